Source: an optimization exercise on an open RTL-to-GDS flow (aim: small area). Production flows keep margins and buffers that such runs may drop. Only simulation tests tie the RTL to the original design; equivalence was not proved. Runs are listed by start time; runs that overlapped did not see each other's results, and the first one shown may already differ from the original design. Some runs may be left out. An edit can pass the tests and still lose a function that they never use. Power is estimated from default activity; no workload was simulated. No driver is modelled on the clock port, so clocking that relies on it looks cheaper here than on a real chip.

==> design.v <==
module Axi4LiteSupporter (
    input       S_AXI_ACLK,
    input       S_AXI_ARESETN,
    input       S_AXI_AWVALID,
    input       S_AXI_WVALID,
    input       S_AXI_BREADY,
    input       S_AXI_ARVALID,
    input       S_AXI_RREADY,
    output      wr,
    output      rd,
    output      S_AXI_AWREADY,
    output      S_AXI_WREADY,
    output      S_AXI_BVALID,
    output      S_AXI_ARREADY,
    output      S_AXI_RVALID
    );
    reg rd1;
    assign wr = ~rd1 & S_AXI_AWVALID & S_AXI_WVALID & S_AXI_BREADY;
    assign rd = ~rd1 & S_AXI_ARVALID;
    assign S_AXI_AWREADY = wr;
    assign S_AXI_WREADY  = wr;
    assign S_AXI_BVALID  = wr;
    assign S_AXI_ARREADY = rd;
    assign S_AXI_RVALID  = rd1;
    always @(posedge S_AXI_ACLK) begin
        if (!S_AXI_ARESETN)
            rd1 <= 1'b0;
        else if (rd1)
            rd1 <= ~S_AXI_RREADY;
        else
            rd1 <= S_AXI_ARVALID;
    end
endmodule
module FIR_Filter #(parameter C_S_AXI_ADDR_WIDTH = 6, C_S_AXI_DATA_WIDTH = 32, TAP_WIDTH=16)
    (
    input       S_AXI_ACLK,
    input       S_AXI_ARESETN,
    input       [C_S_AXI_ADDR_WIDTH-1:0] S_AXI_AWADDR,
    input       S_AXI_AWVALID,
    output      S_AXI_AWREADY,
    input       [C_S_AXI_DATA_WIDTH-1:0] S_AXI_WDATA,
    input       [3:0] S_AXI_WSTRB,
    input       S_AXI_WVALID,
    output      S_AXI_WREADY,
    output      [1:0] S_AXI_BRESP,
    output      S_AXI_BVALID,
    input       S_AXI_BREADY,
    input       [C_S_AXI_ADDR_WIDTH-1:0] S_AXI_ARADDR,
    input       S_AXI_ARVALID,
    output      S_AXI_ARREADY,
    output      [C_S_AXI_DATA_WIDTH-1:0] S_AXI_RDATA,
    output      [1:0] S_AXI_RRESP,
    output      S_AXI_RVALID,
    input       S_AXI_RREADY,
    input       signed [15:0] attenInput0,
    input       signed [15:0] attenInput1,
    input       signed [15:0] attenInput2,
    input       signed [15:0] attenInput3,
    input       signed [15:0] attenInput4,
    input       signed [15:0] attenInput5,
    input       signed [15:0] attenInput6,
    input       signed [15:0] attenInput7,
    input       signed [15:0] attenInput8,
    input       signed [15:0] attenInput9,
    input       signed [15:0] attenInput10,
    input       signed [15:0] attenInput11,
    input       signed [15:0] attenInput12
    );
    wire wr, rd;
    Axi4LiteSupporter bus (
        .S_AXI_ACLK(S_AXI_ACLK),
        .S_AXI_ARESETN(S_AXI_ARESETN),
        .S_AXI_AWVALID(S_AXI_AWVALID),
        .S_AXI_WVALID(S_AXI_WVALID),
        .S_AXI_BREADY(S_AXI_BREADY),
        .S_AXI_ARVALID(S_AXI_ARVALID),
        .S_AXI_RREADY(S_AXI_RREADY),
        .wr(wr),
        .rd(rd),
        .S_AXI_AWREADY(S_AXI_AWREADY),
        .S_AXI_WREADY(S_AXI_WREADY),
        .S_AXI_BVALID(S_AXI_BVALID),
        .S_AXI_ARREADY(S_AXI_ARREADY),
        .S_AXI_RVALID(S_AXI_RVALID)
    );
    assign S_AXI_BRESP = 2'b00;
    assign S_AXI_RRESP = 2'b00;
    reg        busy;             
    reg [1:0]  phase;            
    localparam PRE = 2'd0, MAC = 2'd1, GAIN = 2'd2;
    reg [3:0]  cnt;              
    reg [3:0]  band;
    reg        ch;
    reg [3:0]  nm1;              
    reg signed [30:0] acc;       
    reg signed [29:0] r;         
    reg        doneQ;
    wire idle_wr   = wr & ~busy;
    wire addr_hi0  = (S_AXI_AWADDR[5:2] == 4'd0);
    wire wr_ntaps  = idle_wr & addr_hi0 & (S_AXI_AWADDR[1:0] == 2'd0);
    wire wr_tap    = idle_wr & addr_hi0 & (S_AXI_AWADDR[1:0] == 2'd1);
    wire wr_sample = idle_wr & addr_hi0 & S_AXI_AWADDR[1];
    wire done_now  = ~busy & ~wr_sample;
    wire pre_rot = busy & (phase == PRE) & (cnt != 4'd15);
    wire in_mac  = busy & (phase == MAC);
    wire in_gain = busy & (phase == GAIN);
    reg [15:0] tr [0:12][0:15];
    integer f, i;
    always @(posedge S_AXI_ACLK) begin
        for (f = 0; f < 13; f = f + 1) begin
            if (pre_rot | (in_mac & (band == f)) | (wr_tap & (S_AXI_WDATA[31:28] == f))) begin
                for (i = 0; i < 15; i = i + 1)
                    tr[f][i] <= tr[f][i+1];
                tr[f][15] <= wr_tap ? S_AXI_WDATA[15:0] : tr[f][0];
            end
        end
    end
    reg [15:0] hist [0:1][0:15];
    integer c;
    always @(posedge S_AXI_ACLK) begin
        for (c = 0; c < 2; c = c + 1) begin
            if (wr_sample & (S_AXI_AWADDR[0] == c)) begin
                hist[c][0] <= S_AXI_WDATA[15:0];
                for (i = 1; i < 16; i = i + 1)
                    hist[c][i] <= hist[c][i-1];
            end
        end
    end
    reg [15:0] head, gain_sel;
    always @* begin
        head = tr[0][0];
        for (f = 1; f < 13; f = f + 1)
            if (band == f) head = tr[f][0];
        case (band)
            4'd0:  gain_sel = attenInput0;
            4'd1:  gain_sel = attenInput1;
            4'd2:  gain_sel = attenInput2;
            4'd3:  gain_sel = attenInput3;
            4'd4:  gain_sel = attenInput4;
            4'd5:  gain_sel = attenInput5;
            4'd6:  gain_sel = attenInput6;
            4'd7:  gain_sel = attenInput7;
            4'd8:  gain_sel = attenInput8;
            4'd9:  gain_sel = attenInput9;
            4'd10: gain_sel = attenInput10;
            4'd11: gain_sel = attenInput11;
            default: gain_sel = attenInput12;
        endcase
    end
    wire [15:0] xs = hist[ch][cnt];
    wire signed [15:0] opa = in_gain ? acc[30:15] : xs;
    wire signed [15:0] opb = in_gain ? gain_sel : head;
    wire signed [31:0] prod = opa * opb;
    wire [30:0] addend = in_gain ? {1'b0, r} : acc;
    wire [30:0] sum = addend + prod[30:0];
    always @(posedge S_AXI_ACLK) begin
        if (!S_AXI_ARESETN) begin
            busy <= 1'b0;
            r <= 30'd0;
        end else begin
            if (wr_ntaps)
                nm1 <= S_AXI_WDATA[3:0] - 4'd1;
            if (wr_sample) begin
                busy  <= 1'b1;
                phase <= PRE;
                cnt   <= nm1;
                band  <= 4'd0;
                ch    <= S_AXI_AWADDR[0];
                acc   <= 31'h4000;
                r     <= 30'h2000;
            end
            if (busy) begin
                case (phase)
                    PRE: begin
                        if (cnt == 4'd15) begin
                            phase <= MAC;
                            cnt <= 4'd0;
                        end else
                            cnt <= cnt + 4'd1;
                    end
                    MAC: begin
                        acc <= sum;
                        if (cnt == nm1) begin
                            phase <= GAIN;
                            cnt <= 4'd0;
                        end else
                            cnt <= cnt + 4'd1;
                    end
                    default: begin
                        r <= sum[29:0];
                        acc <= 31'h4000;
                        band <= band + 4'd1;
                        if (band == 4'd12)
                            busy <= 1'b0;
                        else
                            phase <= MAC;
                    end
                endcase
            end
        end
    end
    always @(posedge S_AXI_ACLK)
        if (rd) doneQ <= done_now;
    assign S_AXI_RDATA = {doneQ, 15'd0, r[29:14]};
endmodule
==> run.sh <==
#!/bin/bash
# synth_recipe.tcl (not shown) runs the flow's synth.tcl, then flattens the netlist and writes it again
# the make line also repeats each setting of config.mk as NAME=value (left out here)
make -C /OpenROAD-flow-scripts/flow DESIGN_CONFIG=/design/flow/config.mk WORK_HOME=/design/flow/orfs CLKGATE_MAP_FILE= SYNTH_SCRIPT=/design/flow/synth_recipe.tcl finish
==> config.mk <==
export PLATFORM = sky130hd
export DESIGN_NAME = FIR_Filter
export DESIGN_NICKNAME = FIR_Filter
export VERILOG_FILES = /design/flow/design.v
export SDC_FILE = /design/flow/constraint.sdc
export NUM_CORES = 4
export LEC_CHECK = 0
export ABC_AREA = 1
export CAP_MARGIN = 20
export CORE_MARGIN = 2
export CORE_UTILIZATION = 65
export SLEW_MARGIN = 20
==> constraint.sdc <==
create_clock -name core_clock -period 50.0 [get_ports {S_AXI_ACLK}]
set_input_delay 10.0000 -clock core_clock [delete_from_list [all_inputs] [get_ports {S_AXI_ACLK}]]
set_output_delay 10.0000 -clock core_clock [all_outputs]
set_load 0.01 [all_outputs]
==> results of run 1 <==
routing by layer:
metal | global-route usage | vias up
met3 | 0.0470 | 500
met1 | 0.406 | 33500
met5 | 0.00439 | -
li1 | - | 28700
met4 | 0.0923 | 8
met2 | 0.398 | 2536
placed cells by master, fill, tap and decap left out, drive strengths merged, types with 63 or more instances in the layout:
master	n
nand4	78
buf	110
inv	784
ha	104
edfxtp	3887
nand2	690
a221oi	78
nor2	153
clkbuf	455
clkinv	164
a22o	63
nand3	217
o21ai	420
a21oi	196
fa	285
clkdlybuf4s50	261
critical path, cell delays in order:
cell and delay [ps]:
clkdlybuf4s50_1 460, nand2_1 50, nor2_1 510, clkdlybuf4s50_1 670
where the power goes:
group / internal (mW) / leakage (nW) / switching (mW) / total [mW]
sequential: 3.57 / 35.2 / 0.00502 / 3.57
combinational: 1.59 / 12.7 / 2.76 / 4.35
clock: 1.60 / 5.83 / 1.16 / 2.75
total: 6.75 / 53.8 / 3.92 / 10.7
how the worst max path moves through the flow:
stage,cells past startpoint,endpoint,slack [ps]
3_3_place_gp,4,S_AXI_BVALID,28320
6_report,4,S_AXI_WREADY,28310
2_1_floorplan,7,tr[192][0]$_DFFE_PP_,19060
5_1_grt,4,S_AXI_WREADY,28300
3_5_place_dp,4,S_AXI_WREADY,28300
4_1_cts,4,S_AXI_WREADY,28300
final cells by class:
type / count / area [um^2]
multi-input combinational: 2558 / 18500
fill: 12400 / 56300
sequential: 3919 / 117000
clock inverter: 215 / 1950
clock buffer: 455 / 9970
tap: 2838 / 3550
timing repair buffer: 371 / 3610
antenna: 15 / 37.5
inverter: 783 / 2950
through the flow:
| stage | hold WS (ps) | util | area, um^2 | power [mW] |
|---|---|---|---|---|
| final | 376 | 0.737 | 158000 | 10.7 |
| after global routing | 373 | 0.737 | 158000 | 11.4 |
| after CTS | 369 | 0.736 | 158000 | 10.7 |
| after detailed placement | 405 | 0.681 | 146000 | 7.93 |
| after global placement | 400 | 0.681 | 146000 | 7.93 |
| after floorplan | 400 | - | 140000 | 6.82 |
cell families after synthesis:
logic type / synth area share
AO/OA/AOI/OAI: 0.0404
other: 0.0000268
buffers and inverters: 0.0298
flip-flops: 0.840
adder cells (fa/ha/maj): 0.0501
XOR/XNOR: 0.00219
AND/OR/NAND/NOR: 0.0374
state kept, by name (all words and copies together), names as in the netlist, 2 cells and up:
name / flops
acc: 31
nm1: 4
hist: 512
phase: 2
cnt: 4
band: 4
tr: 3328
r: 30
==> notes.md, run 1 <==
- The number of top-level pins is 304.
- The number of H-tree levels is 5.
- The count of hold buffers inserted by post-cts repair is 0.
- The placed wire-length estimate after detailed placement is 179 mm.
- The CTS tree is built.
- edfxtp_1 takes more of the synthesized area than any other cell.
- The first routing iteration left 7666 violations.
- OpenSTA, run right after detailed placement, puts the worst setup slack at 28300 ps.
- For this run, the register share of the synthesized area comes to 0.840.
- The summed instance area of the synthesized netlist is 140000 um^2.
- The per-instance average area after synthesis is 18.7 um^2.
- For the worst setup path, the data required time is 40000 ps.
- The data arrival time of the critical path is 11690 ps.
- The capture instance of the worst register-to-register path is acc[30]$_DFFE_PP_.
- The die is 468 um wide.
- The final critical delay including setup and external delays is 21690 ps.
- Yosys instantiated no cell more often than edfxtp_1.
- The initial cell density of the core is 0.652.
- The worst register-to-register path begins at band[1]$_DFFE_PP_.
- The final layout contains routed wiring with a total length of 293 mm.
- The worst hold path endpoint is tr[152][1]$_DFFE_PP_.
- The number of global-route vias before repair is 64000.
- The flow ran to the end and the layout has no timing, DRC or antenna violations.
- The setup clock skew after layout is 108 ps.
- The wire length on met3 is 19.4 mm.
- For this run, design rule violations remaining after detail routing come to 0.
- The path type of the worst setup path is in2out.
- The vias after detailed routing is 65200.
- The setup slack of the critical path after layout is 28310 ps.
- The post-synthesis instance total is 7470.
- Once layout is complete, the cells apart from fillers number 11200.
- Dividing the detail-routed via count by the number of cells gives 5.85.
- The leftover overflow at the end of global routing is 0.
- CTS saw 3919 sinks.
- The wire length the detailed router placed on met1 is 128 mm.
- The hold violation total from the final report came to 0.
- The timing startpoint of the critical path is S_AXI_BREADY.
- Once the clock tree was built, the resizer swapped 0 gates to a different size.
- The count of flip-flops with a built-in enable after synthesis is 3887.
- The leakage dissipation is 53.8 nW.
- The setup total negative slack is 0 ps.
- After clock tree synthesis, the setup repair step added 0 buffers.
- The async set or reset register ratio after synthesis is 0.
- The slack of the worst reg-to-reg path is 38970 ps.
- In this run, placement finished with an instance count of 10500.
- From bottom edge to top edge, the die measures 468 um.
- Yosys attributes the largest share of cell area to edfxtp_1 84%, fa_1 4.1%, inv_1 2.0%.
- The number of setup violations in the final report is 0.
- Clock latency on the worst-skew pair, taken at its later pin, is 980 ps.
- The average wire per standard cell is 26.3 um.
- Setup repair after global routing left no endpoint under its margin.
- The area growth from synthesis to layout is 13.0%.
- The number of iterations in the first detailed-routing pass is 6.
- The number of flip-flops and latches in the synthesized netlist is 3919.
- The synthesized netlist contains 64 unique library cells.
- The number of cell rows is 170.
- The library cell used as clock root buffer is clkbuf_16.
- The first global-routing pass estimated 420 mm of wire.
- Clock-pin slew was measured on the worst setup and hold paths at 60 ps.
- The most common flop cell mapped by yosys is edfxtp_1.
- The TritonCTS buffer count is 378.
- Static timing analysis puts the maximum clock frequency at 46.1 MHz.
- Entering global routing, the biggest net connects 179 pins.
- The remaining max-slew budget at the tightest pin is 0.151.
- Routability-driven placement finished with a final weighted congestion of 0.899.
- The uppermost signal routing layer after detailed routing is met5.
- The critical-path maximum fanout is 5.
- Dividing the final minimum period by the clock period gives 0.434.
- IR analysis of the VDD net gives a maximum drop of 0.355 mV.
- The met2 routed wirelength is 135 mm.
- The share of layout cells above drive strength 1 is 0.0929.
- The count of final max-slew check failures was 0.
- Power spread over the standard cell area amounts to 67.6 nW/um^2.
- The endpoint kind of the worst setup timing path is an output pin.
- Sorting the synthesized cells by how often they occur yields 3887 x edfxtp_1, 746 x inv_1, 675 x nand2_1.
- The area share of the leading cell type in the synthesized netlist is 0.835.
- The class of the tightest hold or removal check is reg2reg.
- The startpoint type of the worst setup path is a primary input.
- Across every metal layer, demand over resource in global routing totals 0.267.
- The count of nets left with antenna violations after detail routing is 0.
- The final-stage net count is 8663.
- No sink is reached through more buffers than the 4 on the longest clock path.
- The number of cells on the worst hold path is 0.
- The core box area is 214000 um^2.
- At the pin with the least slew margin, the transition time is 1270 ps.
- The number of cells traversed by the worst register-to-register path is 42.
- The max-capacitance violation count is 0.
- The total die area is 219000 um^2.
- The critical hold path startpoint is tr[153][1]$_DFFE_PP_.
- The count of buffers inserted at the top-level ports is 262.
- During synthesis, Yosys emitted a total of 4 warnings.
- The initial antenna violation count is 24.
==> run 2, diff against run 1 <==
==> design.v (replaced) <==
module Axi4LiteSupporter (
    input       S_AXI_ACLK,
    input       S_AXI_ARESETN,
    input       S_AXI_AWVALID,
    input       S_AXI_WVALID,
    input       S_AXI_BREADY,
    input       S_AXI_ARVALID,
    input       S_AXI_RREADY,
    output      wr,
    output      rd,
    output      S_AXI_AWREADY,
    output      S_AXI_WREADY,
    output      S_AXI_BVALID,
    output      S_AXI_ARREADY,
    output      S_AXI_RVALID
    );
    reg rd1;
    assign wr = ~rd1 & S_AXI_AWVALID & S_AXI_WVALID & S_AXI_BREADY;
    assign rd = ~rd1 & S_AXI_ARVALID;
    assign S_AXI_AWREADY = wr;
    assign S_AXI_WREADY  = wr;
    assign S_AXI_BVALID  = wr;
    assign S_AXI_ARREADY = rd;
    assign S_AXI_RVALID  = rd1;
    always @(posedge S_AXI_ACLK) begin
        if (!S_AXI_ARESETN)
            rd1 <= 1'b0;
        else if (rd1)
            rd1 <= ~S_AXI_RREADY;
        else
            rd1 <= S_AXI_ARVALID;
    end
endmodule
module FIR_Filter #(parameter C_S_AXI_ADDR_WIDTH = 6, C_S_AXI_DATA_WIDTH = 32, TAP_WIDTH=16)
    (
    input       S_AXI_ACLK,
    input       S_AXI_ARESETN,
    input       [C_S_AXI_ADDR_WIDTH-1:0] S_AXI_AWADDR,
    input       S_AXI_AWVALID,
    output      S_AXI_AWREADY,
    input       [C_S_AXI_DATA_WIDTH-1:0] S_AXI_WDATA,
    input       [3:0] S_AXI_WSTRB,
    input       S_AXI_WVALID,
    output      S_AXI_WREADY,
    output      [1:0] S_AXI_BRESP,
    output      S_AXI_BVALID,
    input       S_AXI_BREADY,
    input       [C_S_AXI_ADDR_WIDTH-1:0] S_AXI_ARADDR,
    input       S_AXI_ARVALID,
    output      S_AXI_ARREADY,
    output      [C_S_AXI_DATA_WIDTH-1:0] S_AXI_RDATA,
    output      [1:0] S_AXI_RRESP,
    output      S_AXI_RVALID,
    input       S_AXI_RREADY,
    input       signed [15:0] attenInput0,
    input       signed [15:0] attenInput1,
    input       signed [15:0] attenInput2,
    input       signed [15:0] attenInput3,
    input       signed [15:0] attenInput4,
    input       signed [15:0] attenInput5,
    input       signed [15:0] attenInput6,
    input       signed [15:0] attenInput7,
    input       signed [15:0] attenInput8,
    input       signed [15:0] attenInput9,
    input       signed [15:0] attenInput10,
    input       signed [15:0] attenInput11,
    input       signed [15:0] attenInput12
    );
    wire wr, rd;
    Axi4LiteSupporter bus (
        .S_AXI_ACLK(S_AXI_ACLK),
        .S_AXI_ARESETN(S_AXI_ARESETN),
        .S_AXI_AWVALID(S_AXI_AWVALID),
        .S_AXI_WVALID(S_AXI_WVALID),
        .S_AXI_BREADY(S_AXI_BREADY),
        .S_AXI_ARVALID(S_AXI_ARVALID),
        .S_AXI_RREADY(S_AXI_RREADY),
        .wr(wr),
        .rd(rd),
        .S_AXI_AWREADY(S_AXI_AWREADY),
        .S_AXI_WREADY(S_AXI_WREADY),
        .S_AXI_BVALID(S_AXI_BVALID),
        .S_AXI_ARREADY(S_AXI_ARREADY),
        .S_AXI_RVALID(S_AXI_RVALID)
    );
    assign S_AXI_BRESP = 2'b00;
    assign S_AXI_RRESP = 2'b00;
    integer f, i, j, c;
    reg  [3:0]  psi;             
    wire [1:0]  phi = psi[1:0];
    reg  [3:0]  nm1;             
    reg  [3:0]  ptr;             
    reg  [1:0]  cb [0:12];       
    reg         busy;
    reg  [1:0]  st;              
    localparam  SEL = 2'd0, MAC = 2'd1, GAIN = 2'd2;
    reg  [12:0] pend;            
    reg  [3:0]  cur;             
    reg  [3:0]  k;               
    reg  [3:0]  m;               
    reg         ch;
    reg  signed [30:0] acc;
    reg  signed [29:0] r;
    reg         doneQ;
    wire idle_wr   = wr & ~busy;
    wire addr_hi0  = (S_AXI_AWADDR[5:2] == 4'd0);
    wire wr_ntaps  = idle_wr & addr_hi0 & (S_AXI_AWADDR[1:0] == 2'd0);
    wire wr_tap    = idle_wr & addr_hi0 & (S_AXI_AWADDR[1:0] == 2'd1);
    wire wr_sample = idle_wr & addr_hi0 & S_AXI_AWADDR[1];
    wire done_now  = ~busy & ~wr_sample;
    reg  [15:0] fd [0:3];
    reg  [3:0]  fb [0:3];
    reg  [3:0]  fk [0:3];
    reg  [1:0]  frp;
    reg  [2:0]  fcnt;
    wire [1:0]  fwp = frp + fcnt[1:0];
    wire [15:0] hd = fd[frp];
    wire [3:0]  hb = fb[frp];
    wire [3:0]  hk = fk[frp];
    reg  [1:0]  hc;
    always @* begin
        hc = cb[0];
        for (f = 1; f < 13; f = f + 1)
            if (hb == f) hc = cb[f];
    end
    wire retire = (fcnt != 3'd0) & ((hk == 4'd0) | (((hk[1:0] + hc) & 2'd3) == phi));
    always @(posedge S_AXI_ACLK) begin
        if (wr_tap) begin
            fd[fwp] <= S_AXI_WDATA[15:0];
            fb[fwp] <= S_AXI_WDATA[31:28];
            fk[fwp] <= ptr;
        end
        if (retire & (hk == 4'd0))
            for (f = 0; f < 13; f = f + 1)
                if (hb == f) cb[f] <= phi;
    end
    always @(posedge S_AXI_ACLK) begin
        if (!S_AXI_ARESETN) begin
            fcnt <= 3'd0;
        end else begin
            fcnt <= fcnt + {2'b0, wr_tap} - {2'b0, retire};
            if (retire) frp <= frp + 2'd1;
        end
    end
    reg [15:0] tl [0:12][0:3][0:3];
    always @(posedge S_AXI_ACLK) begin
        for (f = 0; f < 13; f = f + 1)
            for (j = 0; j < 4; j = j + 1) begin
                for (i = 0; i < 3; i = i + 1)
                    tl[f][j][i] <= tl[f][j][i+1];
                tl[f][j][3] <= (retire & (hb == f) & (hk[3:2] == j)) ? hd : tl[f][j][0];
            end
    end
    reg [15:0] sr [0:1][0:15];
    reg [3:0]  pc [0:1];
    reg [15:0] hold;
    reg        spend;            
    wire       swr = spend & (psi == pc[ch]);
    always @(posedge S_AXI_ACLK) begin
        for (c = 0; c < 2; c = c + 1) begin
            for (i = 0; i < 15; i = i + 1)
                sr[c][i] <= sr[c][i+1];
            sr[c][15] <= (swr & (ch == c)) ? hold : sr[c][0];
        end
    end
    reg [15:0] tap, gsel;
    always @* begin
        tap = tl[0][k[3:2]][0];
        for (f = 1; f < 13; f = f + 1)
            if (cur == f) tap = tl[f][k[3:2]][0];
        case (cur)
            4'd0:  gsel = attenInput0;
            4'd1:  gsel = attenInput1;
            4'd2:  gsel = attenInput2;
            4'd3:  gsel = attenInput3;
            4'd4:  gsel = attenInput4;
            4'd5:  gsel = attenInput5;
            4'd6:  gsel = attenInput6;
            4'd7:  gsel = attenInput7;
            4'd8:  gsel = attenInput8;
            4'd9:  gsel = attenInput9;
            4'd10: gsel = attenInput10;
            4'd11: gsel = attenInput11;
            default: gsel = attenInput12;
        endcase
    end
    wire [3:0]  sidx = pc[ch] - k - psi;
    wire [15:0] xs = (k == 4'd0) ? hold : sr[ch][sidx];
    wire in_gain = (st == GAIN);
    wire signed [15:0] opa = in_gain ? acc[30:15] : xs;
    wire signed [15:0] opb = in_gain ? gsel : tap;
    wire signed [31:0] prod = opa * opb;
    wire [30:0] addend = in_gain ? {1'b0, r} : acc;
    wire [30:0] sum = addend + prod[30:0];
    wire [1:0] phn = phi + 2'd1;
    wire       anyph = (nm1[1:0] == 2'd3);
    reg        found;
    reg [3:0]  nsel;
    reg [12:0] pmask;
    always @* begin
        pmask = pend;
        if (st == GAIN) pmask[cur] = 1'b0;
        found = 1'b0;
        nsel = 4'd0;
        for (f = 12; f >= 0; f = f - 1)
            if (pmask[f] & (anyph | (cb[f] == phn))) begin
                found = 1'b1;
                nsel = f;
            end
    end
    reg [1:0] ncb;
    always @* begin
        ncb = cb[0];
        for (f = 1; f < 13; f = f + 1)
            if (nsel == f) ncb = cb[f];
    end
    wire can_sel = busy & (((st == SEL) & (fcnt == 3'd0)) | (st == GAIN));
    always @(posedge S_AXI_ACLK) begin
        psi <= psi + 4'd1;
        if (wr_ntaps) begin
            nm1 <= S_AXI_WDATA[3:0] - 4'd1;
            ptr <= 4'd0;
        end
        if (wr_tap)
            ptr <= (ptr == nm1) ? 4'd0 : ptr + 4'd1;
        if (swr)
            spend <= 1'b0;
        if (wr_sample) begin
            hold  <= S_AXI_WDATA[15:0];
            ch    <= S_AXI_AWADDR[0];
            for (c = 0; c < 2; c = c + 1)
                if (S_AXI_AWADDR[0] == c) pc[c] <= pc[c] + 4'd1;
            spend <= 1'b1;
            st    <= SEL;
            pend  <= 13'h1fff;
            acc   <= 31'h4000;
        end
        if (busy) begin
            if (st == MAC) begin
                acc <= sum;
                k   <= (k == nm1) ? 4'd0 : k + 4'd1;
                m   <= m + 4'd1;
                if (m == nm1) st <= GAIN;
            end
            if (st == GAIN) begin
                acc  <= 31'h4000;
                pend <= pmask;
                st   <= SEL;
            end
            if (can_sel & found) begin
                st  <= MAC;
                cur <= nsel;
                k   <= {2'b00, phn - ncb};
                m   <= 4'd0;
            end
        end
        if (!S_AXI_ARESETN) begin
            busy  <= 1'b0;
            spend <= 1'b0;
            r     <= 30'd0;
        end else begin
            if (wr_sample) begin
                busy <= 1'b1;
                r    <= 30'h2000;
            end
            if (busy & (st == GAIN)) begin
                r <= sum[29:0];
                if (pmask == 13'd0) busy <= 1'b0;
            end
        end
    end
    always @(posedge S_AXI_ACLK)
        if (rd) doneQ <= done_now;
    assign S_AXI_RDATA = {doneQ, 15'd0, r[29:14]};
endmodule
==> run 2 against run 1 <==
  * Still clean on timing, DRC and antenna
  * Clock-buffer cell count grew 83
  * Total power shrank 19%
  * Cell count up 31%
  * Wire length increased by 15%
  * Sequential power grew 5%
  * Worst hold slack worse by 96 ps
  * Setup slack better by 480 ps
  * Largest power group is now registers
==> notes.md, run 2 <==
- The run finished with no timing, DRC or antenna violations.
- The wire length of the first global-routing pass is 511 mm (+22%).
- The top cell types in the final layout, fill and taps aside, are 3928 x dfxtp_1, 3112 x nand2_1, 1057 x nand4_1, 549 x inv_1, 389 x clkbuf_16.
- The remaining max-slew budget at the tightest pin came to 0.214 (+0.0632).
- The setup total negative slack is 0 ps (unchanged).
- The number of clock sinks is 4098 (+4.6%).
- The die span in y is 444 um (-5.1%).
- The average wire per standard cell is 23.0 um (-12%).
- The initial cell density of the core is 0.653 (+0.00115).
- The count of flip-flops with a built-in enable after synthesis was 170 (-96%).
- The area share of the leading cell type in the synthesized netlist is 0.625 (-0.210).
- The worst hold margin is 280 ps (-96.4 ps).
- The critical-path maximum fanout is 4 (-1).
- The post-synthesis instance total came to 11700 (+57%).
- The number of cells traversed by the worst register-to-register path is 51 (+21%).
- The number of distinct library cells after synthesis was 71 (+11%).
- Summed over all instances, the cell type with the most area after synthesis is dfxtp_1.
- The TritonCTS buffer count came to 386 (+2.1%).
- The endpoint kind of the worst setup timing path is an output pin.
- The clock transition at the register clock pins on the worst setup and hold paths after CTS is 60 ps (about the same).
- The signal on the critical path passes through clkdlybuf4s50_1, nand4_1, inv_1, clkdlybuf4s50_1.
- The maximum number of pins on one net before global-route repair is 134 (-25%).
- The most common flop cell mapped by yosys is dfxtp_1.
- The detail-routed via count per cell is 5.78 (-1.2%).
- The setup clock skew after layout is 115 ps (+6.13 ps).
- The count of final max-slew check failures came to 0 (unchanged).
- The class of the tightest hold or removal check is reg2reg.
- The number of cell rows is 161 (-5.3%).
- The startpoint identified for the worst register-to-register timing path is ch$_DFFE_PP_.
- The per-instance average area after synthesis came to 10.7 um^2 (-43%).
- The count of hold buffers inserted by post-cts repair is 0 (unchanged).
- The library cell used as clock root buffer is clkbuf_16.
- The number of setup violations in the final report is 0 (unchanged).
- The max-capacitance violation count is 0 (unchanged).
- By count the netlist is led by 3928 x dfxtp_1, 3112 x nand2_1, 1057 x nand4_1.
- The final critical delay including setup and external delays is 21220 ps (-478 ps).
- Among cell families on the critical path, the largest total delay comes from buffers and inverters.
- The initial antenna violation count came to 8 (-67%).
- The number of remaining DRC errors was 0 (unchanged).
- Setup repair after global routing left no endpoint under its margin.
- The most frequent standard cell in the layout excluding fill and tap cells is dfxtp_1.
- The sum of buffers and inverters on the critical path is 3 (+1).
- The summed instance area of the synthesized netlist was 126000 um^2 (-10%).
- The total die area was 197000 um^2 (-9.9%).
- The hold violation total from the final report is 0 (unchanged).
- The capture instance of the worst register-to-register path is acc[30]$_DFF_P_.
- The number of iterations in the first detailed-routing pass is 6 (unchanged).
- The leakage dissipation is 60.6 nW (+13%).
- Ranked by total cell area, the synthesized netlist is headed by dfxtp_1 63%, nand2_1 9.3%, nand4_1 5.3%.
- The number of top-level pins was 304 (unchanged).
- The overall routing resource usage was 0.337 (+0.0698).
- The core box area is 192000 um^2 (-10%).
- The number of global-route vias before repair is 84500 (+32%).
- The highest clock rate is 47.1 MHz (+2.3%).
- The data arrival time of the critical path is 11220 ps (-470 ps).
- The dominant cell type by count on the critical path is clkdlybuf4s50_1.
- The path type of the worst setup path is in2out.
- The ratio of total power to cell area is 60.3 nW/um^2 (-11%).
- The delay of the slowest critical-path stage is 550 ps (-120 ps).
- The count of nets left with antenna violations after detail routing was 0 (unchanged).
- The weighted congestion reported at the end of routability-driven placement is 0.913 (+1.6%).
- The number of violations reported at the end of detailed-routing iteration 0 was 7468 (-2.6%).
- TritonCTS built the clock tree.
- The critical path starts at S_AXI_WVALID.
- The horizontal die dimension is 444 um (-5.1%).
- The share of layout cells above drive strength 1 is 0.0774 (-0.0155).
- The number of H-tree levels came to 5 (unchanged).
- The register area share after synthesis came to 0.666 (-0.174).
- The number of flip-flops and latches in the synthesized netlist was 4098 (+4.6%).
- The maximum clock insertion buffer count is 4 (unchanged).
- The number of flip-flops under the largest register name was 3328 (unchanged).
- The final clock period utilization by the worst path is 0.424 (-0.00956).
- The startpoint type of the worst setup path is a primary input.
- The total of warnings raised by yosys is 6 (+2).
- Relative to the synthesized area, the layout overhead comes to 13.5%.
- The number of cells on the worst hold path was 0 (unchanged).
- The maximum ir drop on the vdd rail is 0.0615 mV (-83%).
- The leftover overflow at the end of global routing is 0 (unchanged).
- The cell with the biggest individual delay on the critical path is clkdlybuf4s50_1.
- The total routed wirelength was 337 mm (+15%).
- The post-CTS repair timing setup buffer count is 0 (unchanged).
- The count of buffers inserted at the top-level ports came to 262 (unchanged).
- The latest clock arrival within the worst-skew pair was 980 ps (about the same).
- Among all cell types in the netlist, the one instantiated most often is dfxtp_1.
- The largest registers in the layout are tl x3328, sr x512, fd x64.
- The placed wire-length estimate after detailed placement came to 198 mm (+11%).
- The endpoint required time on the critical path came to 40000 ps (about the same).
- Ranked by flip-flop count, first place goes to tl.
- The number of gates given a new drive strength after cts came to 0 (unchanged).
- The async set or reset register ratio after synthesis came to 0 (unchanged).
- The final-stage net count is 12500 (+44%).
- The slack of the worst reg-to-reg path is 36880 ps (-2090 ps).
- The actual slew at the worst max-slew pin was 1180 ps (-98.1 ps).
- The vias after detailed routing was 84500 (+30%).
- The critical hold path startpoint is tl[201][5]$_DFF_P_.
- The path with the worst hold slack has its endpoint at tl[200][5]$_DFF_P_.
[run 2: through the flow]
stage                     setup slack (ps)  cells   util  total power, mW  cell area [um^2]
after floorplan                      29650  11700      -             4.99            126000
after global placement               28800  13900  0.674             5.64            130000
after detailed placement             28760  13900  0.674             5.68            130000
after CTS                            28760  14600  0.741             8.60            143000
after global routing                 28700  14600  0.741             8.91            143000
final                                28780  14600  0.741             8.60            143000
[run 2: power by group]
group,internal [mW],switching [mW]
Sequential,3.63,0.111
Combinational,0.421,1.49
Clock,1.74,1.21
[run 2: worst reg2reg max path, delay by kind of cell, from the launching register on]
kind / cells / cell delay [ps]
compound gates: 16 / 4220
fa+ha+maj: 9 / 3670
simple gates: 17 / 2810
buf+inv: 9 / 1950
flops: 1 / 350
[run 2: logic make-up after synthesis]
group | count (synthesis) | share of synthesized area
fa+ha+maj | 404 | 0.0575
mux | 19 | 0.00170
compound gates | 1011 | 0.0527
xor+xnor | 93 | 0.00648
flops | 4098 | 0.666
simple gates | 4769 | 0.169
buf+inv | 1319 | 0.0461
other cells | 1 | 0.0000298
[run 2: cell type report]
type                            instances  area, um^2
Antenna cell                            6        15.0
Tap cell                             2526        3160
Sequential cell                      4098       83700
Multi-Input combinational cell       6315       36700
Inverter                              585        2210
Timing Repair Buffer                  422        3900
Fill cell                           13100       49700
Clock inverter                        144        1770
Clock buffer                          538       11200
[run 2: how the worst max path moves through the flow]
stage / end / slack (ps) / cells past startpoint
2_1_floorplan: S_AXI_BVALID / 29650 / 3
5_1_grt: S_AXI_WREADY / 28700 / 4
6_report: S_AXI_WREADY / 28780 / 4
3_3_place_gp: S_AXI_AWREADY / 28800 / 4
4_1_cts: S_AXI_WREADY / 28760 / 4
3_5_place_dp: S_AXI_WREADY / 28760 / 4
[run 2: metal layers]
metal  vias to the layer above  GRT usage  routed length [um]
met3                       702     0.0476               22300
met1                     41700      0.457              142000
met4                         8      0.140               14300
li1                      38900          -                   -
met2                      3196      0.545              158000
met5                         -          0                  45
==> run 3, diff against run 2 <==
--- a/config.mk
+++ b/config.mk
@@ -9,4 +9,6 @@
 export CAP_MARGIN = 20
 export CORE_MARGIN = 2
 export CORE_UTILIZATION = 65
+export CTS_CLUSTER_DIAMETER = 100
+export CTS_CLUSTER_SIZE = 25
 export SLEW_MARGIN = 20
==> run 3 against run 2 <==
  * Global-route usage shrank 1.0 points
  * Still clean on timing, DRC and antenna
  * Worst hold slack gained 36 ps
  * Synthesized area unchanged
  * Clock skew fell by 59 ps
  * Setup slack is essentially flat
  * Critical path depth is the same
  * Total power decreased by 15%
==> notes.md, run 3 <==
- The actual slew at the worst max-slew pin was 1140 ps (-30.4 ps).
- The TritonCTS buffer count came to 184 (-52%).
- The setup clock skew after layout came to 55.1 ps (-59.5 ps).
- The total die area was 197000 um^2 (unchanged).
- The critical-path maximum fanout came to 4 (unchanged).
- The number of flip-flops and latches in the synthesized netlist came to 4098 (unchanged).
- The average wire per standard cell was 23.0 um (about the same).
- The count of nets left with antenna violations after detail routing is 0 (unchanged).
- The register area share after synthesis was 0.666 (unchanged).
- The cell with the biggest individual delay on the critical path is clkdlybuf4s50_1.
- TritonCTS built the clock tree.
- The cell accounting for the most synthesized area is dfxtp_1.
- The sum of internal, switching and leakage power was 7.29 mW (-15%).
- The weighted congestion reported at the end of routability-driven placement is 0.913 (unchanged).
- Walking the worst path, the cells encountered are clkdlybuf4s50_1, nand4_1, inv_1, clkdlybuf4s50_1.
- The startpoint type of the worst setup path is a primary input.
- The fill cell instance count of the final layout is 14200 (+8.5%).
- The core box area is 192000 um^2 (unchanged).
- The count of flip-flops with a built-in enable after synthesis was 170 (unchanged).
- The number of clock sinks came to 4098 (unchanged).
- The number of global-route vias before repair is 81000 (-4.1%).
- The wire length the detailed router placed on met1 is 141 mm (-0.90%).
- The hold violation total from the final report is 0 (unchanged).
- The critical path's top delay family is buffers and inverters.
- The worst setup slack before clock tree synthesis is 28760 ps (unchanged).
- The endpoint kind of the worst setup timing path is an output pin.
- The number of gates given a new drive strength after cts is 0 (unchanged).
- The die span in y came to 444 um (unchanged).
- The count of final max-slew check failures came to 0 (unchanged).
- The horizontal die dimension is 444 um (unchanged).
- The initial cell density of the core is 0.653 (unchanged).
- The number of flip-flops under the largest register name was 3328 (unchanged).
- The number of remaining DRC errors is 0 (unchanged).
- The highest clock rate came to 47.1 MHz (about the same).
- The area taken by multi-input logic gates is 36700 um^2 (unchanged).
- The delay of the slowest critical-path stage is 550 ps (about the same).
- The number of cell rows was 161 (unchanged).
- The layout overhead on the synthesized area is 7.13%.
- The wire length on met3 came to 20.8 mm (-6.6%).
- The number of violations reported at the end of detailed-routing iteration 0 came to 7558 (+1.2%).
- The clock transition at the register clock pins on the worst setup and hold paths after CTS came to 90 ps (+30 ps).
- The post-synthesis instance total is 11700 (unchanged).
- The class of the tightest hold or removal check is reg2reg.
- The number of distinct library cells after synthesis is 71 (unchanged).
- The total routed wirelength is 326 mm (-3.2%).
- The cell sitting at the root of the clock tree is a clkbuf_16.
- The post-CTS repair timing setup buffer count is 0 (unchanged).
- Setup repair after global routing left no endpoint under its margin.
- The leakage dissipation is 56.7 nW (-6.5%).
- The maximum clock insertion buffer count came to 3 (-1).
- The max-capacitance violation count is 0 (unchanged).
- The area share of the leading cell type in the synthesized netlist is 0.625 (unchanged).
- The most frequent standard cell in the layout excluding fill and tap cells is dfxtp_1.
- The worst setup path is of the in2out kind.
- The library cells used most frequently in the layout, excluding fill and tap cells, are 3928 x dfxtp_1, 3112 x nand2_1, 1057 x nand4_1, 549 x inv_1, 316 x a21oi_1.
- The sum of buffers and inverters on the critical path is 3 (unchanged).
- The overall routing resource usage was 0.326 (-0.0105).
- In the synthesized netlist the dominant register cell turns out to be dfxtp_1.
- The setup total negative slack is 0 ps (unchanged).
- The per-instance average area after synthesis was 10.7 um^2 (unchanged).
- The latest clock arrival within the worst-skew pair is 860 ps (-120 ps).
- The count of hold buffers inserted by post-cts repair is 0 (unchanged).
- The number of H-tree levels was 4 (-1).
- The data arrival time of the critical path is 11220 ps (about the same).
- The summed instance area of the synthesized netlist is 126000 um^2 (unchanged).
- The wire length of the first global-routing pass is 495 mm (-3.2%).
- The uppermost signal routing layer after detailed routing is met5.
- The placed wire-length estimate after detailed placement is 198 mm (unchanged).
- The number of iterations in the first detailed-routing pass is 6 (unchanged).
- The maximum number of pins on one net before global-route repair is 134 (unchanged).
- The met2 routed wirelength was 152 mm (-3.9%).
- The share of layout cells above drive strength 1 came to 0.0451 (-0.0323).
- The final-stage net count is 12300 (-1.6%).
- The maximum ir drop on the vdd rail is 0.0706 mV (+15%).
- The number of top-level pins is 304 (unchanged).
- The remaining max-slew budget at the tightest pin is 0.235 (+0.0203).
- The async set or reset register ratio after synthesis is 0 (unchanged).
- The final clock period utilization by the worst path is 0.424 (about the same).
- In the synthesized netlist, the cells that appear most often are 3928 x dfxtp_1, 3112 x nand2_1, 1057 x nand4_1.
- The number of setup violations in the final report is 0 (unchanged).
- The endpoint required time on the critical path came to 40000 ps (about the same).
- The run finished with no timing, DRC or antenna violations.
- The detail-routed via count per cell is 5.80 (+0.44%).
- The sequential cell area is 83700 um^2 (unchanged).
- The vias after detailed routing is 82200 (-2.7%).
- The final critical delay including setup and external delays is 21220 ps (+0.100 ps).
- The setup slack of the critical path after layout was 28780 ps (-0.100 ps).
- The largest register by flop count is tl.
- The total of warnings raised by yosys is 6 (unchanged).
- Among all cell types in the netlist, the one instantiated most often is dfxtp_1.
- The count of buffers inserted at the top-level ports came to 262 (unchanged).
- The cell that appears most often on the critical path is clkdlybuf4s50_1.
- The ratio of total power to cell area was 54.1 nW/um^2 (-10%).
- The leftover overflow at the end of global routing was 0 (unchanged).
- The largest registers in the layout are tl x3328, sr x512, fd x64.
- Sorting the synthesized cells by area gives the leading types as dfxtp_1 63%, nand2_1 9.3%, nand4_1 5.3%.
- The initial antenna violation count is 6 (-2).
[run 3: kinds of logic after synthesis]
logic type | count (synthesis) | share of synthesized area
flops | 4098 | 0.666
xor+xnor | 93 | 0.00648
other cells | 1 | 0.0000298
fa+ha+maj | 404 | 0.0575
simple gates | 4769 | 0.169
compound gates | 1011 | 0.0527
mux | 19 | 0.00170
buf+inv | 1319 | 0.0461
[run 3: metal layers]
layer  GRT usage  vias up
met5           0        -
met4       0.118        6
met3      0.0433      534
met2       0.526     2943
met1       0.453    40500
li1            -    38200
[run 3: worst paths after layout]
path | endpoint | slack [ps] | from | cells after the start
setup / recovery | S_AXI_WREADY | 28780 | S_AXI_WVALID | 4
hold / removal | tl[56][3]$_DFF_P_ | 320 | tl[57][3]$_DFF_P_ | 0
setup reg to reg | acc[30]$_DFF_P_ | 37010 | ch$_DFFE_PP_ | 49
hold reg to reg | tl[56][3]$_DFF_P_ | 320 | tl[57][3]$_DFF_P_ | 0
[run 3: final cells by class]
type,count,share of cell area
repair buffers,422,0.0289
clock buffers,204,0.0351
diodes,3,0.0000557
clock inverters,17,0.00203
well taps,2526,0.0235
inverters,585,0.0164
flip-flops and latches,4098,0.622
multi-input cells,6315,0.272
[run 3: power by group]
| group | leakage [nW] | internal, mW | total [mW] | switching [mW] |
|---|---|---|---|---|
| Sequential | 33.1 | 3.62 | 3.73 | 0.108 |
| Clock | 2.44 | 0.681 | 1.65 | 0.971 |
| Combinational | 21.1 | 0.421 | 1.90 | 1.48 |
[run 3: stage by stage]
stage,cells,instance area [um^2],util,hold slack (ps)
detailed placement,13900,130000,0.674,312
floorplan,11700,126000,-,310
CTS,14200,135000,0.700,301
global route,14200,135000,0.700,314
global placement,13900,130000,0.674,309
finish,14200,135000,0.700,315
==> run 4, diff against run 3 <==
==> flow/run.sh (new file) <==
#!/bin/bash
# The standard layout (standard.sh: standard synthesis, then ORFS to
# finish) with two placement/CTS choices passed to ORFS:
#  - port buffers are sky130_fd_sc_hd__buf_1 (every port still gets one);
#  - CTS clusters up to 25 sinks within 100 um per leaf buffer and inserts
#    no dummy loads.
# The full output of the run goes to standard.log; ORFS keeps each step's own
# log under orfs/logs/.
export BUFFER_PORTS_ARGS="-buffer_cell sky130_fd_sc_hd__buf_1"
export CTS_ARGS="-sink_clustering_enable -repair_clock_nets -sink_clustering_size 25 -sink_clustering_max_diameter 100 -dont_use_dummy_load"
bash standard.sh finish > standard.log 2>&1
==> standard.sh (new file) <==
#!/bin/bash
# synth_recipe.tcl (not shown) runs the flow's synth.tcl, then flattens the netlist and writes it again
# the make line also repeats each setting of config.mk as NAME=value (left out here)
make -C /OpenROAD-flow-scripts/flow DESIGN_CONFIG=/design/flow/config.mk WORK_HOME=/design/flow/orfs CLKGATE_MAP_FILE= SYNTH_SCRIPT=/design/flow/synth_recipe.tcl "${@:-finish}"
--- a/config.mk
+++ b/config.mk
@@ -9,6 +9,4 @@
 export CAP_MARGIN = 20
 export CORE_MARGIN = 2
 export CORE_UTILIZATION = 65
-export CTS_CLUSTER_DIAMETER = 100
-export CTS_CLUSTER_SIZE = 25
 export SLEW_MARGIN = 20
removed: run.sh
==> run 4 against run 3 <==
  * Via count increased by 0.18%
  * Clock power decreased by 4%
  * Fmax increased by 3.7%
  * Still clean on timing, DRC and antenna
  * Utilization decreased by 1.1 points
  * Synthesized area unchanged
  * Setup slack improved by 760 ps
  * Wire length increased by 0.26%
  * Clock skew increased by 37 ps
  * Sequential power about the same
==> notes.md, run 4 <==
- The share of layout cells above drive strength 1 came to 0.0429 (-0.00216).
- The actual slew at the worst max-slew pin is 1120 ps (-20.4 ps).
- The delay of the slowest critical-path stage is 160 ps (-390 ps).
- The initial antenna violation count is 4 (-2).
- The largest registers in the layout are tl x3328, sr x512, fd x64.
- The data arrival time of the critical path is 10460 ps (-760 ps).
- The setup total negative slack came to 0 ps (unchanged).
- The register area share after synthesis is 0.666 (unchanged).
- The async set or reset register ratio after synthesis is 0 (unchanged).
- The area taken by multi-input logic gates is 36700 um^2 (about the same).
- The number of distinct library cells after synthesis is 71 (unchanged).
- The TritonCTS buffer count came to 182 (-1.1%).
- For this design, the slowest cell found on the critical path is buf_1.
- The maximum ir drop on the vdd rail is 0.0942 mV (+33%).
- The critical-path maximum fanout is 4 (unchanged).
- The number of flip-flops and latches in the synthesized netlist came to 4098 (unchanged).
- The fill cell instance count of the final layout is 14600 (+2.1%).
- The sequential cell area is 83700 um^2 (unchanged).
- The post-CTS repair timing setup buffer count is 0 (unchanged).
- STA classifies the critical path endpoint as an output pin.
- The number of cell rows is 161 (unchanged).
- The final clock period utilization by the worst path was 0.409 (-0.0151).
- The average wire per standard cell came to 23.1 um (+0.56%).
- The instance count after placement with tap cells included is 13900 (-0.036%).
- In the synthesized netlist, the cells that appear most often are 3928 x dfxtp_1, 3112 x nand2_1, 1057 x nand4_1.
- The leftover overflow at the end of global routing is 0 (unchanged).
- The detail-routed via count per cell is 5.83 (+0.47%).
- STA classifies the critical path startpoint as a primary input.
- The placed wire-length estimate after detailed placement is 197 mm (-0.12%).
- The count of buffers inserted at the top-level ports is 262 (unchanged).
- The leakage dissipation is 55.8 nW (-1.6%).
- The cell accounting for the most synthesized area is dfxtp_1.
- The hold violation total from the final report is 0 (unchanged).
- The worst hold margin was 254 ps (-61.4 ps).
- The die span in y is 444 um (unchanged).
- The number of gates given a new drive strength after cts is 0 (unchanged).
- Setup repair after global routing left no endpoint under its margin.
- The most common cell in the netlist is dfxtp_1.
- The count of nets left with antenna violations after detail routing came to 0 (unchanged).
- The clock transition at the register clock pins on the worst setup and hold paths after CTS is 90 ps (about the same).
- The number of clock sinks is 4098 (unchanged).
- The total die area is 197000 um^2 (unchanged).
- The number of setup violations in the final report is 0 (unchanged).
- The number of H-tree levels is 4 (unchanged).
- The count of placed standard cells in the final layout, fillers left out is 14100 (-0.30%).
- The number of iterations in the first detailed-routing pass was 6 (unchanged).
- The count of flip-flops with a built-in enable after synthesis is 170 (unchanged).
- By area the synthesized netlist is led by dfxtp_1 63%, nand2_1 9.3%, nand4_1 5.3%.
- The core box area is 192000 um^2 (unchanged).
- The total routed wirelength came to 327 mm (+0.26%).
- From synthesis to final layout, the design area changed by 5.50%.
- The initial cell density of the core is 0.653 (unchanged).
- The horizontal die dimension is 444 um (unchanged).
- The CTS tree is built.
- The cell area after placement is 128000 um^2 (-1.3%).
- The number of global-route vias before repair came to 81600 (+0.75%).
- The path class of the tightest hold or removal check is reg2reg.
- The most common flop cell mapped by yosys is dfxtp_1.
- The total of warnings raised by yosys is 6 (unchanged).
- The final critical delay including setup and external delays is 20460 ps (-757 ps).
- The number of flip-flops under the largest register name was 3328 (unchanged).
- The maximum number of pins on one net before global-route repair is 173 (+29%).
- The final-stage net count came to 12300 (-0.057%).
- The wire length of the first global-routing pass came to 496 mm (+0.20%).
- The per-instance average area after synthesis is 10.7 um^2 (unchanged).
- The overall routing resource usage was 0.327 (+0.00112).
- The number of violations reported at the end of detailed-routing iteration 0 is 7627 (+0.91%).
- The post-synthesis instance total is 11700 (unchanged).
- The count of final max-slew check failures was 0 (unchanged).
- The latest clock arrival within the worst-skew pair is 890 ps (+30 ps).
- The highest clock rate is 48.9 MHz (+3.7%).
- The final standard cell area without fillers is 133000 um^2 (-1.5%).
- The weighted congestion reported at the end of routability-driven placement was 0.915 (+0.15%).
- The remaining max-slew budget at the tightest pin came to 0.243 (+0.00880).
- The maximum clock insertion buffer count is 3 (unchanged).
- The signal on the critical path passes through buf_1, nand4_1, inv_1, buf_1.
- The setup clock skew after layout is 91.6 ps (+36.5 ps).
- The summed instance area of the synthesized netlist is 126000 um^2 (unchanged).
- The count of hold buffers inserted by post-cts repair is 0 (unchanged).
- The path type of the worst setup path is in2out.
- The most frequent standard cell in the layout excluding fill and tap cells is dfxtp_1.
- The ratio of total power to cell area is 54.3 nW/um^2 (+0.40%).
- The dominant cell type by count on the critical path is buf_1.
- The largest register by flop count is tl.
- The library cell used as clock root buffer is clkbuf_16.
- The number of remaining DRC errors was 0 (unchanged).
- The run finished with no timing, DRC or antenna violations.
- The area share of the leading cell type in the synthesized netlist is 0.625 (unchanged).
- The number of top-level pins is 304 (unchanged).
- In the layout the commonest cells are 3928 x dfxtp_1, 3112 x nand2_1, 1057 x nand4_1, 549 x inv_1, 316 x a21oi_1.
- The max-capacitance violation count is 0 (unchanged).
- The endpoint required time on the critical path is 40000 ps (about the same).
- The vias after detailed routing is 82400 (+0.18%).
[run 4: cell counts after synthesis]
Identical to the previous run, type by type.
[run 4: worst paths after layout]
kind | start | end | slack (ps) | depth (start not counted)
max reg2reg | ch$_DFFE_PP_ | acc[27]$_DFF_P_ | 36830 | 49
min | tl[79][9]$_DFF_P_ | tl[78][9]$_DFF_P_ | 250 | 0
max | S_AXI_AWVALID | S_AXI_AWREADY | 29540 | 4
min reg2reg | tl[79][9]$_DFF_P_ | tl[78][9]$_DFF_P_ | 250 | 0
[run 4: area by class of cell]
| type | count | share of cell area |
|---|---|---|
| tap | 2526 | 0.0238 |
| sequential | 4098 | 0.631 |
| inverter | 585 | 0.0167 |
| clock buffer | 182 | 0.0343 |
| timing repair buffer | 417 | 0.0172 |
| multi-input combinational | 6315 | 0.276 |
| antenna | 5 | 0.0000943 |
[run 4: cells by family after synthesis]
| kind of cell | count (synthesis) | share of synthesized area |
|---|---|---|
| AND/OR/NAND/NOR | 4769 | 0.169 |
| XOR/XNOR | 93 | 0.00648 |
| AO/OA/AOI/OAI | 1011 | 0.0527 |
| multiplexers | 19 | 0.00170 |
| flip-flops | 4098 | 0.666 |
| other | 1 | 0.0000298 |
| adder cells (fa/ha/maj) | 404 | 0.0575 |
| buffers and inverters | 1319 | 0.0461 |
[run 4: where the power goes]
part | switching, mW | internal (mW) | leakage [nW]
sequential | 0.106 | 3.62 | 33.1
combinational | 1.48 | 0.406 | 20.4
clock | 0.942 | 0.651 | 2.24
[run 4: critical path: cells and delay by family]
kind | cells | cell delay, ps
buffers and inverters | 3 | 350
AND/OR/NAND/NOR | 1 | 110
[run 4: layer usage]
layer	global-route usage	routed length (um)	part of all wire
met4	0.135	14200	0.043
met3	0.0406	19900	0.061
met5	0	0	0
met1	0.451	141000	0.43
met2	0.527	152000	0.46
[run 4: through the flow]
step / total power [mW] / utilization / setup WS [ps]
3_3_place_gp: 5.63 / 0.666 / 29570
4_1_cts: 7.21 / 0.689 / 29530
3_5_place_dp: 5.66 / 0.666 / 29540
6_report: 7.20 / 0.689 / 29540
2_1_floorplan: 4.99 / - / 29650
5_1_grt: 7.49 / 0.689 / 29490
==> run 5, diff against run 4 <==
--- a/design.v
+++ b/design.v
@@ -31,6 +31,1549 @@
             rd1 <= S_AXI_ARVALID;
     end
 endmodule
+module mac16 (
+    input  [15:0] a,
+    input  [15:0] b,
+    input  [30:0] c,
+    output [30:0] s
+    );
+    wire t1;
+    assign t1 = a[0] & b[0];
+    wire t2;
+    assign t2 = a[0] & b[1];
+    wire t3;
+    assign t3 = a[0] & b[2];
+    wire t4;
+    assign t4 = a[0] & b[3];
+    wire t5;
+    assign t5 = a[0] & b[4];
+    wire t6;
+    assign t6 = a[0] & b[5];
+    wire t7;
+    assign t7 = a[0] & b[6];
+    wire t8;
+    assign t8 = a[0] & b[7];
+    wire t9;
+    assign t9 = a[0] & b[8];
+    wire t10;
+    assign t10 = a[0] & b[9];
+    wire t11;
+    assign t11 = a[0] & b[10];
+    wire t12;
+    assign t12 = a[0] & b[11];
+    wire t13;
+    assign t13 = a[0] & b[12];
+    wire t14;
+    assign t14 = a[0] & b[13];
+    wire t15;
+    assign t15 = a[0] & b[14];
+    wire t16;
+    assign t16 = ~(a[0] & b[15]);
+    wire t17;
+    assign t17 = a[1] & b[0];
+    wire t18;
+    assign t18 = a[1] & b[1];
+    wire t19;
+    assign t19 = a[1] & b[2];
+    wire t20;
+    assign t20 = a[1] & b[3];
+    wire t21;
+    assign t21 = a[1] & b[4];
+    wire t22;
+    assign t22 = a[1] & b[5];
+    wire t23;
+    assign t23 = a[1] & b[6];
+    wire t24;
+    assign t24 = a[1] & b[7];
+    wire t25;
+    assign t25 = a[1] & b[8];
+    wire t26;
+    assign t26 = a[1] & b[9];
+    wire t27;
+    assign t27 = a[1] & b[10];
+    wire t28;
+    assign t28 = a[1] & b[11];
+    wire t29;
+    assign t29 = a[1] & b[12];
+    wire t30;
+    assign t30 = a[1] & b[13];
+    wire t31;
+    assign t31 = a[1] & b[14];
+    wire t32;
+    assign t32 = ~(a[1] & b[15]);
+    wire t33;
+    assign t33 = a[2] & b[0];
+    wire t34;
+    assign t34 = a[2] & b[1];
+    wire t35;
+    assign t35 = a[2] & b[2];
+    wire t36;
+    assign t36 = a[2] & b[3];
+    wire t37;
+    assign t37 = a[2] & b[4];
+    wire t38;
+    assign t38 = a[2] & b[5];
+    wire t39;
+    assign t39 = a[2] & b[6];
+    wire t40;
+    assign t40 = a[2] & b[7];
+    wire t41;
+    assign t41 = a[2] & b[8];
+    wire t42;
+    assign t42 = a[2] & b[9];
+    wire t43;
+    assign t43 = a[2] & b[10];
+    wire t44;
+    assign t44 = a[2] & b[11];
+    wire t45;
+    assign t45 = a[2] & b[12];
+    wire t46;
+    assign t46 = a[2] & b[13];
+    wire t47;
+    assign t47 = a[2] & b[14];
+    wire t48;
+    assign t48 = ~(a[2] & b[15]);
+    wire t49;
+    assign t49 = a[3] & b[0];
+    wire t50;
+    assign t50 = a[3] & b[1];
+    wire t51;
+    assign t51 = a[3] & b[2];
+    wire t52;
+    assign t52 = a[3] & b[3];
+    wire t53;
+    assign t53 = a[3] & b[4];
+    wire t54;
+    assign t54 = a[3] & b[5];
+    wire t55;
+    assign t55 = a[3] & b[6];
+    wire t56;
+    assign t56 = a[3] & b[7];
+    wire t57;
+    assign t57 = a[3] & b[8];
+    wire t58;
+    assign t58 = a[3] & b[9];
+    wire t59;
+    assign t59 = a[3] & b[10];
+    wire t60;
+    assign t60 = a[3] & b[11];
+    wire t61;
+    assign t61 = a[3] & b[12];
+    wire t62;
+    assign t62 = a[3] & b[13];
+    wire t63;
+    assign t63 = a[3] & b[14];
+    wire t64;
+    assign t64 = ~(a[3] & b[15]);
+    wire t65;
+    assign t65 = a[4] & b[0];
+    wire t66;
+    assign t66 = a[4] & b[1];
+    wire t67;
+    assign t67 = a[4] & b[2];
+    wire t68;
+    assign t68 = a[4] & b[3];
+    wire t69;
+    assign t69 = a[4] & b[4];
+    wire t70;
+    assign t70 = a[4] & b[5];
+    wire t71;
+    assign t71 = a[4] & b[6];
+    wire t72;
+    assign t72 = a[4] & b[7];
+    wire t73;
+    assign t73 = a[4] & b[8];
+    wire t74;
+    assign t74 = a[4] & b[9];
+    wire t75;
+    assign t75 = a[4] & b[10];
+    wire t76;
+    assign t76 = a[4] & b[11];
+    wire t77;
+    assign t77 = a[4] & b[12];
+    wire t78;
+    assign t78 = a[4] & b[13];
+    wire t79;
+    assign t79 = a[4] & b[14];
+    wire t80;
+    assign t80 = ~(a[4] & b[15]);
+    wire t81;
+    assign t81 = a[5] & b[0];
+    wire t82;
+    assign t82 = a[5] & b[1];
+    wire t83;
+    assign t83 = a[5] & b[2];
+    wire t84;
+    assign t84 = a[5] & b[3];
+    wire t85;
+    assign t85 = a[5] & b[4];
+    wire t86;
+    assign t86 = a[5] & b[5];
+    wire t87;
+    assign t87 = a[5] & b[6];
+    wire t88;
+    assign t88 = a[5] & b[7];
+    wire t89;
+    assign t89 = a[5] & b[8];
+    wire t90;
+    assign t90 = a[5] & b[9];
+    wire t91;
+    assign t91 = a[5] & b[10];
+    wire t92;
+    assign t92 = a[5] & b[11];
+    wire t93;
+    assign t93 = a[5] & b[12];
+    wire t94;
+    assign t94 = a[5] & b[13];
+    wire t95;
+    assign t95 = a[5] & b[14];
+    wire t96;
+    assign t96 = ~(a[5] & b[15]);
+    wire t97;
+    assign t97 = a[6] & b[0];
+    wire t98;
+    assign t98 = a[6] & b[1];
+    wire t99;
+    assign t99 = a[6] & b[2];
+    wire t100;
+    assign t100 = a[6] & b[3];
+    wire t101;
+    assign t101 = a[6] & b[4];
+    wire t102;
+    assign t102 = a[6] & b[5];
+    wire t103;
+    assign t103 = a[6] & b[6];
+    wire t104;
+    assign t104 = a[6] & b[7];
+    wire t105;
+    assign t105 = a[6] & b[8];
+    wire t106;
+    assign t106 = a[6] & b[9];
+    wire t107;
+    assign t107 = a[6] & b[10];
+    wire t108;
+    assign t108 = a[6] & b[11];
+    wire t109;
+    assign t109 = a[6] & b[12];
+    wire t110;
+    assign t110 = a[6] & b[13];
+    wire t111;
+    assign t111 = a[6] & b[14];
+    wire t112;
+    assign t112 = ~(a[6] & b[15]);
+    wire t113;
+    assign t113 = a[7] & b[0];
+    wire t114;
+    assign t114 = a[7] & b[1];
+    wire t115;
+    assign t115 = a[7] & b[2];
+    wire t116;
+    assign t116 = a[7] & b[3];
+    wire t117;
+    assign t117 = a[7] & b[4];
+    wire t118;
+    assign t118 = a[7] & b[5];
+    wire t119;
+    assign t119 = a[7] & b[6];
+    wire t120;
+    assign t120 = a[7] & b[7];
+    wire t121;
+    assign t121 = a[7] & b[8];
+    wire t122;
+    assign t122 = a[7] & b[9];
+    wire t123;
+    assign t123 = a[7] & b[10];
+    wire t124;
+    assign t124 = a[7] & b[11];
+    wire t125;
+    assign t125 = a[7] & b[12];
+    wire t126;
+    assign t126 = a[7] & b[13];
+    wire t127;
+    assign t127 = a[7] & b[14];
+    wire t128;
+    assign t128 = ~(a[7] & b[15]);
+    wire t129;
+    assign t129 = a[8] & b[0];
+    wire t130;
+    assign t130 = a[8] & b[1];
+    wire t131;
+    assign t131 = a[8] & b[2];
+    wire t132;
+    assign t132 = a[8] & b[3];
+    wire t133;
+    assign t133 = a[8] & b[4];
+    wire t134;
+    assign t134 = a[8] & b[5];
+    wire t135;
+    assign t135 = a[8] & b[6];
+    wire t136;
+    assign t136 = a[8] & b[7];
+    wire t137;
+    assign t137 = a[8] & b[8];
+    wire t138;
+    assign t138 = a[8] & b[9];
+    wire t139;
+    assign t139 = a[8] & b[10];
+    wire t140;
+    assign t140 = a[8] & b[11];
+    wire t141;
+    assign t141 = a[8] & b[12];
+    wire t142;
+    assign t142 = a[8] & b[13];
+    wire t143;
+    assign t143 = a[8] & b[14];
+    wire t144;
+    assign t144 = ~(a[8] & b[15]);
+    wire t145;
+    assign t145 = a[9] & b[0];
+    wire t146;
+    assign t146 = a[9] & b[1];
+    wire t147;
+    assign t147 = a[9] & b[2];
+    wire t148;
+    assign t148 = a[9] & b[3];
+    wire t149;
+    assign t149 = a[9] & b[4];
+    wire t150;
+    assign t150 = a[9] & b[5];
+    wire t151;
+    assign t151 = a[9] & b[6];
+    wire t152;
+    assign t152 = a[9] & b[7];
+    wire t153;
+    assign t153 = a[9] & b[8];
+    wire t154;
+    assign t154 = a[9] & b[9];
+    wire t155;
+    assign t155 = a[9] & b[10];
+    wire t156;
+    assign t156 = a[9] & b[11];
+    wire t157;
+    assign t157 = a[9] & b[12];
+    wire t158;
+    assign t158 = a[9] & b[13];
+    wire t159;
+    assign t159 = a[9] & b[14];
+    wire t160;
+    assign t160 = ~(a[9] & b[15]);
+    wire t161;
+    assign t161 = a[10] & b[0];
+    wire t162;
+    assign t162 = a[10] & b[1];
+    wire t163;
+    assign t163 = a[10] & b[2];
+    wire t164;
+    assign t164 = a[10] & b[3];
+    wire t165;
+    assign t165 = a[10] & b[4];
+    wire t166;
+    assign t166 = a[10] & b[5];
+    wire t167;
+    assign t167 = a[10] & b[6];
+    wire t168;
+    assign t168 = a[10] & b[7];
+    wire t169;
+    assign t169 = a[10] & b[8];
+    wire t170;
+    assign t170 = a[10] & b[9];
+    wire t171;
+    assign t171 = a[10] & b[10];
+    wire t172;
+    assign t172 = a[10] & b[11];
+    wire t173;
+    assign t173 = a[10] & b[12];
+    wire t174;
+    assign t174 = a[10] & b[13];
+    wire t175;
+    assign t175 = a[10] & b[14];
+    wire t176;
+    assign t176 = ~(a[10] & b[15]);
+    wire t177;
+    assign t177 = a[11] & b[0];
+    wire t178;
+    assign t178 = a[11] & b[1];
+    wire t179;
+    assign t179 = a[11] & b[2];
+    wire t180;
+    assign t180 = a[11] & b[3];
+    wire t181;
+    assign t181 = a[11] & b[4];
+    wire t182;
+    assign t182 = a[11] & b[5];
+    wire t183;
+    assign t183 = a[11] & b[6];
+    wire t184;
+    assign t184 = a[11] & b[7];
+    wire t185;
+    assign t185 = a[11] & b[8];
+    wire t186;
+    assign t186 = a[11] & b[9];
+    wire t187;
+    assign t187 = a[11] & b[10];
+    wire t188;
+    assign t188 = a[11] & b[11];
+    wire t189;
+    assign t189 = a[11] & b[12];
+    wire t190;
+    assign t190 = a[11] & b[13];
+    wire t191;
+    assign t191 = a[11] & b[14];
+    wire t192;
+    assign t192 = ~(a[11] & b[15]);
+    wire t193;
+    assign t193 = a[12] & b[0];
+    wire t194;
+    assign t194 = a[12] & b[1];
+    wire t195;
+    assign t195 = a[12] & b[2];
+    wire t196;
+    assign t196 = a[12] & b[3];
+    wire t197;
+    assign t197 = a[12] & b[4];
+    wire t198;
+    assign t198 = a[12] & b[5];
+    wire t199;
+    assign t199 = a[12] & b[6];
+    wire t200;
+    assign t200 = a[12] & b[7];
+    wire t201;
+    assign t201 = a[12] & b[8];
+    wire t202;
+    assign t202 = a[12] & b[9];
+    wire t203;
+    assign t203 = a[12] & b[10];
+    wire t204;
+    assign t204 = a[12] & b[11];
+    wire t205;
+    assign t205 = a[12] & b[12];
+    wire t206;
+    assign t206 = a[12] & b[13];
+    wire t207;
+    assign t207 = a[12] & b[14];
+    wire t208;
+    assign t208 = ~(a[12] & b[15]);
+    wire t209;
+    assign t209 = a[13] & b[0];
+    wire t210;
+    assign t210 = a[13] & b[1];
+    wire t211;
+    assign t211 = a[13] & b[2];
+    wire t212;
+    assign t212 = a[13] & b[3];
+    wire t213;
+    assign t213 = a[13] & b[4];
+    wire t214;
+    assign t214 = a[13] & b[5];
+    wire t215;
+    assign t215 = a[13] & b[6];
+    wire t216;
+    assign t216 = a[13] & b[7];
+    wire t217;
+    assign t217 = a[13] & b[8];
+    wire t218;
+    assign t218 = a[13] & b[9];
+    wire t219;
+    assign t219 = a[13] & b[10];
+    wire t220;
+    assign t220 = a[13] & b[11];
+    wire t221;
+    assign t221 = a[13] & b[12];
+    wire t222;
+    assign t222 = a[13] & b[13];
+    wire t223;
+    assign t223 = a[13] & b[14];
+    wire t224;
+    assign t224 = ~(a[13] & b[15]);
+    wire t225;
+    assign t225 = a[14] & b[0];
+    wire t226;
+    assign t226 = a[14] & b[1];
+    wire t227;
+    assign t227 = a[14] & b[2];
+    wire t228;
+    assign t228 = a[14] & b[3];
+    wire t229;
+    assign t229 = a[14] & b[4];
+    wire t230;
+    assign t230 = a[14] & b[5];
+    wire t231;
+    assign t231 = a[14] & b[6];
+    wire t232;
+    assign t232 = a[14] & b[7];
+    wire t233;
+    assign t233 = a[14] & b[8];
+    wire t234;
+    assign t234 = a[14] & b[9];
+    wire t235;
+    assign t235 = a[14] & b[10];
+    wire t236;
+    assign t236 = a[14] & b[11];
+    wire t237;
+    assign t237 = a[14] & b[12];
+    wire t238;
+    assign t238 = a[14] & b[13];
+    wire t239;
+    assign t239 = a[14] & b[14];
+    wire t240;
+    assign t240 = ~(a[14] & b[15]);
+    wire t241;
+    assign t241 = ~(a[15] & b[0]);
+    wire t242;
+    assign t242 = ~(a[15] & b[1]);
+    wire t243;
+    assign t243 = ~(a[15] & b[2]);
+    wire t244;
+    assign t244 = ~(a[15] & b[3]);
+    wire t245;
+    assign t245 = ~(a[15] & b[4]);
+    wire t246;
+    assign t246 = ~(a[15] & b[5]);
+    wire t247;
+    assign t247 = ~(a[15] & b[6]);
+    wire t248;
+    assign t248 = ~(a[15] & b[7]);
+    wire t249;
+    assign t249 = ~(a[15] & b[8]);
+    wire t250;
+    assign t250 = ~(a[15] & b[9]);
+    wire t251;
+    assign t251 = ~(a[15] & b[10]);
+    wire t252;
+    assign t252 = ~(a[15] & b[11]);
+    wire t253;
+    assign t253 = ~(a[15] & b[12]);
+    wire t254;
+    assign t254 = ~(a[15] & b[13]);
+    wire t255;
+    assign t255 = ~(a[15] & b[14]);
+    wire t256;
+    assign t256 = a[15] & b[15];
+    wire t257;
+    wire t258;
+    assign t257 = t13 ^ t28;
+    assign t258 = t13 & t28;
+    wire t259;
+    wire t260;
+    assign t259 = t14 ^ t29 ^ t44;
+    assign t260 = (t14 & t29) | (t14 & t44) | (t29 & t44);
+    wire t261;
+    wire t262;
+    assign t261 = t59 ^ t74;
+    assign t262 = t59 & t74;
+    wire t263;
+    wire t264;
+    assign t263 = t15 ^ t30 ^ t45;
+    assign t264 = (t15 & t30) | (t15 & t45) | (t30 & t45);
+    wire t265;
+    wire t266;
+    assign t265 = t60 ^ t75 ^ t90;
+    assign t266 = (t60 & t75) | (t60 & t90) | (t75 & t90);
+    wire t267;
+    wire t268;
+    assign t267 = t105 ^ t120;
+    assign t268 = t105 & t120;
+    wire t269;
+    wire t270;
+    assign t269 = t16 ^ t31 ^ t46;
+    assign t270 = (t16 & t31) | (t16 & t46) | (t31 & t46);
+    wire t271;
+    wire t272;
+    assign t271 = t61 ^ t76 ^ t91;
+    assign t272 = (t61 & t76) | (t61 & t91) | (t76 & t91);
+    wire t273;
+    wire t274;
+    assign t273 = t106 ^ t121 ^ t136;
+    assign t274 = (t106 & t121) | (t106 & t136) | (t121 & t136);
+    wire t275;
+    wire t276;
+    assign t275 = t151 ^ t166;
+    assign t276 = t151 & t166;
+    wire t277;
+    wire t278;
+    assign t277 = t32 ^ t47 ^ t62;
+    assign t278 = (t32 & t47) | (t32 & t62) | (t47 & t62);
+    wire t279;
+    wire t280;
+    assign t279 = t77 ^ t92 ^ t107;
+    assign t280 = (t77 & t92) | (t77 & t107) | (t92 & t107);
+    wire t281;
+    wire t282;
+    assign t281 = t122 ^ t137 ^ t152;
+    assign t282 = (t122 & t137) | (t122 & t152) | (t137 & t152);
+    wire t283;
+    wire t284;
+    assign t283 = t167 ^ t182 ^ t197;
+    assign t284 = (t167 & t182) | (t167 & t197) | (t182 & t197);
+    wire t285;
+    wire t286;
+    assign t285 = t48 ^ t63 ^ t78;
+    assign t286 = (t48 & t63) | (t48 & t78) | (t63 & t78);
+    wire t287;
+    wire t288;
+    assign t287 = t93 ^ t108 ^ t123;
+    assign t288 = (t93 & t108) | (t93 & t123) | (t108 & t123);
+    wire t289;
+    wire t290;
+    assign t289 = t138 ^ t153 ^ t168;
+    assign t290 = (t138 & t153) | (t138 & t168) | (t153 & t168);
+    wire t291;
+    wire t292;
+    assign t291 = t64 ^ t79 ^ t94;
+    assign t292 = (t64 & t79) | (t64 & t94) | (t79 & t94);
+    wire t293;
+    wire t294;
+    assign t293 = t109 ^ t124 ^ t139;
+    assign t294 = (t109 & t124) | (t109 & t139) | (t124 & t139);
+    wire t295;
+    wire t296;
+    assign t295 = t80 ^ t95 ^ t110;
+    assign t296 = (t80 & t95) | (t80 & t110) | (t95 & t110);
+    wire t297;
+    wire t298;
+    assign t297 = t9 ^ t24;
+    assign t298 = t9 & t24;
+    wire t299;
+    wire t300;
+    assign t299 = t10 ^ t25 ^ t40;
+    assign t300 = (t10 & t25) | (t10 & t40) | (t25 & t40);
+    wire t301;
+    wire t302;
+    assign t301 = t55 ^ t70;
+    assign t302 = t55 & t70;
+    wire t303;
+    wire t304;
+    assign t303 = t11 ^ t26 ^ t41;
+    assign t304 = (t11 & t26) | (t11 & t41) | (t26 & t41);
+    wire t305;
+    wire t306;
+    assign t305 = t56 ^ t71 ^ t86;
+    assign t306 = (t56 & t71) | (t56 & t86) | (t71 & t86);
+    wire t307;
+    wire t308;
+    assign t307 = t101 ^ t116;
+    assign t308 = t101 & t116;
+    wire t309;
+    wire t310;
+    assign t309 = t12 ^ t27 ^ t42;
+    assign t310 = (t12 & t27) | (t12 & t42) | (t27 & t42);
+    wire t311;
+    wire t312;
+    assign t311 = t57 ^ t72 ^ t87;
+    assign t312 = (t57 & t72) | (t57 & t87) | (t72 & t87);
+    wire t313;
+    wire t314;
+    assign t313 = t102 ^ t117 ^ t132;
+    assign t314 = (t102 & t117) | (t102 & t132) | (t117 & t132);
+    wire t315;
+    wire t316;
+    assign t315 = t147 ^ t162;
+    assign t316 = t147 & t162;
+    wire t317;
+    wire t318;
+    assign t317 = t43 ^ t58 ^ t73;
+    assign t318 = (t43 & t58) | (t43 & t73) | (t58 & t73);
+    wire t319;
+    wire t320;
+    assign t319 = t88 ^ t103 ^ t118;
+    assign t320 = (t88 & t103) | (t88 & t118) | (t103 & t118);
+    wire t321;
+    wire t322;
+    assign t321 = t133 ^ t148 ^ t163;
+    assign t322 = (t133 & t148) | (t133 & t163) | (t148 & t163);
+    wire t323;
+    wire t324;
+    assign t323 = t178 ^ t193 ^ c[12];
+    assign t324 = (t178 & t193) | (t178 & c[12]) | (t193 & c[12]);
+    wire t325;
+    wire t326;
+    assign t325 = t89 ^ t104 ^ t119;
+    assign t326 = (t89 & t104) | (t89 & t119) | (t104 & t119);
+    wire t327;
+    wire t328;
+    assign t327 = t134 ^ t149 ^ t164;
+    assign t328 = (t134 & t149) | (t134 & t164) | (t149 & t164);
+    wire t329;
+    wire t330;
+    assign t329 = t179 ^ t194 ^ t209;
+    assign t330 = (t179 & t194) | (t179 & t209) | (t194 & t209);
+    wire t331;
+    wire t332;
+    assign t331 = c[13] ^ t258 ^ t259;
+    assign t332 = (c[13] & t258) | (c[13] & t259) | (t258 & t259);
+    wire t333;
+    wire t334;
+    assign t333 = t135 ^ t150 ^ t165;
+    assign t334 = (t135 & t150) | (t135 & t165) | (t150 & t165);
+    wire t335;
+    wire t336;
+    assign t335 = t180 ^ t195 ^ t210;
+    assign t336 = (t180 & t195) | (t180 & t210) | (t195 & t210);
+    wire t337;
+    wire t338;
+    assign t337 = t225 ^ c[14] ^ t260;
+    assign t338 = (t225 & c[14]) | (t225 & t260) | (c[14] & t260);
+    wire t339;
+    wire t340;
+    assign t339 = t262 ^ t263 ^ t265;
+    assign t340 = (t262 & t263) | (t262 & t265) | (t263 & t265);
+    wire t341;
+    wire t342;
+    assign t341 = t181 ^ t196 ^ t211;
+    assign t342 = (t181 & t196) | (t181 & t211) | (t196 & t211);
+    wire t343;
+    wire t344;
+    assign t343 = t226 ^ t241 ^ c[15];
+    assign t344 = (t226 & t241) | (t226 & c[15]) | (t241 & c[15]);
+    wire t345;
+    wire t346;
+    assign t345 = t264 ^ t266 ^ t268;
+    assign t346 = (t264 & t266) | (t264 & t268) | (t266 & t268);
+    wire t347;
+    wire t348;
+    assign t347 = t269 ^ t271 ^ t273;
+    assign t348 = (t269 & t271) | (t269 & t273) | (t271 & t273);
+    wire t349;
+    wire t350;
+    assign t349 = t212 ^ t227 ^ t242;
+    assign t350 = (t212 & t227) | (t212 & t242) | (t227 & t242);
+    wire t351;
+    wire t352;
+    assign t351 = 1'b1 ^ c[16] ^ t270;
+    assign t352 = (1'b1 & c[16]) | (1'b1 & t270) | (c[16] & t270);
+    wire t353;
+    wire t354;
+    assign t353 = t272 ^ t274 ^ t276;
+    assign t354 = (t272 & t274) | (t272 & t276) | (t274 & t276);
+    wire t355;
+    wire t356;
+    assign t355 = t277 ^ t279 ^ t281;
+    assign t356 = (t277 & t279) | (t277 & t281) | (t279 & t281);
+    wire t357;
+    wire t358;
+    assign t357 = t183 ^ t198 ^ t213;
+    assign t358 = (t183 & t198) | (t183 & t213) | (t198 & t213);
+    wire t359;
+    wire t360;
+    assign t359 = t228 ^ t243 ^ c[17];
+    assign t360 = (t228 & t243) | (t228 & c[17]) | (t243 & c[17]);
+    wire t361;
+    wire t362;
+    assign t361 = t278 ^ t280 ^ t282;
+    assign t362 = (t278 & t280) | (t278 & t282) | (t280 & t282);
+    wire t363;
+    wire t364;
+    assign t363 = t284 ^ t285 ^ t287;
+    assign t364 = (t284 & t285) | (t284 & t287) | (t285 & t287);
+    wire t365;
+    wire t366;
+    assign t365 = t154 ^ t169 ^ t184;
+    assign t366 = (t154 & t169) | (t154 & t184) | (t169 & t184);
+    wire t367;
+    wire t368;
+    assign t367 = t199 ^ t214 ^ t229;
+    assign t368 = (t199 & t214) | (t199 & t229) | (t214 & t229);
+    wire t369;
+    wire t370;
+    assign t369 = t244 ^ c[18] ^ t286;
+    assign t370 = (t244 & c[18]) | (t244 & t286) | (c[18] & t286);
+    wire t371;
+    wire t372;
+    assign t371 = t288 ^ t290 ^ t291;
+    assign t372 = (t288 & t290) | (t288 & t291) | (t290 & t291);
+    wire t373;
+    wire t374;
+    assign t373 = t125 ^ t140 ^ t155;
+    assign t374 = (t125 & t140) | (t125 & t155) | (t140 & t155);
+    wire t375;
+    wire t376;
+    assign t375 = t170 ^ t185 ^ t200;
+    assign t376 = (t170 & t185) | (t170 & t200) | (t185 & t200);
+    wire t377;
+    wire t378;
+    assign t377 = t215 ^ t230 ^ t245;
+    assign t378 = (t215 & t230) | (t215 & t245) | (t230 & t245);
+    wire t379;
+    wire t380;
+    assign t379 = c[19] ^ t292 ^ t294;
+    assign t380 = (c[19] & t292) | (c[19] & t294) | (t292 & t294);
+    wire t381;
+    wire t382;
+    assign t381 = t96 ^ t111 ^ t126;
+    assign t382 = (t96 & t111) | (t96 & t126) | (t111 & t126);
+    wire t383;
+    wire t384;
+    assign t383 = t141 ^ t156 ^ t171;
+    assign t384 = (t141 & t156) | (t141 & t171) | (t156 & t171);
+    wire t385;
+    wire t386;
+    assign t385 = t186 ^ t201 ^ t216;
+    assign t386 = (t186 & t201) | (t186 & t216) | (t201 & t216);
+    wire t387;
+    wire t388;
+    assign t387 = t231 ^ t246 ^ c[20];
+    assign t388 = (t231 & t246) | (t231 & c[20]) | (t246 & c[20]);
+    wire t389;
+    wire t390;
+    assign t389 = t112 ^ t127 ^ t142;
+    assign t390 = (t112 & t127) | (t112 & t142) | (t127 & t142);
+    wire t391;
+    wire t392;
+    assign t391 = t157 ^ t172 ^ t187;
+    assign t392 = (t157 & t172) | (t157 & t187) | (t172 & t187);
+    wire t393;
+    wire t394;
+    assign t393 = t202 ^ t217 ^ t232;
+    assign t394 = (t202 & t217) | (t202 & t232) | (t217 & t232);
+    wire t395;
+    wire t396;
+    assign t395 = t128 ^ t143 ^ t158;
+    assign t396 = (t128 & t143) | (t128 & t158) | (t143 & t158);
+    wire t397;
+    wire t398;
+    assign t397 = t173 ^ t188 ^ t203;
+    assign t398 = (t173 & t188) | (t173 & t203) | (t188 & t203);
+    wire t399;
+    wire t400;
+    assign t399 = t144 ^ t159 ^ t174;
+    assign t400 = (t144 & t159) | (t144 & t174) | (t159 & t174);
+    wire t401;
+    wire t402;
+    assign t401 = t6 ^ t21;
+    assign t402 = t6 & t21;
+    wire t403;
+    wire t404;
+    assign t403 = t7 ^ t22 ^ t37;
+    assign t404 = (t7 & t22) | (t7 & t37) | (t22 & t37);
+    wire t405;
+    wire t406;
+    assign t405 = t52 ^ t67;
+    assign t406 = t52 & t67;
+    wire t407;
+    wire t408;
+    assign t407 = t8 ^ t23 ^ t38;
+    assign t408 = (t8 & t23) | (t8 & t38) | (t23 & t38);
+    wire t409;
+    wire t410;
+    assign t409 = t53 ^ t68 ^ t83;
+    assign t410 = (t53 & t68) | (t53 & t83) | (t68 & t83);
+    wire t411;
+    wire t412;
+    assign t411 = t98 ^ t113;
+    assign t412 = t98 & t113;
+    wire t413;
+    wire t414;
+    assign t413 = t39 ^ t54 ^ t69;
+    assign t414 = (t39 & t54) | (t39 & t69) | (t54 & t69);
+    wire t415;
+    wire t416;
+    assign t415 = t84 ^ t99 ^ t114;
+    assign t416 = (t84 & t99) | (t84 & t114) | (t99 & t114);
+    wire t417;
+    wire t418;
+    assign t417 = t129 ^ c[8] ^ t297;
+    assign t418 = (t129 & c[8]) | (t129 & t297) | (c[8] & t297);
+    wire t419;
+    wire t420;
+    assign t419 = t85 ^ t100 ^ t115;
+    assign t420 = (t85 & t100) | (t85 & t115) | (t100 & t115);
+    wire t421;
+    wire t422;
+    assign t421 = t130 ^ t145 ^ c[9];
+    assign t422 = (t130 & t145) | (t130 & c[9]) | (t145 & c[9]);
+    wire t423;
+    wire t424;
+    assign t423 = t298 ^ t299 ^ t301;
+    assign t424 = (t298 & t299) | (t298 & t301) | (t299 & t301);
+    wire t425;
+    wire t426;
+    assign t425 = t131 ^ t146 ^ t161;
+    assign t426 = (t131 & t146) | (t131 & t161) | (t146 & t161);
+    wire t427;
+    wire t428;
+    assign t427 = c[10] ^ t300 ^ t302;
+    assign t428 = (c[10] & t300) | (c[10] & t302) | (t300 & t302);
+    wire t429;
+    wire t430;
+    assign t429 = t303 ^ t305 ^ t307;
+    assign t430 = (t303 & t305) | (t303 & t307) | (t305 & t307);
+    wire t431;
+    wire t432;
+    assign t431 = t177 ^ c[11] ^ t304;
+    assign t432 = (t177 & c[11]) | (t177 & t304) | (c[11] & t304);
+    wire t433;
+    wire t434;
+    assign t433 = t306 ^ t308 ^ t309;
+    assign t434 = (t306 & t308) | (t306 & t309) | (t308 & t309);
+    wire t435;
+    wire t436;
+    assign t435 = t311 ^ t313 ^ t315;
+    assign t436 = (t311 & t313) | (t311 & t315) | (t313 & t315);
+    wire t437;
+    wire t438;
+    assign t437 = t257 ^ t310 ^ t312;
+    assign t438 = (t257 & t310) | (t257 & t312) | (t310 & t312);
+    wire t439;
+    wire t440;
+    assign t439 = t314 ^ t316 ^ t317;
+    assign t440 = (t314 & t316) | (t314 & t317) | (t316 & t317);
+    wire t441;
+    wire t442;
+    assign t441 = t319 ^ t321 ^ t323;
+    assign t442 = (t319 & t321) | (t319 & t323) | (t321 & t323);
+    wire t443;
+    wire t444;
+    assign t443 = t261 ^ t318 ^ t320;
+    assign t444 = (t261 & t318) | (t261 & t320) | (t318 & t320);
+    wire t445;
+    wire t446;
+    assign t445 = t322 ^ t324 ^ t325;
+    assign t446 = (t322 & t324) | (t322 & t325) | (t324 & t325);
+    wire t447;
+    wire t448;
+    assign t447 = t327 ^ t329 ^ t331;
+    assign t448 = (t327 & t329) | (t327 & t331) | (t329 & t331);
+    wire t449;
+    wire t450;
+    assign t449 = t267 ^ t326 ^ t328;
+    assign t450 = (t267 & t326) | (t267 & t328) | (t326 & t328);
+    wire t451;
+    wire t452;
+    assign t451 = t330 ^ t332 ^ t333;
+    assign t452 = (t330 & t332) | (t330 & t333) | (t332 & t333);
+    wire t453;
+    wire t454;
+    assign t453 = t335 ^ t337 ^ t339;
+    assign t454 = (t335 & t337) | (t335 & t339) | (t337 & t339);
+    wire t455;
+    wire t456;
+    assign t455 = t275 ^ t334 ^ t336;
+    assign t456 = (t275 & t334) | (t275 & t336) | (t334 & t336);
+    wire t457;
+    wire t458;
+    assign t457 = t338 ^ t340 ^ t341;
+    assign t458 = (t338 & t340) | (t338 & t341) | (t340 & t341);
+    wire t459;
+    wire t460;
+    assign t459 = t343 ^ t345 ^ t347;
+    assign t460 = (t343 & t345) | (t343 & t347) | (t345 & t347);
+    wire t461;
+    wire t462;
+    assign t461 = t283 ^ t342 ^ t344;
+    assign t462 = (t283 & t342) | (t283 & t344) | (t342 & t344);
+    wire t463;
+    wire t464;
+    assign t463 = t346 ^ t348 ^ t349;
+    assign t464 = (t346 & t348) | (t346 & t349) | (t348 & t349);
+    wire t465;
+    wire t466;
+    assign t465 = t351 ^ t353 ^ t355;
+    assign t466 = (t351 & t353) | (t351 & t355) | (t353 & t355);
+    wire t467;
+    wire t468;
+    assign t467 = t289 ^ t350 ^ t352;
+    assign t468 = (t289 & t350) | (t289 & t352) | (t350 & t352);
+    wire t469;
+    wire t470;
+    assign t469 = t354 ^ t356 ^ t357;
+    assign t470 = (t354 & t356) | (t354 & t357) | (t356 & t357);
+    wire t471;
+    wire t472;
+    assign t471 = t359 ^ t361 ^ t363;
+    assign t472 = (t359 & t361) | (t359 & t363) | (t361 & t363);
+    wire t473;
+    wire t474;
+    assign t473 = t293 ^ t358 ^ t360;
+    assign t474 = (t293 & t358) | (t293 & t360) | (t358 & t360);
+    wire t475;
+    wire t476;
+    assign t475 = t362 ^ t364 ^ t365;
+    assign t476 = (t362 & t364) | (t362 & t365) | (t364 & t365);
+    wire t477;
+    wire t478;
+    assign t477 = t367 ^ t369 ^ t371;
+    assign t478 = (t367 & t369) | (t367 & t371) | (t369 & t371);
+    wire t479;
+    wire t480;
+    assign t479 = t295 ^ t366 ^ t368;
+    assign t480 = (t295 & t366) | (t295 & t368) | (t366 & t368);
+    wire t481;
+    wire t482;
+    assign t481 = t370 ^ t372 ^ t373;
+    assign t482 = (t370 & t372) | (t370 & t373) | (t372 & t373);
+    wire t483;
+    wire t484;
+    assign t483 = t375 ^ t377 ^ t379;
+    assign t484 = (t375 & t377) | (t375 & t379) | (t377 & t379);
+    wire t485;
+    wire t486;
+    assign t485 = t296 ^ t374 ^ t376;
+    assign t486 = (t296 & t374) | (t296 & t376) | (t374 & t376);
+    wire t487;
+    wire t488;
+    assign t487 = t378 ^ t380 ^ t381;
+    assign t488 = (t378 & t380) | (t378 & t381) | (t380 & t381);
+    wire t489;
+    wire t490;
+    assign t489 = t383 ^ t385 ^ t387;
+    assign t490 = (t383 & t385) | (t383 & t387) | (t385 & t387);
+    wire t491;
+    wire t492;
+    assign t491 = t247 ^ c[21] ^ t382;
+    assign t492 = (t247 & c[21]) | (t247 & t382) | (c[21] & t382);
+    wire t493;
+    wire t494;
+    assign t493 = t384 ^ t386 ^ t388;
+    assign t494 = (t384 & t386) | (t384 & t388) | (t386 & t388);
+    wire t495;
+    wire t496;
+    assign t495 = t389 ^ t391 ^ t393;
+    assign t496 = (t389 & t391) | (t389 & t393) | (t391 & t393);
+    wire t497;
+    wire t498;
+    assign t497 = t218 ^ t233 ^ t248;
+    assign t498 = (t218 & t233) | (t218 & t248) | (t233 & t248);
+    wire t499;
+    wire t500;
+    assign t499 = c[22] ^ t390 ^ t392;
+    assign t500 = (c[22] & t390) | (c[22] & t392) | (t390 & t392);
+    wire t501;
+    wire t502;
+    assign t501 = t394 ^ t395 ^ t397;
+    assign t502 = (t394 & t395) | (t394 & t397) | (t395 & t397);
+    wire t503;
+    wire t504;
+    assign t503 = t189 ^ t204 ^ t219;
+    assign t504 = (t189 & t204) | (t189 & t219) | (t204 & t219);
+    wire t505;
+    wire t506;
+    assign t505 = t234 ^ t249 ^ c[23];
+    assign t506 = (t234 & t249) | (t234 & c[23]) | (t249 & c[23]);
+    wire t507;
+    wire t508;
+    assign t507 = t396 ^ t398 ^ t399;
+    assign t508 = (t396 & t398) | (t396 & t399) | (t398 & t399);
+    wire t509;
+    wire t510;
+    assign t509 = t160 ^ t175 ^ t190;
+    assign t510 = (t160 & t175) | (t160 & t190) | (t175 & t190);
+    wire t511;
+    wire t512;
+    assign t511 = t205 ^ t220 ^ t235;
+    assign t512 = (t205 & t220) | (t205 & t235) | (t220 & t235);
+    wire t513;
+    wire t514;
+    assign t513 = t250 ^ c[24] ^ t400;
+    assign t514 = (t250 & c[24]) | (t250 & t400) | (c[24] & t400);
+    wire t515;
+    wire t516;
+    assign t515 = t176 ^ t191 ^ t206;
+    assign t516 = (t176 & t191) | (t176 & t206) | (t191 & t206);
+    wire t517;
+    wire t518;
+    assign t517 = t221 ^ t236 ^ t251;
+    assign t518 = (t221 & t236) | (t221 & t251) | (t236 & t251);
+    wire t519;
+    wire t520;
+    assign t519 = t192 ^ t207 ^ t222;
+    assign t520 = (t192 & t207) | (t192 & t222) | (t207 & t222);
+    wire t521;
+    wire t522;
+    assign t521 = t4 ^ t19;
+    assign t522 = t4 & t19;
+    wire t523;
+    wire t524;
+    assign t523 = t5 ^ t20 ^ t35;
+    assign t524 = (t5 & t20) | (t5 & t35) | (t20 & t35);
+    wire t525;
+    wire t526;
+    assign t525 = t50 ^ t65;
+    assign t526 = t50 & t65;
+    wire t527;
+    wire t528;
+    assign t527 = t36 ^ t51 ^ t66;
+    assign t528 = (t36 & t51) | (t36 & t66) | (t51 & t66);
+    wire t529;
+    wire t530;
+    assign t529 = t81 ^ c[5] ^ t401;
+    assign t530 = (t81 & c[5]) | (t81 & t401) | (c[5] & t401);
+    wire t531;
+    wire t532;
+    assign t531 = t82 ^ t97 ^ c[6];
+    assign t532 = (t82 & t97) | (t82 & c[6]) | (t97 & c[6]);
+    wire t533;
+    wire t534;
+    assign t533 = t402 ^ t403 ^ t405;
+    assign t534 = (t402 & t403) | (t402 & t405) | (t403 & t405);
+    wire t535;
+    wire t536;
+    assign t535 = c[7] ^ t404 ^ t406;
+    assign t536 = (c[7] & t404) | (c[7] & t406) | (t404 & t406);
+    wire t537;
+    wire t538;
+    assign t537 = t407 ^ t409 ^ t411;
+    assign t538 = (t407 & t409) | (t407 & t411) | (t409 & t411);
+    wire t539;
+    wire t540;
+    assign t539 = t408 ^ t410 ^ t412;
+    assign t540 = (t408 & t410) | (t408 & t412) | (t410 & t412);
+    wire t541;
+    wire t542;
+    assign t541 = t413 ^ t415 ^ t417;
+    assign t542 = (t413 & t415) | (t413 & t417) | (t415 & t417);
+    wire t543;
+    wire t544;
+    assign t543 = t414 ^ t416 ^ t418;
+    assign t544 = (t414 & t416) | (t414 & t418) | (t416 & t418);
+    wire t545;
+    wire t546;
+    assign t545 = t419 ^ t421 ^ t423;
+    assign t546 = (t419 & t421) | (t419 & t423) | (t421 & t423);
+    wire t547;
+    wire t548;
+    assign t547 = t420 ^ t422 ^ t424;
+    assign t548 = (t420 & t422) | (t420 & t424) | (t422 & t424);
+    wire t549;
+    wire t550;
+    assign t549 = t425 ^ t427 ^ t429;
+    assign t550 = (t425 & t427) | (t425 & t429) | (t427 & t429);
+    wire t551;
+    wire t552;
+    assign t551 = t426 ^ t428 ^ t430;
+    assign t552 = (t426 & t428) | (t426 & t430) | (t428 & t430);
+    wire t553;
+    wire t554;
+    assign t553 = t431 ^ t433 ^ t435;
+    assign t554 = (t431 & t433) | (t431 & t435) | (t433 & t435);
+    wire t555;
+    wire t556;
+    assign t555 = t432 ^ t434 ^ t436;
+    assign t556 = (t432 & t434) | (t432 & t436) | (t434 & t436);
+    wire t557;
+    wire t558;
+    assign t557 = t437 ^ t439 ^ t441;
+    assign t558 = (t437 & t439) | (t437 & t441) | (t439 & t441);
+    wire t559;
+    wire t560;
+    assign t559 = t438 ^ t440 ^ t442;
+    assign t560 = (t438 & t440) | (t438 & t442) | (t440 & t442);
+    wire t561;
+    wire t562;
+    assign t561 = t443 ^ t445 ^ t447;
+    assign t562 = (t443 & t445) | (t443 & t447) | (t445 & t447);
+    wire t563;
+    wire t564;
+    assign t563 = t444 ^ t446 ^ t448;
+    assign t564 = (t444 & t446) | (t444 & t448) | (t446 & t448);
+    wire t565;
+    wire t566;
+    assign t565 = t449 ^ t451 ^ t453;
+    assign t566 = (t449 & t451) | (t449 & t453) | (t451 & t453);
+    wire t567;
+    wire t568;
+    assign t567 = t450 ^ t452 ^ t454;
+    assign t568 = (t450 & t452) | (t450 & t454) | (t452 & t454);
+    wire t569;
+    wire t570;
+    assign t569 = t455 ^ t457 ^ t459;
+    assign t570 = (t455 & t457) | (t455 & t459) | (t457 & t459);
+    wire t571;
+    wire t572;
+    assign t571 = t456 ^ t458 ^ t460;
+    assign t572 = (t456 & t458) | (t456 & t460) | (t458 & t460);
+    wire t573;
+    wire t574;
+    assign t573 = t461 ^ t463 ^ t465;
+    assign t574 = (t461 & t463) | (t461 & t465) | (t463 & t465);
+    wire t575;
+    wire t576;
+    assign t575 = t462 ^ t464 ^ t466;
+    assign t576 = (t462 & t464) | (t462 & t466) | (t464 & t466);
+    wire t577;
+    wire t578;
+    assign t577 = t467 ^ t469 ^ t471;
+    assign t578 = (t467 & t469) | (t467 & t471) | (t469 & t471);
+    wire t579;
+    wire t580;
+    assign t579 = t468 ^ t470 ^ t472;
+    assign t580 = (t468 & t470) | (t468 & t472) | (t470 & t472);
+    wire t581;
+    wire t582;
+    assign t581 = t473 ^ t475 ^ t477;
+    assign t582 = (t473 & t475) | (t473 & t477) | (t475 & t477);
+    wire t583;
+    wire t584;
+    assign t583 = t474 ^ t476 ^ t478;
+    assign t584 = (t474 & t476) | (t474 & t478) | (t476 & t478);
+    wire t585;
+    wire t586;
+    assign t585 = t479 ^ t481 ^ t483;
+    assign t586 = (t479 & t481) | (t479 & t483) | (t481 & t483);
+    wire t587;
+    wire t588;
+    assign t587 = t480 ^ t482 ^ t484;
+    assign t588 = (t480 & t482) | (t480 & t484) | (t482 & t484);
+    wire t589;
+    wire t590;
+    assign t589 = t485 ^ t487 ^ t489;
+    assign t590 = (t485 & t487) | (t485 & t489) | (t487 & t489);
+    wire t591;
+    wire t592;
+    assign t591 = t486 ^ t488 ^ t490;
+    assign t592 = (t486 & t488) | (t486 & t490) | (t488 & t490);
+    wire t593;
+    wire t594;
+    assign t593 = t491 ^ t493 ^ t495;
+    assign t594 = (t491 & t493) | (t491 & t495) | (t493 & t495);
+    wire t595;
+    wire t596;
+    assign t595 = t492 ^ t494 ^ t496;
+    assign t596 = (t492 & t494) | (t492 & t496) | (t494 & t496);
+    wire t597;
+    wire t598;
+    assign t597 = t497 ^ t499 ^ t501;
+    assign t598 = (t497 & t499) | (t497 & t501) | (t499 & t501);
+    wire t599;
+    wire t600;
+    assign t599 = t498 ^ t500 ^ t502;
+    assign t600 = (t498 & t500) | (t498 & t502) | (t500 & t502);
+    wire t601;
+    wire t602;
+    assign t601 = t503 ^ t505 ^ t507;
+    assign t602 = (t503 & t505) | (t503 & t507) | (t505 & t507);
+    wire t603;
+    wire t604;
+    assign t603 = t504 ^ t506 ^ t508;
+    assign t604 = (t504 & t506) | (t504 & t508) | (t506 & t508);
+    wire t605;
+    wire t606;
+    assign t605 = t509 ^ t511 ^ t513;
+    assign t606 = (t509 & t511) | (t509 & t513) | (t511 & t513);
+    wire t607;
+    wire t608;
+    assign t607 = c[25] ^ t510 ^ t512;
+    assign t608 = (c[25] & t510) | (c[25] & t512) | (t510 & t512);
+    wire t609;
+    wire t610;
+    assign t609 = t514 ^ t515 ^ t517;
+    assign t610 = (t514 & t515) | (t514 & t517) | (t515 & t517);
+    wire t611;
+    wire t612;
+    assign t611 = t237 ^ t252 ^ c[26];
+    assign t612 = (t237 & t252) | (t237 & c[26]) | (t252 & c[26]);
+    wire t613;
+    wire t614;
+    assign t613 = t516 ^ t518 ^ t519;
+    assign t614 = (t516 & t518) | (t516 & t519) | (t518 & t519);
+    wire t615;
+    wire t616;
+    assign t615 = t208 ^ t223 ^ t238;
+    assign t616 = (t208 & t223) | (t208 & t238) | (t223 & t238);
+    wire t617;
+    wire t618;
+    assign t617 = t253 ^ c[27] ^ t520;
+    assign t618 = (t253 & c[27]) | (t253 & t520) | (c[27] & t520);
+    wire t619;
+    wire t620;
+    assign t619 = t224 ^ t239 ^ t254;
+    assign t620 = (t224 & t239) | (t224 & t254) | (t239 & t254);
+    wire t621;
+    wire t622;
+    assign t621 = t3 ^ t18;
+    assign t622 = t3 & t18;
+    wire t623;
+    wire t624;
+    assign t623 = t34 ^ t49 ^ c[3];
+    assign t624 = (t34 & t49) | (t34 & c[3]) | (t49 & c[3]);
+    wire t625;
+    wire t626;
+    assign t625 = c[4] ^ t522 ^ t523;
+    assign t626 = (c[4] & t522) | (c[4] & t523) | (t522 & t523);
+    wire t627;
+    wire t628;
+    assign t627 = t524 ^ t526 ^ t527;
+    assign t628 = (t524 & t526) | (t524 & t527) | (t526 & t527);
+    wire t629;
+    wire t630;
+    assign t629 = t528 ^ t530 ^ t531;
+    assign t630 = (t528 & t530) | (t528 & t531) | (t530 & t531);
+    wire t631;
+    wire t632;
+    assign t631 = t532 ^ t534 ^ t535;
+    assign t632 = (t532 & t534) | (t532 & t535) | (t534 & t535);
+    wire t633;
+    wire t634;
+    assign t633 = t536 ^ t538 ^ t539;
+    assign t634 = (t536 & t538) | (t536 & t539) | (t538 & t539);
+    wire t635;
+    wire t636;
+    assign t635 = t540 ^ t542 ^ t543;
+    assign t636 = (t540 & t542) | (t540 & t543) | (t542 & t543);
+    wire t637;
+    wire t638;
+    assign t637 = t544 ^ t546 ^ t547;
+    assign t638 = (t544 & t546) | (t544 & t547) | (t546 & t547);
+    wire t639;
+    wire t640;
+    assign t639 = t548 ^ t550 ^ t551;
+    assign t640 = (t548 & t550) | (t548 & t551) | (t550 & t551);
+    wire t641;
+    wire t642;
+    assign t641 = t552 ^ t554 ^ t555;
+    assign t642 = (t552 & t554) | (t552 & t555) | (t554 & t555);
+    wire t643;
+    wire t644;
+    assign t643 = t556 ^ t558 ^ t559;
+    assign t644 = (t556 & t558) | (t556 & t559) | (t558 & t559);
+    wire t645;
+    wire t646;
+    assign t645 = t560 ^ t562 ^ t563;
+    assign t646 = (t560 & t562) | (t560 & t563) | (t562 & t563);
+    wire t647;
+    wire t648;
+    assign t647 = t564 ^ t566 ^ t567;
+    assign t648 = (t564 & t566) | (t564 & t567) | (t566 & t567);
+    wire t649;
+    wire t650;
+    assign t649 = t568 ^ t570 ^ t571;
+    assign t650 = (t568 & t570) | (t568 & t571) | (t570 & t571);
+    wire t651;
+    wire t652;
+    assign t651 = t572 ^ t574 ^ t575;
+    assign t652 = (t572 & t574) | (t572 & t575) | (t574 & t575);
+    wire t653;
+    wire t654;
+    assign t653 = t576 ^ t578 ^ t579;
+    assign t654 = (t576 & t578) | (t576 & t579) | (t578 & t579);
+    wire t655;
+    wire t656;
+    assign t655 = t580 ^ t582 ^ t583;
+    assign t656 = (t580 & t582) | (t580 & t583) | (t582 & t583);
+    wire t657;
+    wire t658;
+    assign t657 = t584 ^ t586 ^ t587;
+    assign t658 = (t584 & t586) | (t584 & t587) | (t586 & t587);
+    wire t659;
+    wire t660;
+    assign t659 = t588 ^ t590 ^ t591;
+    assign t660 = (t588 & t590) | (t588 & t591) | (t590 & t591);
+    wire t661;
+    wire t662;
+    assign t661 = t592 ^ t594 ^ t595;
+    assign t662 = (t592 & t594) | (t592 & t595) | (t594 & t595);
+    wire t663;
+    wire t664;
+    assign t663 = t596 ^ t598 ^ t599;
+    assign t664 = (t596 & t598) | (t596 & t599) | (t598 & t599);
+    wire t665;
+    wire t666;
+    assign t665 = t600 ^ t602 ^ t603;
+    assign t666 = (t600 & t602) | (t600 & t603) | (t602 & t603);
+    wire t667;
+    wire t668;
+    assign t667 = t604 ^ t606 ^ t607;
+    assign t668 = (t604 & t606) | (t604 & t607) | (t606 & t607);
+    wire t669;
+    wire t670;
+    assign t669 = t608 ^ t610 ^ t611;
+    assign t670 = (t608 & t610) | (t608 & t611) | (t610 & t611);
+    wire t671;
+    wire t672;
+    assign t671 = t612 ^ t614 ^ t615;
+    assign t672 = (t612 & t614) | (t612 & t615) | (t614 & t615);
+    wire t673;
+    wire t674;
+    assign t673 = c[28] ^ t616 ^ t618;
+    assign t674 = (c[28] & t616) | (c[28] & t618) | (t616 & t618);
+    wire t675;
+    wire t676;
+    assign t675 = t240 ^ t255 ^ c[29];
+    assign t676 = (t240 & t255) | (t240 & c[29]) | (t255 & c[29]);
+    wire t677;
+    wire t678;
+    assign t677 = t2 ^ t17;
+    assign t678 = t2 & t17;
+    wire t679;
+    wire t680;
+    assign t679 = t33 ^ c[2] ^ t621;
+    assign t680 = (t33 & c[2]) | (t33 & t621) | (c[2] & t621);
+    wire t681;
+    wire t682;
+    assign t681 = t521 ^ t622 ^ t623;
+    assign t682 = (t521 & t622) | (t521 & t623) | (t622 & t623);
+    wire t683;
+    wire t684;
+    assign t683 = t525 ^ t624 ^ t625;
+    assign t684 = (t525 & t624) | (t525 & t625) | (t624 & t625);
+    wire t685;
+    wire t686;
+    assign t685 = t529 ^ t626 ^ t627;
+    assign t686 = (t529 & t626) | (t529 & t627) | (t626 & t627);
+    wire t687;
+    wire t688;
+    assign t687 = t533 ^ t628 ^ t629;
+    assign t688 = (t533 & t628) | (t533 & t629) | (t628 & t629);
+    wire t689;
+    wire t690;
+    assign t689 = t537 ^ t630 ^ t631;
+    assign t690 = (t537 & t630) | (t537 & t631) | (t630 & t631);
+    wire t691;
+    wire t692;
+    assign t691 = t541 ^ t632 ^ t633;
+    assign t692 = (t541 & t632) | (t541 & t633) | (t632 & t633);
+    wire t693;
+    wire t694;
+    assign t693 = t545 ^ t634 ^ t635;
+    assign t694 = (t545 & t634) | (t545 & t635) | (t634 & t635);
+    wire t695;
+    wire t696;
+    assign t695 = t549 ^ t636 ^ t637;
+    assign t696 = (t549 & t636) | (t549 & t637) | (t636 & t637);
+    wire t697;
+    wire t698;
+    assign t697 = t553 ^ t638 ^ t639;
+    assign t698 = (t553 & t638) | (t553 & t639) | (t638 & t639);
+    wire t699;
+    wire t700;
+    assign t699 = t557 ^ t640 ^ t641;
+    assign t700 = (t557 & t640) | (t557 & t641) | (t640 & t641);
+    wire t701;
+    wire t702;
+    assign t701 = t561 ^ t642 ^ t643;
+    assign t702 = (t561 & t642) | (t561 & t643) | (t642 & t643);
+    wire t703;
+    wire t704;
+    assign t703 = t565 ^ t644 ^ t645;
+    assign t704 = (t565 & t644) | (t565 & t645) | (t644 & t645);
+    wire t705;
+    wire t706;
+    assign t705 = t569 ^ t646 ^ t647;
+    assign t706 = (t569 & t646) | (t569 & t647) | (t646 & t647);
+    wire t707;
+    wire t708;
+    assign t707 = t573 ^ t648 ^ t649;
+    assign t708 = (t573 & t648) | (t573 & t649) | (t648 & t649);
+    wire t709;
+    wire t710;
+    assign t709 = t577 ^ t650 ^ t651;
+    assign t710 = (t577 & t650) | (t577 & t651) | (t650 & t651);
+    wire t711;
+    wire t712;
+    assign t711 = t581 ^ t652 ^ t653;
+    assign t712 = (t581 & t652) | (t581 & t653) | (t652 & t653);
+    wire t713;
+    wire t714;
+    assign t713 = t585 ^ t654 ^ t655;
+    assign t714 = (t585 & t654) | (t585 & t655) | (t654 & t655);
+    wire t715;
+    wire t716;
+    assign t715 = t589 ^ t656 ^ t657;
+    assign t716 = (t589 & t656) | (t589 & t657) | (t656 & t657);
+    wire t717;
+    wire t718;
+    assign t717 = t593 ^ t658 ^ t659;
+    assign t718 = (t593 & t658) | (t593 & t659) | (t658 & t659);
+    wire t719;
+    wire t720;
+    assign t719 = t597 ^ t660 ^ t661;
+    assign t720 = (t597 & t660) | (t597 & t661) | (t660 & t661);
+    wire t721;
+    wire t722;
+    assign t721 = t601 ^ t662 ^ t663;
+    assign t722 = (t601 & t662) | (t601 & t663) | (t662 & t663);
+    wire t723;
+    wire t724;
+    assign t723 = t605 ^ t664 ^ t665;
+    assign t724 = (t605 & t664) | (t605 & t665) | (t664 & t665);
+    wire t725;
+    wire t726;
+    assign t725 = t609 ^ t666 ^ t667;
+    assign t726 = (t609 & t666) | (t609 & t667) | (t666 & t667);
+    wire t727;
+    wire t728;
+    assign t727 = t613 ^ t668 ^ t669;
+    assign t728 = (t613 & t668) | (t613 & t669) | (t668 & t669);
+    wire t729;
+    wire t730;
+    assign t729 = t617 ^ t670 ^ t671;
+    assign t730 = (t617 & t670) | (t617 & t671) | (t670 & t671);
+    wire t731;
+    wire t732;
+    assign t731 = t619 ^ t672 ^ t673;
+    assign t732 = (t619 & t672) | (t619 & t673) | (t672 & t673);
+    wire t733;
+    wire t734;
+    assign t733 = t620 ^ t674 ^ t675;
+    assign t734 = (t620 & t674) | (t620 & t675) | (t674 & t675);
+    wire t735;
+    wire t736;
+    assign t735 = t256 ^ c[30] ^ t676;
+    assign t736 = (t256 & c[30]) | (t256 & t676) | (c[30] & t676);
+    wire [30:0] r0 = {t734, t732, t730, t728, t726, t724, t722, t720, t718, t716, t714, t712, t710, t708, t706, t704, t702, t700, t698, t696, t694, t692, t690, t688, t686, t684, t682, t680, t678, c[1], t1};
+    wire [30:0] r1 = {t735, t733, t731, t729, t727, t725, t723, t721, t719, t717, t715, t713, t711, t709, t707, t705, t703, t701, t699, t697, t695, t693, t691, t689, t687, t685, t683, t681, t679, t677, c[0]};
+    wire cy0 = 1'b0;
+    assign s[0] = r0[0] ^ r1[0] ^ cy0;
+    wire cy1 = (r0[0] & r1[0]) | (r0[0] & cy0) | (r1[0] & cy0);
+    assign s[1] = r0[1] ^ r1[1] ^ cy1;
+    wire cy2 = (r0[1] & r1[1]) | (r0[1] & cy1) | (r1[1] & cy1);
+    assign s[2] = r0[2] ^ r1[2] ^ cy2;
+    wire cy3 = (r0[2] & r1[2]) | (r0[2] & cy2) | (r1[2] & cy2);
+    assign s[3] = r0[3] ^ r1[3] ^ cy3;
+    wire cy4 = (r0[3] & r1[3]) | (r0[3] & cy3) | (r1[3] & cy3);
+    assign s[4] = r0[4] ^ r1[4] ^ cy4;
+    wire cy5 = (r0[4] & r1[4]) | (r0[4] & cy4) | (r1[4] & cy4);
+    assign s[5] = r0[5] ^ r1[5] ^ cy5;
+    wire cy6 = (r0[5] & r1[5]) | (r0[5] & cy5) | (r1[5] & cy5);
+    assign s[6] = r0[6] ^ r1[6] ^ cy6;
+    wire cy7 = (r0[6] & r1[6]) | (r0[6] & cy6) | (r1[6] & cy6);
+    assign s[7] = r0[7] ^ r1[7] ^ cy7;
+    wire cy8 = (r0[7] & r1[7]) | (r0[7] & cy7) | (r1[7] & cy7);
+    assign s[8] = r0[8] ^ r1[8] ^ cy8;
+    wire cy9 = (r0[8] & r1[8]) | (r0[8] & cy8) | (r1[8] & cy8);
+    assign s[9] = r0[9] ^ r1[9] ^ cy9;
+    wire cy10 = (r0[9] & r1[9]) | (r0[9] & cy9) | (r1[9] & cy9);
+    assign s[10] = r0[10] ^ r1[10] ^ cy10;
+    wire cy11 = (r0[10] & r1[10]) | (r0[10] & cy10) | (r1[10] & cy10);
+    assign s[11] = r0[11] ^ r1[11] ^ cy11;
+    wire cy12 = (r0[11] & r1[11]) | (r0[11] & cy11) | (r1[11] & cy11);
+    assign s[12] = r0[12] ^ r1[12] ^ cy12;
+    wire cy13 = (r0[12] & r1[12]) | (r0[12] & cy12) | (r1[12] & cy12);
+    assign s[13] = r0[13] ^ r1[13] ^ cy13;
+    wire cy14 = (r0[13] & r1[13]) | (r0[13] & cy13) | (r1[13] & cy13);
+    assign s[14] = r0[14] ^ r1[14] ^ cy14;
+    wire cy15 = (r0[14] & r1[14]) | (r0[14] & cy14) | (r1[14] & cy14);
+    assign s[15] = r0[15] ^ r1[15] ^ cy15;
+    wire cy16 = (r0[15] & r1[15]) | (r0[15] & cy15) | (r1[15] & cy15);
+    assign s[16] = r0[16] ^ r1[16] ^ cy16;
+    wire cy17 = (r0[16] & r1[16]) | (r0[16] & cy16) | (r1[16] & cy16);
+    assign s[17] = r0[17] ^ r1[17] ^ cy17;
+    wire cy18 = (r0[17] & r1[17]) | (r0[17] & cy17) | (r1[17] & cy17);
+    assign s[18] = r0[18] ^ r1[18] ^ cy18;
+    wire cy19 = (r0[18] & r1[18]) | (r0[18] & cy18) | (r1[18] & cy18);
+    assign s[19] = r0[19] ^ r1[19] ^ cy19;
+    wire cy20 = (r0[19] & r1[19]) | (r0[19] & cy19) | (r1[19] & cy19);
+    assign s[20] = r0[20] ^ r1[20] ^ cy20;
+    wire cy21 = (r0[20] & r1[20]) | (r0[20] & cy20) | (r1[20] & cy20);
+    assign s[21] = r0[21] ^ r1[21] ^ cy21;
+    wire cy22 = (r0[21] & r1[21]) | (r0[21] & cy21) | (r1[21] & cy21);
+    assign s[22] = r0[22] ^ r1[22] ^ cy22;
+    wire cy23 = (r0[22] & r1[22]) | (r0[22] & cy22) | (r1[22] & cy22);
+    assign s[23] = r0[23] ^ r1[23] ^ cy23;
+    wire cy24 = (r0[23] & r1[23]) | (r0[23] & cy23) | (r1[23] & cy23);
+    assign s[24] = r0[24] ^ r1[24] ^ cy24;
+    wire cy25 = (r0[24] & r1[24]) | (r0[24] & cy24) | (r1[24] & cy24);
+    assign s[25] = r0[25] ^ r1[25] ^ cy25;
+    wire cy26 = (r0[25] & r1[25]) | (r0[25] & cy25) | (r1[25] & cy25);
+    assign s[26] = r0[26] ^ r1[26] ^ cy26;
+    wire cy27 = (r0[26] & r1[26]) | (r0[26] & cy26) | (r1[26] & cy26);
+    assign s[27] = r0[27] ^ r1[27] ^ cy27;
+    wire cy28 = (r0[27] & r1[27]) | (r0[27] & cy27) | (r1[27] & cy27);
+    assign s[28] = r0[28] ^ r1[28] ^ cy28;
+    wire cy29 = (r0[28] & r1[28]) | (r0[28] & cy28) | (r1[28] & cy28);
+    assign s[29] = r0[29] ^ r1[29] ^ cy29;
+    wire cy30 = (r0[29] & r1[29]) | (r0[29] & cy29) | (r1[29] & cy29);
+    assign s[30] = r0[30] ^ r1[30] ^ cy30;
+endmodule
 module FIR_Filter #(parameter C_S_AXI_ADDR_WIDTH = 6, C_S_AXI_DATA_WIDTH = 32, TAP_WIDTH=16)
     (
     input       S_AXI_ACLK,
@@ -189,9 +1732,9 @@
     wire in_gain = (st == GAIN);
     wire signed [15:0] opa = in_gain ? acc[30:15] : xs;
     wire signed [15:0] opb = in_gain ? gsel : tap;
-    wire signed [31:0] prod = opa * opb;
     wire [30:0] addend = in_gain ? {1'b0, r} : acc;
-    wire [30:0] sum = addend + prod[30:0];
+    wire [30:0] sum;
+    mac16 mac (.a(opa), .b(opb), .c(addend), .s(sum));
     wire [1:0] phn = phi + 2'd1;
     wire       anyph = (nm1[1:0] == 2'd3);
     reg        found;
==> run 5 against run 4 <==
  * Still clean
  * Sequential power grew 5.9%
  * Combinational power grew 2%
  * Total power grew 3.7%
  * Die area shrank 2.7%
  * Clock skew grew 1.4 ps
  * Clock-buffer cell count grew 3
  * Synthesized area shrank 2.7%
  * Global-route usage grew 0.78 points
  * Setup slack lost 3700 ps
  * Sequential cell count is the same
  * Cell count shrank 3.0%
  * Largest power group unchanged
==> notes.md, run 5 <==
- The number of flip-flops under the largest register name was 3328 (unchanged).
- The maximum clock insertion buffer count was 3 (unchanged).
- The summed instance area of the synthesized netlist is 122000 um^2 (-2.7%).
- The fraction of met2 tracks used by global routing is 0.531 (+0.00430).
- The area share of the leading cell type in the synthesized netlist is 0.643 (+0.0175).
- The flow ran to the end and the layout has no timing, DRC or antenna violations.
- The sequential share of power came to 0.528 (+0.010).
- The count of final max-slew check failures was 0 (unchanged).
- The cell with the biggest individual delay on the critical path is a221oi_1.
- The worst setup path is launched from a primary input.
- The fill cell instance count of the final layout was 14000 (-3.8%).
- The vias after detailed routing is 80200 (-2.6%).
- The number of gates given a new drive strength after cts is 0 (unchanged).
- The number of violations reported at the end of detailed-routing iteration 0 is 7762 (+1.8%).
- The largest register by flop count is tl.
- The capture instance of the worst register-to-register path is acc[30]$_DFF_P_.
- The maximum ir drop on the vdd rail came to 0.0778 mV (-17%).
- The fraction of power consumed by the clock network is 0.215 (-0.006).
- The met1 track demand over resource in global routing is 0.466 (+0.0146).
- The wire length of the first global-routing pass was 488 mm (-1.5%).
- The met3 track demand over resource in global routing came to 0.0576 (+0.0170).
- The number of flip-flops and latches in the synthesized netlist is 4098 (unchanged).
- The final-stage net count was 11800 (-4.1%).
- The number of distinct library cells after synthesis is 63 (-11%).
- The number of H-tree levels is 4 (unchanged).
- The average wire per standard cell came to 23.9 um (+3.4%).
- The actual slew at the worst max-slew pin is 1120 ps (-0.749 ps).
- The highest clock rate is 41.3 MHz (-15%).
- The most common cell in the netlist is dfxtp_1.
- In the final layout, the registers with the most flip-flops are tl x3328, sr x512, fd x64.
- The critical-path maximum fanout was 12 (+8).
- The busiest layer in global routing is met2.
- The dominant cell type by count on the critical path is fa_1.
- The total of warnings raised by yosys is 6 (unchanged).
- For this run, the leading register cell type out of synthesis is dfxtp_1.
- The hold violation total from the final report is 0 (unchanged).
- STA classifies the critical path endpoint as a flip-flop.
- The data arrival time of the critical path was 24900 ps (+14440 ps).
- The setup total negative slack is 0 ps (unchanged).
- The core box area came to 187000 um^2 (-2.6%).
- Ranked by total cell area, the synthesized netlist is headed by dfxtp_1 64%, nand2_1 9.0%, nand4_1 5.1%.
- The class of the tightest hold or removal check is reg2reg.
- The total routed wirelength is 328 mm (+0.31%).
- The CTS tree is built.
- Grouping stages by cell kind, the critical path spends the most delay in adder cells.
- The net switching power figure is 2.57 mW (+1.8%).
- The delay of the slowest critical-path stage was 560 ps (+400 ps).
- The clock transition at the register clock pins on the worst setup and hold paths after CTS is 90 ps (about the same).
- The switching part of the total power is 0.344 (-0.00636).
- The die span in y is 438 um (-1.4%).
- The count of nets left with antenna violations after detail routing is 0 (unchanged).
- The overall routing resource usage came to 0.335 (+0.00776).
- The number of top-level pins is 304 (unchanged).
- The launch instance of the worst register-to-register path is k[3]$_SDFFCE_PP0P_.
- The initial cell density of the core is 0.653 (-0.000955).
- The detail-routed via count per cell was 5.85 (+0.40%).
- The share of layout cells above drive strength 1 is 0.0427 (-0.000216).
- The leftover overflow at the end of global routing is 0 (unchanged).
- The slack of the worst reg-to-reg path is 30290 ps (-6540 ps).
- The number of iterations in the first detailed-routing pass is 6 (unchanged).
- The initial antenna violation count came to 11 (+7).
- The internal power consumption was 4.90 mW (+4.7%).
- The cell accounting for the most synthesized area is dfxtp_1.
- The number of cells traversed by the worst register-to-register path is 64 (+31%).
- The TritonCTS buffer count is 185 (+1.6%).
- The number of clock sinks was 4098 (unchanged).
- The worst hold path begins at tl[178][7]$_DFF_P_.
- The number of setup violations in the final report is 0 (unchanged).
- The endpoint required time on the critical path is 50700 ps (+10700 ps).
- The max-capacitance violation count is 0 (unchanged).
- The leakage dissipation was 54.5 nW (-2.3%).
- The sum of buffers and inverters on the critical path is 7 (+4).
- The placed wire-length estimate after detailed placement is 198 mm (+0.19%).
- The async set or reset register ratio after synthesis came to 0 (unchanged).
- Compared with the post-synthesis result, the final layout area differs by 6.06%.
- The horizontal die dimension is 438 um (-1.4%).
- The register area share after synthesis is 0.685 (+0.0187).
- In the layout the commonest cells are 3928 x dfxtp_1, 2932 x nand2_1, 996 x nand4_1, 562 x inv_1, 292 x a21oi_1.
- The critical path is of the in2reg type.
- The post-synthesis instance total is 11300 (-3.6%).
- The core utilization of the finished layout is 0.692 (+0.00270).
- The number of global-route vias before repair is 78200 (-4.2%).
- The total die area came to 192000 um^2 (-2.7%).
- The post-CTS repair timing setup buffer count is 0 (unchanged).
- The worst hold path endpoint is tl[177][7]$_DFF_P_.
- The ratio of total power to cell area was 57.6 nW/um^2 (+6.0%).
- The count of hold buffers inserted by post-cts repair is 0 (unchanged).
- The remaining max-slew budget at the tightest pin is 0.249 (+0.00531).
- Setup repair after global routing left no endpoint under its margin.
- The count of buffers inserted at the top-level ports is 262 (unchanged).
- The weighted congestion reported at the end of routability-driven placement is 0.939 (+2.6%).
- The power share of the combinational group came to 0.257 (-0.004).
- The per-instance average area after synthesis came to 10.8 um^2 (+0.95%).
- The count of flip-flops with a built-in enable after synthesis came to 170 (unchanged).
- The maximum number of pins on one net before global-route repair is 153 (-12%).
- The latest clock arrival within the worst-skew pair was 890 ps (about the same).
- The final critical delay including setup and external delays came to 24200 ps (+3740 ps).
- In the synthesized netlist, the cells that appear most often are 3928 x dfxtp_1, 2934 x nand2_1, 996 x nand4_1.
- The number of cells on the worst hold path is 0 (unchanged).
- The setup clock skew after layout is 93.0 ps (+1.41 ps).
- The library cell used most frequently in the layout, excluding fill and tap cells, is dfxtp_1.
- The final clock period utilization by the worst path is 0.484 (+0.0748).
- The number of cell rows is 159 (-1.2%).
- In this run the clock root is driven by a clkbuf_16.
- The number of remaining DRC errors is 0 (unchanged).
-- run 5: cell type report --
type	instances	area, um^2	share of cell area
Multi-Input combinational cell	5899	33600	0.259
Timing Repair Buffer	430	2360	0.0182
Clock buffer	185	4630	0.0357
Tap cell	2495	3120	0.0241
Sequential cell	4098	83700	0.646
Inverter	599	2260	0.0175
Antenna cell	3	7.51	0.0000579
-- run 5: worst max-delay path by stage --
stage | endpoint | slack (ps) | depth (start not counted) | from
after detailed placement | acc[30]$_DFF_P_ | 25150 | 50 | attenInput2[1]
after global placement | acc[30]$_DFF_P_ | 25130 | 50 | attenInput2[1]
final | acc[30]$_DFF_P_ | 25800 | 50 | attenInput2[1]
after CTS | acc[30]$_DFF_P_ | 26010 | 50 | attenInput2[1]
after floorplan | acc[30]$_DFF_P_ | 26680 | 51 | attenInput1[1]
after global routing | acc[30]$_DFF_P_ | 25400 | 50 | attenInput2[1]
-- run 5: layer usage --
metal  vias to the layer above  share of wire
met5                         -       0.000098
li1                      36900              -
met1                     39500           0.42
met4                         6          0.038
met2                      3207           0.46
met3                       616          0.080
-- run 5: worst reg2reg max path: cells and delay by family (launching register included) --
kind	cells	cell delay, ps
buffers and inverters	9	2430
AOI/OAI and AO/OA	10	2270
xor gates and xnor gates	4	760
DFF	1	610
and+or+nand+nor	13	2660
adders and majority gates	28	10860
-- run 5: power groups by stage --
| stage | registers [mW] | logic (mW) | clock network, mW |
|---|---|---|---|
| global placement | 3.99 | 1.88 | 0 |
| floorplan | 3.95 | 1.19 | 0 |
| finish | 3.95 | 1.92 | 1.61 |
| CTS | 3.94 | 1.91 | 1.62 |
| global route | 3.99 | 2.06 | 1.73 |
| detailed placement | 4.01 | 1.90 | 0 |
-- run 5: kinds of logic after synthesis --
| kind of cell | after synthesis | share of synthesized area |
|---|---|---|
| simple gates | 4498 | 0.164 |
| fa+ha+maj | 293 | 0.0457 |
| mux | 18 | 0.00152 |
| other cells | 1 | 0.0000307 |
| flops | 4098 | 0.685 |
| compound gates | 1006 | 0.0550 |
| xor+xnor | 65 | 0.00466 |
| buf+inv | 1308 | 0.0447 |
-- run 5: stage by stage --
stage               setup slack (ps)  hold slack (ps)  cells  instance area, um^2  power [mW]
finish                         25800              283  13700               130000        7.47
global route                   25400              285  13700               130000        7.78
CTS                            26010              285  13700               130000        7.47
detailed placement             25150              312  13500               125000        5.91
global placement               25130              310  13500               125000        5.87
floorplan                      26680              310  11300               122000        5.15
==> run 6, diff against run 5 <==
--- a/config.mk
+++ b/config.mk
@@ -8,5 +8,5 @@
 export ABC_AREA = 1
 export CAP_MARGIN = 20
 export CORE_MARGIN = 2
-export CORE_UTILIZATION = 65
+export CORE_UTILIZATION = 75
 export SLEW_MARGIN = 20
==> run 6 against run 5 <==
  * Total power grew 0.22%
  * Global-route usage up 6.5 points
  * Cell count shrank 2.4%
  * Clock power about the same
  * Non-clock buffer count down 5
  * Combinational power about the same
  * Critical path type unchanged
  * Highest routed layer unchanged
  * Die area decreased by 13%
  * Clock-buffer cell count is 1 lower
  * Sequential share of layout area increased by 0.25 points
  * Setup slack worse by 88 ps
  * Final area is 0.38% lower
  * Fmax fell by 0.36%
  * Largest power group unchanged
==> notes.md, run 6 <==
- The largest register by flop count is tl.
- The clock transition at the register clock pins on the worst setup and hold paths after CTS is 100 ps (about the same).
- The register area share after synthesis is 0.685 (unchanged).
- The number of iterations in the first detailed-routing pass is 8 (+2).
- The capture instance of the worst register-to-register path is acc[30]$_DFF_P_.
- The number of setup violations in the final report is 0 (unchanged).
- The number of remaining DRC errors is 0 (unchanged).
- The initial antenna violation count is 12 (+1).
- The number of distinct library cells after synthesis is 63 (unchanged).
- The CTS tree is built.
- The final clock period utilization by the worst path came to 0.486 (+0.00176).
- The maximum clock insertion buffer count is 3 (unchanged).
- The highest clock rate is 41.2 MHz (-0.36%).
- The number of cells traversed by the worst register-to-register path was 62 (-3.1%).
- The class of the tightest hold or removal check is reg2reg.
- The maximum ir drop on the vdd rail is 0.0829 mV (+6.5%).
- The biggest area contributor in the post-synthesis netlist is dfxtp_1.
- The actual slew at the worst max-slew pin was 1180 ps (+52.5 ps).
- The maximum number of pins on one net before global-route repair is 120 (-22%).
- The met2 routed wirelength was 158 mm (+5.0%).
- The remaining max-slew budget at the tightest pin is 0.214 (-0.0345).
- The number of violations reported at the end of detailed-routing iteration 0 is 10200 (+31%).
- The horizontal die dimension is 408 um (-6.8%).
- The data arrival time of the critical path was 25040 ps (+140 ps).
- The number of flip-flops under the largest register name is 3328 (unchanged).
- The slack of the worst reg-to-reg path was 30140 ps (-150 ps).
- The total of warnings raised by yosys came to 6 (unchanged).
- The endpoint required time on the critical path is 50750 ps (+50 ps).
- The share of layout cells above drive strength 1 was 0.0421 (-0.000602).
- The summed instance area of the synthesized netlist is 122000 um^2 (unchanged).
- The post-CTS repair timing setup buffer count came to 0 (unchanged).
- The setup total negative slack is 0 ps (unchanged).
- The vias after detailed routing is 84500 (+5.3%).
- The count of final max-slew check failures is 0 (unchanged).
- The number of flip-flops and latches in the synthesized netlist was 4098 (unchanged).
- The run finished with no timing, DRC or antenna violations.
- The number of global-route vias before repair was 85000 (+8.6%).
- The worst hold margin was 257 ps (-26.3 ps).
- The TritonCTS buffer count came to 184 (-0.54%).
- The number of clock sinks is 4098 (unchanged).
- The most numerous cell type found on the critical path is fa_1.
- The path with the worst hold slack has its endpoint at tl[160][5]$_DFF_P_.
- STA classifies the critical path startpoint as a primary input.
- The die span in y is 408 um (-6.8%).
- The cell area after placement is 125000 um^2 (-0.38%).
- The total routed wirelength is 340 mm (+3.6%).
- The weighted congestion reported at the end of routability-driven placement was 0.946 (+0.70%).
- The post-synthesis instance total is 11300 (unchanged).
- The commonest cells after synthesis are 3928 x dfxtp_1, 2934 x nand2_1, 996 x nand4_1.
- Compared with the post-synthesis result, the final layout area differs by 5.66%.
- The max-capacitance violation count is 0 (unchanged).
- The fill cell instance count of the final layout is 9164 (-35%).
- The wire length the detailed router placed on met1 came to 130 mm (-6.2%).
- The latest clock arrival within the worst-skew pair is 890 ps (about the same).
- The number of gates given a new drive strength after cts is 0 (unchanged).
- The leftover overflow at the end of global routing is 0 (unchanged).
- The per-instance average area after synthesis is 10.8 um^2 (unchanged).
- The total die area came to 166000 um^2 (-13%).
- The hold violation total from the final report came to 0 (unchanged).
- After synthesis, the cell types taking the most area are dfxtp_1 64%, nand2_1 9.0%, nand4_1 5.1%.
- The library cells used most frequently in the layout, excluding fill and tap cells, are 3928 x dfxtp_1, 2932 x nand2_1, 996 x nand4_1, 562 x inv_1, 292 x a21oi_1.
- The most common cell in the netlist is dfxtp_1.
- The final-stage net count was 11800 (-0.051%).
- The number of top-level pins is 304 (unchanged).
- The setup clock skew after layout is 145 ps (+51.5 ps).
- The final standard cell area without fillers came to 129000 um^2 (-0.38%).
- The count of buffers inserted at the top-level ports is 262 (unchanged).
- The number of H-tree levels is 4 (unchanged).
- The final critical delay including setup and external delays was 24290 ps (+87.9 ps).
- The endpoint kind of the worst setup timing path is a flip-flop.
- The count of nets left with antenna violations after detail routing is 0 (unchanged).
- The worst hold path begins at tl[161][5]$_DFF_P_.
- The placed wire-length estimate after detailed placement is 200 mm (+1.0%).
- The number of cells on the worst hold path was 0 (unchanged).
- The most common flop cell mapped by yosys is dfxtp_1.
- The initial cell density of the core is 0.753 (+0.100).
- The number of cell rows is 148 (-6.9%).
- The largest registers in the layout are tl x3328, sr x512, fd x64.
- The delay of the slowest critical-path stage is 750 ps (+190 ps).
- The leakage dissipation is 54.4 nW (about the same).
- The wire length on met3 was 31.8 mm (+21%).
- The sum of internal, switching and leakage power is 7.49 mW (+0.22%).
- The async set or reset register ratio after synthesis came to 0 (unchanged).
- The count of hold buffers inserted by post-cts repair is 0 (unchanged).
- On the critical path, the stage with the largest delay is an instance of a221oi_1.
- The count of flip-flops with a built-in enable after synthesis is 170 (unchanged).
- The tree is rooted in a clkbuf_16.
- The overall routing resource usage is 0.400 (+0.0647).
- The most frequent standard cell in the layout excluding fill and tap cells is dfxtp_1.
- Setup repair after global routing left no endpoint under its margin.
- The wire length of the first global-routing pass is 509 mm (+4.3%).
- The critical-path maximum fanout came to 12 (unchanged).
- The path type of the worst setup path is in2reg.
- The ratio of total power to cell area is 58.0 nW/um^2 (+0.61%).
- The detail-routed via count per cell is 6.31 (+7.9%).
- In this run the top signal layer used is met5.
- The worst register-to-register path begins at k[2]$_SDFFCE_PP0P_.
- The average wire per standard cell is 25.4 um (+6.1%).
- The core box area was 162000 um^2 (-13%).
- The area share of the leading cell type in the synthesized netlist is 0.643 (unchanged).
run 6: cell counts after synthesis:
No cell type changed its count.
run 6: worst max-delay path, delay by kind of cell:
family                     cells  cell delay (ps)
xor gates and xnor gates       4              790
adders and majority gates     30            11690
buffers and inverters          7              700
AOI/OAI and AO/OA              5             1530
and+or+nand+nor                4              310
run 6: routing by layer:
metal,global-route usage,up-vias
li1,-,36800
met1,0.530,41500
met2,0.635,5128
met3,0.0653,1094
met4,0.218,6
met5,0,-
run 6: kinds of logic (layout without fill, tap and decap cells):
group	Yosys count	in the layout	synth area share
xor+xnor	65	65	0.00466
compound gates	1006	1006	0.0550
flops	4098	4098	0.685
fa+ha+maj	293	293	0.0457
mux	18	18	0.00152
buf+inv	1308	1208	0.0447
simple gates	4498	4498	0.164
other cells	1	22	0.0000307
run 6: worst max-delay path by stage:
stage	startpoint	to	depth (start not counted)
6_report	attenInput9[1]	acc[30]$_DFF_P_	50
4_1_cts	attenInput9[1]	acc[30]$_DFF_P_	50
2_1_floorplan	attenInput1[1]	acc[30]$_DFF_P_	51
3_3_place_gp	attenInput9[1]	acc[30]$_DFF_P_	50
3_5_place_dp	attenInput9[1]	acc[30]$_DFF_P_	50
5_1_grt	attenInput9[1]	acc[30]$_DFF_P_	50
run 6: cell type report:
cell class	instances	area [um^2]	share of cell area
Antenna cell	3	7.51	0.0000581
Clock buffer	184	4600	0.0356
Inverter	599	2260	0.0175
Multi-Input combinational cell	5899	33600	0.260
Sequential cell	4098	83700	0.648
Tap cell	2175	2720	0.0211
Timing Repair Buffer	425	2310	0.0179
run 6: where the power goes:
part	switching, mW	total [mW]	internal [mW]
logic	1.46	1.91	0.448
registers	0.179	3.97	3.79
clock network	0.952	1.61	0.657
run 6: metrics by stage:
stage / std cells / utilization / worst slack, ps
4_1_cts: 13400 / 0.796 / 25930
5_1_grt: 13400 / 0.796 / 25380
6_report: 13400 / 0.796 / 25710
3_3_place_gp: 13200 / 0.767 / 24970
2_1_floorplan: 11300 / - / 26680
3_5_place_dp: 13200 / 0.767 / 25060
==> run 7, diff against run 6 <==
--- a/design.v
+++ b/design.v
@@ -1632,7 +1632,6 @@
     reg  [3:0]  psi;             
     wire [1:0]  phi = psi[1:0];
     reg  [3:0]  nm1;             
-    reg  [3:0]  ptr;             
     reg  [1:0]  cb [0:12];       
     reg         busy;
     reg  [1:0]  st;              
@@ -1653,13 +1652,12 @@
     wire done_now  = ~busy & ~wr_sample;
     reg  [15:0] fd [0:3];
     reg  [3:0]  fb [0:3];
-    reg  [3:0]  fk [0:3];
     reg  [1:0]  frp;
     reg  [2:0]  fcnt;
+    reg  [3:0]  hk;
     wire [1:0]  fwp = frp + fcnt[1:0];
     wire [15:0] hd = fd[frp];
     wire [3:0]  hb = fb[frp];
-    wire [3:0]  hk = fk[frp];
     reg  [1:0]  hc;
     always @* begin
         hc = cb[0];
@@ -1671,7 +1669,6 @@
         if (wr_tap) begin
             fd[fwp] <= S_AXI_WDATA[15:0];
             fb[fwp] <= S_AXI_WDATA[31:28];
-            fk[fwp] <= ptr;
         end
         if (retire & (hk == 4'd0))
             for (f = 0; f < 13; f = f + 1)
@@ -1680,9 +1677,14 @@
     always @(posedge S_AXI_ACLK) begin
         if (!S_AXI_ARESETN) begin
             fcnt <= 3'd0;
+            hk <= 4'd0;
         end else begin
             fcnt <= fcnt + {2'b0, wr_tap} - {2'b0, retire};
-            if (retire) frp <= frp + 2'd1;
+            if (retire) begin
+                frp <= frp + 2'd1;
+                hk <= (hk == nm1) ? 4'd0 : hk + 4'd1;
+            end else if (wr_ntaps & (fcnt == 3'd0))
+                hk <= 4'd0;
         end
     end
     reg [15:0] tl [0:12][0:3][0:3];
@@ -1760,12 +1762,9 @@
     wire can_sel = busy & (((st == SEL) & (fcnt == 3'd0)) | (st == GAIN));
     always @(posedge S_AXI_ACLK) begin
         psi <= psi + 4'd1;
-        if (wr_ntaps) begin
+        if (wr_ntaps)
             nm1 <= S_AXI_WDATA[3:0] - 4'd1;
-            ptr <= 4'd0;
-        end
-        if (wr_tap)
-            ptr <= (ptr == nm1) ? 4'd0 : ptr + 4'd1;
+        acc <= (busy & (st == MAC)) ? sum : 31'h4000;
         if (swr)
             spend <= 1'b0;
         if (wr_sample) begin
@@ -1776,17 +1775,14 @@
             spend <= 1'b1;
             st    <= SEL;
             pend  <= 13'h1fff;
-            acc   <= 31'h4000;
         end
         if (busy) begin
             if (st == MAC) begin
-                acc <= sum;
                 k   <= (k == nm1) ? 4'd0 : k + 4'd1;
                 m   <= m + 4'd1;
                 if (m == nm1) st <= GAIN;
             end
             if (st == GAIN) begin
-                acc  <= 31'h4000;
                 pend <= pmask;
                 st   <= SEL;
             end
==> run 7 against run 6 <==
  * Non-clock buffer count is the same
  * Wire length shrank 4.1%
  * Synthesized area shrank 0.43%
  * Sequential share of layout area shrank 0.16 points
  * Sequential power shrank 8.1%
  * Clock skew shrank 40 ps
  * Largest power group unchanged
  * Setup slack gained 910 ps
  * Synthesized cell count grew 0.59%
  * Die area shrank 0.42%
==> notes.md, run 7 <==
- The total routed wirelength is 326 mm (-4.1%).
- The timing startpoint of the critical path is attenInput1[4].
- The overall routing resource usage came to 0.388 (-0.0113).
- dfxtp_1 is the most common cell in the netlist.
- The share of layout cells above drive strength 1 is 0.0424 (+0.000297).
- The number of global-route vias before repair is 82300 (-3.1%).
- The final standard cell area without fillers is 129000 um^2 (-0.38%).
- The worst setup path is captured at a flip-flop.
- The highest clock rate is 42.8 MHz (+3.9%).
- The path type of the worst setup path is in2reg.
- The worst setup path endpoint is acc[30]$_SDFF_PN0_.
- The placed wire-length estimate after detailed placement came to 193 mm (-3.6%).
- The setup slack of the critical path after layout was 26620 ps (+910 ps).
- The number of clock sinks is 4082 (-0.39%).
- The delay of the slowest critical-path stage is 490 ps (-260 ps).
- Ranked by flip-flop count, first place goes to tl.
- The initial antenna violation count is 16 (+4).
- The summed instance area of the synthesized netlist is 122000 um^2 (-0.43%).
- The startpoint identified for the worst register-to-register timing path is ch$_DFFE_PP_.
- The layout overhead on the synthesized area is 5.71% (about the same).
- The worst hold path belongs to the class reg2reg.
- The hold violation total from the final report came to 0 (unchanged).
- The cell with the biggest individual delay on the critical path is fa_1.
- The average wire per standard cell is 24.2 um (-4.5%).
- The count of final max-slew check failures is 0 (unchanged).
- The area share of the leading cell type in the synthesized netlist is 0.646 (+0.00341).
- The number of distinct library cells after synthesis is 65 (+3.2%).
- The horizontal die dimension is 407 um (-0.21%).
- The setup clock skew after layout is 105 ps (-39.9 ps).
- The setup total negative slack is 0 ps (unchanged).
- The vias after detailed routing is 82900 (-1.8%).
- The total of warnings raised by yosys was 6 (unchanged).
- The TritonCTS buffer count was 183 (-0.54%).
- The fill cell instance count of the final layout was 9509 (+3.8%).
- The count of flip-flops with a built-in enable after synthesis was 150 (-12%).
- The number of top-level pins is 304 (unchanged).
- In the final layout, the registers with the most flip-flops are tl x3328, sr x512, fd x64.
- The worst setup slack before clock tree synthesis is 25860 ps (+802 ps).
- The actual slew at the worst max-slew pin came to 1200 ps (+22.2 ps).
- The weighted congestion reported at the end of routability-driven placement is 0.957 (+1.2%).
- The count of placed standard cells in the final layout, fillers left out is 13400 (+0.41%).
- The number of cell rows is 147 (-0.68%).
- The number of setup violations in the final report is 0 (unchanged).
- The number of flip-flops and latches in the synthesized netlist is 4082 (-0.39%).
- The core box area came to 161000 um^2 (-0.90%).
- The number of cells traversed by the worst register-to-register path is 56 (-9.7%).
- The CTS tree is built.
- The slack of the worst reg-to-reg path came to 30790 ps (+650 ps).
- The count of nets left with antenna violations after detail routing came to 0 (unchanged).
- The initial cell density of the core is 0.757 (+0.00361).
- The number of gates given a new drive strength after cts is 0 (unchanged).
- The max-capacitance violation count was 0 (unchanged).
- STA classifies the critical path startpoint as a primary input.
- The most frequent standard cell in the layout excluding fill and tap cells is dfxtp_1.
- The count of hold buffers inserted by post-cts repair came to 0 (unchanged).
- The worst hold margin was 282 ps (+24.6 ps).
- The dominant cell type by count on the critical path is fa_1.
- The register area share after synthesis is 0.683 (-0.00134).
- The post-CTS repair timing setup buffer count is 0 (unchanged).
- Sorting the synthesized cells by area gives the leading types as dfxtp_1 65%, nand2_1 9.6%, nand4_1 5.3%.
- The post-synthesis instance total is 11400 (+0.59%).
- The number of cells on the worst hold path was 0 (unchanged).
- The library cell used as clock root buffer is clkbuf_16.
- The clock transition at the register clock pins on the worst setup and hold paths after CTS is 100 ps (about the same).
- The number of iterations in the first detailed-routing pass is 8 (unchanged).
- The maximum clock insertion buffer count is 3 (unchanged).
- The remaining max-slew budget at the tightest pin is 0.199 (-0.0154).
- The number of H-tree levels is 4 (unchanged).
- The cell accounting for the most synthesized area is dfxtp_1.
- The core utilization of the finished layout was 0.800 (+0.00421).
- The endpoint identified for the worst register-to-register timing path is acc[30]$_SDFF_PN0_.
- The latest clock arrival within the worst-skew pair is 820 ps (-70 ps).
- Setup repair after global routing left no endpoint under its margin.
- The number of remaining DRC errors is 0 (unchanged).
- The final clock period utilization by the worst path is 0.468 (-0.0182).
- The final critical delay including setup and external delays is 23380 ps (-910 ps).
- The sum of internal, switching and leakage power is 6.94 mW (-7.4%).
- The leakage dissipation came to 54.4 nW (-0.13%).
- The most common flop cell mapped by yosys is dfxtp_1.
- The ratio of total power to cell area came to 53.9 nW/um^2 (-7.0%).
- The async set or reset register ratio after synthesis was 0 (unchanged).
- The die span in y is 407 um (-0.21%).
- The wire length of the first global-routing pass was 488 mm (-4.2%).
- The leftover overflow at the end of global routing is 0 (unchanged).
- The count of buffers inserted at the top-level ports is 262 (unchanged).
- The detail-routed via count per cell came to 6.17 (-2.2%).
- The run finished with no timing, DRC or antenna violations.
- The number of violations reported at the end of detailed-routing iteration 0 is 9003 (-12%).
- The top cell types in the final layout, fill and taps aside, are 3932 x dfxtp_1, 3105 x nand2_1, 1027 x nand4_1, 583 x inv_1, 275 x a21oi_1.
- The maximum ir drop on the vdd rail was 0.107 mV (+29%).
- The data arrival time of the critical path is 24110 ps (-930 ps).
- The number of flip-flops under the largest register name was 3328 (unchanged).
- The maximum number of pins on one net before global-route repair is 166 (+38%).
- The instance count after placement with tap cells included is 13200 (+0.36%).
- The final-stage net count is 11800 (+0.54%).
- The per-instance average area after synthesis came to 10.7 um^2 (-1.0%).
- The critical-path maximum fanout is 11 (-1).
- The endpoint required time on the critical path is 50730 ps (-20 ps).
- Sorting the synthesized cells by how often they occur yields 3932 x dfxtp_1, 3105 x nand2_1, 1027 x nand4_1.
- The cell area after placement was 124000 um^2 (-0.41%).
- The total die area is 166000 um^2 (-0.42%).
## run 7: changes by cell type after synthesis, moves of 20 or more
| cell | delta |
|---|---|
| nand2_1 | +171 |
| a22oi_1 | -56 |
| clkbuf_1 | -46 |
| buf_2 | +39 |
| nand3_1 | -36 |
| nand4_1 | +31 |
| o211ai_1 | -30 |
| buf_1 | +28 |
| buf_4 | -28 |
| a221oi_1 | -24 |
| inv_1 | +23 |
| edfxtp_1 | -20 |
## run 7: cell families after synthesis
| logic type | after synthesis | share of synthesized area |
|---|---|---|
| other cells | 1 | 0.0000308 |
| flops | 4082 | 0.683 |
| buf+inv | 1325 | 0.0455 |
| simple gates | 4679 | 0.170 |
| mux | 20 | 0.00169 |
| xor+xnor | 58 | 0.00436 |
| compound gates | 895 | 0.0494 |
| fa+ha+maj | 294 | 0.0460 |
## run 7: area by class of cell
class                           instances  area, um^2  share of cell area
Sequential cell                      4082       83200               0.647
Multi-Input combinational cell       5965       33500               0.261
Clock buffer                          183        4580              0.0356
Tap cell                             2160        2700              0.0210
Timing Repair Buffer                  425        2330              0.0181
Inverter                              613        2320              0.0181
Antenna cell                           10        25.0            0.000194
## run 7: how the worst min path moves through the flow
| stage | start | end | slack [ps] |
|---|---|---|---|
| finish | tl[187][6]$_DFF_P_ | tl[186][6]$_DFF_P_ | 280 |
| floorplan | tl[1][0]$_DFF_P_ | tl[0][0]$_DFF_P_ | 310 |
| detailed placement | tl[111][10]$_DFF_P_ | tl[110][10]$_DFF_P_ | 310 |
| global placement | tl[203][11]$_DFF_P_ | tl[202][11]$_DFF_P_ | 310 |
| global route | tl[191][10]$_DFF_P_ | tl[190][10]$_DFF_P_ | 280 |
| CTS | tl[191][10]$_DFF_P_ | tl[190][10]$_DFF_P_ | 270 |
## run 7: metal layers
layer	vias to the layer above	wire length, um	GRT usage
met1	40700	127000	0.512
li1	36800	-	-
met3	841	32000	0.0782
met2	4534	151000	0.620
met4	10	15600	0.183
met5	-	183	0.00684
## run 7: power by group
group          internal [mW]  switching [mW]
clock                  0.654           0.938
combinational          0.395            1.30
sequential              3.55          0.0984
## run 7: critical path, delay by kind of cell
family,cells,cell delay (ps)
adders and majority gates,29,11350
and+or+nand+nor,6,940
buffers and inverters,7,630
AOI/OAI and AO/OA,3,600
xor gates and xnor gates,3,570
==> run 8, diff against run 7 <==
==> flow/run.sh (replaced) <==
#!/bin/bash
# The standard layout (standard.sh: standard synthesis, then ORFS to
# finish) with two placement/CTS choices passed to ORFS:
#  - port buffers are sky130_fd_sc_hd__buf_1 (every port still gets one);
#  - CTS clusters up to 30 sinks within 80 um per leaf buffer and inserts
#    no dummy loads.
# The full output of the run goes to standard.log; ORFS keeps each step's own
# log under orfs/logs/.
export BUFFER_PORTS_ARGS="-buffer_cell sky130_fd_sc_hd__buf_1"
export CTS_ARGS="-sink_clustering_enable -repair_clock_nets -sink_clustering_size 30 -sink_clustering_max_diameter 80 -dont_use_dummy_load"
bash standard.sh finish > standard.log 2>&1
==> run 8 against run 7 <==
  * Synthesized area is the same
  * Utilization is 0.35 points lower
  * Sequential share of layout area is 0.28 points higher
  * Clock-buffer cell count is 22 lower
  * Die area did not move
  * Setup slack got worse by 43 ps
  * Combinational power is essentially flat
  * Still clean on timing, DRC and antenna
==> notes.md, run 8 <==
- The fill cell instance count of the final layout is 9663 (+1.6%).
- The detail-routed via count per cell was 6.14 (-0.50%).
- The TritonCTS buffer count was 161 (-12%).
- The die span in y is 407 um (unchanged).
- The capture instance of the worst register-to-register path is acc[30]$_SDFF_PN0_.
- The number of distinct library cells after synthesis is 65 (unchanged).
- The post-CTS repair timing setup buffer count came to 0 (unchanged).
- The critical hold path startpoint is tl[43][14]$_DFF_P_.
- The sum of buffers and inverters on the critical path was 7 (unchanged).
- The internal power consumption came to 4.52 mW (-1.6%).
- The net switching power figure is 2.32 mW (-0.91%).
- The number of remaining DRC errors came to 0 (unchanged).
- The final critical delay including setup and external delays is 23420 ps (+42.7 ps).
- The power share of the combinational group is 0.247 (+0.002).
- The total die area is 166000 um^2 (unchanged).
- The post-synthesis share of cell area spent on full adders, half adders and majority gates is 0.0460 (unchanged).
- The endpoint kind of the worst setup timing path is a flip-flop.
- The number of flip-flops under the largest register name is 3328 (unchanged).
- The number of violations reported at the end of detailed-routing iteration 0 is 9145 (+1.6%).
- The number of gates given a new drive strength after cts is 0 (unchanged).
- The area taken by multi-input logic gates is 33500 um^2 (unchanged).
- The post-synthesis instance total was 11400 (unchanged).
- The final standard cell area without fillers came to 128000 um^2 (-0.44%).
- The root buffer cell chosen for the clock tree is clkbuf_16.
- The hold violation total from the final report is 0 (unchanged).
- The async set or reset register ratio after synthesis is 0 (unchanged).
- The count of final max-slew check failures is 0 (unchanged).
- Sorting the synthesized cells by how often they occur yields 3932 x dfxtp_1, 3105 x nand2_1, 1027 x nand4_1.
- The final-stage net count is 11800 (-0.19%).
- The data arrival time of the critical path is 24090 ps (-20 ps).
- The class of the tightest hold or removal check is reg2reg.
- The CTS tree is built.
- The register area share after synthesis is 0.683 (unchanged).
- The number of cells on the worst hold path is 0 (unchanged).
- The startpoint type of the worst setup path is a primary input.
- The overall routing resource usage is 0.386 (-0.00277).
- The most used flip-flop cell after synthesis is dfxtp_1.
- The wire length of the first global-routing pass came to 485 mm (-0.71%).
- The total of warnings raised by yosys is 6 (unchanged).
- dfxtp_1 is the most common cell in the netlist.
- The sequential cell area is 83200 um^2 (unchanged).
- The dominant cell type by count on the critical path is fa_1.
- The highest clock rate is 42.7 MHz (-0.18%).
- The maximum ir drop on the vdd rail was 0.0930 mV (-13%).
- The number of cells traversed by the worst register-to-register path is 56 (unchanged).
- The setup total negative slack is 0 ps (unchanged).
- The count of flip-flops with a built-in enable after synthesis is 150 (unchanged).
- The sum of internal, switching and leakage power is 6.84 mW (-1.4%).
- The horizontal die dimension is 407 um (unchanged).
- The number of cell rows is 147 (unchanged).
- The core utilization of the finished layout is 0.796 (-0.00348).
- The count of buffers inserted at the top-level ports is 262 (unchanged).
- The number of clock sinks came to 4082 (unchanged).
- The weighted congestion reported at the end of routability-driven placement was 0.957 (unchanged).
- The maximum clock insertion buffer count is 3 (unchanged).
- The sequential share of power is 0.533 (+0.007).
- The remaining max-slew budget at the tightest pin is 0.250 (+0.0513).
- The placed wire-length estimate after detailed placement is 193 mm (unchanged).
- The total routed wirelength came to 323 mm (-0.81%).
- The count of hold buffers inserted by post-cts repair was 0 (unchanged).
- The flow ran to the end and the layout has no timing, DRC or antenna violations.
- The share of layout cells above drive strength 1 came to 0.0405 (-0.00187).
- The final clock period utilization by the worst path is 0.468 (+0.000854).
- The average wire per standard cell came to 24.1 um (-0.63%).
- The number of H-tree levels is 4 (unchanged).
- The per-instance average area after synthesis came to 10.7 um^2 (unchanged).
- The actual slew at the worst max-slew pin is 1120 ps (-78.6 ps).
- The endpoint required time on the critical path is 50670 ps (-60 ps).
- The combinational family with the most area after synthesis is simple AND/OR/NAND/NOR gates.
- The maximum number of pins on one net before global-route repair is 166 (unchanged).
- The worst setup slack before clock tree synthesis is 25860 ps (unchanged).
- The launch instance of the worst register-to-register path is ch$_DFFE_PP_.
- The summed instance area of the synthesized netlist was 122000 um^2 (unchanged).
- The cell with the biggest individual delay on the critical path is fa_1.
- The path type of the worst setup path is in2reg.
- The layout overhead on the synthesized area is 5.25%.
- The leftover overflow at the end of global routing is 0 (unchanged).
- The top cell types in the final layout, fill and taps aside, are 3932 x dfxtp_1, 3105 x nand2_1, 1027 x nand4_1, 583 x inv_1, 275 x a21oi_1.
- The latest clock arrival within the worst-skew pair is 880 ps (+60 ps).
- The initial cell density of the core was 0.757 (unchanged).
- The critical-path maximum fanout is 11 (unchanged).
- The basic-gate share of the synthesized area counting and, or, nand and nor cells is 0.170 (unchanged).
- The largest register by flop count is tl.
- The initial antenna violation count is 15 (-1).
- The fraction of power consumed by the clock network came to 0.220 (-0.009).
- The leakage dissipation was 54.1 nW (-0.50%).
- The largest registers in the layout are tl x3328, sr x512, fd x64.
- The setup slack of the critical path after layout is 26580 ps (-42.7 ps).
- The max-capacitance violation count was 0 (unchanged).
- The switching part of the total power is 0.339 (+0.00157).
- The area share of the leading cell type in the synthesized netlist is 0.646 (unchanged).
- The area share of xor/xnor cells in the synthesized design is 0.00436 (unchanged).
- The fraction of the mapped netlist area in compound gates is 0.0494 (unchanged).
- The ratio of total power to cell area is 53.4 nW/um^2 (-0.94%).
- The library cell used most frequently in the layout, excluding fill and tap cells, is dfxtp_1.
- The largest total area in the synthesized netlist belongs to dfxtp_1.
- The cell area after placement is 124000 um^2 (unchanged).
- The count of nets left with antenna violations after detail routing is 0 (unchanged).
- The number of iterations in the first detailed-routing pass is 6 (-2).
- The core box area is 161000 um^2 (unchanged).
- The number of flip-flops and latches in the synthesized netlist came to 4082 (unchanged).
- The number of setup violations in the final report is 0 (unchanged).
- Tracing the worst setup path back leads to its startpoint at attenInput1[4].
- Setup repair after global routing left no endpoint under its margin.
- The clock transition at the register clock pins on the worst setup and hold paths after CTS is 110 ps (about the same).
- The critical path's top delay family is adder cells.
- The worst hold path terminates at tl[42][14]$_DFF_P_.
- The delay of the slowest critical-path stage was 490 ps (about the same).
- The post-synthesis mux area share came to 0.00169 (unchanged).
- The slack of the worst reg-to-reg path is 30720 ps (-70 ps).
- The setup clock skew after layout came to 130 ps (+25.6 ps).
- The number of global-route vias before repair is 81500 (-0.92%).
- By area the synthesized netlist is led by dfxtp_1 65%, nand2_1 9.6%, nand4_1 5.3%.
- The number of top-level pins is 304 (unchanged).
- The vias after detailed routing was 82400 (-0.69%).
- The total number of cells along the worst setup path came to 48 (unchanged).
==> run 8: cell types whose count changed in the layout (fill, tap and decap cells not counted), sizes merged <==
cell | before | now
clkbuf | 184 | 161
diode | 10 | 7
buf | 424 | 425
==> run 8: through the flow <==
stage                     hold slack (ps)  instances
final                                 261      13400
after global routing                  269      13400
after CTS                             264      13400
after detailed placement              312      13200
after global placement                310      13200
after floorplan                       310      11400
==> run 8: power by group through the flow <==
stage	Sequential, mW	Combinational, mW	Clock (mW)
global placement	3.70	1.61	0
finish	3.65	1.69	1.50
detailed placement	3.71	1.65	0
global route	3.67	1.83	1.61
floorplan	3.68	1.16	0
CTS	3.64	1.66	1.50
==> run 8: routing by layer <==
metal | track usage | vias up | wire length (um)
li1 | - | 36800 | -
met1 | 0.511 | 40400 | 126000
met2 | 0.611 | 4352 | 149000
met3 | 0.0793 | 859 | 31800
met4 | 0.181 | 14 | 15900
met5 | 0.0116 | - | 325
==> run 8: final cells by class <==
cell class                      count  share of cell area
Inverter                          613              0.0181
Sequential cell                  4082               0.649
Tap cell                         2160              0.0211
Clock buffer                      161              0.0314
Antenna cell                        7            0.000137
Multi-Input combinational cell   5965               0.262
Timing Repair Buffer              425              0.0182
==> run 8: worst reg2reg max path: cells and delay by family (launching register included) <==
| kind | cells | cell delay, ps |
|---|---|---|
| buffers and inverters | 8 | 2000 |
| AO/OA/AOI/OAI | 4 | 1510 |
| XOR/XNOR | 4 | 690 |
| flip-flops | 1 | 760 |
| AND/OR/NAND/NOR | 9 | 1940 |
| adder cells (fa/ha/maj) | 31 | 12240 |
==> run 8: how the worst max path moves through the flow <==
stage | to | slack [ps]
after floorplan | acc[30]$_SDFF_PN0_ | 27070
after global placement | acc[30]$_SDFF_PN0_ | 25910
after detailed placement | acc[30]$_SDFF_PN0_ | 25860
after CTS | acc[30]$_SDFF_PN0_ | 26620
after global routing | acc[30]$_SDFF_PN0_ | 26020
final | acc[30]$_SDFF_PN0_ | 26580
==> run 8: cell families after synthesis <==
kind of cell	Yosys count
other	1
AO/OA/AOI/OAI	895
AND/OR/NAND/NOR	4679
multiplexers	20
buffers and inverters	1325
flip-flops	4082
adder cells (fa/ha/maj)	294
XOR/XNOR	58

## afterwards: timing with drivers on the ports
No port has a modelled driver above. Below, the same layouts with a new extraction and two added sets of constraints.
Step 1: set_driving_cell puts a clkbuf_16 on S_AXI_ACLK and a buf_2 on each other input, an assumption about the parent block.
Step 2 moves the port delays by t, midway between the first and last clock arrival at a register: inputs arrive t later, outputs are due t later. That takes back most of the time a late clock gives input paths.
Three values: no drivers, after step 1, after step 2; two values: the first two.
| run | shift t [ns] | setup slack, ns | latest minus earliest clock arrival (ns) | worst slew at a driven data input, ns |
|---|---|---|---|---|
| run 1 | 1.020 | 28.306 / 28.266 / 28.266 | 0.117 / 0.117 | 0.17 |
| run 2 | 1.010 | 28.784 / 28.755 / 28.755 | 0.126 / 0.126 | 0.13 |
| run 3 | 0.931 | 28.784 / 28.755 / 28.755 | 0.055 / 0.055 | 0.12 |
| run 4 | 0.928 | 29.541 / 29.517 / 29.517 | 0.092 / 0.092 | 0.12 |
| run 5 | 0.934 | 25.799 / 25.866 / 24.932 | 0.100 / 0.100 | 0.18 |
| run 6 | 0.907 | 25.711 / 25.770 / 24.862 | 0.144 / 0.145 | 0.12 |
| run 7 | 0.875 | 26.622 / 26.655 / 25.780 | 0.147 / 0.147 | 0.16 |
| run 8 | 0.899 | 26.579 / 26.616 / 25.717 | 0.138 / 0.138 | 0.10 |
After both steps setup and hold are still met in every run listed. The setup slack of run 5, which loses most, moves by +0.067 ns with the drivers and by -0.867 ns with both steps.
